This is an optimization exercise on Yosys and OpenROAD, whose aim is small area, a short achievable clock period and few clock cycles, not a production implementation.
Only simulation tests tie the RTL to the original design; equivalence was not proved.
Runs are listed by start time; runs that overlapped did not see each other's results, and the first one shown may already differ from the original design.
Not every run is shown, and edits may drop behaviour that the tests do not exercise.
Power is estimated from default activity; no workload was simulated.

## design.v

```verilog
`timescale 1ns / 1ps
module Adder(InA, InB, Out);
    input [31:0] InA, InB;
    output [31:0] Out;
    assign Out = InA + InB;
endmodule
`timescale 1ns / 1ps
module Mux32Bit2To1(Out, In0, In1, Sel);
    input [31:0] In0, In1;
    input Sel;
    output [31:0] Out;
    assign Out = (Sel) ? (In1):(In0);
endmodule
`timescale 1ns / 1ps
module Mux32Bit4To1(Out, In0, In1, In2, In3, Sel);
    output reg [31:0] Out;
    input [31:0] In0, In1, In2, In3;
    input [1:0] Sel;
    always @(*) begin
        case(Sel)
            2'b00: Out = In0;
            2'b01: Out = In1; 
            2'b10: Out = In2; 
            2'b11: Out = In3;
        endcase
    end
endmodule
`timescale 1ns / 1ps
module ShiftLeft(In, Out, Shift);
    input [31:0] In;
    input [4:0] Shift;
    output [31:0] Out;
    assign Out = In <<< Shift;
endmodule
`timescale 1ns / 1ps
module SignExtension(In, Out, Control);
    input Control;
    input [15:0] In;
    output reg [31:0] Out;
    always @(*) begin
        if(Control) begin
            Out = {{16{In[15]}},In};
        end else begin
            Out = {16'b0, In};
        end
    end
endmodule
`timescale 1ns / 1ps
 module ProgramCounter(NewPC, PC, Reset, Clock, WriteEnable);
 	input [31:0] NewPC;
 	input Reset, Clock, WriteEnable;
 	output reg [31:0] PC;
    reg hold;
    always @(posedge Clock) begin
        if(Reset == 1)begin
            PC <= 0;
            hold <= 1;
        end else if(NewPC > 2048)begin
            PC <= 0;
        end else if(hold) begin
            hold <= 0;
            PC <= PC;
        end else if(WriteEnable) begin
            PC <= NewPC;
        end
    end
 endmodule
`timescale 1ns / 1ps
module IF_STAGE(Clock, Reset, Jump, Branch, BranchDest, JumpDest, Instruction, PC_Out, WriteEnable, IM_Data);
    input Clock, Reset, Jump, Branch, WriteEnable;
    input [31:0] JumpDest, BranchDest;
    input [31:0] IM_Data;     
    wire [31:0] NewPC, PC_Src_Out, JumpMux_Out;
    output wire [31:0] Instruction, PC_Out;            
    ProgramCounter PC(
        .WriteEnable(WriteEnable),
        .NewPC(PC_Src_Out),
        .PC(PC_Out),
        .Reset(Reset),
        .Clock(Clock)); 
    Adder PC_ADDER(
        .InA(PC_Out),
        .InB(32'd4),
        .Out(NewPC));
    assign Instruction = IM_Data;
    Mux32Bit4To1 PC_Src_Mux(
        .Out(PC_Src_Out),
        .In0(NewPC),
        .In1(BranchDest),
        .In2(JumpDest),
        .In3(32'b0),
        .Sel({Jump, Branch}));    
endmodule
`timescale 1ns / 1ps
module IFID_Reg(Clock, Reset, Flush , WriteEnable, Instruction_In, Instruction_Out, PC_In, PC_Out, IFID_JFlush_Out);
    input Clock, Reset, Flush, WriteEnable;
    input [31:0] Instruction_In, PC_In;
    output reg [31:0] Instruction_Out, PC_Out;
    output reg IFID_JFlush_Out;
    always @(posedge Clock) begin
        if(Reset || Flush) begin
            Instruction_Out <= 32'b0;
            PC_Out <= 32'b0;
            IFID_JFlush_Out <= 1;
        end else begin
            if(WriteEnable)begin
                PC_Out <= PC_In;
                Instruction_Out <= Instruction_In;
                IFID_JFlush_Out <= 0;
            end
        end
    end
endmodule
`timescale 1ns / 1ps
module HazardDetectionUnit(
    Reset, MemReadFromEXMEM, MemReadFromIDEX, MemReadFromID, BranchFromController, BranchFromBC, RegWriteFromIDEX, JumpFromController,
    IDInstruction, EXInstruction, MEMInstruction,
    IDEXFlush, PCWriteEnable, IFIDWriteEnable, Branch, Jump);
    input Reset, MemReadFromEXMEM, MemReadFromIDEX, MemReadFromID, BranchFromController, BranchFromBC, RegWriteFromIDEX, JumpFromController;
    input [31:0] IDInstruction, EXInstruction, MEMInstruction;
    output reg IDEXFlush, PCWriteEnable, IFIDWriteEnable, Branch, Jump;
    reg stall;
    wire IDIsJR = (IDInstruction[31:26] == 6'd0) && (IDInstruction[5:0] == 6'b001000);
    wire IDUsesRT = (IDInstruction[31:26] == 6'b000100 || IDInstruction[31:26] == 6'b000101 ||
                     IDInstruction[31:26] == 6'b000110 || IDInstruction[31:26] == 6'b000111 ||
                     IDInstruction[31:26] == 6'b111110);
    wire IDReadsInDecode = BranchFromController || IDIsJR;
    wire EXWritesRD  = (EXInstruction[31:26] == 6'd0)  || (EXInstruction[31:26] == 6'b011100)  || (EXInstruction[31:26] == 6'b011111);
    wire MEMWritesRD = (MEMInstruction[31:26] == 6'd0) || (MEMInstruction[31:26] == 6'b011100) || (MEMInstruction[31:26] == 6'b011111);
    wire [4:0] EXDest  = EXWritesRD  ? EXInstruction[15:11]  : EXInstruction[20:16];
    wire [4:0] MEMDest = MEMWritesRD ? MEMInstruction[15:11] : MEMInstruction[20:16];
    wire StallMEM = IDReadsInDecode && MemReadFromEXMEM &&
                    (MEMDest == IDInstruction[25:21] || (IDUsesRT && MEMDest == IDInstruction[20:16]));
    wire StallEX  = IDReadsInDecode && (RegWriteFromIDEX || MemReadFromIDEX) &&
                    (EXDest == IDInstruction[25:21] || (IDUsesRT && EXDest == IDInstruction[20:16]));
    wire StallJ   = JumpFromController && RegWriteFromIDEX && (EXDest == 5'd31);
    wire StallLW  = MemReadFromIDEX &&
                    ((EXInstruction[31:26] == 6'd0 && EXInstruction[15:11] == IDInstruction[25:21]) ||
                     (EXInstruction[31:26] == 6'd0 && EXInstruction[15:11] == IDInstruction[20:16]) ||
                     (EXInstruction[31:26] != 6'd0 && EXInstruction[20:16] == IDInstruction[20:16]) ||
                     (EXInstruction[31:26] != 6'd0 && EXInstruction[20:16] == IDInstruction[25:21]));
    always @(*) begin
        stall = StallMEM | StallEX | StallJ | StallLW;
        if(stall) begin
            PCWriteEnable = 0;
            IFIDWriteEnable = 0;
            IDEXFlush = 1;
            Branch = 0;
            Jump = 0;
        end else begin
            PCWriteEnable = 1;
            IFIDWriteEnable = 1;
            IDEXFlush = 0;
            Branch = BranchFromController & BranchFromBC;
            Jump = JumpFromController;
        end
    end
endmodule
`timescale 1ns / 1ps
module Comparator(Clock, InA, InB, Result, Control);
    input Clock;
    input [31:0] InA, InB;
    input [2:0] Control;
    output reg Result;
    localparam [2:0]    BEQ  = 'b000,  
                        BGEZ = 'b001,
                        BGTZ = 'b010,  
                        BLEZ = 'b011,  
                        BLTZ = 'b100,
                        BNE  = 'b101,  
                        BGT = 'b110;  
    always @(*)begin
        Result = 0;
        case (Control)
            BEQ: begin
                Result = (InA == InB) ? 1 : 0;
            end
            BGEZ, BLTZ: begin
                if(InB == 32'd0)begin
                    Result = ($signed(InA) < 0) ? 1 : 0;
                end else if(InB == 32'd1) begin
                    Result = ($signed(InA) >= 0) ? 1 : 0;
                end
            end
            BGTZ: begin
                Result = ($signed(InA) > $signed(InB)) ? 1 : 0;
            end
            BLEZ: begin
                Result = ($signed(InA) <= $signed(InB)) ? 1 : 0;
            end
            BNE: begin
                Result = (InA != InB) ? 1 : 0;
            end
            BGT: begin
          		Result = ($signed(InA) > $signed(InB)) ? 1 : 0;
          	end
        endcase
    end
endmodule
`timescale 1ns / 1ps
module DatapathController(
    Clock, 
    OpCode, Funct, IFID_JFlush,
    RegDest, RegWrite, AluSrc, AluOp, MemWrite, MemRead, Branch, MemToReg, SignExt, Jump, JumpMux, ByteSel, BCControl, BranchSourceMux, JAL, LB4
    );
    input Clock, IFID_JFlush;
    input[5:0] OpCode, Funct;
    output reg RegWrite, AluSrc, MemWrite, MemRead, Branch, SignExt, Jump, JumpMux, BranchSourceMux, JAL, LB4;
    output reg [1:0] RegDest, MemToReg, ByteSel;
    output reg [2:0] BCControl;
    output reg [4:0] AluOp;
    localparam [5:0]  INITIAL = 'b111111,     
                    OP_000000 = 'b000000,    
                    OP_000001 = 'b000001,    
                    OP_000010 = 'b000010,    
                    OP_000011 = 'b000011,    
                    OP_000100 = 'b000100,    
                    OP_000101 = 'b000101,    
                    OP_000110 = 'b000110,    
                    OP_000111 = 'b000111,    
                    OP_001000 = 'b001000,    
                    OP_001001 = 'b001001,    
                    OP_001010 = 'b001010,    
                    OP_001011 = 'b001011,    
                    OP_001100 = 'b001100,    
                    OP_001101 = 'b001101,    
                    OP_001110 = 'b001110,    
                    OP_001111 = 'b001111,    
                    OP_011100 = 'b011100,    
                    OP_011111 = 'b011111,    
                    OP_100000 = 'b100000,    
                    OP_100001 = 'b100001,	 
                    OP_100011 = 'b100011,	 
                    OP_101000 = 'b101000,	 
                    OP_101001 = 'b101001,	 
                    OP_101011 = 'b101011,    
                    OP_110011 = 'b110011,    
                    OP_111110 = 'b111110;    
    always @ (*) begin
        RegDest = 2'b00; RegWrite = 0; AluSrc = 0;
        MemWrite = 0; MemRead = 0; Branch = 0;
        MemToReg = 2'b00; SignExt = 0; AluOp = 'b00000;
        Jump = 0; JumpMux = 0; ByteSel = 2'b00;
        BCControl = 'b000; BranchSourceMux = 0; JAL = 0; LB4 = 0;
        case(OpCode)
            INITIAL: begin 
                RegDest = 2'b00; RegWrite = 0; AluSrc = 0; 
                MemWrite = 0; MemRead = 0; Branch = 0; 
                MemToReg = 2'b00; SignExt = 0; AluOp = 'b00001;
                Jump = 0; JumpMux = 0; ByteSel = 2'b00;
                BCControl = 'b000; BranchSourceMux = 0; JAL = 0; LB4 = 0;
            end
            OP_000000: begin  
                if(IFID_JFlush) RegWrite = 0;
                else  RegWrite = 1;
                RegDest = 2'b00; AluSrc = 0; 
                MemWrite = 0; MemRead = 0; Branch = 0; 
                MemToReg = 2'b00; SignExt = 1; AluOp = 'b00000;
                JumpMux = 1; ByteSel = 2'b00;
                BCControl = 'b000; BranchSourceMux = 0; JAL = 0; LB4 = 0;
                Jump = (Funct == 6'b001000) ? 1 : 0;
            end
            OP_000001: begin  
                RegDest = 2'b01; RegWrite = 0; AluSrc = 0;
                MemWrite = 0; MemRead = 0; Branch = 1;
                MemToReg = 2'b11; SignExt = 1; AluOp = 'b10000;
                Jump = 0; JumpMux = 0; ByteSel = 2'b00;
                BCControl = 'b001; BranchSourceMux = 1; JAL = 0; LB4 = 0;
            end
            OP_000010: begin  
                RegDest = 2'b00; RegWrite = 0; AluSrc = 0; 
                MemWrite = 0; MemRead = 0; Branch = 0; 
                MemToReg = 2'b00; SignExt = 1; AluOp = 'b00000;
                Jump = 1; JumpMux = 0; ByteSel = 2'b00;
                BCControl = 'b000; BranchSourceMux = 0; JAL = 0; LB4 = 0;
            end
            OP_000011: begin  
                RegDest = 2'b10; RegWrite = 0; AluSrc = 0; 
                MemWrite = 0; MemRead = 0; Branch = 0; 
                MemToReg = 2'b10; SignExt = 1; AluOp = 'b00000;
                Jump = 1; JumpMux = 0; ByteSel = 2'b00;
                BCControl = 'b000; BranchSourceMux = 0; JAL = 1; LB4 = 0;
            end
            OP_000100: begin  
                RegDest = 2'b01; RegWrite = 0; AluSrc = 0;
                MemWrite = 0; MemRead = 0; Branch = 1;
                MemToReg = 2'b11; SignExt = 1; AluOp = 'b01110;
                Jump = 0; JumpMux = 0; ByteSel = 2'b00; 
                BCControl = 'b000; BranchSourceMux = 0; JAL = 0; LB4 = 0;
            end
            OP_000101: begin  
                RegDest = 2'b01; RegWrite = 0; AluSrc = 0;
                MemWrite = 0; MemRead = 0; Branch = 1;
                MemToReg = 2'b11; SignExt = 1; AluOp = 'b01111;
                Jump = 0; JumpMux = 0; ByteSel = 2'b00;
                BCControl = 'b101; BranchSourceMux = 0; JAL = 0; LB4 = 0;
            end
            OP_000110: begin  
               RegDest = 2'b01; RegWrite = 0; AluSrc = 0;
                MemWrite = 0; MemRead = 0; Branch = 1;
                MemToReg = 2'b11; SignExt = 1; AluOp = 'b10010;
                Jump = 0; JumpMux = 0; ByteSel = 2'b00;
                BCControl = 'b011; BranchSourceMux = 0; JAL = 0; LB4 = 0;
            end
            OP_000111: begin  
                RegDest = 2'b01; RegWrite = 0; AluSrc = 0;
                MemWrite = 0; MemRead = 0; Branch = 1;
                MemToReg = 2'b11; SignExt = 1; AluOp = 'b10001;
                Jump = 0; JumpMux = 0; ByteSel = 2'b00;
                BCControl = 'b010; BranchSourceMux = 0; JAL = 0; LB4 = 0;
            end
            OP_001000: begin  
                RegDest = 2'b01; RegWrite = 1; AluSrc = 1; 
                MemWrite = 0; MemRead = 0; Branch = 0; 
                MemToReg = 2'b00; SignExt = 1; AluOp = 'b00001;
                Jump = 0; JumpMux = 0; ByteSel = 2'b00;
                BCControl = 'b000; BranchSourceMux = 0; JAL = 0; LB4 = 0;
            end
            OP_001001: begin  
                RegDest = 2'b01; RegWrite = 1; AluSrc = 1; 
                MemWrite = 0; MemRead = 0; Branch = 0; 
                MemToReg = 2'b00; SignExt = 1; AluOp = 'b00111;
                Jump = 0; JumpMux = 0; ByteSel = 2'b00;
                BCControl = 'b000; BranchSourceMux = 0; JAL = 0; LB4 = 0;
            end
            OP_001010: begin  
                RegDest = 2'b01; RegWrite = 1; AluSrc = 1; 
                MemWrite = 0; MemRead = 0; Branch = 0; 
                MemToReg = 2'b00; SignExt = 1; AluOp = 'b01010;
                Jump = 0; JumpMux = 0; ByteSel = 2'b00;
                BCControl = 'b000; BranchSourceMux = 0; JAL = 0; LB4 = 0;
            end
            OP_001011: begin  
                RegDest = 2'b01; RegWrite = 1; AluSrc = 1; 
                MemWrite = 0; MemRead = 0; Branch = 0; 
                MemToReg = 2'b00; SignExt = 1; AluOp = 'b01011;
                Jump = 0; JumpMux = 0; ByteSel = 2'b00;
                BCControl = 'b000; BranchSourceMux = 0; JAL = 0; LB4 = 0;
            end
            OP_001100: begin  
                RegDest = 2'b01; RegWrite = 1; AluSrc = 1; 
                MemWrite = 0; MemRead = 0; Branch = 0; 
                MemToReg = 2'b00; SignExt = 0; AluOp = 'b00100;
                Jump = 0; JumpMux = 0; ByteSel = 2'b00;
                BCControl = 'b000; BranchSourceMux = 0; JAL = 0; LB4 = 0;
            end
            OP_001101: begin  
                RegDest = 2'b01; RegWrite = 1; AluSrc = 1; 
                MemWrite = 0; MemRead = 0; Branch = 0; 
                MemToReg = 2'b000; SignExt = 0; AluOp = 'b00011;
                Jump = 0; JumpMux = 0; ByteSel = 2'b00;
                BCControl = 'b00; BranchSourceMux = 0; JAL = 0; LB4 = 0;
            end
            OP_001110: begin  
                RegDest = 2'b01; RegWrite = 1; AluSrc = 1; 
                MemWrite = 0; MemRead = 0; Branch = 0; 
                MemToReg = 2'b00; SignExt = 0; AluOp = 'b00101;
                Jump = 0; JumpMux = 0; ByteSel = 2'b00;
                BCControl = 'b000; BranchSourceMux = 0; JAL = 0; LB4 = 0;
            end
            OP_001111: begin  
                RegDest = 2'b01; RegWrite = 1; AluSrc = 1;
                MemWrite = 0; MemRead = 0; Branch = 0;
                MemToReg = 2'b00; SignExt = 1; AluOp = 'b10011;
                Jump = 0; JumpMux =0; ByteSel = 2'b00;
                BCControl = 'b000; BranchSourceMux = 0; JAL = 0; LB4 = 0;
            end
            OP_011100: begin  
                RegDest = 2'b00; RegWrite = 1; AluSrc = 0; 
                MemWrite = 0; MemRead = 0; Branch = 0; 
                MemToReg = 2'b00; SignExt = 1; AluOp = 'b01100;
                Jump = 0; JumpMux = 0; ByteSel = 2'b00;
                BCControl = 'b000; BranchSourceMux = 0; JAL = 0; LB4 = 0;
            end
            OP_011111: begin  
                RegDest = 2'b00; RegWrite = 1; AluSrc = 0; 
                MemWrite = 0; MemRead = 0; Branch = 0; 
                MemToReg = 2'b00; SignExt = 0; AluOp = 'b01101;
                Jump = 0; JumpMux = 0; ByteSel = 2'b00;
                BCControl = 'b000; BranchSourceMux = 0; JAL = 0; LB4 = 0;
            end
            OP_100000: begin  
                RegDest = 2'b01; RegWrite = 1; AluSrc = 1;
                MemWrite = 0; MemRead = 1; Branch = 0;
                MemToReg = 2'b01; SignExt = 1; AluOp = 'b00001;  
                Jump = 0; JumpMux = 0; ByteSel = 2'b01;
                BCControl = 'b000; BranchSourceMux = 0; JAL = 0; LB4 = 0;
            end
            OP_100001: begin  
                RegDest = 2'b01; RegWrite = 1; AluSrc = 1;
                MemWrite = 0; MemRead = 1; Branch = 0;
                MemToReg = 2'b01; SignExt = 1; AluOp = 'b00001;  
                Jump = 0; JumpMux = 0; ByteSel = 2'b11;
                BCControl = 'b000; BranchSourceMux = 0; JAL = 0; LB4 = 0;
            end
            OP_100011: begin  
                RegDest = 2'b01; RegWrite = 1; AluSrc = 1;
                MemWrite = 0; MemRead = 1; Branch = 0;
                MemToReg = 2'b01; SignExt = 1; AluOp = 'b00001;  
                Jump = 0; JumpMux = 0; ByteSel = 2'b00;
                BCControl = 'b000; BranchSourceMux = 0; JAL = 0; LB4 = 0;
            end
            OP_101000: begin  
                RegDest = 2'b01; RegWrite = 0; AluSrc = 1;
                MemWrite = 1; MemRead = 0; Branch = 0;
                MemToReg = 2'b11; SignExt = 1; AluOp = 'b00001;  
                Jump = 0; JumpMux = 0; ByteSel = 2'b01;
                BCControl = 'b000; BranchSourceMux = 0; JAL = 0; LB4 = 0;
            end
            OP_101001: begin  
                RegDest = 2'b01; RegWrite = 0; AluSrc = 1;
                MemWrite = 1; MemRead = 0; Branch = 0;
                MemToReg = 2'b11; SignExt = 1; AluOp = 'b00001;  
                Jump = 0; JumpMux = 0; ByteSel = 2'b11;
                BCControl = 'b000; BranchSourceMux = 0; JAL = 0; LB4 = 0;
            end
            OP_101011: begin  
            	RegDest = 2'b01; RegWrite = 0; AluSrc = 1;
            	MemWrite = 1; MemRead = 0; Branch = 0;
            	MemToReg = 2'b11; SignExt = 1; AluOp = 'b00001;  
            	Jump = 0; JumpMux = 0; ByteSel = 2'b00;
            	BCControl = 'b000; BranchSourceMux = 0; JAL = 0; LB4 = 0;
            end
            OP_110011: begin  
                RegDest = 2'b01; RegWrite = 1; AluSrc = 1;
                MemWrite = 0; MemRead = 1; Branch = 0;
                MemToReg = 2'b01; SignExt = 1; AluOp = 'b00001;  
                Jump = 0; JumpMux = 0; ByteSel = 2'b00;
                BCControl = 'b000; BranchSourceMux = 0; JAL = 0; LB4 = 1;
            end
            OP_111110: begin  
                RegDest = 2'b01; RegWrite = 0; AluSrc = 0;
                MemWrite = 0; MemRead = 0; Branch = 1;
                MemToReg = 2'b11; SignExt = 1; AluOp = 'b10000;
                Jump = 0; JumpMux = 0; ByteSel = 2'b00;
                BCControl = 'b110; BranchSourceMux = 0; JAL = 0; LB4 = 0;
            end
        endcase
     end
endmodule
`timescale 1ns / 1ps
module RegisterFile(
    Clk, Reset,
    RegWrite, JAL,
    ReadRegister1, ReadRegister2, WriteRegister1, WriteRegister2, 
    WriteData1, WriteData2,  ReadData1, ReadData2);
    input [4:0] ReadRegister1, ReadRegister2, WriteRegister1, WriteRegister2;
    input [31:0] WriteData1, WriteData2;
    input RegWrite, Reset, JAL;
    input Clk;
    output [31:0] ReadData1, ReadData2;
    reg [31:0] registers [0:31];
    integer i;
    always @(posedge Clk) begin
        if(Reset) begin
            for(i = 0; i < 32; i = i + 1)
                registers[i] <= 32'd0;
        end else begin
            if(RegWrite)
                registers[WriteRegister1] <= WriteData1;
            if(JAL)
                registers[WriteRegister2] <= WriteData2;
        end
    end
    assign ReadData1 = (RegWrite && WriteRegister1 == ReadRegister1) ? WriteData1 : registers[ReadRegister1];
    assign ReadData2 = (RegWrite && WriteRegister1 == ReadRegister2) ? WriteData1 : registers[ReadRegister2];
endmodule
`timescale 1ns / 1ps
module ID_STAGE(
    Clock, Reset,
    RegWrite_In, MemReadFromEXMEM, MemReadFromIDEX, FWMuxAControl, FWMuxBControl, RegWriteFromIDEX, IFID_JFlush,
    MEM_Instruction_In, EX_Instruction_In, Instruction, PC, WriteAddress, WriteData, FWFromMEM, FWFromWB,  
    IDEXFlush, ALUOp, RegWrite, ALUSrc, MemWrite, MemRead, Branch_Out, MemToReg, ByteSel, RegDestMuxControl, Jump, PC_WriteEnable, IFIDWriteEnable_Out, IFIDFlush, LB4,
    SE_Out, RF_RD1, RF_RD2, BranchDest, JumpDest);
    input Clock, Reset, RegWrite_In, MemReadFromIDEX, RegWriteFromIDEX, MemReadFromEXMEM, IFID_JFlush;
    input [1:0] FWMuxAControl, FWMuxBControl;
    input [4:0] WriteAddress;
    input [31:0] Instruction, MEM_Instruction_In, EX_Instruction_In, WriteData, PC, FWFromMEM, FWFromWB;
    output wire [31:0] SE_Out, RF_RD1, RF_RD2, BranchDest;
    output IDEXFlush, RegWrite, ALUSrc, MemWrite, MemRead, Branch_Out, Jump, PC_WriteEnable, IFIDWriteEnable_Out, IFIDFlush, LB4;
    output [1:0] ByteSel, RegDestMuxControl, MemToReg;      
    output [4:0] ALUOp;
    output [31:0] JumpDest;
    wire SignExt, LoadMuxControl, Control_WriteEnableMux, Controller_Branch_Out, Controller_Jump_Out, JumpMuxSel, BC_Out, BranchSourceMuxControl, JAL;
    wire [2:0] BCControl;
    wire [31:0] BranchShift_Out, JumpShift_Out, WriteEnable, BranchSourceMux_Out, FWMuxA_Out, FWMuxB_Out;
    HazardDetectionUnit HDU(
        .Reset(Reset),
        .MemReadFromIDEX(MemReadFromIDEX),
        .MemReadFromID(MemRead),
        .MemReadFromEXMEM(MemReadFromEXMEM),
        .BranchFromController(Controller_Branch_Out),
        .BranchFromBC(BC_Out),
        .RegWriteFromIDEX(RegWriteFromIDEX),
        .JumpFromController(Controller_Jump_Out),
        .IDInstruction(Instruction),
        .EXInstruction(EX_Instruction_In),
        .MEMInstruction(MEM_Instruction_In),
        .PCWriteEnable(PC_WriteEnable),
        .IFIDWriteEnable(IFIDWriteEnable_Out),
        .IDEXFlush(IDEXFlush),
        .Branch(Branch_Out),
        .Jump(Jump));
    ShiftLeft JumpShift(
        .In({6'b0,Instruction[25:0]}),
        .Out(JumpShift_Out),
        .Shift(5'd2));
    Mux32Bit2To1 JumpMux(
        .In0({PC[31:28],JumpShift_Out[27:0]}),
        .In1(FWMuxA_Out),
        .Out(JumpDest),
        .Sel(JumpMuxSel));
    Adder BranchAdder(
        .InA(PC+4),
        .InB(BranchShift_Out),
        .Out(BranchDest));
    ShiftLeft BranchShift(
        .In(SE_Out),
        .Out(BranchShift_Out),
        .Shift(5'd2));
    Mux32Bit4To1 FWMuxA(
        .In0(RF_RD1),
        .In1(FWFromMEM),
        .In2(FWFromWB),
        .In3(32'b0),
        .Out(FWMuxA_Out),
        .Sel(FWMuxAControl));
    Mux32Bit4To1 FWMuxB(
        .In0(RF_RD2),
        .In1(FWFromMEM),
        .In2(FWFromWB),
        .In3(32'b0),
        .Out(FWMuxB_Out),
        .Sel(FWMuxBControl));
    Mux32Bit2To1 BranchSourceMux(
        .In0(FWMuxB_Out),
        .In1({27'b0,Instruction[20:16]}),
        .Out(BranchSourceMux_Out),
        .Sel(BranchSourceMuxControl));
    Comparator BranchComparator(
        .Clock(Clock),
        .InA(FWMuxA_Out),
        .InB(BranchSourceMux_Out),
        .Result(BC_Out),
        .Control(BCControl));
    DatapathController Controller(
        .Clock(Clock),
        .OpCode(Instruction[31:26]),
        .IFID_JFlush(IFID_JFlush),
        .Funct(Instruction[5:0]),
        .AluOp(ALUOp),
        .RegDest(RegDestMuxControl),
        .RegWrite(RegWrite),
        .AluSrc(ALUSrc),
        .MemWrite(MemWrite),
        .MemRead(MemRead),
        .Branch(Controller_Branch_Out),
        .MemToReg(MemToReg),
        .SignExt(SignExt),
        .Jump(Controller_Jump_Out),
        .JumpMux(JumpMuxSel),
        .ByteSel(ByteSel),
        .BCControl(BCControl),
        .BranchSourceMux(BranchSourceMuxControl),
        .JAL(JAL),
        .LB4(LB4));
     RegisterFile RF(
        .ReadRegister1(Instruction[25:21]),
        .ReadRegister2(Instruction[20:16]),
        .WriteRegister1(WriteAddress),
        .WriteRegister2(5'd31),
        .WriteData1(WriteData),
        .WriteData2(PC+4),
        .RegWrite(RegWrite_In),
        .JAL(JAL),
        .Clk(Clock),
        .ReadData1(RF_RD1),
        .ReadData2(RF_RD2),
        .Reset(Reset));
     SignExtension SE(
        .Control(SignExt),
        .In(Instruction[15:0]),
        .Out(SE_Out));
     assign IFIDFlush = Branch_Out | Jump;
endmodule
`timescale 1ns / 1ps
module IDEX_Reg(
    Clock, Reset,  Flush,
    RegWrite_In, ALUSrc_In, MemWrite_In, MemRead_In, MemToReg_In, ByteSel_In, RegDestMuxControl_In, ALUOp_In, LB4_In,
    Instruction_In,  SE_In, RF_RD1_In, RF_RD2_In, PC_In, 
    RegWrite_Out, ALUSrc_Out, MemWrite_Out, MemRead_Out, MemToReg_Out, ByteSel_Out, RegDestMuxControl_Out, ALUOp_Out, LB4_Out,
    Instruction_Out, SE_Out, RF_RD1_Out, RF_RD2_Out, PC_Out);
    input Clock, Reset, Flush;
    input RegWrite_In, ALUSrc_In, MemWrite_In, MemRead_In, LB4_In;
    input [1:0] ByteSel_In, RegDestMuxControl_In, MemToReg_In;
    input [4:0] ALUOp_In;
    input [31:0] Instruction_In, SE_In, RF_RD1_In, RF_RD2_In, PC_In;
    output reg RegWrite_Out, ALUSrc_Out, MemWrite_Out, MemRead_Out, LB4_Out;
    output reg [1:0] ByteSel_Out, RegDestMuxControl_Out, MemToReg_Out;
    output reg [4:0] ALUOp_Out;
    output reg [31:0] Instruction_Out, SE_Out, PC_Out, RF_RD1_Out, RF_RD2_Out;
    reg WriteEnable;
    always @(posedge Clock) begin
        if(Reset || Flush) begin
            RegWrite_Out            <= 0; 
            ALUSrc_Out              <= 0;
            MemWrite_Out            <= 0; 
            MemRead_Out             <= 0; 
            MemToReg_Out            <= 0; 
            ByteSel_Out             <= 0; 
            RegDestMuxControl_Out   <= 0; 
            ALUOp_Out               <= 0;
            PC_Out                  <= 0;
            RF_RD1_Out              <= 0;
            RF_RD2_Out              <= 0;
            SE_Out                  <= 0;
            Instruction_Out         <= 0;
            LB4_Out                 <= 0;
        end else begin
                RegWrite_Out            <= RegWrite_In; 
                ALUSrc_Out              <= ALUSrc_In;
                MemWrite_Out            <= MemWrite_In; 
                MemRead_Out             <= MemRead_In; 
                MemToReg_Out            <= MemToReg_In; 
                ByteSel_Out             <= ByteSel_In; 
                RegDestMuxControl_Out   <= RegDestMuxControl_In; 
                ALUOp_Out               <= ALUOp_In;
                PC_Out                  <= PC_In;
                RF_RD1_Out              <= RF_RD1_In;
                RF_RD2_Out              <= RF_RD2_In;
                SE_Out                  <= SE_In;
                Instruction_Out         <= Instruction_In;
                LB4_Out                 <= LB4_In;
        end
    end       
endmodule
`timescale 1ns / 1ps
module ALU_Controller(AluOp, Funct, ALUControl);
    input [4:0] AluOp;            
    input [5:0] Funct;            
    output reg [5:0] ALUControl;  
    localparam [4:0] ALUOP_DC 		= 'b00000,  
                     ALUOP_ADDI 	= 'b00001,  
                     ALUOP_SUBI 	= 'b00010,  
                     ALUOP_ORI 		= 'b00011,  
                     ALUOP_ANDI 	= 'b00100,  
                     ALUOP_XORI 	= 'b00101,  
                     ALUOP_NORI 	= 'b00110,  
                     ALUOP_ADDUI 	= 'b00111,  
                     ALUOP_SUBUI 	= 'b01000,  
                     ALUOP_MULTUI 	= 'b01001,  
                     ALUOP_SLTI 	= 'b01010,  
                     ALUOP_SLTIU 	= 'b01011,  
                     ALUOP_MUL		= 'b01100,  
                     ALUOP_SE 		= 'b01101,  
                     ALUOP_BEQ      = 'b01110,  
                     ALUOP_BNE      = 'b01111,  
                     ALUOP_BLTZ_BGEZ= 'b10000,  
                     ALUOP_BGTZ     = 'b10001,  
                     ALUOP_BLEZ     = 'b10010,  
                     ALUOP_LUI      = 'b10011;  
    localparam [5:0] FC_add  	=  'b100000,	 
                     FC_addu 	=  'b100001,	 
                     FC_sub  	=  'b100010,	 
                     FC_mult 	=  'b011000,	 
                     FC_multu	=  'b011001,	 
                     FC_and  	=  'b100100,	 
                     FC_or   	=  'b100101,	 
                     FC_nor  	=  'b100111,	 
                     FC_xor  	=  'b100110,	 
                     FC_sll  	=  'b000000,	 
                     FC_srl  	=  'b000010,	 
                     FC_sllv 	=  'b000100,	 
                     FC_slt  	=  'b101010,	 
                     FC_movn 	=  'b001011,  	 
                     FC_movz 	=  'b001010,  	 
                     FC_srlv 	=  'b000110,  	 
                     FC_sra  	=  'b000011,  	 
                     FC_srav 	=  'b000111,  	 
                     FC_sltu 	=  'b101011,  	 
                     FC_mul  	=  'b000010,  	 
                     FC_madd 	=  'b000000,  	 
                     FC_msub 	=  'b000100,  	 
                     FC_mfhi 	=  'b010000, 	 
                     FC_mflo 	=  'b010010, 	 
                     FC_mthi 	=  'b010001, 	 
                     FC_mtlo 	=  'b010011, 	 
                     FC_jr      =  'b001000,     
                     FC_AD4B    =  'b111111;     
    localparam [5:0] ADD        = 'b000000,  
                     ADDU       = 'b000001,  
                     SUB        = 'b000010,  
                     MULT       = 'b000011,  
                     MULTU      = 'b000100,  
                     AND        = 'b000101,  
                     OR         = 'b000110,  
                     NOR        = 'b000111,  
                     XOR        = 'b001000,  
                     SLL        = 'b001001,  
                     SRL        = 'b001010,  
                     SLLV       = 'b001011,  
                     SLT        = 'b001100,  
                     MOVN       = 'b001101,  
                     MOVZ       = 'b001110,  
                     SRLV       = 'b001111,  
                     SRA        = 'b010000,  
                     SRAV       = 'b010001,  
                     SLTU       = 'b010010,  
                     MUL        = 'b010011,  
                     MADD       = 'b010100,  
                     MSUB       = 'b010101,  
                     SE         = 'b010110,  
                     MFHI       = 'b010111,  
                     MFLO       = 'b011000,  
                     MTHI       = 'b011001,  
                     MTLO       = 'b011010,  
                     EQ         = 'b011011,  
                     BLTZ_BGEZ  = 'b011100,  
                     BGTZ       = 'b011101,  
                     BLEZ       = 'b011110,  
                     JR         = 'b011111,  
                     LUI        = 'b100000,  
                     AD4B       = 'b100001;  
    always @(*) begin
        ALUControl = ADD;
        if(AluOp == ALUOP_DC) begin  
            case(Funct)
                FC_add: begin   
                    ALUControl = ADD;
                end
                FC_addu: begin   
                    ALUControl = ADDU;
                end
                FC_sub: begin   
                    ALUControl = SUB;
                end
                FC_mult: begin   
                    ALUControl = MULT;
                end
                FC_multu: begin   
                    ALUControl = MULTU;
                end
                FC_and: begin   
                    ALUControl = AND;
                end
                FC_or: begin   
                    ALUControl = OR;
                end
                FC_nor: begin   
                    ALUControl = NOR;
                end
                FC_xor: begin   
                    ALUControl = XOR;
                end
                FC_sll: begin   
                    ALUControl = SLL;
                end
                FC_srl: begin   
                    ALUControl = SRL;
                end
                FC_sllv: begin   
                    ALUControl = SLLV;
                end
                FC_slt: begin   
                    ALUControl = SLT;
                end
                FC_movn: begin   
                    ALUControl = MOVN;
                end
                FC_movz: begin   
                    ALUControl = MOVZ;
                end
                FC_srlv: begin   
                    ALUControl = SRLV;
                end
                FC_sra: begin   
                    ALUControl = SRA;
                end
                FC_srav: begin   
                    ALUControl = SRAV;
                end
                FC_sltu: begin   
                    ALUControl = SLTU;
                end
                FC_mfhi: begin   
                    ALUControl = MFHI;
                end
                FC_mflo: begin   
                    ALUControl = MFLO;
                end
                FC_mthi: begin   
                    ALUControl = MTHI;
                end
                FC_mtlo: begin   
                    ALUControl = MTLO;
                end
                FC_jr: begin  
                    ALUControl = JR;
                end
                FC_AD4B: begin  
                    ALUControl = AD4B;
                end  
                default: begin
                    ALUControl = ADD;
                end
            endcase
        end else begin  
            case(AluOp)  
                ALUOP_ADDI: begin
                    ALUControl = ADD;
                end
                ALUOP_SUBI: begin
                    ALUControl = SUB;
                end
                ALUOP_ORI: begin
                    ALUControl = OR;
                end
                ALUOP_ANDI: begin
                    ALUControl = AND;
                end
                ALUOP_XORI: begin
                    ALUControl = XOR;
                end
                ALUOP_NORI: begin
                    ALUControl = NOR;
                end
                ALUOP_ADDUI: begin
                    ALUControl = ADDU;
                end
                ALUOP_SUBUI: begin
                    ALUControl = SUB;
                end
                ALUOP_MULTUI: begin
                    ALUControl = MULT;
                end
                ALUOP_SLTI: begin
                    ALUControl = SLT;
                end
                ALUOP_SLTIU: begin
                    ALUControl = SLTU;
                end
                ALUOP_MUL: begin
                    if(Funct == FC_mul) begin
                    	ALUControl = MUL;
                    end
                    else if(Funct == FC_madd) begin
                    	ALUControl = MADD;
                    end
                    else if(Funct == FC_msub) begin
                        ALUControl = MSUB;
                    end
                    else begin
                        ALUControl = ADD;
                    end
                end
                ALUOP_SE: begin
                    ALUControl = SE;
                end
                ALUOP_BEQ: begin
                    ALUControl = SUB;
                end
                ALUOP_BNE: begin
                    ALUControl = EQ;
                end
                ALUOP_BLTZ_BGEZ: begin  
                    ALUControl = BLTZ_BGEZ;
                end
                ALUOP_BGTZ: begin  
                    ALUControl = BGTZ;
                end
                ALUOP_BLEZ: begin  
                    ALUControl = BLEZ;
                end
                ALUOP_LUI: begin  
                    ALUControl = LUI;
                end
            endcase
        end 
    end
endmodule
`timescale 1ns / 1ps
module ALU32Bit(ALUControl, A, B, Shamt, RS, ALUResult, HiLoEn, HiLoWrite, HiLoRead, RegWrite);
	input [5:0] ALUControl;  
	input [31:0] A, B;	     
	input [4:0] Shamt, RS;        
    input [63:0] HiLoRead;
    output reg HiLoEn;
    output reg [63:0] HiLoWrite;
    output reg RegWrite;
	output reg [31:0] ALUResult;	 
    localparam [5:0] ADD        = 'b000000,
                     ADDU       = 'b000001,
                     SUB        = 'b000010,
                     MULT       = 'b000011,
                     MULTU      = 'b000100,
                     AND        = 'b000101,
                     OR         = 'b000110,
                     NOR        = 'b000111,
                     XOR        = 'b001000,
                     SLL        = 'b001001,
                     SRL        = 'b001010,
                     SLLV       = 'b001011,
                     SLT        = 'b001100,
                     MOVN       = 'b001101,
                     MOVZ       = 'b001110,
                     SRLV       = 'b001111,
                     SRA        = 'b010000,
                     SRAV       = 'b010001,       
                     SLTU       = 'b010010,
                     MUL        = 'b010011,
                     MADD       = 'b010100,
                     MSUB       = 'b010101,
                     SEH_SEB    = 'b010110,
                     MFHI       = 'b010111,  
                     MFLO       = 'b011000,  
                     MTHI       = 'b011001,  
                     MTLO       = 'b011010,  
                     EQ         = 'b011011,  
                     BLTZ_BGEZ  = 'b011100,  
                     BGTZ       = 'b011101,  
                     BLEZ       = 'b011110,  
                     JR         = 'b011111,  
                     LUI        = 'b100000,
                     AD4B       = 'b100001;
    reg [31:0] temp_1, temp_2, temp_3, temp_4, temp_5;
    reg [63:0] temp64;
    always @(*) begin
        HiLoEn = 0;
        RegWrite = 0;
        ALUResult = 0;
        HiLoWrite = 0;
        temp_1 = 0; temp_2 = 0; temp_3 = 0; temp_4 = 0; temp64 = 0;
        case(ALUControl)
            ADD: begin
                RegWrite = 1;  
                ALUResult = $signed(A) + $signed(B);
            end
            ADDU: begin
                RegWrite = 1;  
                ALUResult = A + B;
            end
            SUB: begin
            	RegWrite = 1;  
                ALUResult = $signed(A) - $signed(B);
            end
            MULT: begin
            	RegWrite = 0;  
            	HiLoEn = 1;
                temp64 = $signed(A) * $signed(B);
                HiLoWrite = temp64;
                ALUResult = 0;  
            end
            MULTU: begin
                RegWrite = 0;  
                HiLoEn = 1;
                temp64 = A * B;
                HiLoWrite = temp64;
                ALUResult = 0;  
            end
            AND: begin
            	RegWrite = 1;  
                ALUResult = A & B;
            end
            OR: begin
            	RegWrite = 1;  
                ALUResult = A | B;
            end
            NOR: begin
            	RegWrite = 1;  
                ALUResult = ~(A | B);
            end
            XOR: begin
            	RegWrite = 1;  
                ALUResult = A ^ B;
            end
            SLL: begin
            	RegWrite = 1;  
                ALUResult = B << Shamt;
            end
            SLLV: begin
                RegWrite = 1;  
                ALUResult = B << A;
            end
            SRL: begin
            	RegWrite = 1;  
                if(RS == 5'd0) begin
                    ALUResult = B >> Shamt;
                end else if(RS == 5'd1) begin
                    temp_1 = B >> Shamt;
                    if(Shamt > 0) begin
                        temp_2 = B << (32 - Shamt);
                        temp_1 = temp_1 | temp_2;
                    end
                    ALUResult = temp_1;
                end
            end
            SRLV: begin
                RegWrite = 1;  
                if(Shamt == 0) begin
                    ALUResult = B >> A;
                end else begin
                    temp_1 = B >> A;
                    if(B > 0) begin
                        temp_2 = B << (32 - A);
                        temp_1 = temp_1 | temp_2;
                    end
                ALUResult = temp_1;
                end
            end
            SLT: begin
            	RegWrite = 1;  
                ALUResult = ($signed(A) < $signed(B)) ? 1 : 0; 
            end
            SLTU: begin
                RegWrite = 1;  
                ALUResult = ($unsigned(A) < $unsigned(B)) ? 1 : 0;
            end
            MOVN: begin
                if(B != 0) begin
                    RegWrite = 1;  
                    ALUResult = A;
                end else begin
                	RegWrite = 0;  
            	end
            end
            MOVZ: begin
                if(B == 0) begin
                    RegWrite = 1;  
                    ALUResult = A;
                end else begin
                    RegWrite = 0;  
                end
            end
            SRA: begin  
                RegWrite = 1;  
                ALUResult = (B[30:0] >> Shamt) | (B[31] << 31);
            end
            SRAV: begin
            	RegWrite = 1;  
                ALUResult = (B[30:0] >> A) | (B[31] << 31);
            end
            MUL: begin
            	RegWrite = 1;  
                ALUResult = ($signed(A) * $signed(B));
            end
            MADD: begin
            	RegWrite = 0;  
            	HiLoEn = 1;
                temp64 = $signed(A) * $signed(B);
                HiLoWrite = temp64 + HiLoRead[63:0];
                ALUResult = 0;  
            end
            MSUB: begin
            	RegWrite = 0;  
            	HiLoEn = 1;
                temp64 = ($signed(A) * $signed(B));
                HiLoWrite =  HiLoRead[63:0] - temp64;
                ALUResult = 0;  
            end
            SEH_SEB: begin
            	RegWrite = 1;  
                if(Shamt == 'b11000) begin
                    ALUResult = {{16{B[15]}},B[15:0]};
                end else if(Shamt == 'b10000) begin
                    ALUResult = {{24{B[7]}},B[7:0]};
                end
            end
            MFHI: begin
                RegWrite = 1;  
                ALUResult = HiLoRead[63:32];
            end
            MFLO: begin
                RegWrite = 1;  
                ALUResult = HiLoRead[31:0];
            end
            MTHI: begin
                RegWrite = 0;  
                HiLoEn = 1;
                HiLoWrite = {A,HiLoRead[31:0]};
                ALUResult = 0;
            end
            MTLO: begin
                RegWrite = 0;
                HiLoEn = 1;
                HiLoWrite = {HiLoRead[63:32],A}; 
                ALUResult = 0;
            end 
            EQ: begin  
                RegWrite = 0;
                if(A != B)
                    ALUResult = 0;
                else
                    ALUResult = 1;
            end
            BLTZ_BGEZ: begin
                RegWrite = 0;
                if(B == 0) begin  
                    if($signed(A) < 0)
                        ALUResult = 1;   
                    else
                        ALUResult = 0;
                end
                else begin  
                      if($signed(A) >= 0)
                          ALUResult = 1;  
                      else
                          ALUResult = 0;
                end
            end
            BGTZ: begin
                RegWrite = 0;
                if($signed(A) > 0)  
                    ALUResult = 0;   
                else
                    ALUResult = 1;   
            end
            BLEZ: begin
                RegWrite = 0;
                if($signed(A) <= 0)  
                    ALUResult = 0;   
                else
                    ALUResult = 1;   
            end
            JR: begin
                RegWrite = 0;
                ALUResult = 0;
            end
            LUI: begin
                RegWrite = 1;
                ALUResult = B << 16;
            end
            AD4B: begin
                RegWrite = 1;
                temp_1 = (A[7:0] > B[7:0])     ? (A[7:0]   - B[7:0])  : (B[7:0]   - A[7:0]);
                temp_2 = (A[15:8] > B[15:8])   ? (A[15:8]  - B[15:8]) : (B[15:8]  - A[15:8]);
                temp_3 = (A[23:16] > B[23:16]) ? (A[23:16] - B[23:16]): (B[23:16] - A[23:16]);
                temp_4 = (A[31:24] > B[31:24]) ? (A[31:24] - B[31:24]): (B[31:24] - A[31:24]);
                ALUResult = $unsigned(temp_1[7:0] + temp_2[7:0] + temp_3[7:0] + temp_4[7:0]);
            end
            default: begin
            	RegWrite = 0;  
                ALUResult = 0;
                HiLoEn = 0;
            end
        endcase
    end
endmodule
`timescale 1ns / 1ps
module HiLoRegister(WriteEnable , WriteData, HiLoReg, Clock, Reset);
    input Reset, Clock, WriteEnable;
    input [63:0] WriteData;
    output reg [63:0] HiLoReg; 
    always @(posedge Clock) begin
        if(Reset) begin
            HiLoReg <= 64'd0;
        end else if(WriteEnable) begin
            HiLoReg <= WriteData;
        end
    end
endmodule
`timescale 1ns / 1ps
module EX_STAGE(
    Clock, Reset, 
    ALUSrc, RegDestMuxControl, ALUOp, RegWrite_In, FWMuxAControl, FWMuxBControl,
    PC, Instruction, RF_RD1, RF_RD2, SE_In, FWFromMEM, FWFromWB, MEM_ReadData,
    RegDest, RegWrite_Out,
    ALUResult, FWMuxB_Out);
    input Clock, Reset, ALUSrc, RegWrite_In;
    input [1:0] RegDestMuxControl, FWMuxAControl, FWMuxBControl;
    input [4:0] ALUOp;
    input [31:0] PC, Instruction, RF_RD1, RF_RD2, SE_In, FWFromMEM, FWFromWB, MEM_ReadData;
    output RegWrite_Out;
    output [4:0] RegDest;
    output [31:0] ALUResult;
    output wire [31:0] FWMuxB_Out;
    wire [63:0] HiLoWrite, HiLoRead;
    wire HiLoEn;
    wire [31:0]  ALUSrc_Out, FWMuxA_Out;
    wire [5:0] ALUControl;
    wire ALURegWrite;
    Mux32Bit4To1 FWMuxA(
        .In0(RF_RD1),
        .In1(FWFromMEM),
        .In2(FWFromWB),
        .In3(MEM_ReadData),
        .Out(FWMuxA_Out),
        .Sel(FWMuxAControl));
    Mux32Bit4To1 FWMuxB(
        .In0(RF_RD2),
        .In1(FWFromMEM),
        .In2(FWFromWB),
        .In3(MEM_ReadData),
        .Out(FWMuxB_Out),
        .Sel(FWMuxBControl));
    ALU_Controller ALUController(
        .AluOp(ALUOp),
        .Funct(Instruction[5:0]),
        .ALUControl(ALUControl));
    Mux32Bit2To1 ALUSrcMux(
        .Out(ALUSrc_Out),
        .In0(FWMuxB_Out),
        .In1(SE_In),
        .Sel(ALUSrc));
    ALU32Bit ALU(
        .ALUControl(ALUControl),
        .A(FWMuxA_Out),
        .B(ALUSrc_Out),
        .Shamt(Instruction[10:6]),
        .RS(Instruction[25:21]),
        .ALUResult(ALUResult),
        .HiLoEn(HiLoEn),
        .HiLoWrite(HiLoWrite), 
        .HiLoRead(HiLoRead),
        .RegWrite(ALURegWrite));
    HiLoRegister HiLo(
        .WriteEnable(HiLoEn & RegWrite_In) , 
        .WriteData(HiLoWrite), 
        .HiLoReg(HiLoRead), 
        .Clock(Clock), 
        .Reset(Reset));
    Mux32Bit4To1 RegDestMux(
        .In0({27'b0,Instruction[15:11]}),
        .In1({27'b0,Instruction[20:16]}),
        .In2(32'b11111),
        .In3(32'b0),
        .Out(RegDest),
        .Sel(RegDestMuxControl));
    assign RegWrite_Out = RegWrite_In & ALURegWrite;
endmodule
`timescale 1ns / 1ps
module EXMEM_Reg(
    Clock, Reset,
    MemRead_In, MemWrite_In,  ByteSel_In,
    ALUResult_In, Instruction_In, MemToReg_In, PC_In, RegDest_In, RegWrite_In, WriteData_In, LB4_In,
    MemRead_Out, MemWrite_Out, ByteSel_Out, LB4_Out,
    ALUResult_Out, Instruction_Out, MemToReg_Out, PC_Out, RegDest_Out, RegWrite_Out, WriteData_Out);
    input Clock, Reset, MemRead_In, MemWrite_In, RegWrite_In, LB4_In;
    input [1:0] ByteSel_In, MemToReg_In;
    input [4:0] RegDest_In;
    input [31:0] ALUResult_In, Instruction_In, PC_In, WriteData_In;
    output reg MemRead_Out, MemWrite_Out, RegWrite_Out, LB4_Out;
    output reg [1:0] ByteSel_Out, MemToReg_Out;
    output reg [4:0] RegDest_Out;
    output reg [31:0] ALUResult_Out, Instruction_Out, PC_Out, WriteData_Out;
    always @(posedge Clock) begin
        if(Reset) begin
            ALUResult_Out       <= 32'b0;
            ByteSel_Out         <= 2'b0;
            Instruction_Out     <= 32'b0;
            MemToReg_Out        <= 2'b0;
            MemRead_Out         <= 0;
            MemWrite_Out        <= 0;
            PC_Out              <= 32'b0;
            RegDest_Out         <= 5'b0;
            RegWrite_Out        <= 0;
            WriteData_Out       <= 32'b0;
            LB4_Out             <= 0;
        end else begin
            ALUResult_Out       <= ALUResult_In;
            ByteSel_Out         <= ByteSel_In;
            Instruction_Out     <= Instruction_In;
            MemToReg_Out        <= MemToReg_In;
            MemRead_Out         <= MemRead_In;
            MemWrite_Out        <= MemWrite_In;
            PC_Out              <= PC_In;
            RegDest_Out         <= RegDest_In;
            RegWrite_Out        <= RegWrite_In;
            WriteData_Out       <= WriteData_In;
            LB4_Out             <= LB4_In;
        end
    end 
endmodule
`timescale 1ns / 1ps
module MEMWB_Reg(
    Clock, Reset,
    MemToReg_In, RegDest_In, RegWrite_In,
    ALUResult_In, PC_In, ReadData_In,  
    MemToReg_Out, RegDest_Out, RegWrite_Out,
    ALUResult_Out, PC_Out, ReadData_Out);
    input Clock, Reset, RegWrite_In;
    input [1:0] MemToReg_In;
    input [4:0] RegDest_In;
    input [31:0] ALUResult_In, PC_In, ReadData_In;
    output reg RegWrite_Out;
    output reg [1:0] MemToReg_Out;
    output reg [4:0] RegDest_Out;
    output reg [31:0] ALUResult_Out, ReadData_Out;
    (* mark_debus = "true"*) output reg [31:0] PC_Out;
    always @(posedge Clock) begin
        if(Reset) begin
            ALUResult_Out       <= 0;
            MemToReg_Out        <= 0;
            PC_Out             <= 0;
            ReadData_Out        <= 0;
            RegDest_Out         <= 0;
            RegWrite_Out        <= 0;
        end else begin
            ALUResult_Out       <= ALUResult_In;
            MemToReg_Out        <= MemToReg_In;
            PC_Out              <= PC_In;
            ReadData_Out        <= ReadData_In;
            RegDest_Out         <= RegDest_In;
            RegWrite_Out        <= RegWrite_In;
        end
    end
endmodule
`timescale 1ns / 1ps
module WB_STAGE(MemToReg, ALUResult, ReadData, PC, MemToReg_Out);
    input [1:0] MemToReg;
    input [31:0] ALUResult, ReadData, PC;
    output [31:0] MemToReg_Out;
    Mux32Bit4To1 MemToRegMux(
        .Out(MemToReg_Out),
        .In0(ALUResult),
        .In1(ReadData),
        .In2(PC),
        .In3(32'b0),
        .Sel(MemToReg));
endmodule
`timescale 1ns / 1ps
module Forwarder(
    Clock,
    Reset,
    RegWriteFromEXMEM, RegWriteFromMEMWB,
    EX_Instruction, ID_Instruction, RegDestFromEXMEM, RegDestFromMEMWB,
    EXFWMuxAControl, EXFWMuxBControl, IDFWMuxAControl, IDFWMuxBControl);
    input Clock, Reset, RegWriteFromEXMEM, RegWriteFromMEMWB;
    input [4:0] RegDestFromEXMEM, RegDestFromMEMWB;
    input [31:0] ID_Instruction, EX_Instruction;
    output reg [1:0] EXFWMuxAControl, EXFWMuxBControl, IDFWMuxAControl, IDFWMuxBControl;
    reg [4:0] EX_RegRS, EX_RegRT, ID_RegRS, ID_RegRT;
    always @(*) begin
        EX_RegRS = EX_Instruction[25:21];
        EX_RegRT = EX_Instruction[20:16];
        ID_RegRS = ID_Instruction[25:21];
        ID_RegRT = ID_Instruction[20:16];
        EXFWMuxAControl = 2'b00;
        EXFWMuxBControl = 2'b00;
        IDFWMuxAControl = 2'b00;
        IDFWMuxBControl = 2'b00;
        if(RegWriteFromMEMWB) begin
            if(EX_RegRS == RegDestFromMEMWB && EX_RegRS != 5'b00000) EXFWMuxAControl = 2'b10;
            if(EX_RegRT == RegDestFromMEMWB) EXFWMuxBControl = 2'b10;
            if(ID_RegRS == RegDestFromMEMWB && ID_RegRS != 5'b00000) IDFWMuxAControl = 2'b10;
            if(ID_RegRT == RegDestFromMEMWB) IDFWMuxBControl = 2'b10;
        end
        if(RegWriteFromEXMEM) begin
            if(EX_RegRS == RegDestFromEXMEM && EX_RegRS != 5'b00000) EXFWMuxAControl = 2'b01;
            if(EX_RegRT == RegDestFromEXMEM && EX_RegRT != 5'b00000) EXFWMuxBControl = 2'b01;
            if(ID_RegRS == RegDestFromEXMEM && ID_RegRS != 5'b00000) IDFWMuxAControl = 2'b01;
            if(ID_RegRT == RegDestFromEXMEM && ID_RegRT != 5'b00000) IDFWMuxBControl = 2'b01;
        end
    end
endmodule
`timescale 1ns / 1ps
module artemis_cpu(clk, rst, imem_addr, imem_data,
                   dmem_addr, dmem_wdata, dmem_we, dmem_re, dmem_bytesel, dmem_lb4, dmem_rdata);
    input clk, rst;
    output [31:0] imem_addr;
    input  [31:0] imem_data;
    output [31:0] dmem_addr, dmem_wdata;
    output dmem_we, dmem_re, dmem_lb4;
    output [1:0] dmem_bytesel;
    input  [31:0] dmem_rdata;
    wire ClkOut = clk;
    wire Rst = rst;
    wire [1:0] FU_EXFWMuxAControl_Out, FU_EXFWMuxBControl_Out, FU_IDFWMuxAControl_Out, FU_IDFWMuxBControl_Out;
    wire [31:0] IF_Instruction_Out, IF_PC_Out;
    wire IFID_JFlush_Out;
    wire [31:0] IFID_Instruction_Out, IFID_PC_Out;
    wire ID_IFIDFlush_Out, ID_Flush_Out, ID_RegWrite_Out, ID_ALUSrc_Out, ID_MemWrite_Out, ID_MemRead_Out, ID_Branch_Out, ID_SignExt_Out, ID_PCWriteEnable_Out, ID_IFIDWriteEnable_Out, ID_Jump_Out, ID_LB4_Out;
    wire [1:0] ID_ByteSel_Out, ID_RegDestMuxControl_Out, ID_MemToReg_Out;
    wire [4:0] ID_ALUOp_Out;
    wire [31:0] ID_RF_RD1_Out, ID_RF_RD2_Out, ID_SE_Out, ID_BranchDest_Out, ID_JumpDest_Out;
    wire IDEX_RegWrite_Out, IDEX_ALUSrc_Out, IDEX_MemWrite_Out, IDEX_MemRead_Out, IDEX_Branch_Out, IDEX_SignExt_Out, IDEX_LB4_Out;      
    wire [1:0] IDEX_ByteSel_Out, IDEX_RegDestMuxControl_Out, IDEX_MemToReg_Out;
    wire [4:0] IDEX_ALUOp_Out;
    wire [31:0] IDEX_Instruction_Out, IDEX_SE_Out, IDEX_RF_RD1_Out, IDEX_RF_RD2_Out, IDEX_PC_Out;
    wire EX_RegWrite_Out, EX_Zero_Out, EX_Jump_Out;
    wire [4:0] EX_RegDest_Out;
    wire [31:0] EX_ALUResult_Out, EX_WriteData_Out;
    wire EXMEM_RegWrite_Out, EXMEM_MemRead_Out, EXMEM_MemWrite_Out, EXMEM_LB4_Out;
    wire [1:0] EXMEM_ByteSel_Out, EXMEM_MemToReg_Out;
    wire [4:0] EXMEM_RegDest_Out;
    wire [31:0] EXMEM_WriteData_Out, EXMEM_Instruction_Out;
    wire [31:0] EXMEM_ALUResult_Out, EXMEM_PC_Out;
    wire [31:0] MEM_ReadData_Out;
    wire MEMWB_RegWrite_Out;
    wire [1:0] MEMWB_MemToReg_Out;
    wire [4:0] MEMWB_RegDest_Out;
    wire [31:0] MEMWB_ALUResult_Out, MEMWB_ReadData_Out, MEMWB_WriteAddress_Out, MEMWB_PC_Out;
    wire [31:0] WB_MemToReg_Out;
    Forwarder FU(
        .Clock(ClkOut),
        .Reset(Rst),
        .RegWriteFromEXMEM(EXMEM_RegWrite_Out),
        .RegWriteFromMEMWB(MEMWB_RegWrite_Out),
        .RegDestFromMEMWB(MEMWB_RegDest_Out),
        .RegDestFromEXMEM(EXMEM_RegDest_Out),
        .ID_Instruction(IFID_Instruction_Out),
        .EX_Instruction(IDEX_Instruction_Out),
        .IDFWMuxAControl(FU_IDFWMuxAControl_Out),
        .IDFWMuxBControl(FU_IDFWMuxBControl_Out),
        .EXFWMuxAControl(FU_EXFWMuxAControl_Out),
        .EXFWMuxBControl(FU_EXFWMuxBControl_Out));
    IF_STAGE    IF(
        .Clock(ClkOut), 
        .Reset(Rst), 
        .Jump(ID_Jump_Out),
        .Branch(ID_Branch_Out), 
        .BranchDest(ID_BranchDest_Out), 
        .JumpDest(ID_JumpDest_Out),
        .WriteEnable(ID_PCWriteEnable_Out),
        .IM_Data(imem_data),
        .Instruction(IF_Instruction_Out),
        .PC_Out(IF_PC_Out));
    IFID_Reg     IFID_SR(
        .Clock(ClkOut), 
        .Reset(Rst),
        .Flush(ID_IFIDFlush_Out),
        .WriteEnable(ID_IFIDWriteEnable_Out),
        .Instruction_In(IF_Instruction_Out),
        .PC_In(IF_PC_Out),
        .Instruction_Out(IFID_Instruction_Out), 
        .PC_Out(IFID_PC_Out),
        .IFID_JFlush_Out(IFID_JFlush_Out));
    ID_STAGE    ID(
        .Clock(ClkOut),
        .Reset(Rst),
        .FWMuxAControl(FU_IDFWMuxAControl_Out),
        .FWMuxBControl(FU_IDFWMuxBControl_Out),
        .RegWrite_In(MEMWB_RegWrite_Out),
        .RegWriteFromIDEX(IDEX_RegWrite_Out),
        .MemReadFromIDEX(IDEX_MemRead_Out),
        .MemReadFromEXMEM(EXMEM_MemRead_Out),
        .Instruction(IFID_Instruction_Out),
        .EX_Instruction_In(IDEX_Instruction_Out),
        .MEM_Instruction_In(EXMEM_Instruction_Out),
        .WriteAddress(MEMWB_RegDest_Out),
        .WriteData(WB_MemToReg_Out),
        .PC(IFID_PC_Out),
        .FWFromMEM(EXMEM_ALUResult_Out),
        .FWFromWB(WB_MemToReg_Out),
        .IFID_JFlush(IFID_JFlush_Out),
        .Jump(ID_Jump_Out),
        .ALUOp(ID_ALUOp_Out),
        .RegWrite(ID_RegWrite_Out),
        .ALUSrc(ID_ALUSrc_Out),
        .MemWrite(ID_MemWrite_Out),
        .MemRead(ID_MemRead_Out), 
        .Branch_Out(ID_Branch_Out),
        .MemToReg(ID_MemToReg_Out),
        .ByteSel(ID_ByteSel_Out), 
        .RegDestMuxControl(ID_RegDestMuxControl_Out),
        .PC_WriteEnable(ID_PCWriteEnable_Out),
        .IFIDWriteEnable_Out(ID_IFIDWriteEnable_Out),
        .IDEXFlush(ID_Flush_Out),
        .LB4(ID_LB4_Out),
        .SE_Out(ID_SE_Out),
        .RF_RD1(ID_RF_RD1_Out),
        .RF_RD2(ID_RF_RD2_Out),
        .IFIDFlush(ID_IFIDFlush_Out),
        .JumpDest(ID_JumpDest_Out),
        .BranchDest(ID_BranchDest_Out));
     IDEX_Reg    IDEX_SR(
        .Clock(ClkOut),
        .Reset(Rst),
        .Flush(ID_Flush_Out),
        .RegWrite_In(ID_RegWrite_Out),
        .ALUSrc_In(ID_ALUSrc_Out),
        .MemWrite_In(ID_MemWrite_Out),
        .MemRead_In(ID_MemRead_Out),
        .MemToReg_In(ID_MemToReg_Out),
        .ByteSel_In(ID_ByteSel_Out),
        .RegDestMuxControl_In(ID_RegDestMuxControl_Out),
        .ALUOp_In(ID_ALUOp_Out), 
        .LB4_In(ID_LB4_Out),
        .Instruction_In(IFID_Instruction_Out),
        .SE_In(ID_SE_Out),
        .PC_In(IFID_PC_Out),
        .RF_RD1_In(ID_RF_RD1_Out),
        .RF_RD2_In(ID_RF_RD2_Out),
        .RegWrite_Out(IDEX_RegWrite_Out),
        .ALUSrc_Out(IDEX_ALUSrc_Out),
        .MemWrite_Out(IDEX_MemWrite_Out),
        .MemRead_Out(IDEX_MemRead_Out),
        .MemToReg_Out(IDEX_MemToReg_Out),
        .ByteSel_Out(IDEX_ByteSel_Out),
        .RegDestMuxControl_Out(IDEX_RegDestMuxControl_Out),
        .ALUOp_Out(IDEX_ALUOp_Out),
        .LB4_Out(IDEX_LB4_Out),
        .Instruction_Out(IDEX_Instruction_Out),
        .PC_Out(IDEX_PC_Out),
        .RF_RD1_Out(IDEX_RF_RD1_Out),
        .RF_RD2_Out(IDEX_RF_RD2_Out),
        .SE_Out(IDEX_SE_Out));
    EX_STAGE    EX(
        .Clock(ClkOut),
        .Reset(Rst),
        .ALUSrc(IDEX_ALUSrc_Out),
        .Instruction(IDEX_Instruction_Out),
        .ALUOp(IDEX_ALUOp_Out),
        .RegDestMuxControl(IDEX_RegDestMuxControl_Out),
        .RegWrite_In(IDEX_RegWrite_Out),
        .FWMuxAControl(FU_EXFWMuxAControl_Out),
        .FWMuxBControl(FU_EXFWMuxBControl_Out),
        .PC(IDEX_PC_Out),
        .FWFromMEM(EXMEM_ALUResult_Out),
        .FWFromWB(WB_MemToReg_Out),
        .RF_RD1(IDEX_RF_RD1_Out),
        .RF_RD2(IDEX_RF_RD2_Out),
        .SE_In(IDEX_SE_Out),
        .MEM_ReadData(MEM_ReadData_Out),
        .RegWrite_Out(EX_RegWrite_Out),
        .ALUResult(EX_ALUResult_Out),
        .RegDest(EX_RegDest_Out),
        .FWMuxB_Out(EX_WriteData_Out));
    EXMEM_Reg EXMEM_SR(
        .Clock(ClkOut),
        .Reset(Rst),
        .Instruction_In(IDEX_Instruction_Out),
        .MemToReg_In(IDEX_MemToReg_Out),
        .RegWrite_In(EX_RegWrite_Out),
        .MemRead_In(IDEX_MemRead_Out),
        .MemWrite_In(IDEX_MemWrite_Out),
        .ByteSel_In(IDEX_ByteSel_Out),
        .LB4_In(IDEX_LB4_Out),
        .ALUResult_In(EX_ALUResult_Out),
        .PC_In(IDEX_PC_Out),
        .WriteData_In(EX_WriteData_Out),
        .RegDest_In(EX_RegDest_Out),
        .MemToReg_Out(EXMEM_MemToReg_Out),
        .RegWrite_Out(EXMEM_RegWrite_Out),
        .MemRead_Out(EXMEM_MemRead_Out),
        .MemWrite_Out(EXMEM_MemWrite_Out),
        .ByteSel_Out(EXMEM_ByteSel_Out),
        .LB4_Out(EXMEM_LB4_Out),
        .ALUResult_Out(EXMEM_ALUResult_Out),
        .Instruction_Out(EXMEM_Instruction_Out),
        .PC_Out(EXMEM_PC_Out),
        .WriteData_Out(EXMEM_WriteData_Out),
        .RegDest_Out(EXMEM_RegDest_Out));
    assign dmem_addr    = EXMEM_ALUResult_Out;
    assign dmem_wdata   = EXMEM_WriteData_Out;
    assign dmem_we      = EXMEM_MemWrite_Out;
    assign dmem_re      = EXMEM_MemRead_Out;
    assign dmem_bytesel = EXMEM_ByteSel_Out;
    assign dmem_lb4     = EXMEM_LB4_Out;
    assign MEM_ReadData_Out = dmem_rdata;
    MEMWB_Reg   MEMWB_SR(
        .Clock(ClkOut),
        .Reset(Rst),
        .MemToReg_In(EXMEM_MemToReg_Out),
        .RegWrite_In(EXMEM_RegWrite_Out),
        .ALUResult_In(EXMEM_ALUResult_Out),
        .ReadData_In(MEM_ReadData_Out),
        .PC_In(EXMEM_PC_Out),
        .RegDest_In(EXMEM_RegDest_Out),
        .MemToReg_Out(MEMWB_MemToReg_Out),
        .RegWrite_Out(MEMWB_RegWrite_Out),
        .ALUResult_Out(MEMWB_ALUResult_Out),
        .ReadData_Out(MEMWB_ReadData_Out),
        .RegDest_Out(MEMWB_RegDest_Out),
        .PC_Out(MEMWB_PC_Out));
    WB_STAGE    WB(
        .MemToReg(MEMWB_MemToReg_Out),
        .ALUResult(MEMWB_ALUResult_Out),
        .ReadData(MEMWB_ReadData_Out),
        .PC(MEMWB_PC_Out),
        .MemToReg_Out(WB_MemToReg_Out));
    assign imem_addr = IF_PC_Out;
endmodule
```

## run.sh

```bash
#!/bin/bash
# synth_recipe.tcl (not shown) runs the flow's synth.tcl, then flattens the netlist and writes it again
# the make line also repeats each setting of config.mk as NAME=value (left out here)
make -C /OpenROAD-flow-scripts/flow DESIGN_CONFIG=/design/flow/config.mk WORK_HOME=/design/flow/orfs CLKGATE_MAP_FILE= SYNTH_SCRIPT=/design/flow/synth_recipe.tcl finish
```

## config.mk

```make
export PLATFORM = sky130hd
export DESIGN_NAME = artemis_cpu
export DESIGN_NICKNAME = artemis_cpu
export VERILOG_FILES = /design/flow/design.v
export SDC_FILE = /design/flow/constraint.sdc
export NUM_CORES = 4
export LEC_CHECK = 0
export CAP_MARGIN = 20
export CORE_MARGIN = 2
export CORE_UTILIZATION = 30
export SLEW_MARGIN = 20
```

## constraint.sdc

```tcl
create_clock -name core_clock -period 20.0 [get_ports {clk}]
set_input_delay 4.0000 -clock core_clock [delete_from_list [all_inputs] [get_ports {clk}]]
set_output_delay 4.0000 -clock core_clock [all_outputs]
set_load 0.01 [all_outputs]
```

==> summary.txt, run 1 <==
Synthesis
  – Synth Flop Type: edfxtp_1
  – #FFs+latches synth: 1,577
  – Post-synth EDFFs: 1,024
  – Mapped cell area: 0.155 sq mm
  – Post-synth cell types: 121
  – Async SR Flop Fraction: 0%
  – Sequential share of the synthesized area: 27.0%
  – Cells after Synth: 15,991
  – Syn_area_per_cell: 9.68 sq um
  – Synth warnings: 16

GRT
  – Grt ovf: 0
  – First-pass GRT wire length: 1,090,000 um
  – Vias in the first global route: 131,443
  – Initial antenna violation count: 125
  – Pin count of the biggest net entering global routing: 128
  – Total Routing Usage GR: 29.9%

Finish
  – Area delta synth->final: 11.4%
  – Commonest non-fill, non-tap cell in the layout: nor2_1
  – Fill count: 52,311
  – Commonest non-fill, non-tap cells in the layout: nor2_1, inv_1, fa_1, nand2_1, edfxtp_1
  – Multi-input logic area: 0.103 sq mm
  – Fin nets: 18,006
  – Register Area: 0.0419 sq mm
  – Layout cells sized above 1: 12.2%

Detailed routing
  – Final WL: 804,000 um
  – Post-route ant nets: 0
  – Via Count: 136,511
  – Wirelength per Cell: 35.3 um
  – DR pass1 iterations: 6
  – Starting DRT DRC Count: 20,801
  – DRC viols: 0
  – Via-to-Cell Ratio: 5.99

STA
  – Skew final: 128 ps
  – Final setup violation count: 0
  – TNS Setup: 0 ps
  – Final Max Tran Viols: 0
  – Fin crit period: 18,680 ps
  – Period utilization: 93.4%
  – Fin. Hold Viols: 0
  – RSZ-0062 raised after global routing: false
  – Peak Freq: 53.5 MHz
  – Rel. slew slack: 8.25%
  – Slew @ Worst Pin: 1360 ps

Critical path
  – Crit path buffers/inverters: 9
  – CP endpoint kind: flip-flop
  – Kind of critical path: flip-flop to flip-flop
  – Critical path peak fanout: 35
  – Arr. time, crit path: 19,440 ps
  – Crit path largest cell delay: 1040 ps
  – Top delay family on crit path: compound AO/OA/AOI/OAI gates
  – Startpoint Class: flip-flop
  – Top cell by count, worst path: fa_1
  – Required @ worst endpoint: 20,760 ps
  – Crit path max-delay cell type: o311ai_0

Die
  – Die W: 722 um
  – Die area: 0.522 sq mm
  – Row count: 263
  – Die H: 722 um
  – IO Pins: 167
  – Initial core utilization: 30.1%
  – Core area: 0.513 sq mm

Placed design
  – Port bufs: 166
  – GPL Wtd Cong: 1.13
  – Final HPWL DP: 602,000 um

Clock tree
  – Clk pin slew, worst setup/hold paths: 70 ps
  – Post-CTS setup buffer count: 0
  – Cts hold-fix bufs: 0
  – H-tree Lvls: 4
  – # clock sinks: 1,577
  – Worst-Skew Late Latency: 960 ps
  – CTS buffer count: 171
  – Root Driver: clkbuf_16
  – Post-cts resize count: 0
  – CTS Buffer Depth: 4
  – CTS tree: yes

Run
  – # Max-Cap Violations: 0

Run status
  – Status: complete, no violations

Hold path
  – Hold Path Class: flip-flop to flip-flop
[worst register-to-register path: cells and delay by family (launching register included)]
family          cells  cell delay [ps]
flops               1              480
fa+ha+maj          10             4630
buf+inv             9             2230
simple gates       15             4520
xor+xnor            2              330
compound gates     14             6370
[kinds of logic (layout without fill, tap and decap cells)]
kind of cell	count (synthesis)	in the layout	share of synthesized area, %
AOI/OAI and AO/OA	2657	2657	11.3
adders and majority gates	2156	2156	24.7
other	0	123	0
DFF	1577	1577	27.0
muxes	1144	1144	12.8
buffers and inverters	2916	2848	7.21
xor gates and xnor gates	446	446	2.54
and+or+nand+nor	5095	5095	14.4
[synth_stat cells (all sizes together), types with 26 or more instances]
cell type	count	area, sq um
o21a	56	420
edfxtp	1024	30700
o21ai	578	2900
inv	1745	6550
xnor2	282	2480
a31oi	94	601
o311ai	38	333
mux4	663	14900
ha	659	8250
nand3	187	936
dfxtp	553	11100
clkbuf	857	3220
nand2	1393	5230
a22oi	83	648
or2	29	181
nand2b	124	776
mux2	84	946
o21bai	68	510
nor4	56	393
a21oi	724	3630
fa	1497	30000
o22ai	79	500
or3	66	418
buf	290	1300
a221oi	73	639
o211ai	93	698
and2	114	713
nor2b	237	1480
a2111oi	36	335
nor2	2329	8740
a211oi	117	908
o221ai	70	619
a21o	155	1160
and3	79	494
mux2i	397	3980
a311oi	26	228
nand4	119	757
xor2	163	1430
o31ai	55	418
o2111ai	31	289
nor3	251	1300
[per-stage QoR]
stage                     utilization, %  setup slack (ps)  area [sq um]  cells  hold WS, ps
final                               33.6              1320        172000  22803          396
after global routing                33.6               921        172000  22744          439
after CTS                           33.5              1980        172000  22674          422
after detailed placement            32.4              2020        166000  22362          420
after global placement              32.3              2210        166000  22359          420
after floorplan                        -              6270        155000  15991          414
[layer usage]
metal	GRT usage (%)	vias up	part of all wire [%]
met5	0.139	-	0.095
met4	19.9	98	8.3
met3	12.1	2395	15
met2	41.0	10194	40
met1	38.5	69148	38
li1	-	54676	-
[sequential cells by signal, summed over array words and instances, names as in the netlist, 5 cells and up, named ones only]
signal	cells
IFID_SR.PC_Out	32
MEMWB_SR.ALUResult_Out	32
EXMEM_SR.ALUResult_Out	32
IF.PC.PC	32
IDEX_SR.RF_RD1_Out	32
IDEX_SR.SE_Out	18
IFID_SR.Instruction_Out	32
MEMWB_SR.RegDest_Out	5
ID.RF.registers	1024
IDEX_SR.PC_Out	32
IDEX_SR.Instruction_Out	16
EXMEM_SR.RegDest_Out	5
EXMEM_SR.PC_Out	32
EXMEM_SR.Instruction_Out	16
IDEX_SR.RF_RD2_Out	32
EX.HiLo.HiLoReg	64
MEMWB_SR.PC_Out	32
IDEX_SR.ALUOp_Out	5
MEMWB_SR.ReadData_Out	32
EXMEM_SR.WriteData_Out	32
[final cells by class]
cell class	count	area share (%)
Clock buffer	214	2.70
Clock inverter	98	0.693
Tap cell	6757	4.90
Timing Repair Buffer	767	3.67
Inverter	1769	3.85
Multi-Input combinational cell	11498	59.7
Antenna cell	123	0.178
Sequential cell	1577	24.3
[worst paths after layout]
check	start	to	slack (ps)	cells after the start
worst max-delay path	IDEX_SR.Instruction_Out[17]	EX.HiLo.HiLoReg[61]	1320	50
worst min-delay path	EXMEM_SR.PC_Out[4]	MEMWB_SR.PC_Out[4]	400	1
worst max register to register	IDEX_SR.Instruction_Out[17]	EX.HiLo.HiLoReg[61]	1320	50
worst min register to register	EXMEM_SR.PC_Out[4]	MEMWB_SR.PC_Out[4]	400	1
Testbench counts, summed over its fixed seeds: cycles 255,764.
Power of run 1 is not shown: default switching activity piles up to over one toggle a cycle in this logic, so the estimate is an artifact.
==> run 2: changes to the inputs <==
==> design.v (replaced) <==
`timescale 1ns / 1ps
module artemis_cpu(clk, rst, imem_addr, imem_data,
                   dmem_addr, dmem_wdata, dmem_we, dmem_re, dmem_bytesel, dmem_lb4, dmem_rdata);
    input clk, rst;
    output [31:0] imem_addr;
    input  [31:0] imem_data;
    output [31:0] dmem_addr, dmem_wdata;
    output dmem_we, dmem_re, dmem_lb4;
    output [1:0] dmem_bytesel;
    input  [31:0] dmem_rdata;
    reg  [8:0]  pc;              
    reg  [31:0] d_ir;            
    reg  [8:0]  d_pc;
    reg         d_v;
    reg         d_hit;
    reg  [1:0]  d_hidx;
    reg  [31:0] ir;              
    reg  [8:0]  ir_pc;
    reg         ir_v;
    reg         ir_hit;
    reg  [1:0]  ir_hidx;
    reg  [31:0] e_a, e_b;        
    reg  [31:0] m_res;           
    reg  [31:0] m_wdata;
    reg  [4:0]  m_dst;
    reg         m_we, m_ld, m_st, m_lb4;
    reg  [1:0]  m_bs;
    reg  [31:0] rf [1:31];
    reg  [31:0] hi, lo;
    reg  [3:0]  bv;
    reg  [8:0]  btag [0:3];
    reg  [8:0]  btgt [0:3];
    reg  [1:0]  bctr [0:3];
    reg  [1:0]  bptr;
    wire [3:0] bhit;
    genvar gi;
    generate for (gi = 0; gi < 4; gi = gi + 1) begin : g_btb
        assign bhit[gi] = bv[gi] && (btag[gi] == pc);
    end endgenerate
    wire       f_hit  = |bhit;
    wire [1:0] f_hidx = {bhit[3] | bhit[2], bhit[3] | bhit[1]};
    wire       f_take = (bhit[0] & bctr[0][1]) | (bhit[1] & bctr[1][1]) |
                        (bhit[2] & bctr[2][1]) | (bhit[3] & bctr[3][1]);
    wire [8:0] f_tgt  = ({9{bhit[0]}} & btgt[0]) | ({9{bhit[1]}} & btgt[1]) |
                        ({9{bhit[2]}} & btgt[2]) | ({9{bhit[3]}} & btgt[3]);
    wire [5:0] op = ir[31:26];
    wire [4:0] rs = ir[25:21];
    wire [4:0] rt = ir[20:16];
    wire [4:0] rd = ir[15:11];
    wire [4:0] sh = ir[10:6];
    wire [5:0] fn = ir[5:0];
    wire o_r    = (op == 6'd0);
    wire o_sp2  = (op == 6'd28);
    wire o_31   = (op == 6'd31);
    wire o_rim  = (op == 6'd1);
    wire o_j    = (op == 6'd2);
    wire o_jal  = (op == 6'd3);
    wire o_beq  = (op == 6'd4);
    wire o_bne  = (op == 6'd5);
    wire o_blez = (op == 6'd6);
    wire o_bgt  = (op == 6'd7) || (op == 6'd62);
    wire o_alui = (op[5:3] == 3'b001);           
    wire o_ld   = (op == 6'd32) || (op == 6'd33) || (op == 6'd35) || (op == 6'd51);
    wire o_st   = (op == 6'd40) || (op == 6'd41) || (op == 6'd43);
    wire f_sll  = o_r && fn == 6'd0;
    wire f_srl  = o_r && fn == 6'd2;
    wire f_sra  = o_r && fn == 6'd3;
    wire f_sllv = o_r && fn == 6'd4;
    wire f_srlv = o_r && fn == 6'd6;
    wire f_srav = o_r && fn == 6'd7;
    wire f_jr   = o_r && fn == 6'd8;
    wire f_movz = o_r && fn == 6'd10;
    wire f_movn = o_r && fn == 6'd11;
    wire f_mfhi = o_r && fn == 6'd16;
    wire f_mthi = o_r && fn == 6'd17;
    wire f_mflo = o_r && fn == 6'd18;
    wire f_mtlo = o_r && fn == 6'd19;
    wire f_mult = o_r && fn == 6'd24;
    wire f_multu= o_r && fn == 6'd25;
    wire f_sub  = o_r && fn == 6'd34;
    wire f_and  = o_r && fn == 6'd36;
    wire f_or   = o_r && fn == 6'd37;
    wire f_xor  = o_r && fn == 6'd38;
    wire f_nor  = o_r && fn == 6'd39;
    wire f_slt  = o_r && fn == 6'd42;
    wire f_sltu = o_r && fn == 6'd43;
    wire f_ad4b = o_r && fn == 6'd63;
    wire s_mul  = o_sp2 && fn == 6'd2;
    wire s_madd = o_sp2 && fn == 6'd0;
    wire s_msub = o_sp2 && fn == 6'd4;
    wire i_slti  = (op == 6'd10);
    wire i_sltiu = (op == 6'd11);
    wire i_andi  = (op == 6'd12);
    wire i_ori   = (op == 6'd13);
    wire i_xori  = (op == 6'd14);
    wire i_lui   = (op == 6'd15);
    wire is_shift = f_sll | f_srl | f_sra | f_sllv | f_srlv | f_srav;
    wire is_mulop = f_mult | f_multu | s_mul | s_madd | s_msub;
    wire [4:0] dst = o_jal ? 5'd31 : (o_r | o_sp2 | o_31) ? rd : rt;
    wire wr_static = (o_r & ~(f_jr | f_mthi | f_mtlo | f_mult | f_multu | f_movz | f_movn)) |
                     (o_sp2 & ~(s_madd | s_msub)) | o_31 | o_alui | o_ld | o_jal;
    wire wr_maybe  = wr_static | f_movz | f_movn;
    wire [31:0] va = e_a;
    wire [31:0] vb = e_b;
    wire imm_s = ~(i_andi | i_ori | i_xori);
    wire [31:0] imm = {{16{imm_s & ir[15]}}, ir[15:0]};
    wire use_imm = o_alui | o_ld | o_st;
    wire [31:0] opb = use_imm ? imm : vb;
    wire do_sub = f_sub | f_slt | f_sltu | i_slti | i_sltiu;
    wire [32:0] sum = {1'b0, va} + {1'b0, opb ^ {32{do_sub}}} + {32'd0, do_sub};
    wire lt_s = (va[31] != opb[31]) ? va[31] : sum[31];
    wire lt_u = ~sum[32];
    wire slt_r = (f_sltu | i_sltiu) ? lt_u : lt_s;
    reg [31:0] lres;
    always @(*) begin
        if (f_and | i_andi)      lres = va & opb;
        else if (f_or | i_ori)   lres = va | opb;
        else if (f_xor | i_xori) lres = va ^ opb;
        else if (f_nor)          lres = ~(va | opb);
        else if (i_lui)          lres = {ir[15:0], 16'd0};
        else                     lres = va;              
    end
    wire var_sh = f_sllv | f_srlv | f_srav;
    wire [4:0]  samt = var_sh ? va[4:0] : sh;
    wire big = var_sh && (va[31:5] != 27'd0);           
    wire left = f_sll | f_sllv;
    wire [4:0] ramt = left ? (5'd0 - samt) : samt;
    wire [31:0] sin = (f_sra | f_srav) ? {1'b0, vb[30:0]} : vb;
    wire [63:0] sdbl = {sin, sin} >> ramt;
    wire [31:0] rot = sdbl[31:0];
    wire [31:0] rmask = 32'hFFFFFFFF >> samt;
    wire [31:0] lmask = 32'hFFFFFFFF << samt;
    wire rot_srl  = f_srl && rs == 5'd1;
    wire rot_srlv = f_srlv && sh != 5'd0;
    wire zero_srl = f_srl && rs[4:1] != 4'd0;
    wire srlv_ok  = (va[31:6] == 26'd0) && (!va[5] || va[4:0] == 5'd0);   
    reg [31:0] shres;
    always @(*) begin
        if (rot_srlv)       shres = srlv_ok ? rot : 32'd0;
        else if (rot_srl)   shres = rot;
        else if (zero_srl)  shres = 32'd0;
        else if (big)       shres = (f_srav) ? {vb[31], 31'd0} : 32'd0;
        else if (left)      shres = rot & lmask;
        else if (f_sra | f_srav) shres = {vb[31], rot[30:0] & rmask[30:0]};
        else                shres = rot & rmask;
    end
    wire [8:0] d0 = {1'b0, va[7:0]}   - {1'b0, vb[7:0]};
    wire [8:0] d1 = {1'b0, va[15:8]}  - {1'b0, vb[15:8]};
    wire [8:0] d2 = {1'b0, va[23:16]} - {1'b0, vb[23:16]};
    wire [8:0] d3 = {1'b0, va[31:24]} - {1'b0, vb[31:24]};
    wire [7:0] n0 = vb[7:0]   - va[7:0];
    wire [7:0] n1 = vb[15:8]  - va[15:8];
    wire [7:0] n2 = vb[23:16] - va[23:16];
    wire [7:0] n3 = vb[31:24] - va[31:24];
    wire [7:0] x0 = d0[8] ? n0 : d0[7:0];
    wire [7:0] x1 = d1[8] ? n1 : d1[7:0];
    wire [7:0] x2 = d2[8] ? n2 : d2[7:0];
    wire [7:0] x3 = d3[8] ? n3 : d3[7:0];
    wire [7:0] cs_s1 = x0 ^ x1 ^ x2;
    wire [7:0] cs_c1 = {(x0[6:0] & x1[6:0]) | (x0[6:0] & x2[6:0]) | (x1[6:0] & x2[6:0]), 1'b0};
    wire [7:0] cs_s2 = cs_s1 ^ cs_c1 ^ x3;
    wire [7:0] cs_c2 = {(cs_s1[6:0] & cs_c1[6:0]) | (cs_s1[6:0] & x3[6:0]) | (cs_c1[6:0] & x3[6:0]), 1'b0};
    wire [7:0] ad_sum = cs_s2 + cs_c2;
    wire [31:0] seres = (sh == 5'd24) ? {{16{vb[15]}}, vb[15:0]} :
                        (sh == 5'd16) ? {{24{vb[7]}}, vb[7:0]} : 32'd0;
    localparam M_IDLE = 3'd0, M_STEP = 3'd1, M_FIN = 3'd2, M_ACCH = 3'd3;
    reg  [2:0]  mst;
    reg  [4:0]  mcnt;
    reg  [32:0] ph;
    reg  [31:0] pl;
    reg         mcy;
    wire m_signed = ~f_multu;
    wire m_acc    = s_madd | s_msub;
    wire [32:0] aext = {m_signed & va[31], va};
    wire m_last   = (mcnt == 5'd31);
    wire m_neg    = m_signed & m_last;                  
    reg  [33:0] mx, my;
    reg         mci;
    always @(*) begin
        mx = {ph[32], ph};
        my = {aext[32], aext} & {34{pl[0]}};
        mci = 1'b0;
        if (mst == M_STEP) begin
            if (m_neg) begin my = ~my; mci = 1'b1; end
        end else if (mst == M_FIN) begin
            mx = {2'b0, lo};
            my = {2'b0, pl ^ {32{s_msub}}};
            mci = s_msub;
        end else begin
            mx = {2'b0, hi};
            my = {2'b0, ph[31:0] ^ {32{s_msub}}};
            mci = mcy;
        end
    end
    wire [33:0] msum = mx + my + {33'd0, mci};
    wire m_busy = ir_v && is_mulop && !((mst == M_FIN && !m_acc) || mst == M_ACCH);
    always @(posedge clk) begin
        if (rst) begin
            mst <= M_IDLE;
        end else if (ir_v && is_mulop) begin
            case (mst)
                M_IDLE: begin
                    mst <= M_STEP;
                    mcnt <= 5'd0;
                    ph <= 33'd0;
                    pl <= vb;
                end
                M_STEP: begin
                    ph <= msum[33:1];
                    pl <= {msum[0], pl[31:1]};
                    mcnt <= mcnt + 5'd1;
                    if (m_last) mst <= M_FIN;
                end
                M_FIN: begin
                    mcy <= msum[32];
                    mst <= m_acc ? M_ACCH : M_IDLE;
                end
                default: mst <= M_IDLE;
            endcase
        end
    end
    always @(posedge clk) begin
        if (rst) begin
            hi <= 32'd0;
            lo <= 32'd0;
        end else if (ir_v) begin
            if (f_mthi) hi <= va;
            if (f_mtlo) lo <= va;
            if (mst == M_FIN && (f_mult | f_multu)) begin
                hi <= ph[31:0];
                lo <= pl;
            end
            if (mst == M_FIN && m_acc) lo <= msum[31:0];
            if (mst == M_ACCH) hi <= msum[31:0];
        end
    end
    wire eq  = (va == vb);
    wire gt  = ($signed(va) > $signed(vb));
    wire taken = (o_beq & eq) | (o_bne & ~eq) | (o_blez & ~gt) | (o_bgt & gt) |
                 (o_rim & rt == 5'd0 & va[31]) | (o_rim & rt == 5'd1 & ~va[31]) |
                 o_j | o_jal | f_jr;
    wire [8:0] pc1  = ir_pc + 9'd1;
    wire [8:0] btar = pc1 + ir[8:0];
    wire [8:0] tgt  = f_jr ? va[10:2] : (o_j | o_jal) ? ir[8:0] : btar;
    wire is_cti = o_beq | o_bne | o_blez | o_bgt | o_rim | o_j | o_jal | f_jr;
    wire [8:0] nxt  = taken ? tgt : pc1;
    wire ex_go = ir_v && !m_busy;                       
    wire redirect = ex_go && (!d_v || (taken ? (tgt != d_pc) : (pc1 != d_pc)));
    wire [31:0] link = {21'd0, pc1, 2'b00} + {21'd0, (pc1 == 9'd0), 11'd0};    
    reg [31:0] res;
    always @(*) begin
        if (is_shift)                         res = shres;
        else if (f_slt | f_sltu | i_slti | i_sltiu) res = {31'd0, slt_r};
        else if (f_and | f_or | f_xor | f_nor | i_andi | i_ori | i_xori | i_lui | f_movz | f_movn)
                                              res = lres;
        else if (f_ad4b)                      res = {24'd0, ad_sum};
        else if (o_31)                        res = seres;
        else if (f_mfhi)                      res = hi;
        else if (f_mflo)                      res = lo;
        else if (s_mul)                       res = pl;
        else if (o_jal)                       res = link;
        else                                  res = sum[31:0];
    end
    wire bz = (vb == 32'd0);
    wire ex_wr = wr_static | (f_movn & ~bz) | (f_movz & bz);
    wire [5:0] d_op = d_ir[31:26];
    wire [4:0] d_rs = d_ir[25:21];
    wire [4:0] d_rt = d_ir[20:16];
    wire d_o_r = (d_op == 6'd0);
    wire d_use_rs = d_o_r | (d_op == 6'd28) | (d_op == 6'd1) | (d_op[5:2] == 4'b0001) |
                    (d_op == 6'd62) | (d_op[5:3] == 3'b001) | (d_op[5:3] == 3'b100) |
                    (d_op[5:3] == 3'b101) | (d_op == 6'd51);
    wire d_use_rt = d_o_r | (d_op == 6'd28) | (d_op == 6'd31) | (d_op[5:2] == 4'b0001) |
                    (d_op == 6'd62) | (d_op[5:3] == 3'b101);
    wire [31:0] wb = m_ld ? dmem_rdata : m_res;
    wire [31:0] rf_a = (d_rs == 5'd0) ? 32'd0 : rf[d_rs];
    wire [31:0] rf_b = (d_rt == 5'd0) ? 32'd0 : rf[d_rt];
    wire [31:0] rd_a = (m_we && m_dst == d_rs) ? wb : rf_a;
    wire [31:0] rd_b = (m_we && m_dst == d_rt) ? wb : rf_b;
    wire ex_w = ex_go && ex_wr && (dst != 5'd0);
    wire fwd_a = ex_w && (dst == d_rs);
    wire fwd_b = ex_w && (dst == d_rt);
    wire ld_stall = d_v && ir_v && o_ld && (dst != 5'd0) &&
                    ((d_use_rs && dst == d_rs) || (d_use_rt && dst == d_rt));
    wire f_stall = ld_stall | m_busy;
    wire [8:0] pc_next = redirect ? nxt :
                         f_stall ? pc :
                         f_take ? f_tgt : pc + 9'd1;
    always @(posedge clk) begin
        if (rst) begin
            pc <= 9'd0;
            d_v <= 1'b0;
        end else begin
            pc <= pc_next;
            if (redirect) d_v <= 1'b0;
            else if (!f_stall) d_v <= 1'b1;
        end
        if (!f_stall) begin
            d_ir <= imem_data;
            d_pc <= pc;
            d_hit <= f_hit;
            d_hidx <= f_hidx;
        end
    end
    always @(posedge clk) begin
        if (rst) begin
            ir_v <= 1'b0;
        end else if (!m_busy) begin
            ir_v <= d_v && !ld_stall && !redirect;
        end
        if (!m_busy) begin
            ir <= d_ir;
            ir_pc <= d_pc;
            ir_hit <= d_hit;
            ir_hidx <= d_hidx;
            e_a <= fwd_a ? res : rd_a;
            e_b <= fwd_b ? res : rd_b;
        end
    end
    always @(posedge clk) begin
        if (rst) begin
            m_we <= 1'b0;
            m_ld <= 1'b0;
            m_st <= 1'b0;
            m_lb4 <= 1'b0;
        end else begin
            m_we <= ex_w;
            m_ld <= ex_go && o_ld;
            m_st <= ex_go && o_st;
            m_lb4 <= ex_go && (op == 6'd51);
        end
        m_res <= res;
        m_wdata <= vb;
        m_dst <= dst;
        m_bs <= (op == 6'd32 || op == 6'd40) ? 2'b01 : (op == 6'd33 || op == 6'd41) ? 2'b11 : 2'b00;
    end
    always @(posedge clk) begin
        if (rst) begin
            bv <= 4'd0;
            bptr <= 2'd0;
        end else if (ex_go && is_cti) begin
            if (ir_hit) begin
                if (taken) begin
                    if (bctr[ir_hidx] != 2'd3) bctr[ir_hidx] <= bctr[ir_hidx] + 2'd1;
                    btgt[ir_hidx] <= tgt;
                end else if (bctr[ir_hidx] != 2'd0) begin
                    bctr[ir_hidx] <= bctr[ir_hidx] - 2'd1;
                end
            end else if (taken) begin
                bv[bptr] <= 1'b1;
                btag[bptr] <= ir_pc;
                btgt[bptr] <= tgt;
                bctr[bptr] <= 2'd2;
                bptr <= bptr + 2'd1;
            end
        end
    end
    integer i;
    always @(posedge clk) begin
        for (i = 1; i < 32; i = i + 1)
            if (rst || (m_we && m_dst == i)) rf[i] <= rst ? 32'd0 : wb;
    end
    assign imem_addr    = {21'd0, pc, 2'b00};
    assign dmem_addr    = m_res;
    assign dmem_wdata   = m_wdata;
    assign dmem_we      = m_st;
    assign dmem_re      = m_ld;
    assign dmem_lb4     = m_lb4;
    assign dmem_bytesel = m_bs;
endmodule
==> flow/run.sh (new file) <==
#!/bin/bash
# The standard ORFS layout (standard.sh, unchanged synthesis), with
# repair_timing asked to reach a setup slack margin so that the design is
# sped up below the 20 ns clock constraint. The clock, the IO constraints
# and every other setting stay the standard flow's. make's output goes to standard.log;
# ORFS keeps each tool's own log under orfs/logs/.
set -euo pipefail
export SETUP_SLACK_MARGIN=14.5
bash standard.sh > standard.log 2>&1
==> standard.sh (new file) <==
#!/bin/bash
# synth_recipe.tcl (not shown) runs the flow's synth.tcl, then flattens the netlist and writes it again
# the make line also repeats each setting of config.mk as NAME=value (left out here)
make -C /OpenROAD-flow-scripts/flow DESIGN_CONFIG=/design/flow/config.mk WORK_HOME=/design/flow/orfs CLKGATE_MAP_FILE= SYNTH_SCRIPT=/design/flow/synth_recipe.tcl "${@:-finish}"
removed: run.sh
==> summary.txt, run 2 <==
Run
  – # Max-Cap Violations: 0

Synthesis
  – Most common cell in the netlist: edfxtp_1
  – Synth warnings: 34
  – Synth Flop Type: edfxtp_1
  – Syn_area_per_cell: 11.1 sq um
  – Yosys top cell area share: 49.0%
  – Leading area contributor after synthesis: edfxtp_1
  – Main combinational cell family by area after synthesis: compound AO/OA/AOI/OAI gates
  – Most area-consuming cells after synthesis: edfxtp_1, dfxtp_1, ha_1, a22oi_1, a21oi_1
  – Post-synthesis xor/xnor area fraction: 3.21%
  – Post-synth EDFFs: 1,295
  – Cells after Synth: 7,141
  – Mux cell area share after synthesis: 3.75%
  – Post-Synth Adder-Cell Area: 4.23%
  – Mapped cell area: 0.0794 sq mm
  – #FFs+latches synth: 1,455
  – Post-synth top cells: edfxtp_1, a21oi_1, nor2_1, clkbuf_1, nand2_1
  – Async SR Flop Fraction: 0%
  – Sequential share of the synthesized area: 53.0%
  – Post-synth cell types: 109
  – Simple-gate share of the synthesized area: 9.94%
  – Compound-Gate Fraction of Synth Area: 22.1%

Critical path
  – Crit path max-delay cell type: fa_1
  – CP endpoint kind: flip-flop
  – Critical Path, Cell by Cell: inv_2, ha_4, inv_2, fa_2, a21o_1, a21o_1, a21o_4, buf_4, mux2i_2, xnor2_2, fa_1, fa_2, fa_2, a21o_1, a21oi_4, o21bai_4, a21oi_4, xnor2_2, a2111o_1, nand4_1, xor2_1, xnor3_1, o22ai_2, a21oi_1
  – Arr. time, crit path: 6590 ps
  – WP depth: 24
  – Crit path largest cell delay: 580 ps
  – Critical path peak fanout: 7
  – Kind of critical path: flip-flop to flip-flop
  – R2r startpoint: e_a[16]
  – Required @ worst endpoint: 20,550 ps
  – Reg2reg path depth: 24
  – Crit path buffers/inverters: 3
  – Top delay family on crit path: adder cells
  – Startpoint Class: flip-flop
  – Critical Path Source: e_a[16]

Die
  – Die W: 519 um
  – Core area: 0.263 sq mm
  – Row count: 188
  – Die area: 0.269 sq mm
  – IO Pins: 167
  – Die H: 519 um
  – Initial core utilization: 30.2%

Clock tree
  – Clk pin slew, worst setup/hold paths: 70 ps
  – CTS buffer count: 154
  – # clock sinks: 1,455
  – Cts hold-fix bufs: 0
  – CTS tree: yes
  – Worst-Skew Late Latency: 860 ps
  – Root Driver: clkbuf_16
  – H-tree Lvls: 4
  – CTS Buffer Depth: 3

Detailed routing
  – Wirelength per Cell: 36.4 um
  – Starting DRT DRC Count: 15,031
  – Final WL: 401,000 um
  – Via Count: 73,304
  – DR pass1 iterations: 14
  – DRC viols: 0
  – Post-route ant nets: 0
  – Via-to-Cell Ratio: 6.65

Run status
  – Status: complete, no violations

GRT
  – Grt ovf: 0
  – Pin count of the biggest net entering global routing: 80
  – Met2 usage: 42.5%
  – Met1 Use GR: 33.9%
  – First-pass GRT wire length: 541,000 um
  – Met3 Use GR: 10.7%
  – Layer with the highest usage: met2
  – Initial antenna violation count: 27
  – Vias in the first global route: 67,138
  – Total Routing Usage GR: 28.3%

STA
  – Period utilization: 30.2%
  – RSZ-0062 raised after global routing: true
  – TNS Setup: 0 ps
  – Slew @ Worst Pin: 1360 ps
  – Rel. slew slack: 8.02%
  – Skew final: 69.8 ps
  – Fin crit period: 6040 ps
  – Fin. Hold Viols: 0
  – Final setup violation count: 0
  – Peak Freq: 165 MHz
  – Worst Hold Slack: 395 ps
  – Final Max Tran Viols: 0

Power
  – Pwr dens: 130 mW/mm^2
  – Leakage: 33.8 nW
  – VDD IR max: 0.555 mV

Finish
  – Number of flip-flops in the largest register: 992
  – Register Area: 0.0422 sq mm
  – Reg with most FFs: rf
  – Commonest non-fill, non-tap cells in the layout: edfxtp_1, a21oi_1, nand2_1, buf_4, a22oi_1
  – Final Non-Filler Cells: 11,026
  – Multi-input logic area: 0.0368 sq mm
  – Commonest non-fill, non-tap cell in the layout: edfxtp_1
  – Biggest regs: rf x992, btag x36, btgt x36
  – Area delta synth->final: 19.6%
  – Layout cells sized above 1: 16.5%
  – Fill count: 25,602
  – Fin nets: 7,677

Hold path
  – Hold Path Class: flip-flop to flip-flop
  – Worst hold path startpoint: d_ir[7]
  – Worst Hold Depth: 0

Placed design
  – GPL Wtd Cong: 0.993
  – Final HPWL DP: 251,000 um
  – Port bufs: 143
  – Placed insts: 10,524
[run 2: path summary, 6_finish.rpt]
kind | end | slack (ps)
setup / recovery | e_b[7] | 13960
hold / removal | ir[7] | 390
setup reg to reg | e_b[7] | 13960
hold reg to reg | ir[7] | 390
[run 2: kinds of logic (layout without fill, tap and decap cells)]
| family | Yosys count | in the layout |
|---|---|---|
| and+or+nand+nor | 1647 | 1649 |
| adders and majority gates | 253 | 253 |
| AOI/OAI and AO/OA | 2494 | 2494 |
| buffers and inverters | 747 | 1072 |
| muxes | 259 | 259 |
| xor gates and xnor gates | 285 | 285 |
| other | 1 | 44 |
| DFF | 1455 | 1455 |
[run 2: area by class of cell]
| type | instances | share of cell area, % |
|---|---|---|
| Timing Repair Buffer | 577 | 5.42 |
| Multi-Input combinational cell | 4963 | 38.8 |
| Sequential cell | 1455 | 44.4 |
| Inverter | 207 | 0.850 |
| Antenna cell | 21 | 0.0553 |
| Clock buffer | 185 | 4.22 |
| Clock inverter | 103 | 1.58 |
| Tap cell | 3515 | 4.63 |
[run 2: stage by stage]
step	power (W)	setup slack [ps]	cell area, sq um	utilization [%]
final	0.0124	13960	95000	36.2
after global routing	0.0127	13800	94900	36.1
after CTS	0.0118	14030	93600	35.6
after detailed placement	0.00834	12590	86100	32.8
after global placement	0.00832	12320	86100	32.8
after floorplan	0.00652	13620	79900	-
[run 2: worst register-to-register path: cells and delay by family, from the launching register on]
kind | cells | cell delay [ps]
AOI/OAI and AO/OA | 10 | 1920
xor gates and xnor gates | 4 | 710
adders and majority gates | 5 | 1970
buffers and inverters | 3 | 320
DFF | 1 | 510
muxes | 1 | 230
and+or+nand+nor | 1 | 100
[run 2: what timing repair did]
action / CTS / global route
pin swaps: 52 / 61
resized for setup: 436 / 132
gates cloned: 6 / 3
setup endpoints to repair: 1214 / 1123
setup buffers: 116 / 66
[run 2: report_power, final]
part / total [W] / leakage (nW) / switching, W / internal (W)
Sequential: 0.00437 / 14.5 / 0.000378 / 0.00399
Clock: 0.00315 / 2.63 / 0.00136 / 0.00179
Combinational: 0.00484 / 16.7 / 0.00304 / 0.00180
Total: 0.0124 / 33.8 / 0.00478 / 0.00758
[run 2: per-layer routing]
metal / part of all wire [%] / wire (um) / up-vias
li1: - / - / 28636
met1: 34 / 138000 / 35688
met2: 42 / 170000 / 7060
met3: 15 / 59000 / 1894
met4: 8.2 / 33000 / 26
met5: 0.10 / 410 / -
Testbench counts for the RTL of run 2, summed over its fixed seeds: cycles 223,534.
==> run 3: changes to the inputs <==
--- a/design.v
+++ b/design.v
@@ -21,4 +21,7 @@
     reg  [1:0]  ir_hidx;
     reg  [31:0] e_a, e_b;        
+    reg         c_sub, c_imm, c_zx, c_sltu, c_var, c_left, c_sra;
+    reg         c_and, c_or, c_xor, c_nor, c_lui, c_msgn, c_msub;
+    reg         r_sum, r_shift, r_slt, r_logic, r_ad4b, r_se, r_hi, r_lo, r_mul, r_link;
     reg  [31:0] m_res;           
     reg  [31:0] m_wdata;
@@ -28,20 +31,22 @@
     reg  [31:0] rf [1:31];
     reg  [31:0] hi, lo;
-    reg  [3:0]  bv;
-    reg  [8:0]  btag [0:3];
-    reg  [8:0]  btgt [0:3];
-    reg  [1:0]  bctr [0:3];
+    reg         rst_q;
+    always @(posedge clk) rst_q <= rst;
+    reg  [2:0]  bv;
+    reg  [8:0]  btag [0:2];
+    reg  [8:0]  btgt [0:2];
+    reg  [1:0]  bctr [0:2];
     reg  [1:0]  bptr;
-    wire [3:0] bhit;
+    wire [2:0] bhit;
     genvar gi;
-    generate for (gi = 0; gi < 4; gi = gi + 1) begin : g_btb
+    generate for (gi = 0; gi < 3; gi = gi + 1) begin : g_btb
         assign bhit[gi] = bv[gi] && (btag[gi] == pc);
     end endgenerate
     wire       f_hit  = |bhit;
-    wire [1:0] f_hidx = {bhit[3] | bhit[2], bhit[3] | bhit[1]};
+    wire [1:0] f_hidx = {bhit[2], bhit[1]};
     wire       f_take = (bhit[0] & bctr[0][1]) | (bhit[1] & bctr[1][1]) |
-                        (bhit[2] & bctr[2][1]) | (bhit[3] & bctr[3][1]);
+                        (bhit[2] & bctr[2][1]);
     wire [8:0] f_tgt  = ({9{bhit[0]}} & btgt[0]) | ({9{bhit[1]}} & btgt[1]) |
-                        ({9{bhit[2]}} & btgt[2]) | ({9{bhit[3]}} & btgt[3]);
+                        ({9{bhit[2]}} & btgt[2]);
     wire [5:0] op = ir[31:26];
     wire [4:0] rs = ir[25:21];
@@ -103,28 +108,21 @@
     wire [31:0] va = e_a;
     wire [31:0] vb = e_b;
-    wire imm_s = ~(i_andi | i_ori | i_xori);
-    wire [31:0] imm = {{16{imm_s & ir[15]}}, ir[15:0]};
-    wire use_imm = o_alui | o_ld | o_st;
-    wire [31:0] opb = use_imm ? imm : vb;
-    wire do_sub = f_sub | f_slt | f_sltu | i_slti | i_sltiu;
+    wire [31:0] imm = {{16{~c_zx & ir[15]}}, ir[15:0]};
+    wire [31:0] opb = c_imm ? imm : vb;
+    wire do_sub = c_sub;
     wire [32:0] sum = {1'b0, va} + {1'b0, opb ^ {32{do_sub}}} + {32'd0, do_sub};
     wire lt_s = (va[31] != opb[31]) ? va[31] : sum[31];
     wire lt_u = ~sum[32];
-    wire slt_r = (f_sltu | i_sltiu) ? lt_u : lt_s;
-    reg [31:0] lres;
-    always @(*) begin
-        if (f_and | i_andi)      lres = va & opb;
-        else if (f_or | i_ori)   lres = va | opb;
-        else if (f_xor | i_xori) lres = va ^ opb;
-        else if (f_nor)          lres = ~(va | opb);
-        else if (i_lui)          lres = {ir[15:0], 16'd0};
-        else                     lres = va;              
-    end
-    wire var_sh = f_sllv | f_srlv | f_srav;
+    wire slt_r = c_sltu ? lt_u : lt_s;
+    wire c_pass = ~(c_and | c_or | c_xor | c_nor | c_lui);      
+    wire [31:0] lres = ({32{c_and}} & (va & opb)) | ({32{c_or}} & (va | opb)) |
+                       ({32{c_xor}} & (va ^ opb)) | ({32{c_nor}} & ~(va | opb)) |
+                       ({32{c_lui}} & {ir[15:0], 16'd0}) | ({32{c_pass}} & va);
+    wire var_sh = c_var;
     wire [4:0]  samt = var_sh ? va[4:0] : sh;
     wire big = var_sh && (va[31:5] != 27'd0);           
-    wire left = f_sll | f_sllv;
+    wire left = c_left;
     wire [4:0] ramt = left ? (5'd0 - samt) : samt;
-    wire [31:0] sin = (f_sra | f_srav) ? {1'b0, vb[30:0]} : vb;
+    wire [31:0] sin = c_sra ? {1'b0, vb[30:0]} : vb;
     wire [63:0] sdbl = {sin, sin} >> ramt;
     wire [31:0] rot = sdbl[31:0];
@@ -142,5 +140,5 @@
         else if (big)       shres = (f_srav) ? {vb[31], 31'd0} : 32'd0;
         else if (left)      shres = rot & lmask;
-        else if (f_sra | f_srav) shres = {vb[31], rot[30:0] & rmask[30:0]};
+        else if (c_sra)     shres = {vb[31], rot[30:0] & rmask[30:0]};
         else                shres = rot & rmask;
     end
@@ -149,26 +147,23 @@
     wire [8:0] d2 = {1'b0, va[23:16]} - {1'b0, vb[23:16]};
     wire [8:0] d3 = {1'b0, va[31:24]} - {1'b0, vb[31:24]};
-    wire [7:0] n0 = vb[7:0]   - va[7:0];
-    wire [7:0] n1 = vb[15:8]  - va[15:8];
-    wire [7:0] n2 = vb[23:16] - va[23:16];
     wire [7:0] n3 = vb[31:24] - va[31:24];
-    wire [7:0] x0 = d0[8] ? n0 : d0[7:0];
-    wire [7:0] x1 = d1[8] ? n1 : d1[7:0];
-    wire [7:0] x2 = d2[8] ? n2 : d2[7:0];
+    wire [7:0] x0 = d0[7:0] ^ {8{d0[8]}};
+    wire [7:0] x1 = d1[7:0] ^ {8{d1[8]}};
+    wire [7:0] x2 = d2[7:0] ^ {8{d2[8]}};
     wire [7:0] x3 = d3[8] ? n3 : d3[7:0];
     wire [7:0] cs_s1 = x0 ^ x1 ^ x2;
-    wire [7:0] cs_c1 = {(x0[6:0] & x1[6:0]) | (x0[6:0] & x2[6:0]) | (x1[6:0] & x2[6:0]), 1'b0};
+    wire [7:0] cs_c1 = {(x0[6:0] & x1[6:0]) | (x0[6:0] & x2[6:0]) | (x1[6:0] & x2[6:0]), d0[8]};
     wire [7:0] cs_s2 = cs_s1 ^ cs_c1 ^ x3;
-    wire [7:0] cs_c2 = {(cs_s1[6:0] & cs_c1[6:0]) | (cs_s1[6:0] & x3[6:0]) | (cs_c1[6:0] & x3[6:0]), 1'b0};
-    wire [7:0] ad_sum = cs_s2 + cs_c2;
+    wire [7:0] cs_c2 = {(cs_s1[6:0] & cs_c1[6:0]) | (cs_s1[6:0] & x3[6:0]) | (cs_c1[6:0] & x3[6:0]), d1[8]};
+    wire [8:0] ad9 = {cs_s2, 1'b1} + {cs_c2, d2[8]};
+    wire [7:0] ad_sum = ad9[8:1];
     wire [31:0] seres = (sh == 5'd24) ? {{16{vb[15]}}, vb[15:0]} :
                         (sh == 5'd16) ? {{24{vb[7]}}, vb[7:0]} : 32'd0;
-    localparam M_IDLE = 3'd0, M_STEP = 3'd1, M_FIN = 3'd2, M_ACCH = 3'd3;
-    reg  [2:0]  mst;
+    localparam M_IDLE = 2'd0, M_STEP = 2'd1, M_FIN = 2'd2, M_ACCH = 2'd3;
+    reg  [1:0]  mst;
     reg  [4:0]  mcnt;
-    reg  [32:0] ph;
-    reg  [31:0] pl;
+    reg         ph32;
     reg         mcy;
-    wire m_signed = ~f_multu;
+    wire m_signed = c_msgn;
     wire m_acc    = s_madd | s_msub;
     wire [32:0] aext = {m_signed & va[31], va};
@@ -178,6 +173,6 @@
     reg         mci;
     always @(*) begin
-        mx = {ph[32], ph};
-        my = {aext[32], aext} & {34{pl[0]}};
+        mx = {ph32, ph32, m_res};
+        my = {aext[32], aext} & {34{vb[0]}};
         mci = 1'b0;
         if (mst == M_STEP) begin
@@ -185,35 +180,23 @@
         end else if (mst == M_FIN) begin
             mx = {2'b0, lo};
-            my = {2'b0, pl ^ {32{s_msub}}};
-            mci = s_msub;
+            my = {2'b0, vb ^ {32{c_msub}}};
+            mci = c_msub;
         end else begin
             mx = {2'b0, hi};
-            my = {2'b0, ph[31:0] ^ {32{s_msub}}};
+            my = {2'b0, vb ^ {32{c_msub}}};
             mci = mcy;
         end
     end
     wire [33:0] msum = mx + my + {33'd0, mci};
+    wire [31:0] mres = (mst == M_IDLE) ? 32'd0 :
+                       (mst == M_STEP) ? msum[32:1] : vb;
     wire m_busy = ir_v && is_mulop && !((mst == M_FIN && !m_acc) || mst == M_ACCH);
     always @(posedge clk) begin
-        if (rst) begin
-            mst <= M_IDLE;
-        end else if (ir_v && is_mulop) begin
+        if (rst) mst <= M_IDLE;
+        else if (ir_v && is_mulop) begin
             case (mst)
-                M_IDLE: begin
-                    mst <= M_STEP;
-                    mcnt <= 5'd0;
-                    ph <= 33'd0;
-                    pl <= vb;
-                end
-                M_STEP: begin
-                    ph <= msum[33:1];
-                    pl <= {msum[0], pl[31:1]};
-                    mcnt <= mcnt + 5'd1;
-                    if (m_last) mst <= M_FIN;
-                end
-                M_FIN: begin
-                    mcy <= msum[32];
-                    mst <= m_acc ? M_ACCH : M_IDLE;
-                end
+                M_IDLE: mst <= M_STEP;
+                M_STEP: if (m_last) mst <= M_FIN;
+                M_FIN:  mst <= m_acc ? M_ACCH : M_IDLE;
                 default: mst <= M_IDLE;
             endcase
@@ -221,5 +204,11 @@
     end
     always @(posedge clk) begin
-        if (rst) begin
+        mcnt <= (mst == M_STEP) ? mcnt + 5'd1 : 5'd0;
+        if (mst == M_STEP) ph32 <= msum[33];
+        else ph32 <= 1'b0;
+        mcy <= msum[32];
+    end
+    always @(posedge clk) begin
+        if (rst_q) begin
             hi <= 32'd0;
             lo <= 32'd0;
@@ -228,6 +217,6 @@
             if (f_mtlo) lo <= va;
             if (mst == M_FIN && (f_mult | f_multu)) begin
-                hi <= ph[31:0];
-                lo <= pl;
+                hi <= m_res;
+                lo <= vb;
             end
             if (mst == M_FIN && m_acc) lo <= msum[31:0];
@@ -248,18 +237,15 @@
     wire redirect = ex_go && (!d_v || (taken ? (tgt != d_pc) : (pc1 != d_pc)));
     wire [31:0] link = {21'd0, pc1, 2'b00} + {21'd0, (pc1 == 9'd0), 11'd0};    
-    reg [31:0] res;
-    always @(*) begin
-        if (is_shift)                         res = shres;
-        else if (f_slt | f_sltu | i_slti | i_sltiu) res = {31'd0, slt_r};
-        else if (f_and | f_or | f_xor | f_nor | i_andi | i_ori | i_xori | i_lui | f_movz | f_movn)
-                                              res = lres;
-        else if (f_ad4b)                      res = {24'd0, ad_sum};
-        else if (o_31)                        res = seres;
-        else if (f_mfhi)                      res = hi;
-        else if (f_mflo)                      res = lo;
-        else if (s_mul)                       res = pl;
-        else if (o_jal)                       res = link;
-        else                                  res = sum[31:0];
-    end
+    wire [31:0] res_f = ({32{r_shift}} & shres) |
+                      ({32{r_slt}}   & {31'd0, slt_r}) |
+                      ({32{r_logic}} & lres) |
+                      ({32{r_ad4b}}  & {24'd0, ad_sum}) |
+                      ({32{r_se}}    & seres) |
+                      ({32{r_hi}}    & hi) |
+                      ({32{r_lo}}    & lo) |
+                      ({32{r_mul}}   & vb) |
+                      ({32{r_link}}  & link) |
+                      ({32{r_sum}}   & sum[31:0]);
+    wire [31:0] res = r_mul ? mres : res_f;
     wire bz = (vb == 32'd0);
     wire ex_wr = wr_static | (f_movn & ~bz) | (f_movz & bz);
@@ -274,8 +260,23 @@
                     (d_op == 6'd62) | (d_op[5:3] == 3'b101);
     wire [31:0] wb = m_ld ? dmem_rdata : m_res;
-    wire [31:0] rf_a = (d_rs == 5'd0) ? 32'd0 : rf[d_rs];
-    wire [31:0] rf_b = (d_rt == 5'd0) ? 32'd0 : rf[d_rt];
+    reg  [31:0] rf_a, rf_b;
+    integer j;
+    always @(*) begin
+        rf_a = 32'd0;
+        rf_b = 32'd0;
+        for (j = 1; j < 32; j = j + 1) begin
+            rf_a = rf_a | (rf[j] & {32{d_rs == j}});
+            rf_b = rf_b | (rf[j] & {32{d_rt == j}});
+        end
+    end
     wire [31:0] rd_a = (m_we && m_dst == d_rs) ? wb : rf_a;
     wire [31:0] rd_b = (m_we && m_dst == d_rt) ? wb : rf_b;
+    wire k_sub, k_imm, k_zx, k_sltu, k_var, k_left, k_sra, k_and, k_or, k_xor, k_nor, k_lui;
+    wire k_sum, k_shift, k_slt, k_logic, k_ad4b, k_se, k_hi, k_lo, k_mul, k_link;
+    alu_decode u_dec (.i(d_ir),
+        .c_sub(k_sub), .c_imm(k_imm), .c_zx(k_zx), .c_sltu(k_sltu), .c_var(k_var), .c_left(k_left),
+        .c_sra(k_sra), .c_and(k_and), .c_or(k_or), .c_xor(k_xor), .c_nor(k_nor), .c_lui(k_lui),
+        .r_sum(k_sum), .r_shift(k_shift), .r_slt(k_slt), .r_logic(k_logic), .r_ad4b(k_ad4b),
+        .r_se(k_se), .r_hi(k_hi), .r_lo(k_lo), .r_mul(k_mul), .r_link(k_link));
     wire ex_w = ex_go && ex_wr && (dst != 5'd0);
     wire fwd_a = ex_w && (dst == d_rs);
@@ -309,11 +310,21 @@
             ir_v <= d_v && !ld_stall && !redirect;
         end
-        if (!m_busy) begin
+        if (m_busy) begin
+            if (mst == M_STEP) e_b <= {msum[0], e_b[31:1]};
+            else if (mst == M_FIN) e_b <= m_res;        
+        end else begin
             ir <= d_ir;
             ir_pc <= d_pc;
             ir_hit <= d_hit;
             ir_hidx <= d_hidx;
-            e_a <= fwd_a ? res : rd_a;
-            e_b <= fwd_b ? res : rd_b;
+            e_a <= fwd_a ? res_f : rd_a;
+            e_b <= fwd_b ? res_f : rd_b;
+            {c_sub, c_imm, c_zx, c_sltu, c_var, c_left, c_sra} <=
+                {k_sub, k_imm, k_zx, k_sltu, k_var, k_left, k_sra};
+            {c_and, c_or, c_xor, c_nor, c_lui} <= {k_and, k_or, k_xor, k_nor, k_lui};
+            c_msgn <= ~(d_ir[31:26] == 6'd0 && d_ir[5:0] == 6'd25);     
+            c_msub <= (d_ir[31:26] == 6'd28 && d_ir[5:0] == 6'd4);      
+            {r_sum, r_shift, r_slt, r_logic, r_ad4b, r_se, r_hi, r_lo, r_mul, r_link} <=
+                {k_sum, k_shift, k_slt, k_logic, k_ad4b, k_se, k_hi, k_lo, k_mul, k_link};
         end
     end
@@ -335,23 +346,27 @@
         m_bs <= (op == 6'd32 || op == 6'd40) ? 2'b01 : (op == 6'd33 || op == 6'd41) ? 2'b11 : 2'b00;
     end
+    wire b_upd   = ex_go && is_cti;
+    wire b_alloc = b_upd && !ir_hit && taken;
     always @(posedge clk) begin
         if (rst) begin
-            bv <= 4'd0;
+            bv <= 3'd0;
             bptr <= 2'd0;
-        end else if (ex_go && is_cti) begin
-            if (ir_hit) begin
-                if (taken) begin
-                    if (bctr[ir_hidx] != 2'd3) bctr[ir_hidx] <= bctr[ir_hidx] + 2'd1;
-                    btgt[ir_hidx] <= tgt;
-                end else if (bctr[ir_hidx] != 2'd0) begin
-                    bctr[ir_hidx] <= bctr[ir_hidx] - 2'd1;
-                end
-            end else if (taken) begin
-                bv[bptr] <= 1'b1;
-                btag[bptr] <= ir_pc;
-                btgt[bptr] <= tgt;
-                bctr[bptr] <= 2'd2;
-                bptr <= bptr + 2'd1;
+        end else if (b_alloc) begin
+            bv[bptr] <= 1'b1;
+            bptr <= (bptr == 2'd2) ? 2'd0 : bptr + 2'd1;
+        end
+    end
+    always @(posedge clk) begin
+        if (b_upd && ir_hit) begin
+            if (taken) begin
+                if (bctr[ir_hidx] != 2'd3) bctr[ir_hidx] <= bctr[ir_hidx] + 2'd1;
+                btgt[ir_hidx] <= tgt;
+            end else if (bctr[ir_hidx] != 2'd0) begin
+                bctr[ir_hidx] <= bctr[ir_hidx] - 2'd1;
             end
+        end else if (b_alloc) begin
+            btag[bptr] <= ir_pc;
+            btgt[bptr] <= tgt;
+            bctr[bptr] <= 2'd2;
         end
     end
@@ -359,5 +374,5 @@
     always @(posedge clk) begin
         for (i = 1; i < 32; i = i + 1)
-            if (rst || (m_we && m_dst == i)) rf[i] <= rst ? 32'd0 : wb;
+            if (rst_q || (m_we && m_dst == i)) rf[i] <= rst_q ? 32'd0 : wb;
     end
     assign imem_addr    = {21'd0, pc, 2'b00};
@@ -369,2 +384,66 @@
     assign dmem_bytesel = m_bs;
 endmodule
+module alu_decode(i, c_sub, c_imm, c_zx, c_sltu, c_var, c_left, c_sra, c_and, c_or, c_xor, c_nor,
+                  c_lui, r_sum, r_shift, r_slt, r_logic, r_ad4b, r_se, r_hi, r_lo, r_mul, r_link);
+    input  [31:0] i;
+    output c_sub, c_imm, c_zx, c_sltu, c_var, c_left, c_sra, c_and, c_or, c_xor, c_nor, c_lui;
+    output r_sum, r_shift, r_slt, r_logic, r_ad4b, r_se, r_hi, r_lo, r_mul, r_link;
+    wire [5:0] op = i[31:26];
+    wire [5:0] fn = i[5:0];
+    wire o_r   = (op == 6'd0);
+    wire o_sp2 = (op == 6'd28);
+    wire f_sll  = o_r && fn == 6'd0;
+    wire f_srl  = o_r && fn == 6'd2;
+    wire f_sra  = o_r && fn == 6'd3;
+    wire f_sllv = o_r && fn == 6'd4;
+    wire f_srlv = o_r && fn == 6'd6;
+    wire f_srav = o_r && fn == 6'd7;
+    wire f_movz = o_r && fn == 6'd10;
+    wire f_movn = o_r && fn == 6'd11;
+    wire f_mfhi = o_r && fn == 6'd16;
+    wire f_mflo = o_r && fn == 6'd18;
+    wire f_mult = o_r && fn == 6'd24;
+    wire f_multu= o_r && fn == 6'd25;
+    wire f_sub  = o_r && fn == 6'd34;
+    wire f_and  = o_r && fn == 6'd36;
+    wire f_or   = o_r && fn == 6'd37;
+    wire f_xor  = o_r && fn == 6'd38;
+    wire f_nor  = o_r && fn == 6'd39;
+    wire f_slt  = o_r && fn == 6'd42;
+    wire f_sltu = o_r && fn == 6'd43;
+    wire f_ad4b = o_r && fn == 6'd63;
+    wire s_mul  = o_sp2 && fn == 6'd2;
+    wire s_madd = o_sp2 && fn == 6'd0;
+    wire s_msub = o_sp2 && fn == 6'd4;
+    wire i_slti  = (op == 6'd10);
+    wire i_sltiu = (op == 6'd11);
+    wire i_andi  = (op == 6'd12);
+    wire i_ori   = (op == 6'd13);
+    wire i_xori  = (op == 6'd14);
+    wire i_lui   = (op == 6'd15);
+    wire o_alui  = (op[5:3] == 3'b001);
+    wire o_ld    = (op == 6'd32) || (op == 6'd33) || (op == 6'd35) || (op == 6'd51);
+    wire o_st    = (op == 6'd40) || (op == 6'd41) || (op == 6'd43);
+    assign c_sub  = f_sub | f_slt | f_sltu | i_slti | i_sltiu;
+    assign c_imm  = o_alui | o_ld | o_st;
+    assign c_zx   = i_andi | i_ori | i_xori;
+    assign c_sltu = f_sltu | i_sltiu;
+    assign c_var  = f_sllv | f_srlv | f_srav;
+    assign c_left = f_sll | f_sllv;
+    assign c_sra  = f_sra | f_srav;
+    assign c_and  = f_and | i_andi;
+    assign c_or   = f_or | i_ori;
+    assign c_xor  = f_xor | i_xori;
+    assign c_nor  = f_nor;
+    assign c_lui  = i_lui;
+    assign r_shift = f_sll | f_srl | f_sra | f_sllv | f_srlv | f_srav;
+    assign r_slt   = f_slt | f_sltu | i_slti | i_sltiu;
+    assign r_logic = f_and | f_or | f_xor | f_nor | i_andi | i_ori | i_xori | i_lui | f_movz | f_movn;
+    assign r_ad4b  = f_ad4b;
+    assign r_se    = (op == 6'd31);
+    assign r_hi    = f_mfhi;
+    assign r_lo    = f_mflo;
+    assign r_mul   = f_mult | f_multu | s_mul | s_madd | s_msub;
+    assign r_link  = (op == 6'd3);
+    assign r_sum   = ~(r_shift | r_slt | r_logic | r_ad4b | r_se | r_hi | r_lo | r_mul | r_link);
+endmodule
--- a/config.mk
+++ b/config.mk
@@ -9,3 +9,5 @@
 export CORE_MARGIN = 2
 export CORE_UTILIZATION = 30
+export CTS_CLUSTER_DIAMETER = 60
+export CTS_CLUSTER_SIZE = 30
 export SLEW_MARGIN = 20
==> summary.txt, run 3 <==
Hold path
  – Hold Path Class: flip-flop to flip-flop

GRT
  – First-pass GRT wire length: 545,000 um
  – Total Routing Usage GR: 30.6%
  – Grt ovf: 0
  – Pin count of the biggest net entering global routing: 80
  – Initial antenna violation count: 40
  – Vias in the first global route: 64,460

Die
  – Die area: 0.254 sq mm
  – Die W: 504 um
  – Core area: 0.249 sq mm
  – Die H: 504 um
  – IO Pins: 167
  – Row count: 183
  – Initial core utilization: 30.2%

Placed design
  – Final HPWL DP: 248,000 um
  – Dpl ws: 13,530 ps
  – GPL Wtd Cong: 1.03
  – Port bufs: 143

STA
  – TNS Setup: 0 ps
  – Period utilization: 27.7%
  – Skew final: 136 ps
  – Slew @ Worst Pin: 1310 ps
  – Final worst setup slack: 14,460 ps
  – Peak Freq: 181 MHz
  – RSZ-0062 raised after global routing: true
  – Rel. slew slack: 11.8%
  – Fin crit period: 5540 ps
  – Final Max Tran Viols: 0
  – Fin. Hold Viols: 0
  – Final setup violation count: 0

Critical path
  – Worst R2R Setup Slack: 14,460 ps
  – Reg2reg end: e_a[0]
  – Arr. time, crit path: 6100 ps
  – Kind of critical path: flip-flop to flip-flop
  – Reg2reg path depth: 21
  – Critical path peak fanout: 7
  – Crit path capture: e_a[0]
  – Required @ worst endpoint: 20,570 ps
  – Critical Path Source: e_b[8]
  – R2r startpoint: e_b[8]
  – Startpoint Class: flip-flop
  – CP endpoint kind: flip-flop

Clock tree
  – Worst-Skew Late Latency: 900 ps
  – CTS buffer count: 116
  – Clk pin slew, worst setup/hold paths: 80 ps
  – H-tree Lvls: 3
  – CTS tree: yes
  – # clock sinks: 1,397
  – CTS Buffer Depth: 3
  – Root Driver: clkbuf_16

Synthesis
  – Leading area contributor after synthesis: edfxtp_1
  – Mapped cell area: 0.0750 sq mm
  – Cells after Synth: 6,631
  – Post-synth top cells: edfxtp_1, clkbuf_1, a22oi_1, nand2_1, nor2_1
  – Most common cell in the netlist: edfxtp_1
  – #FFs+latches synth: 1,397
  – Post-synth cell types: 90
  – Yosys top cell area share: 49.3%
  – Sequential share of the synthesized area: 53.7%
  – Synth Flop Type: edfxtp_1
  – Post-synth EDFFs: 1,230
  – Async SR Flop Fraction: 0%
  – Syn_area_per_cell: 11.3 sq um
  – Synth warnings: 2
  – Most area-consuming cells after synthesis: edfxtp_1, dfxtp_1, a22oi_1, a221oi_1, ha_1

Run
  – # Max-Cap Violations: 0

Finish
  – Number of flip-flops in the largest register: 992
  – Fill count: 24,446
  – Reg with most FFs: rf
  – Register Area: 0.0405 sq mm
  – Layout cells sized above 1: 15.1%
  – Area delta synth->final: 17.1%
  – Commonest non-fill, non-tap cells in the layout: edfxtp_1, a22oi_1, nand2_1, buf_4, a21oi_1
  – Multi-input logic area: 0.0332 sq mm
  – Commonest non-fill, non-tap cell in the layout: edfxtp_1
  – Fin nets: 7,071

Power
  – VDD IR max: 0.294 mV
  – Leakage: 31.5 nW
  – Pwr dens: 137 mW/mm^2

Detailed routing
  – Wirelength per Cell: 39.8 um
  – DR pass1 iterations: 13
  – Via-to-Cell Ratio: 6.84
  – Via Count: 70,076
  – Starting DRT DRC Count: 15,405
  – Final WL: 408,000 um
  – DRC viols: 0
  – Post-route ant nets: 0

Run status
  – Status: complete, no violations
run 3: cell types whose count changed after synthesis, moves of 33 or more:
| cell | before | now |
|---|---|---|
| xnor2_1 | 229 | 179 |
| xor2_1 | 51 | 89 |
| nand3_1 | 163 | 208 |
| a22oi_1 | 355 | 423 |
| nor2_1 | 451 | 405 |
| nor3_1 | 172 | 102 |
| a211oi_1 | 128 | 75 |
| mux2i_1 | 195 | 149 |
| ha_1 | 227 | 194 |
| a222oi_1 | 71 | 111 |
| edfxtp_1 | 1295 | 1230 |
| o22ai_1 | 106 | 63 |
| a21oi_1 | 509 | 372 |
| o21ai_0 | 326 | 214 |
run 3: stage by stage:
stage	utilization, %	hold slack (ps)	instance area [sq um]	std cells	total power, W
global placement	32.8	388	81500	9864	0.00864
detailed placement	32.8	396	81500	9865	0.00860
finish	35.3	420	87800	10242	0.0121
global route	35.3	432	87800	10221	0.0124
floorplan	-	346	75100	6653	0.00674
CTS	35.2	423	87400	10205	0.0116
run 3: cell type report:
cell class / instances / area share [%]
clock buffer: 122 / 3.37
multi-input combinational: 4503 / 37.9
timing repair buffer: 557 / 5.26
clock inverter: 99 / 1.71
inverter: 212 / 0.926
tap: 3330 / 4.74
sequential: 1397 / 46.1
antenna: 22 / 0.0627
run 3: how the worst min path moves through the flow:
stage,from,end,slack [ps],cells after the start
finish,d_hit,ir_hit,420,0
global placement,e_b[1],m_wdata[1],390,0
CTS,e_b[1],m_wdata[1],420,0
global route,e_b[1],m_wdata[1],430,0
floorplan,e_b[31],m_wdata[31],350,0
detailed placement,e_b[1],m_wdata[1],400,0
run 3: critical path: stages (launching register included):
cell	delay, ps
edfxtp_1	390
buf_12	160
ha_4	140
inv_2	40
fa_2	390
a21o_1	170
a21oi_2	160
o21bai_1	90
buf_6	150
xnor2_2	140
fa_2	540
inv_1	50
fa_2	530
inv_2	40
fa_2	510
inv_1	40
a222oi_1	620
o21ai_1	150
a221o_1	370
a31oi_1	210
o21ai_2	110
mux2_2	290
run 3: logic make-up (layout without fill, tap and decap cells):
logic type | after synthesis | after routing | share of synthesized area [%]
flip-flops | 1397 | 1397 | 53.7
multiplexers | 234 | 234 | 3.90
buffers and inverters | 755 | 990 | 3.95
adder cells (fa/ha/maj) | 218 | 218 | 3.88
AND/OR/NAND/NOR | 1543 | 1545 | 9.77
AO/OA/AOI/OAI | 2214 | 2214 | 21.6
other | 1 | 45 | 0.00500
XOR/XNOR | 269 | 269 | 3.16
run 3: metal layers:
| metal | part of all wire, % | wire, um | GRT usage [%] | vias up |
|---|---|---|---|---|
| met3 | 16 | 66600 | 13.5 | 2327 |
| met1 | 33 | 134000 | 35.4 | 33636 |
| met4 | 10 | 41900 | 23.4 | 36 |
| met2 | 41 | 166000 | 44.1 | 7449 |
| met5 | 0.089 | 364 | 0.526 | - |
| li1 | - | - | - | 26628 |
run 3: repair_timing:
action                                  4_1_cts  5_1_grt
cloned                                        3        1
setup buffers                               116       14
pin swaps                                    31       17
gates resized for setup                     380       42
endpoints found under the setup margin      174       56
hold buffers                                  0        0
run 3: power by group:
part / internal, W / total (W) / switching (W) / leakage [nW]
Combinational: 0.00197 / 0.00512 / 0.00316 / 15.3
Clock: 0.00130 / 0.00266 / 0.00136 / 2.14
Sequential: 0.00384 / 0.00427 / 0.000424 / 14.1
Testbench counts for the RTL of run 3, summed over its fixed seeds: cycles 223,282.
==> run 4: changes to the inputs <==
--- a/design.v
+++ b/design.v
@@ -160,36 +160,20 @@
     wire [31:0] seres = (sh == 5'd24) ? {{16{vb[15]}}, vb[15:0]} :
                         (sh == 5'd16) ? {{24{vb[7]}}, vb[7:0]} : 32'd0;
-    localparam M_IDLE = 2'd0, M_STEP = 2'd1, M_FIN = 2'd2, M_ACCH = 2'd3;
+    localparam M_IDLE = 2'd0, M_STEP = 2'd1, M_FIN = 2'd2;
     reg  [1:0]  mst;
     reg  [4:0]  mcnt;
     reg         ph32;
-    reg         mcy;
     wire m_signed = c_msgn;
     wire m_acc    = s_madd | s_msub;
     wire [32:0] aext = {m_signed & va[31], va};
     wire m_last   = (mcnt == 5'd31);
-    wire m_neg    = m_signed & m_last;                  
-    reg  [33:0] mx, my;
-    reg         mci;
-    always @(*) begin
-        mx = {ph32, ph32, m_res};
-        my = {aext[32], aext} & {34{vb[0]}};
-        mci = 1'b0;
-        if (mst == M_STEP) begin
-            if (m_neg) begin my = ~my; mci = 1'b1; end
-        end else if (mst == M_FIN) begin
-            mx = {2'b0, lo};
-            my = {2'b0, vb ^ {32{c_msub}}};
-            mci = c_msub;
-        end else begin
-            mx = {2'b0, hi};
-            my = {2'b0, vb ^ {32{c_msub}}};
-            mci = mcy;
-        end
-    end
-    wire [33:0] msum = mx + my + {33'd0, mci};
-    wire [31:0] mres = (mst == M_IDLE) ? 32'd0 :
-                       (mst == M_STEP) ? msum[32:1] : vb;
-    wire m_busy = ir_v && is_mulop && !((mst == M_FIN && !m_acc) || mst == M_ACCH);
+    wire m_subst  = c_msub ^ (m_signed & m_last);
+    wire [33:0] mpart = {aext[32], aext} & {34{m_wdata[0]}};
+    wire [33:0] my  = (mst == M_STEP) ? (mpart ^ {34{m_subst}}) : {2'b0, hi};
+    wire        mci = (mst == M_STEP) & m_subst;
+    wire [33:0] msum = {ph32, ph32, m_res} + my + {33'd0, mci};
+    wire [31:0] mres = (mst == M_IDLE) ? (lo & {32{m_acc}}) :
+                       (mst == M_STEP) ? msum[32:1] : m_wdata;
+    wire m_busy = ir_v && is_mulop && (mst != M_FIN);
     always @(posedge clk) begin
         if (rst) mst <= M_IDLE;
@@ -198,5 +182,4 @@
                 M_IDLE: mst <= M_STEP;
                 M_STEP: if (m_last) mst <= M_FIN;
-                M_FIN:  mst <= m_acc ? M_ACCH : M_IDLE;
                 default: mst <= M_IDLE;
             endcase
@@ -207,5 +190,4 @@
         if (mst == M_STEP) ph32 <= msum[33];
         else ph32 <= 1'b0;
-        mcy <= msum[32];
     end
     always @(posedge clk) begin
@@ -216,10 +198,8 @@
             if (f_mthi) hi <= va;
             if (f_mtlo) lo <= va;
-            if (mst == M_FIN && (f_mult | f_multu)) begin
-                hi <= m_res;
-                lo <= vb;
+            if (mst == M_FIN && (f_mult | f_multu | m_acc)) begin
+                hi <= m_acc ? msum[31:0] : m_res;
+                lo <= m_wdata;
             end
-            if (mst == M_FIN && m_acc) lo <= msum[31:0];
-            if (mst == M_ACCH) hi <= msum[31:0];
         end
     end
@@ -244,5 +224,5 @@
                       ({32{r_hi}}    & hi) |
                       ({32{r_lo}}    & lo) |
-                      ({32{r_mul}}   & vb) |
+                      ({32{r_mul}}   & m_wdata) |
                       ({32{r_link}}  & link) |
                       ({32{r_sum}}   & sum[31:0]);
@@ -253,4 +233,5 @@
     wire [4:0] d_rs = d_ir[25:21];
     wire [4:0] d_rt = d_ir[20:16];
+    wire [4:0] ra_a = m_busy ? rs : d_rs;
     wire d_o_r = (d_op == 6'd0);
     wire d_use_rs = d_o_r | (d_op == 6'd28) | (d_op == 6'd1) | (d_op[5:2] == 4'b0001) |
@@ -266,9 +247,9 @@
         rf_b = 32'd0;
         for (j = 1; j < 32; j = j + 1) begin
-            rf_a = rf_a | (rf[j] & {32{d_rs == j}});
+            rf_a = rf_a | (rf[j] & {32{ra_a == j}});
             rf_b = rf_b | (rf[j] & {32{d_rt == j}});
         end
     end
-    wire [31:0] rd_a = (m_we && m_dst == d_rs) ? wb : rf_a;
+    wire [31:0] rd_a = (m_we && m_dst == ra_a) ? wb : rf_a;
     wire [31:0] rd_b = (m_we && m_dst == d_rt) ? wb : rf_b;
     wire k_sub, k_imm, k_zx, k_sltu, k_var, k_left, k_sra, k_and, k_or, k_xor, k_nor, k_lui;
@@ -310,14 +291,11 @@
             ir_v <= d_v && !ld_stall && !redirect;
         end
-        if (m_busy) begin
-            if (mst == M_STEP) e_b <= {msum[0], e_b[31:1]};
-            else if (mst == M_FIN) e_b <= m_res;        
-        end else begin
+        e_a <= fwd_a ? res_f : rd_a;
+        e_b <= fwd_b ? res_f : rd_b;
+        if (!m_busy) begin
             ir <= d_ir;
             ir_pc <= d_pc;
             ir_hit <= d_hit;
             ir_hidx <= d_hidx;
-            e_a <= fwd_a ? res_f : rd_a;
-            e_b <= fwd_b ? res_f : rd_b;
             {c_sub, c_imm, c_zx, c_sltu, c_var, c_left, c_sra} <=
                 {k_sub, k_imm, k_zx, k_sltu, k_var, k_left, k_sra};
@@ -342,5 +320,5 @@
         end
         m_res <= res;
-        m_wdata <= vb;
+        m_wdata <= (mst == M_STEP) ? {msum[0], m_wdata[31:1]} : vb;
         m_dst <= dst;
         m_bs <= (op == 6'd32 || op == 6'd40) ? 2'b01 : (op == 6'd33 || op == 6'd41) ? 2'b11 : 2'b00;
@@ -348,4 +326,5 @@
     wire b_upd   = ex_go && is_cti;
     wire b_alloc = b_upd && !ir_hit && taken;
+    integer e;
     always @(posedge clk) begin
         if (rst) begin
@@ -353,20 +332,23 @@
             bptr <= 2'd0;
         end else if (b_alloc) begin
-            bv[bptr] <= 1'b1;
+            for (e = 0; e < 3; e = e + 1)
+                if (bptr == e) bv[e] <= 1'b1;
             bptr <= (bptr == 2'd2) ? 2'd0 : bptr + 2'd1;
         end
     end
     always @(posedge clk) begin
-        if (b_upd && ir_hit) begin
-            if (taken) begin
-                if (bctr[ir_hidx] != 2'd3) bctr[ir_hidx] <= bctr[ir_hidx] + 2'd1;
-                btgt[ir_hidx] <= tgt;
-            end else if (bctr[ir_hidx] != 2'd0) begin
-                bctr[ir_hidx] <= bctr[ir_hidx] - 2'd1;
+        for (e = 0; e < 3; e = e + 1) begin
+            if (b_upd && ir_hit && ir_hidx == e) begin
+                if (taken) begin
+                    if (bctr[e] != 2'd3) bctr[e] <= bctr[e] + 2'd1;
+                    btgt[e] <= tgt;
+                end else if (bctr[e] != 2'd0) begin
+                    bctr[e] <= bctr[e] - 2'd1;
+                end
+            end else if (b_alloc && bptr == e) begin
+                btag[e] <= ir_pc;
+                btgt[e] <= tgt;
+                bctr[e] <= 2'd2;
             end
-        end else if (b_alloc) begin
-            btag[bptr] <= ir_pc;
-            btgt[bptr] <= tgt;
-            bctr[bptr] <= 2'd2;
         end
     end
==> flow/run.sh (replaced) <==
#!/bin/bash
# The standard ORFS layout (standard.sh, standard synthesis) with two
# changes to how the layout is made; the clock, the IO constraints and every
# other setting stay the standard flow's:
#  - every port is still buffered, with buf_4 cells instead of the delay cells
#    buffer_ports picks by default;
#  - repair_timing is asked to reach a setup slack margin, so that the design
#    is sped up below the 20 ns clock constraint.
# make's output goes to standard.log; ORFS keeps each tool's own log under
# orfs/logs/.
set -euo pipefail
export BUFFER_PORTS_ARGS="-buffer_cell sky130_fd_sc_hd__buf_4"
export SETUP_SLACK_MARGIN=14.5
bash standard.sh > standard.log 2>&1
==> summary.txt, run 4 <==
Run status
  – Status: complete, no violations

Placed design
  – Port bufs: 143
  – GPL Wtd Cong: 1.03
  – Placed inst area: 0.0796 sq mm
  – Final HPWL DP: 248,000 um
  – Dpl ws: 13,470 ps

Synthesis
  – Yosys top cell area share: 47.5%
  – #FFs+latches synth: 1,392
  – Post-synth top cells: edfxtp_1, nand2_1, a22oi_1, clkbuf_1, nor2_1
  – Synth warnings: 5
  – Post-synth EDFFs: 1,164
  – Mapped cell area: 0.0736 sq mm
  – Synth Flop Type: edfxtp_1
  – Sequential share of the synthesized area: 53.7%
  – Async SR Flop Fraction: 0%
  – Most area-consuming cells after synthesis: edfxtp_1, dfxtp_1, a22oi_1, mux2i_1, ha_1
  – Leading area contributor after synthesis: edfxtp_1
  – Syn_area_per_cell: 11.3 sq um
  – Most common cell in the netlist: edfxtp_1
  – Post-synth cell types: 95
  – Cells after Synth: 6,520

GRT
  – Grt ovf: 0
  – Pin count of the biggest net entering global routing: 83
  – First-pass GRT wire length: 521,000 um
  – Total Routing Usage GR: 29.8%
  – Vias in the first global route: 62,289
  – Initial antenna violation count: 38

Critical path
  – CP endpoint kind: flip-flop
  – Arr. time, crit path: 6290 ps
  – Required @ worst endpoint: 20,780 ps
  – Critical path peak fanout: 33
  – Kind of critical path: flip-flop to flip-flop
  – Startpoint Class: flip-flop

Clock tree
  – Worst-Skew Late Latency: 850 ps
  – Root Driver: clkbuf_16
  – Clk pin slew, worst setup/hold paths: 110 ps
  – CTS Buffer Depth: 3
  – H-tree Lvls: 3
  – # clock sinks: 1,392
  – CTS buffer count: 109
  – CTS tree: yes

Finish
  – Multi-input logic area: 0.0328 sq mm
  – Final instance area: 0.0849 sq mm
  – Number of flip-flops in the largest register: 992
  – Fin nets: 6,870
  – Register Area: 0.0397 sq mm
  – Commonest non-fill, non-tap cells in the layout: edfxtp_1, nand2_1, a22oi_1, buf_4, nor2_1
  – Fill count: 23,791
  – Commonest non-fill, non-tap cell in the layout: edfxtp_1
  – Reg with most FFs: rf
  – Area delta synth->final: 15.4%
  – Layout cells sized above 1: 15.2%

STA
  – TNS Setup: 0 ps
  – RSZ-0062 raised after global routing: true
  – Fin crit period: 5510 ps
  – Worst Hold Slack: 430 ps
  – Final Max Tran Viols: 0
  – Rel. slew slack: 9.52%
  – Final setup violation count: 0
  – Fin. Hold Viols: 0
  – Slew @ Worst Pin: 1330 ps
  – Final worst setup slack: 14,490 ps
  – Peak Freq: 181 MHz
  – Period utilization: 27.6%
  – Skew final: 84.5 ps

Die
  – Row count: 181
  – Die W: 499 um
  – IO Pins: 167
  – Die H: 499 um
  – Core area: 0.243 sq mm
  – Die area: 0.249 sq mm
  – Initial core utilization: 30.2%

Detailed routing
  – Via Count: 67,987
  – Post-route ant nets: 0
  – Wirelength per Cell: 39.4 um
  – DRC viols: 0
  – Via-to-Cell Ratio: 6.86
  – DR pass1 iterations: 14
  – Final WL: 390,000 um
  – Starting DRT DRC Count: 16,707

Run
  – # Max-Cap Violations: 0

Hold path
  – Hold Path Class: flip-flop to flip-flop

Power
  – Leakage: 30.3 nW
  – VDD IR max: 0.519 mV
  – Pwr dens: 139 mW/mm^2
## run 4: changes by cell type after synthesis, sizes merged, moves of 61 or more
cell / previous run / this run
a21oi: 373 / 261
clkbuf: 442 / 368
dfxtp: 167 / 228
edfxtp: 1230 / 1164
mux2i: 149 / 279
nand2: 415 / 574
nor2: 405 / 335
o21ai: 218 / 298
## run 4: critical path, cell delays in order (launching register included)
cell and delay (ps):
edfxtp_1 550, or4_1 740, nor4_4 240, o21ai_2 150, nor2_4 260, inv_6 190, mux2_2 790, and2_2 490
buf_4 600, a22oi_1 190, o2111ai_1 150, nor4_1 110, a21oi_1 680, nor2_1 140, a21oi_1 150
## run 4: per-stage QoR
step | util (%) | total power (W) | cells
global route | 34.9 | 0.0122 | 9888
CTS | 34.6 | 0.0113 | 9865
floorplan | - | 0.00674 | 6542
detailed placement | 32.7 | 0.00862 | 9643
global placement | 32.7 | 0.00861 | 9641
finish | 34.9 | 0.0118 | 9907
## run 4: layout make-up
type                            instances  share of cell area (%)
Sequential cell                      1392                    46.8
Multi-Input combinational cell       4469                    38.6
Tap cell                             3202                    4.72
Timing Repair Buffer                  424                    3.90
Clock buffer                          113                    3.32
Clock inverter                         94                    1.73
Inverter                              191                   0.856
Antenna cell                           22                  0.0648
## run 4: per-layer routing
metal	up-vias	routed length, um	global-route usage [%]
li1	25928	-	-
met1	32633	133000	35.6
met2	7231	156000	42.0
met3	2152	65000	14.0
met4	43	35800	20.3
met5	-	751	1.16
## run 4: worst paths after layout
check | from | endpoint | slack [ps] | cells past startpoint
worst min register to register | d_ir[9] | ir[9] | 430 | 0
worst min-delay path | d_ir[9] | ir[9] | 430 | 0
worst max register to register | ir[29] | e_a[20] | 14490 | 14
worst max-delay path | ir[29] | e_a[20] | 14490 | 14
## run 4: cells by family after synthesis
logic type	count (synthesis)	synth area share, %
adders and majority gates	217	3.94
buffers and inverters	681	3.71
other	1	0.00510
and+or+nand+nor	1562	9.89
DFF	1392	53.7
xor gates and xnor gates	251	3.01
muxes	330	4.71
AOI/OAI and AO/OA	2086	21.0
## run 4: power breakdown
| group | internal, W | switching, W |
|---|---|---|
| registers | 0.00381 | 0.000632 |
| logic | 0.00188 | 0.00296 |
| clock network | 0.00119 | 0.00138 |
| total | 0.00687 | 0.00497 |
## run 4: repair_timing
item                       4_1_cts  5_1_grt
gates cloned                     1        1
gates resized for setup        134       82
setup endpoints to repair      132       62
hold buffers                     0        0
pin swaps                        9       17
setup buffers                   14       18
Testbench counts for the RTL of run 4, summed over its fixed seeds: cycles 223,282.
==> run 5: changes to the inputs <==
--- a/design.v
+++ b/design.v
@@ -102,5 +102,6 @@
     wire is_shift = f_sll | f_srl | f_sra | f_sllv | f_srlv | f_srav;
     wire is_mulop = f_mult | f_multu | s_mul | s_madd | s_msub;
-    wire [4:0] dst = o_jal ? 5'd31 : (o_r | o_sp2 | o_31) ? rd : rt;
+    reg  [4:0] dst;
+    reg        e_wrs, e_movn, e_movz;
     wire wr_static = (o_r & ~(f_jr | f_mthi | f_mtlo | f_mult | f_multu | f_movz | f_movn)) |
                      (o_sp2 & ~(s_madd | s_msub)) | o_31 | o_alui | o_ld | o_jal;
@@ -229,5 +230,5 @@
     wire [31:0] res = r_mul ? mres : res_f;
     wire bz = (vb == 32'd0);
-    wire ex_wr = wr_static | (f_movn & ~bz) | (f_movz & bz);
+    wire ex_wr = e_wrs | (e_movn & ~bz) | (e_movz & bz);
     wire [5:0] d_op = d_ir[31:26];
     wire [4:0] d_rs = d_ir[25:21];
@@ -260,8 +261,19 @@
         .r_sum(k_sum), .r_shift(k_shift), .r_slt(k_slt), .r_logic(k_logic), .r_ad4b(k_ad4b),
         .r_se(k_se), .r_hi(k_hi), .r_lo(k_lo), .r_mul(k_mul), .r_link(k_link));
-    wire ex_w = ex_go && ex_wr && (dst != 5'd0);
+    wire [5:0] d_fn = d_ir[5:0];
+    wire d_o_sp2 = (d_op == 6'd28);
+    wire d_o_31  = (d_op == 6'd31);
+    wire d_o_jal = (d_op == 6'd3);
+    wire [4:0] k_dst = d_o_jal ? 5'd31 : (d_o_r | d_o_sp2 | d_o_31) ? d_ir[15:11] : d_rt;
+    wire k_movz = d_o_r && d_fn == 6'd10;
+    wire k_movn = d_o_r && d_fn == 6'd11;
+    wire k_wrs  = (d_o_r & ~(d_fn == 6'd8 || d_fn == 6'd17 || d_fn == 6'd19 || d_fn == 6'd24 ||
+                             d_fn == 6'd25 || d_fn == 6'd10 || d_fn == 6'd11)) |
+                  (d_o_sp2 & ~(d_fn == 6'd0 || d_fn == 6'd4)) | d_o_31 | (d_op[5:3] == 3'b001) |
+                  (d_op == 6'd32) | (d_op == 6'd33) | (d_op == 6'd35) | (d_op == 6'd51) | d_o_jal;
+    wire ex_w = ex_go && ex_wr;
     wire fwd_a = ex_w && (dst == d_rs);
     wire fwd_b = ex_w && (dst == d_rt);
-    wire ld_stall = d_v && ir_v && o_ld && (dst != 5'd0) &&
+    wire ld_stall = d_v && ir_v && o_ld && e_wrs &&
                     ((d_use_rs && dst == d_rs) || (d_use_rt && dst == d_rt));
     wire f_stall = ld_stall | m_busy;
@@ -298,4 +310,8 @@
             ir_hit <= d_hit;
             ir_hidx <= d_hidx;
+            dst <= k_dst;
+            e_wrs <= k_wrs & (k_dst != 5'd0);
+            e_movn <= k_movn & (k_dst != 5'd0);
+            e_movz <= k_movz & (k_dst != 5'd0);
             {c_sub, c_imm, c_zx, c_sltu, c_var, c_left, c_sra} <=
                 {k_sub, k_imm, k_zx, k_sltu, k_var, k_left, k_sra};
==> summary.txt, run 5 <==
Run status
  – Status: complete, no violations

Detailed routing
  – Final WL: 378,000 um
  – Post-route ant nets: 0
  – Starting DRT DRC Count: 14,749
  – Via Count: 67,217
  – DR pass1 iterations: 11
  – DRC viols: 0
  – Wirelength per Cell: 38.2 um
  – Via-to-Cell Ratio: 6.79

Die
  – Initial core utilization: 30.1%
  – Die area: 0.248 sq mm
  – Die W: 498 um
  – Die H: 498 um
  – Core area: 0.243 sq mm
  – Row count: 181
  – IO Pins: 167

Synthesis
  – Cells after Synth: 6,447
  – Mapped cell area: 0.0732 sq mm
  – Leading area contributor after synthesis: edfxtp_1
  – Most area-consuming cells after synthesis: edfxtp_1, dfxtp_1, a22oi_1, ha_1, a221oi_1
  – Async SR Flop Fraction: 0%
  – Post-synth EDFFs: 1,172
  – Post-synth top cells: edfxtp_1, nand2_1, a22oi_1, nor2_1, clkbuf_1
  – Sequential share of the synthesized area: 54.3%
  – Synth warnings: 5
  – #FFs+latches synth: 1,400
  – Most common cell in the netlist: edfxtp_1
  – Yosys top cell area share: 48.1%
  – Syn_area_per_cell: 11.4 sq um
  – Synth Flop Type: edfxtp_1
  – Post-synth cell types: 100

Finish
  – Register Area: 0.0400 sq mm
  – Reg with most FFs: rf
  – Layout cells sized above 1: 16.0%
  – Area delta synth->final: 16.0%
  – Number of flip-flops in the largest register: 992
  – Fill count: 23,829
  – Multi-input logic area: 0.0321 sq mm
  – Fin nets: 6,859
  – Commonest non-fill, non-tap cells in the layout: edfxtp_1, nand2_1, a22oi_1, buf_4, a21oi_1
  – Commonest non-fill, non-tap cell in the layout: edfxtp_1

Power
  – Leakage: 30.3 nW
  – NetSw: 0.00479 W
  – Share of power burned in registers: 37.5%
  – Combinational Power Share: 40.5%
  – Power, Total: 0.0116 W
  – Pwr dens: 137 mW/mm^2
  – P_int: 0.00684 W
  – VDD IR max: 0.352 mV
  – Switching power share of the total: 41.2%
  – Clock power share: 22.0%

Clock tree
  – CTS Buffer Depth: 3
  – H-tree Lvls: 3
  – CTS tree: yes
  – CTS buffer count: 114
  – Cts hold-fix bufs: 0
  – # clock sinks: 1,400
  – Clk pin slew, worst setup/hold paths: 80 ps
  – Worst-Skew Late Latency: 890 ps
  – Root Driver: clkbuf_16

Critical path
  – Critical path peak fanout: 104
  – Crit path buffers/inverters: 4
  – Crit path largest cell delay: 910 ps
  – Critical Path, Cell by Cell: or3_1, nor4_4, buf_4, o211ai_4, buf_12, mux2i_2, buf_4, nor3_4, buf_4, a22oi_1, nand2_1, nor2_1, nand4_1, nor3_1, a221oi_1
  – Startpoint Class: flip-flop
  – Arr. time, crit path: 6360 ps
  – Required @ worst endpoint: 20,630 ps
  – Top delay family on crit path: simple AND/OR/NAND/NOR gates
  – Kind of critical path: flip-flop to flip-flop
  – Top cell by count, worst path: buf_4
  – Crit path max-delay cell type: nor3_4
  – CP endpoint kind: flip-flop

Placed design
  – GPL Wtd Cong: 1.02
  – Port bufs: 143
  – Final HPWL DP: 235,000 um

STA
  – Rel. slew slack: 15.5%
  – Final Max Tran Viols: 0
  – Slew @ Worst Pin: 1270 ps
  – TNS Setup: 0 ps
  – Fin crit period: 5730 ps
  – Skew final: 126 ps
  – Peak Freq: 175 MHz
  – RSZ-0062 raised after global routing: true
  – Period utilization: 28.6%
  – Final setup violation count: 0
  – Fin. Hold Viols: 0

Hold path
  – Hold Path Class: flip-flop to flip-flop

GRT
  – Vias in the first global route: 61,405
  – Total Routing Usage GR: 29.0%
  – Pin count of the biggest net entering global routing: 105
  – Initial antenna violation count: 35
  – First-pass GRT wire length: 508,000 um
  – Grt ovf: 0

Run
  – # Max-Cap Violations: 0
run 5: changes by cell type after synthesis, moves of 30 or more:
cell	previous run	this run
clkbuf_1	368	338
o21ai_0	279	247
a22oi_1	433	487
mux4_2	3	34
a22o_1	260	229
nor3_1	84	120
a21oi_1	261	308
buf_2	42	74
mux2i_1	273	173
run 5: kinds of logic after synthesis:
| family | share of synthesized area, % |
|---|---|
| AOI/OAI and AO/OA | 20.7 |
| xor gates and xnor gates | 2.97 |
| adders and majority gates | 3.95 |
| buffers and inverters | 3.78 |
| DFF | 54.3 |
| muxes | 3.86 |
| other | 0.00512 |
| and+or+nand+nor | 10.5 |
run 5: final timing paths:
check,startpoint,slack [ps],to,cells past startpoint
worst max-delay path,ir[26],14270,e_a[16],15
worst min-delay path,d_hit,430,ir_hit,0
worst max register to register,ir[26],14270,e_a[16],15
worst min register to register,d_hit,430,ir_hit,0
run 5: per-stage QoR:
| step | cells | util [%] | cell area [sq um] | setup slack, ps | hold WS [ps] |
|---|---|---|---|---|---|
| floorplan | 6469 | - | 73300 | 14570 | 400 |
| global placement | 9592 | 32.6 | 79200 | 13160 | 405 |
| detailed placement | 9597 | 32.6 | 79200 | 13430 | 406 |
| CTS | 9840 | 34.6 | 84100 | 14290 | 429 |
| global route | 9881 | 34.9 | 84800 | 14320 | 442 |
| finish | 9901 | 34.9 | 84900 | 14270 | 425 |
run 5: area by class of cell:
cell class / count / area share, %
well taps: 3202 / 4.72
flip-flops and latches: 1400 / 47.1
repair inverters: 1 / 0.00590
clock buffers: 117 / 3.37
repair buffers: 472 / 4.39
inverters: 192 / 0.856
multi-input cells: 4395 / 37.8
clock inverters: 101 / 1.62
diodes: 21 / 0.0619
run 5: metal layers:
metal | track usage, % | routed length, um | share of wire [%]
met5 | 0.598 | 482 | 0.13
met4 | 19.7 | 33400 | 8.8
met3 | 12.1 | 59600 | 16
met2 | 42.1 | 157000 | 41
met1 | 34.7 | 128000 | 34
run 5: timing repair:
action | 4_1_cts | 5_1_grt
setup endpoints to repair | 107 | 94
hold endpoints to repair | 0 | 0
buffers inserted | 22 | 36
resized for setup | 154 | 99
pin swaps | 7 | 38
gates cloned | 3 | 1
run 5: power groups by stage:
stage | Sequential (W) | Clock, W | Combinational [W]
detailed placement | 0.00436 | 0 | 0.00412
CTS | 0.00431 | 0.00256 | 0.00432
global route | 0.00437 | 0.00266 | 0.00499
floorplan | 0.00412 | 0 | 0.00255
global placement | 0.00435 | 0 | 0.00412
finish | 0.00436 | 0.00256 | 0.00471
Testbench counts for the RTL of run 5, summed over its fixed seeds: cycles 223,282.
==> run 6: changes to the inputs <==
--- a/flow/run.sh
+++ b/flow/run.sh
@@ -11,4 +11,4 @@
 set -euo pipefail
 export BUFFER_PORTS_ARGS="-buffer_cell sky130_fd_sc_hd__buf_4"
-export SETUP_SLACK_MARGIN=14.5
+export SETUP_SLACK_MARGIN=14.65
 bash standard.sh > standard.log 2>&1
==> summary.txt, run 6 <==
Hold path
  – Hold Path Class: flip-flop to flip-flop
  – Worst Hold Depth: 0

Power
  – Pwr dens: 141 mW/mm^2
  – Share of power burned in registers: 35.7%
  – Leakage: 30.8 nW
  – VDD IR max: 0.453 mV
  – Switching power share of the total: 40.9%
  – Clock power share: 21.3%
  – NetSw: 0.00494 W
  – Combinational Power Share: 43.0%
  – P_int: 0.00714 W

Synthesis
  – Async SR Flop Fraction: 0%
  – Compound-Gate Fraction of Synth Area: 20.7%
  – Post-Synth Adder-Cell Area: 3.95%
  – Leading area contributor after synthesis: edfxtp_1
  – Most area-consuming cells after synthesis: edfxtp_1, dfxtp_1, a22oi_1, ha_1, a221oi_1
  – Syn_area_per_cell: 11.4 sq um
  – Mux cell area share after synthesis: 3.86%
  – Main combinational cell family by area after synthesis: compound AO/OA/AOI/OAI gates
  – Mapped cell area: 0.0732 sq mm
  – Post-synthesis xor/xnor area fraction: 2.97%
  – Most common cell in the netlist: edfxtp_1
  – Synth Flop Type: edfxtp_1
  – Sequential share of the synthesized area: 54.3%
  – Yosys top cell area share: 48.1%
  – Cells after Synth: 6,447
  – #FFs+latches synth: 1,400
  – Simple-gate share of the synthesized area: 10.5%
  – Post-synth top cells: edfxtp_1, nand2_1, a22oi_1, nor2_1, clkbuf_1
  – Post-synth cell types: 100
  – Synth warnings: 5
  – Post-synth EDFFs: 1,172

Die
  – Core area: 0.243 sq mm
  – Row count: 181
  – Die H: 498 um
  – Die area: 0.248 sq mm
  – IO Pins: 167
  – Initial core utilization: 30.1%
  – Die W: 498 um

GRT
  – Pin count of the biggest net entering global routing: 79
  – Total Routing Usage GR: 29.7%
  – Vias in the first global route: 61,847
  – First-pass GRT wire length: 518,000 um
  – Grt ovf: 0
  – Initial antenna violation count: 45

STA
  – Skew final: 119 ps
  – Final Max Tran Viols: 0
  – Fin crit period: 5440 ps
  – Final setup violation count: 0
  – Slew @ Worst Pin: 1310 ps
  – TNS Setup: 0 ps
  – RSZ-0062 raised after global routing: true
  – Peak Freq: 184 MHz
  – Fin. Hold Viols: 0
  – Period utilization: 27.2%
  – Rel. slew slack: 12.8%

Detailed routing
  – DRC viols: 0
  – Wirelength per Cell: 38.7 um
  – Post-route ant nets: 0
  – Final WL: 386,000 um
  – Starting DRT DRC Count: 15,211
  – Via Count: 67,263
  – DR pass1 iterations: 12
  – Via-to-Cell Ratio: 6.74

Finish
  – Commonest non-fill, non-tap cells in the layout: edfxtp_1, nand2_1, buf_4, a22oi_1, a21oi_1
  – Fill count: 23,760
  – Number of flip-flops in the largest register: 992
  – Layout cells sized above 1: 17.4%
  – Fin nets: 6,937
  – Final core utilization: 35.3%
  – Commonest non-fill, non-tap cell in the layout: edfxtp_1
  – Reg with most FFs: rf
  – Area delta synth->final: 17.3%

Critical path
  – Arr. time, crit path: 6080 ps
  – Reg2reg path depth: 11
  – Critical path peak fanout: 42
  – CP endpoint kind: flip-flop
  – Required @ worst endpoint: 20,630 ps
  – Kind of critical path: flip-flop to flip-flop
  – Startpoint Class: flip-flop

Clock tree
  – CTS buffer count: 115
  – Root Driver: clkbuf_16
  – H-tree Lvls: 3
  – CTS Buffer Depth: 3
  – CTS tree: yes
  – Clk pin slew, worst setup/hold paths: 70 ps
  – Worst-Skew Late Latency: 880 ps
  – # clock sinks: 1,400
  – Cts hold-fix bufs: 0

Placed design
  – GPL Wtd Cong: 1.03
  – Final HPWL DP: 240,000 um
  – Port bufs: 143

Run status
  – Status: complete, no violations

Run
  – # Max-Cap Violations: 0
run 6: layout make-up:
type | count | area [sq um] | share of cell area [%]
Multi-Input combinational cell | 4395 | 32200 | 37.5
Antenna cell | 19 | 47.5 | 0.0554
Clock buffer | 129 | 3010 | 3.51
Inverter | 192 | 727 | 0.846
Clock inverter | 88 | 1230 | 1.44
Sequential cell | 1400 | 40100 | 46.7
Tap cell | 3202 | 4010 | 4.67
Timing Repair Buffer | 550 | 4470 | 5.20
run 6: metal layers:
| layer | wire length, um | global-route usage, % | vias up |
|---|---|---|---|
| met3 | 56900 | 11.3 | 1980 |
| met2 | 160000 | 43.8 | 6629 |
| met5 | 441 | 0.347 | - |
| met1 | 133000 | 35.7 | 32668 |
| met4 | 35800 | 20.8 | 39 |
| li1 | - | - | 25947 |
run 6: power groups by stage:
stage	Sequential (W)	Clock, W	Combinational (W)
5_1_grt	0.00434	0.00268	0.00549
3_5_place_dp	0.00439	0	0.00414
3_3_place_gp	0.00439	0	0.00414
4_1_cts	0.00428	0.00258	0.00465
6_report	0.00432	0.00257	0.00519
2_1_floorplan	0.00412	0	0.00255
run 6: metrics by stage:
stage	area [sq um]	worst slack, ps	hold WS (ps)	cells	power [W]
2_1_floorplan	73300	14660	400	6469	0.00667
3_3_place_gp	79200	13220	404	9592	0.00852
3_5_place_dp	79200	13370	405	9595	0.00853
4_1_cts	85100	14540	403	9910	0.0115
5_1_grt	85800	14480	405	9957	0.0125
6_report	85900	14560	391	9975	0.0121
run 6: kinds of logic (layout without fill, tap and decap cells):
| group | after synthesis | count (layout) |
|---|---|---|
| fa+ha+maj | 217 | 217 |
| compound gates | 2053 | 2053 |
| flops | 1400 | 1400 |
| simple gates | 1626 | 1626 |
| xor+xnor | 245 | 245 |
| buf+inv | 674 | 959 |
| mux | 231 | 231 |
| other cells | 1 | 42 |
run 6: what timing repair did:
action                                  in CTS  in global routing
gates resized for setup                    314                 72
endpoints found under the setup margin     246                152
pin swaps                                   23                 46
gates cloned                                 3                  0
buffers inserted                            95                 43
run 6: path summary, 6_finish.rpt:
kind | startpoint | slack (ps) | end
setup / recovery | ir[3] | 14560 | e_a[9]
hold reg to reg | d_ir[6] | 390 | ir[6]
setup reg to reg | ir[3] | 14560 | e_a[9]
hold / removal | d_ir[6] | 390 | ir[6]
run 6: worst max-delay path, cell delays in order (launching register included):
cell,delay [ps]
edfxtp_1,840
nor4b_2,170
and4_1,280
o211ai_4,360
buf_6,440
mux2_2,590
nor2_4,720
buf_4,680
a222oi_1,250
nand4_1,150
nor3_1,80
a211oi_1,570

port drivers added, routing unchanged:
How much do the figures lean on ideal ports? The routed layouts below were timed once more, with nothing changed but the port constraints. Step 1 sets driving cells, clkbuf_16 on the clock port and buf_2 on the other inputs (assumed; they add their load-dependent delay and slew). Step 2 moves the port delays by t, midway between the first and last clock arrival at a register: inputs arrive t later, outputs are due t later. That takes back most of the time a late clock gives input paths. a / b / c = ideal ports / drivers / drivers and shift; a / b = the first two.
run | shift t [ns] | setup slack, ns | worst setup path at the end | slew at the worst register clock pin (ns) | pins driven straight from the clock port
run 1 | 0.986 | 1.318 / 1.318 / 1.318 | register to register | 0.11 / 0.11 | 1
run 2 | 0.922 | 13.957 / 13.957 / 13.614 | input to register | 0.07 / 0.07 | 1
run 3 | 0.923 | 14.463 / 14.409 / 13.610 | input to register | 0.11 / 0.11 | 1
run 4 | 0.910 | 14.488 / 14.414 / 14.043 | input to register | 0.11 / 0.11 | 1
run 5 | 0.919 | 14.273 / 14.273 / 14.150 | input to register | 0.10 / 0.10 | 1
run 6 | 0.915 | 14.555 / 14.477 / 14.028 | input to register | 0.11 / 0.11 | 1
After both steps setup and hold are still met in every run listed. The setup slack of run 3, which loses most, moves by -0.054 ns with the drivers and by -0.853 ns with both steps.
